What follows belongs to an exercise in optimizing a design on an open flow for small area; a production flow would make more cautious choices. Where RTL was checked, it was by simulation tests only, not by an equivalence proof against the original. Runs are listed by start time; runs that overlapped did not see each other's results, and the first one shown may already differ from the original design. Some runs may be left out. An edit can pass the tests and still lose a function that they never use. No functional check of the RTL was part of runs 3 to 5.

**design/flow/design.v**
```verilog
`timescale 1ns / 1ps
module baud_rate (
    input  wire clk,
    input  wire reset,
    output wire baud_tick
);
    parameter BAUD = 9600;
    parameter BAUD_COUNT = 5;
    reg [$clog2(BAUD_COUNT)-1 : 0] count_reg, count_next; 
    reg [16:0] baud_count;
    reg baud_tick_reg, baud_tick_next;
    assign baud_tick = baud_tick_reg;
    always @(posedge clk, posedge reset) begin
        if (reset) begin 
            count_reg <= 0;
            baud_tick_reg <= 0;
        end
        else begin
            count_reg <= count_next;
            baud_tick_reg <= baud_tick_next;
        end
    end
    always @(*) begin
        count_next = count_reg;
        baud_tick_next = 0;
        if(count_reg == BAUD_COUNT - 1)begin
            count_next = 0;
            baud_tick_next = 1'b1;
        end else begin
            count_next = count_reg + 1;
            baud_tick_next = 1'b0;
        end
    end
endmodule
`timescale 1ns / 1ps
module btn_debounce (
    input  wire clk,
    input  wire reset,
    input  wire i_btn,
    output wire o_btn
);
    parameter F_COUNT = 10;
    reg [$clog2(F_COUNT)-1 : 0] r_counter;
    reg r_clk;
    reg [15:0] q_reg, q_next;
    reg  r_edge_q;
    wire w_debounce;
    always @(posedge clk, posedge reset) begin
        if (reset) begin
            r_counter <= 1'b0;
            r_clk <= 1'b0;
        end else begin
            if (r_counter == F_COUNT - 1) begin
                r_counter <= 1'b0;
                r_clk <= 1'b1;
            end 
            else begin
                r_counter <= r_counter + 1;
                r_clk <= 1'b0;
            end
        end
    end
    always @(posedge clk, posedge reset) begin
        if (reset) begin
            q_reg <= 0;
        end else if (r_clk) begin
            q_reg <= q_next;
        end
    end
    always @(i_btn, q_reg, r_clk) begin
        q_next = {i_btn, q_reg[15:1]};
    end
    assign w_debounce = &q_reg;
    always @(posedge clk, posedge reset) begin
        if (reset) begin
            r_edge_q <= 0;
        end else begin
            r_edge_q <= w_debounce;
        end
    end
    assign o_btn = (~r_edge_q) & w_debounce;
endmodule
`timescale 1ns / 1ps
module dht11_controller (
    input  wire       clk,
    input  wire       reset,
    input  wire       start,
    output wire [7:0] rh_data,
    output wire [7:0] temp_data,
    output wire       dht11_done,
    output wire       dht11_valid,   
    input  wire       dht11_in,
    output wire       dht11_out,
    output wire       dht11_oe
);
    wire w_tick, w_sec_tick;
    tick_gen_10us U_TICK (
        .clk(clk),
        .reset(reset),
        .o_tick(w_tick)
    );
    parameter IDLE = 0, START = 1, WAIT = 2, SYNCL = 3, 
            SYNCH = 4, DATA_SYNC = 5, DATA_DETECT = 6, STOP = 7;
    reg [2:0] c_state, n_state;
    reg [$clog2(1900) - 1:0] tick_cnt_reg, tick_cnt_next;
    reg dht11_reg, dht11_next;
    reg io_en_reg, io_en_next;
    reg valid_reg, valid_next;
    reg dht11_done_reg, dht11_done_next;
    reg [39:0] data_reg, data_next;
    reg [5:0] dcnt_reg, dcnt_next;
    assign dht11_out = dht11_reg;
    assign dht11_oe  = io_en_reg;
    wire   dht11_io  = dht11_in;
    assign dht11_valid = valid_reg;
    assign rh_data = data_reg[39:32];
    assign temp_data = data_reg[23:16];
    always @(posedge clk, posedge reset) begin
        if (reset) begin
            c_state        <= 0;
            tick_cnt_reg   <= 0;
            dht11_reg      <= 1;
            io_en_reg      <= 1;
            data_reg       <= 0;
            valid_reg      <= 0;
            dcnt_reg       <= 0;
            dht11_done_reg <= 0;
        end else begin
            c_state        <= n_state;
            tick_cnt_reg   <= tick_cnt_next;
            dht11_reg      <= dht11_next;
            io_en_reg      <= io_en_next;
            data_reg       <= data_next;
            valid_reg      <= valid_next;
            dcnt_reg       <= dcnt_next;
            dht11_done_reg <= dht11_done_next;
        end
    end
    always @(*) begin
        n_state         = c_state;
        tick_cnt_next   = tick_cnt_reg;
        dht11_next      = dht11_reg;
        io_en_next      = io_en_reg;
        valid_next      = valid_reg;
        data_next       = data_reg;
        dcnt_next       = dcnt_reg;
        dht11_done_next = dht11_done_reg;
        case (c_state)
            IDLE: begin
                dht11_next      = 1'b1;
                io_en_next      = 1'b1;
                dcnt_next       = 0;
                dht11_done_next = 1'b0;
                if (start) begin
                    n_state = START;
                end
            end
            START: begin
                if (w_tick) begin
                    dht11_next = 1'b0;
                    if (tick_cnt_reg == 1900) begin
                        n_state = WAIT;
                        tick_cnt_next = 0;
                    end else begin
                        tick_cnt_next = tick_cnt_reg + 1;
                    end
                end
            end
            WAIT: begin
                dht11_next = 1'b1;
                if (w_tick) begin
                    if (tick_cnt_reg == 2) begin
                        n_state = SYNCL;
                        tick_cnt_next = 0;
                        io_en_next = 0;
                    end else begin
                        tick_cnt_next = tick_cnt_reg + 1;
                    end
                end
            end
            SYNCL: begin
                if (w_tick) begin
                    if (dht11_io) begin
                        n_state = SYNCH;
                    end
                end
            end
            SYNCH: begin
                if (w_tick) begin
                    tick_cnt_next = tick_cnt_reg + 1;
                    if (!dht11_io) begin
                        n_state = DATA_SYNC;
                        tick_cnt_next = 0;
                        valid_next = 0;
                    end 
                    else if (tick_cnt_reg > 1000) begin   
                        n_state = IDLE;   
                        tick_cnt_next = 0;
                    end
                end
            end
            DATA_SYNC: begin
                if (w_tick) begin
                    if (dht11_io) begin
                        tick_cnt_next = 0;
                        n_state = DATA_DETECT;
                    end
                end
                if (dcnt_reg > 39) begin
                    n_state = STOP;
                end
            end
            DATA_DETECT: begin 
                if (w_tick && dcnt_reg < 40) begin
                    if (dht11_io) begin
                        tick_cnt_next = tick_cnt_reg + 1;
                    end else begin
                        if (tick_cnt_reg >= 5) begin
                            data_next[39-dcnt_reg] = 1'b1;
                        end else begin
                            data_next[39-dcnt_reg] = 1'b0;
                        end
                        n_state = DATA_SYNC;
                        dcnt_next = dcnt_reg + 1;
                        tick_cnt_next = 0;
                    end
                end
            end
            STOP: begin
                valid_next = ((data_reg[39:32] + data_reg[31:24] + data_reg[23:16] + data_reg[15:8]) == data_reg[7:0])? 1 : 0;
                if (w_tick) begin
                    if (!dht11_io) begin
                        tick_cnt_next = tick_cnt_reg + 1;
                    end
                    if (tick_cnt_reg > 3) begin
                        n_state = IDLE;
                        tick_cnt_next = 0;
                        dht11_done_next = 1'b1;
                    end
                end
            end
        endcase
    end
endmodule
module tick_gen_10us (
    input  wire clk,
    input  wire reset,
    output wire o_tick
);
    parameter F_COUNT = 4;
    reg [$clog2(F_COUNT)-1 : 0] cnt_reg;
    reg tick_reg;
    assign o_tick = tick_reg;
    always @(posedge clk, posedge reset) begin
        if (reset) begin
            cnt_reg  <= 0;
            tick_reg <= 0;
        end else begin
            if (cnt_reg == F_COUNT - 1) begin
                cnt_reg  <= 0;
                tick_reg <= 1'b1;
            end else begin
                cnt_reg  <= cnt_reg + 1;
                tick_reg <= 1'b0;
            end
        end
    end
endmodule
`timescale 1ns / 1ps
module fifo (
    input wire clk,
    input wire reset,
    input wire push,
    input wire pop,
    input wire [7:0] push_data,
    output wire full,
    output wire empty,
    output wire [7:0] pop_data
);
    wire [3:0] w_w_ptr, w_r_ptr;
    register_file #(
        .DEPTH(16),
        .WIDTH(4)
    ) U_REG_FILE (
        .clk(clk),
        .wr_en(push & (~full)),
        .wdata(push_data),
        .w_ptr(w_w_ptr),   
        .r_ptr(w_r_ptr),   
        .rdata(pop_data)
    );
    fifo_cu U_FIFOCU (
        .clk  (clk),
        .reset(reset),
        .push (push),
        .pop  (pop),
        .w_ptr(w_w_ptr),
        .r_ptr(w_r_ptr),
        .full (full),
        .empty(empty)
    );
endmodule
module register_file #(
    parameter DEPTH = 16,
    WIDTH = 4
) (
    input  wire             clk,
    input  wire             wr_en,
    input  wire [      7:0] wdata,
    input  wire [WIDTH-1:0] w_ptr,   
    input  wire [WIDTH-1:0] r_ptr,   
    output wire [      7:0] rdata
);
    reg [7:0] mem[0:DEPTH-1];   
    assign rdata = mem[r_ptr]; 
    always @(posedge clk) begin
        if (wr_en) begin
            mem[w_ptr] <= wdata;
        end
    end
endmodule
module fifo_cu (
    input  wire       clk,
    input  wire       reset,
    input  wire       push,
    input  wire       pop,
    output wire [3:0] w_ptr,
    output wire [3:0] r_ptr,
    output wire       full,
    output wire       empty
);
    reg [3:0] w_ptr_reg, w_ptr_next, r_ptr_reg, r_ptr_next;
    reg full_reg, full_next, empty_reg, empty_next;
    assign w_ptr = w_ptr_reg;
    assign r_ptr = r_ptr_reg;
    assign full = full_reg;
    assign empty = empty_reg;
    always @(posedge clk, posedge reset) begin
        if (reset) begin
            w_ptr_reg <= 0;
            r_ptr_reg <= 0;
            full_reg  <= 0;
            empty_reg <= 1;
        end else begin
            w_ptr_reg <= w_ptr_next;
            r_ptr_reg <= r_ptr_next;
            full_reg  <= full_next;
            empty_reg <= empty_next;
        end
    end
    always @(*) begin
        w_ptr_next = w_ptr_reg;
        r_ptr_next = r_ptr_reg;
        full_next  = full_reg;
        empty_next = empty_reg;
        case ({
            pop, push
        })
            2'b01: begin
                if (full_reg == 1'b0) begin
                    w_ptr_next = w_ptr_reg + 1;
                    empty_next = 1'b0;
                    if (w_ptr_next == r_ptr_reg) begin
                        full_next = 1'b1;
                    end
                end
            end
            2'b10: begin
                if (empty_reg == 1'b0) begin
                    r_ptr_next = r_ptr_reg + 1;
                    full_next  = 1'b0;
                    if (r_ptr_next == w_ptr_reg) begin
                        empty_next = 1'b1;
                    end
                end
            end
            2'b11: begin
                if (empty_reg == 1'b1) begin
                    w_ptr_next = w_ptr_reg + 1;
                    empty_next = 1'b0;
                end else if (full_reg == 1'b1) begin
                    r_ptr_next = r_ptr_reg + 1;
                    full_next  = 1'b0;
                end else begin
                    w_ptr_next = w_ptr_reg + 1;
                    r_ptr_next = r_ptr_reg + 1;
                end
            end
        endcase
    end
endmodule
`timescale 1ns / 1ps
module sender_uart (
    input  wire       clk,
    input  wire       reset,
    input  wire       rx,
    input  wire       temp_start,
    input  wire       humi_start,
    input  wire [7:0] i_max_temp,
    input  wire [7:0] i_min_temp,
    input  wire [7:0] i_max_humi,
    input  wire [7:0] i_min_humi,
    output wire       tx,
    output wire       rx_done,
    output wire [7:0] rx_data
);
    reg [1:0] c_state, n_state;
    reg [7:0] send_data_reg, send_data_next;
    reg send_reg, send_next;
    reg mode_reg, mode_next;
    reg [4:0] send_cnt_reg, send_cnt_next;
    wire [23:0] w_max_temp, w_min_temp;
    wire [23:0] w_max_humi, w_min_humi;
    wire tx_done, w_tx_full;
    data_to_ascii U_MAX_TEMP (
        .i_data(i_max_temp),
        .o_data(w_max_temp)
    );
    data_to_ascii U_MIN_TEMP (
        .i_data(i_min_temp),
        .o_data(w_min_temp)
    );
    data_to_ascii U_MAX_HUMI (
        .i_data(i_max_humi),
        .o_data(w_max_humi)
    );
    data_to_ascii U_MIN_HUMI (
        .i_data(i_min_humi),
        .o_data(w_min_humi)
    );
    uart_controller U_UART_CTRL (
        .clk(clk),
        .reset(reset),
        .tx_push_data(send_data_reg),
        .rx(rx),
        .tx_push(send_reg),
        .rx_done(rx_done),
        .tx_done(tx_done),
        .tx_full(w_tx_full),
        .rx_data(rx_data),
        .tx(tx),
        .tx_busy()
    );
    always @(posedge clk, posedge reset) begin
        if (reset) begin
            c_state       <= 0;
            send_data_reg <= 0;
            send_reg      <= 0;
            send_cnt_reg  <= 0;
            mode_reg      <= 0;
        end else begin
            c_state       <= n_state;
            send_data_reg <= send_data_next;
            send_reg      <= send_next;
            send_cnt_reg  <= send_cnt_next;
            mode_reg      <= mode_next;
        end
    end
    always @(*) begin
        n_state        = c_state;
        send_data_next = send_data_reg;
        send_next      = send_reg;
        send_cnt_next  = send_cnt_reg;
        mode_next      = mode_reg;
        case (c_state)
            0: begin
                mode_next = 0;
                if (temp_start) begin
                    n_state = 1;
                    send_cnt_next = 0;
                    mode_next = 1;
                end else if (humi_start) begin
                    n_state = 1;
                    send_cnt_next = 0;
                end
            end
            1: begin
                if (~w_tx_full) begin
                    send_next = 1'b1;
                    if (send_cnt_reg < 26) begin
                        case (send_cnt_reg)
                            1: send_data_next = "m";
                            2: send_data_next = "a";
                            3: send_data_next = "x";
                            4: send_data_next = " ";
                            5: send_data_next = (mode_reg) ? "t" : "h";
                            6: send_data_next = (mode_reg) ? "e" : "u";
                            7: send_data_next = (mode_reg) ? "m" : "m";
                            8: send_data_next = (mode_reg) ? "p" : "i";
                            9: send_data_next = " ";   
                            10: send_data_next = (mode_reg) ? w_max_temp[15 :8] : w_max_humi[15 :8];   
                            11:send_data_next = (mode_reg) ? w_max_temp[7: 0] : w_max_humi[7: 0];   
                            12: send_data_next = ",";
                            13: send_data_next = " ";
                            14: send_data_next = "m";
                            15: send_data_next = "i";
                            16: send_data_next = "n";
                            17: send_data_next = " ";
                            18: send_data_next = (mode_reg) ? "t" : "h";
                            19: send_data_next = (mode_reg) ? "e" : "u";
                            20: send_data_next = (mode_reg) ? "m" : "m";
                            21: send_data_next = (mode_reg) ? "p" : "i";
                            22: send_data_next = " ";
                            23: send_data_next = (mode_reg) ? w_min_temp[15 :8] : w_min_humi[15 :8];
                            24: send_data_next = (mode_reg) ? w_min_temp[7: 0] : w_min_humi[7: 0];  
                            25: send_data_next = "\n";
                        endcase
                        send_cnt_next = send_cnt_reg + 1;
                    end else begin
                        n_state   = 0;
                        send_next = 0;
                    end
                end else n_state = c_state;
            end
        endcase
    end
endmodule
module data_to_ascii (
    input  wire [ 7:0] i_data,
    output wire [15:0] o_data
);
    assign o_data[7:0]   = (i_data % 10) + 8'h30;
    assign o_data[15:8]  = ((i_data / 10) % 10) + 8'h30;
endmodule
`timescale 1ns / 1ps
module sender_uart_for_watch (
    input  wire       clk,
    input  wire       reset,
    input  wire       rx,
    input  wire       start,
    input  wire [7:0] i_temp,
    input  wire [7:0] i_humi,
    input  wire [5:0] i_sec,
    input  wire [5:0] i_min,
    input  wire [5:0] i_hour,
    output wire       tx,
    output wire       rx_done,
    output wire [7:0] rx_data
);
    reg [1:0] c_state, n_state;
    reg [7:0] send_data_reg, send_data_next;
    reg send_reg, send_next;
    reg mode_reg, mode_next;
    reg [5:0] send_cnt_reg, send_cnt_next;
    wire [15:0] w_temp;
    wire [15:0] w_humi;
    wire tx_done, w_tx_full;
    data_to_ascii U_TEMP (
        .i_data(i_temp),
        .o_data(w_temp)
    );
    data_to_ascii U_HUMI (
        .i_data(i_humi),
        .o_data(w_humi)
    );
    wire [7:0] ascii_hour_hi = (i_hour / 10) + 8'd48;
    wire [7:0] ascii_hour_lo = (i_hour % 10) + 8'd48;
    wire [7:0] ascii_min_hi  = (i_min / 10)  + 8'd48;
    wire [7:0] ascii_min_lo  = (i_min % 10)  + 8'd48;
    wire [7:0] ascii_sec_hi  = (i_sec / 10)  + 8'd48;
    wire [7:0] ascii_sec_lo  = (i_sec % 10)  + 8'd48;
    uart_controller U_UART_CTRL (
        .clk(clk),
        .reset(reset),
        .tx_push_data(send_data_reg),
        .rx(rx),
        .tx_push(send_reg),
        .rx_done(rx_done),
        .tx_done(tx_done),
        .tx_full(w_tx_full),
        .rx_data(rx_data),
        .tx(tx),
        .tx_busy()
    );
    always @(posedge clk, posedge reset) begin
        if (reset) begin
            c_state       <= 0;
            send_data_reg <= 0;
            send_reg      <= 0;
            send_cnt_reg  <= 0;
        end else begin
            c_state       <= n_state;
            send_data_reg <= send_data_next;
            send_reg      <= send_next;
            send_cnt_reg  <= send_cnt_next;
        end
    end
    always @(*) begin
        n_state        = c_state;
        send_data_next = send_data_reg;
        send_next      = send_reg;
        send_cnt_next  = send_cnt_reg;
        case (c_state)
            0: begin
                if (start) begin
                    n_state = 1;
                end 
            end
            1: begin
                    n_state = 2;
            end
            2: begin
                if (~w_tx_full) begin
                    send_next = 1'b1;
                    if (send_cnt_reg < 34) begin
                        case (send_cnt_reg)
                        0:  send_data_next = "t";
                        1:  send_data_next = "i";
                        2:  send_data_next = "m";
                        3:  send_data_next = "e";
                        4:  send_data_next = " ";
                        5:  send_data_next = ascii_hour_hi;
                        6:  send_data_next = ascii_hour_lo;
                        7:  send_data_next = ":";
                        8:  send_data_next = ascii_min_hi;
                        9:  send_data_next = ascii_min_lo;
                        10: send_data_next = ":";
                        11: send_data_next = ascii_sec_hi;
                        12: send_data_next = ascii_sec_lo;
                        13: send_data_next = ",";
                        14: send_data_next = " ";
                        15: send_data_next = "t";
                        16: send_data_next = "e";
                        17: send_data_next = "m";
                        18: send_data_next = "p";
                        19: send_data_next = " ";
                        20: send_data_next = ":";
                        21: send_data_next = " ";
                        22: send_data_next = w_temp[15:8];
                        23: send_data_next = w_temp[7:0];
                        24: send_data_next = ",";
                        25: send_data_next = " ";
                        26: send_data_next = "h";
                        27: send_data_next = "u";
                        28: send_data_next = "m";
                        29: send_data_next = "i";
                        30: send_data_next = " ";
                        31: send_data_next = w_humi[15:8];
                        32: send_data_next = w_humi[7:0];
                        33: send_data_next = "\n";
                        endcase
                        send_cnt_next = send_cnt_reg + 1;
                    end else begin
                        n_state   = 0;
                        send_next = 0;
                        send_cnt_next = 0;
                    end
                end else n_state = c_state;
            end
        endcase
    end
endmodule
`timescale 1ns / 1ps
module sr04_controller (
    input        clk,
    input        rst,
    input        start,
    input        echo,
    output       trigger,
    output [9:0] dist_data,
    output       dist_done
);
    wire w_tick;
    distance U_distance (
        .clk(clk),
        .rst(rst),
        .echo(echo),
        .i_tick(w_tick),
        .distance(dist_data),
        .dist_done(dist_done)
    );
    start_trigger U_start_trigger (
        .clk(clk),
        .rst(rst),
        .i_tick(w_tick),
        .start(start),
        .o_sr04_trigger(trigger)
    );
    tick_gen U_tick_gen (
        .clk(clk),
        .rst(rst),
        .o_tick_1mhz(w_tick)
    );
endmodule
module distance (
    input        clk,
    input        rst,
    input        echo,
    input        i_tick,                 
    output [9:0] distance,
    output       dist_done
);
    parameter IDLE = 0;
    parameter ECHO = 1;
    reg c_state, n_state;
    reg [5:0] count_reg, count_next;     
    reg [9:0] dist_reg, dist_next;
    reg dist_done_reg, dist_done_next;
    assign distance = dist_reg;
    assign dist_done = dist_done_reg;
    always @(posedge clk, posedge rst) begin
        if (rst) begin
            c_state       <= 0;
            count_reg     <= 0;
            dist_reg      <= 0;
            dist_done_reg <= 0;
        end
        else begin
            c_state       <= n_state;
            count_reg     <= count_next;
            dist_reg      <= dist_next;
            dist_done_reg <= dist_done_next;
        end
    end
    always @(*) begin
        n_state        = c_state;
        count_next     = count_reg;
        dist_next      = dist_reg;
        dist_done_next = dist_done_reg;
        case (c_state)
            IDLE : begin
                dist_done_next = 0;
                if (i_tick) begin
                    if (echo) begin
                        n_state = ECHO;
                        dist_next = 0;
                    end
                end
            end
            ECHO : begin
                if (i_tick) begin
                    count_next = count_reg + 1;
                    if (count_reg == 58) begin
                        count_next = 0;
                        dist_next = dist_reg + 1;
                    end
                    else if (!echo) begin
                        n_state = IDLE;
                        count_next = 0;
                        dist_done_next = 1;
                    end
                end
            end 
        endcase
    end
endmodule
module start_trigger (
    input  clk,
    input  rst,
    input  i_tick,
    input  start,
    output o_sr04_trigger
);
    reg state_reg, state_next;
    reg [3:0] count_reg, count_next;         
    reg sr04_trigg_reg, sr04_tirgg_next;
    assign o_sr04_trigger = sr04_trigg_reg;
    always @(posedge clk, posedge rst) begin
        if (rst) begin
            state_reg      <= 0;
            sr04_trigg_reg <= 0;
            count_reg      <= 0;
        end else begin
            state_reg      <= state_next;
            sr04_trigg_reg <= sr04_tirgg_next;
            count_reg      <= count_next;
        end
    end
    always @(*) begin
        state_next      = state_reg;
        sr04_tirgg_next = sr04_trigg_reg;
        count_next      = count_reg;
        case (state_reg)
            0: begin
                count_next      = 0;
                sr04_tirgg_next = 1'b0;
                if (start) begin
                    state_next = 1;
                end
            end
            1: begin
                if (i_tick) begin
                    sr04_tirgg_next = 1'b1;
                    count_next = count_reg + 1;
                    if (count_reg == 10) begin
                        state_next = 0;
                    end
                end
            end
        endcase
    end
endmodule
module tick_gen (
    input  clk,
    input  rst,
    output o_tick_1mhz
);
    parameter F_COUNT = 4;
    reg [$clog2(F_COUNT-1):0] count;
    reg tick;
    assign o_tick_1mhz = tick;
    always @(posedge clk, posedge rst) begin
        if (rst) begin
            count <= 0;
            tick  <= 0;
        end else begin
            if (count == (F_COUNT-1)) begin
                count <= 0;
                tick  <= 1'b1;
            end else begin
                count <= count + 1;
                tick  <= 1'b0;
            end
        end
    end
endmodule
`timescale 1ns / 1ps
module stop_watch_dp (
    input wire clk,
    input wire reset,
    input wire run_stop,
    input wire clear,
    output wire [6:0] m_sec,
    output wire [5:0] sec,
    output wire [5:0] min,
    output wire [5:0] hour
);
    wire w_tick_100hz, w_sec_tick, w_min_tick, w_hour_tick;
    time_counter #(
        .BIT_WIDTH (7),
        .TICK_COUNT(100),
        .INIT_VAL  (0)
    ) U_MSEC (
        .clk(clk),
        .reset(reset | clear),
        .i_tick(w_tick_100hz),
        .o_time(m_sec),
        .o_tick(w_sec_tick)
    );
    time_counter #(
        .BIT_WIDTH (6),
        .TICK_COUNT(60),
        .INIT_VAL  (0)
    ) U_SEC (
        .clk(clk),
        .reset(reset | clear),
        .i_tick(w_sec_tick),
        .o_time(sec),
        .o_tick(w_min_tick)
    );
    time_counter #(
        .BIT_WIDTH (6),
        .TICK_COUNT(60),
        .INIT_VAL  (0)
    ) U_MIN (
        .clk(clk),
        .reset(reset | clear),
        .i_tick(w_min_tick),
        .o_time(min),
        .o_tick(w_hour_tick)
    );
    time_counter #(
        .BIT_WIDTH (6),
        .TICK_COUNT(24),
        .INIT_VAL  (0)
    ) U_HOUR (
        .clk(clk),
        .reset(reset | clear),
        .i_tick(w_hour_tick),
        .o_time(hour),
        .o_tick()
    );
    tick_gen_100hz U_TICK_100HZ (
        .clk(clk),
        .en(run_stop),
        .reset(reset | clear),
        .o_tick_100(w_tick_100hz)
    );
endmodule
module tick_gen_100hz (
    input  wire clk,
    input  wire en,
    input  wire reset,
    output reg  o_tick_100
);
    parameter FCOUNT = 5;
    reg [$clog2(FCOUNT)-1:0] r_counter;
    always @(posedge clk, posedge reset) begin
        if (reset) begin
            r_counter  <= 0;
            o_tick_100 <= 1'b0;
        end else if (en) begin
            if (r_counter == FCOUNT - 1) begin
                o_tick_100 <= 1'b1;  
                r_counter <= 0;
            end else begin
                o_tick_100 <= 1'b0;
            end
            r_counter <= r_counter + 1;
        end
    end
endmodule
module time_counter #(
    parameter BIT_WIDTH  = 7,
    parameter TICK_COUNT = 100,
    parameter INIT_VAL   = 0
) (
    input  wire                   clk,
    input  wire                   reset,
    input  wire                   i_tick,
    output wire [BIT_WIDTH-1 : 0] o_time,
    output wire                   o_tick
);
    reg [$clog2(TICK_COUNT)-1 : 0] count_reg, count_next;
    reg o_tick_reg, o_tick_next;
    assign o_time = count_reg;
    assign o_tick = o_tick_reg;
    always @(posedge clk, posedge reset) begin
        if (reset) begin
            count_reg  <= INIT_VAL;
            o_tick_reg <= 0;
        end else begin
            count_reg  <= count_next;
            o_tick_reg <= o_tick_next;
        end
    end
    always @(*) begin
        count_next  = count_reg;
        o_tick_next = o_tick_reg;
        if (i_tick == 1'b1)begin
            if (count_reg == (TICK_COUNT - 1)) begin
                count_next  = 0;
                o_tick_next = 1'b1;
            end else begin
                count_next = count_reg + 1;
            end
        end 
        else o_tick_next = 1'b0;
    end
endmodule
`timescale 1ns / 1ps
module stopwatch_cu (
    input  wire clk,
    input  wire reset,
    input  wire i_runstop,
    input  wire i_clear,
    input  wire i_uart_start,
    input  wire i_uart_stop,
    input  wire i_uart_clear,
    output wire o_run_stop,
    output wire o_clear
);
    reg [1:0] c_state, n_state;
    parameter stop = 2'd0;
    parameter run = 2'd1;
    parameter clear = 2'd2;
    assign o_run_stop = (c_state == run) ? 1 : 0;
    assign o_clear = (c_state == clear) ? 1 : 0;
    always @(posedge clk, posedge reset) begin
        if (reset) begin
            c_state <= stop;
        end else begin
            c_state <= n_state;
        end
    end
    always @(*) begin
        n_state = c_state;
        case (c_state)
            stop:
            if (i_clear | i_uart_clear) n_state = clear;
            else if (i_runstop | i_uart_start) n_state = run;
            run: if (i_runstop | i_uart_stop) n_state = stop;
            clear: if (i_clear | i_uart_stop) n_state = stop;
        endcase
    end
endmodule
module time_cu (
    input  wire       clk,
    input  wire       reset,
    input  wire       sw_setting,
    input  wire       left,
    input  wire       right,
    input  wire       up,
    input  wire       down,
    input  wire       i_uart_right,
    input  wire       i_uart_left,
    input  wire       i_uart_up,
    input  wire       i_uart_down,
    output wire       o_sec_up,
    output wire       o_sec_down,
    output wire       o_min_up,
    output wire       o_min_down,
    output wire       o_hour_up,
    output wire       o_hour_down,
    output reg  [1:0] status
);
    reg [1:0] c_state, n_state;
    parameter sec = 2'd0;
    parameter min = 2'd1;
    parameter hour = 2'd2;
    assign o_sec_up    = (sw_setting && (c_state == sec && (up | i_uart_up))) ? 1 : 0;
    assign o_min_up    = (sw_setting && (c_state == min && (up | i_uart_up))) ? 1 : 0;
    assign o_hour_up   = (sw_setting && (c_state == hour && (up | i_uart_up))) ? 1 : 0;
    assign o_sec_down  = (sw_setting && (c_state == sec && (down | i_uart_down))) ? 1 : 0;
    assign o_min_down  = (sw_setting && (c_state == min && (down | i_uart_down))) ? 1 : 0;
    assign o_hour_down = (sw_setting && (c_state == hour && (down | i_uart_down))) ? 1 : 0;
    always @(posedge clk, posedge reset) begin
        if (reset) begin
            c_state <= sec;
        end else begin
            c_state <= n_state;
        end
    end
    always @(*) begin
        n_state = c_state;
        status = 2'd0;
        if (sw_setting) begin
            case (c_state)
                sec: begin
                    if (left | i_uart_left) n_state = min;
                    else if (right | i_uart_right) n_state = hour;
                    status = 2'd0;
                end
                min: begin
                    if (left | i_uart_left) n_state = hour;
                    else if (right | i_uart_right) n_state = sec;
                    status = 2'd1;
                end
                hour: begin
                    if (left | i_uart_left) n_state = sec;
                    else if (right | i_uart_right) n_state = min;
                    status = 2'd2;
                end
            endcase
        end
    end
endmodule
`timescale 1ns / 1ps
module stop_watch_normal_watch (
    input wire       clk,
    input wire       reset,
    input wire       btnL_clear,
    input wire       btnR_runstop,
    input wire       btnU_up,
    input wire       btnD_down,
    input wire       rx_done,
    input wire [7:0] rx_data,
    input wire [1:0] sw,
    input wire       sw_setting,
    output wire [3:0] led_for_mode,
    output wire [1:0] status_time,
    output wire [6:0] msec_watch,
    output wire [5:0] sec_watch,
    output wire [5:0] min_watch,
    output wire [5:0] hour_watch,
    output wire [1:0] final_switch,
    output wire  final_switch15
);
    wire [ 6:0] w_msec_sw;
    wire [ 5:0] w_sec_sw;
    wire [ 5:0] w_min_sw;
    wire [ 5:0] w_hour_sw;
    wire [ 6:0] w_msec_w;
    wire [ 5:0] w_sec_w;
    wire [ 5:0] w_min_w;
    wire [ 5:0] w_hour_w;
    wire [24:0] w_dp_out;
    wire [3:0] w_out_ctrl, w_btn_ti;
    wire w_runstop, w_clear;
    wire w_sec_up, w_min_up, w_hour_up, w_sec_down, w_min_down, w_hour_down;
    wire [1:0] w_btn_sw;
    wire w_uart_start, w_uart_stop, w_uart_clear, w_uart_right, w_uart_reset,
        w_uart_left, w_uart_up, w_uart_down, w_uart_sw0, w_uart_sw1, w_final_sw0, w_final_sw1, w_uart_sw15, w_final_sw15;
    assign msec_watch = w_dp_out[6:0];
    assign sec_watch  = w_dp_out[12:7];
    assign min_watch  = w_dp_out[18:13];
    assign hour_watch = w_dp_out[24:19];
    assign final_switch = {w_final_sw1, w_final_sw0};
    assign final_switch15 = w_final_sw15;
    led_controller U_LED_CTRL (
        .switch(sw),
        .led_for_mode(led_for_mode)
    );
    demux U_DEMUX (
        .sel(w_final_sw1),
        .btnL(btnL_clear),
        .btnR(btnR_runstop),
        .btnU(btnU_up),
        .btnD(btnD_down),
        .btn_sw(w_btn_sw),
        .btn_ti(w_btn_ti)
    );
    stopwatch_cu U_WATCH_CU (
        .clk(clk),
        .reset(reset | w_uart_reset),
        .i_runstop(w_btn_sw[0]),
        .i_clear(w_btn_sw[1]),
        .i_uart_start(w_uart_start),
        .i_uart_stop(w_uart_stop),
        .i_uart_clear(w_uart_clear),
        .o_run_stop(w_runstop),
        .o_clear(w_clear)
    );
    time_cu U_TIME_CU (
        .clk(clk),
        .reset(reset | w_uart_reset),
        .sw_setting(sw_setting),
        .left(w_btn_ti[3]),
        .right(w_btn_ti[2]),
        .up(w_btn_ti[1]),
        .down(w_btn_ti[0]),
        .i_uart_right(w_uart_right),
        .i_uart_left(w_uart_left),
        .i_uart_up(w_uart_up),
        .i_uart_down(w_uart_down),
        .o_sec_up(w_sec_up),
        .o_sec_down(w_sec_down),
        .o_min_up(w_min_up),
        .o_min_down(w_min_down),
        .o_hour_up(w_hour_up),
        .o_hour_down(w_hour_down),
        .status(status_time)
    );
    uart_convert U_CONVERT(   
        .clk(clk),
        .reset(reset),
        .rx_done(rx_done),
        .rx_data(rx_data),
        .uart_start(w_uart_start),
        .uart_stop(w_uart_stop),
        .uart_clear(w_uart_clear),
        .uart_right(w_uart_right),
        .uart_left(w_uart_left),
        .uart_up(w_uart_up),
        .uart_down(w_uart_down),
        .uart_reset(w_uart_reset),
        .uart_sw0(w_uart_sw0),
        .uart_sw1(w_uart_sw1),
        .uart_sw15(w_uart_sw15)
    );
    switch_state_machine U_SWITCH_PRIORITY (
        .clk(clk),
        .reset(reset),
        .i_sw0(sw[0]),
        .i_sw1(sw[1]),
        .i_uart_sw0(w_uart_sw0),
        .i_uart_sw1(w_uart_sw1),
        .final_sw0(w_final_sw0),
        .final_sw1(w_final_sw1)
    );
switch15_state_machine U_SWITCH15_STATE (
    .clk(clk),
    .reset(reset),
    .i_sw15(sw_setting),
    .i_uart_sw15(w_uart_sw15),
    .final_sw15(w_final_sw15)
);
    stop_watch_dp U_Stopwatch_DP (
        .clk(clk),
        .reset(reset | w_uart_reset),
        .run_stop(w_runstop),
        .clear(w_clear),
        .m_sec(w_msec_sw),
        .sec(w_sec_sw),
        .min(w_min_sw),
        .hour(w_hour_sw)
    );
    time_watch_dp U_TIME_DP (
        .clk(clk),
        .reset(reset | w_uart_reset),
        .sw_setting(sw_setting),
        .sec_up(w_sec_up),
        .min_up(w_min_up),
        .hour_up(w_hour_up),
        .sec_down(w_sec_down),
        .min_down(w_min_down),
        .hour_down(w_hour_down),
        .m_sec(w_msec_w),
        .sec  (w_sec_w),
        .min  (w_min_w),
        .hour (w_hour_w)
    );
    mux2x1 U_MUX2X1 (
        .watch_dp({w_hour_w, w_min_w, w_sec_w, w_msec_w}),
        .stop_watch_dp({w_hour_sw, w_min_sw, w_sec_sw, w_msec_sw}),
        .switch1(w_final_sw1),
        .out_data_path(w_dp_out)
    );
endmodule
module mux2x1 (
    input  wire [24:0] watch_dp,
    input  wire [24:0] stop_watch_dp,
    input  wire        switch1,
    output wire [24:0] out_data_path
);
    assign out_data_path = (~switch1) ? watch_dp : stop_watch_dp;
endmodule
module demux (
    input  wire       sel,
    input  wire       btnL,
    input  wire       btnR,
    input  wire       btnU,
    input  wire       btnD,
    output reg  [1:0] btn_sw,
    output reg  [3:0] btn_ti
);
    always @(*) begin
        btn_sw = 0;
        btn_ti = 0;
        if (sel == 1) btn_sw = {btnL, btnR};
        else btn_ti = {btnL, btnR, btnU, btnD};
    end
endmodule
module led_controller (
    input  wire [1:0] switch,
    output reg  [3:0] led_for_mode
);
    always @(*) begin
        case (switch)
            0: led_for_mode = 4'b0001;
            1: led_for_mode = 4'b0010;
            2: led_for_mode = 4'b1001;
            3: led_for_mode = 4'b1111;
        endcase
    end
endmodule
module switch_state_machine (
    input  wire clk,
    input  wire reset,
    input  wire i_sw0,
    input  wire i_sw1,
    input  wire i_sw15,
    input  wire i_uart_sw0,
    input  wire i_uart_sw1,
    input  wire i_uart_sw15,
    output reg  final_sw0,
    output reg  final_sw1,
    output reg  final_sw15
);
    localparam SW_SEC = 0, SW_MIN = 1, TI_SEC = 2, TI_MIN = 3;
    reg sw0_pre, sw1_pre, uart_sw0_pre, uart_sw1_pre;
    reg edge_sw0, edge_sw1, u_edge_sw0, u_edge_sw1;
    reg [1:0] c_state, n_state;
    always @(posedge clk or posedge reset) begin
        if (reset) begin
            sw0_pre      <= 1'b0;
            sw1_pre      <= 1'b0;
            uart_sw0_pre <= 1'b0;
            uart_sw1_pre <= 1'b0;
            edge_sw0     <= 1'b0;
            edge_sw1     <= 1'b0;
            u_edge_sw0   <= 1'b0;
            u_edge_sw1   <= 1'b0;
            c_state      <= 0;
        end else begin
            edge_sw0     <= i_sw0 ^ sw0_pre;
            edge_sw1     <= i_sw1 ^ sw1_pre;
            u_edge_sw0   <= i_uart_sw0 ^ uart_sw0_pre;
            u_edge_sw1   <= i_uart_sw1 ^ uart_sw1_pre;
            sw0_pre      <= i_sw0;
            sw1_pre      <= i_sw1;
            uart_sw0_pre <= i_uart_sw0;
            uart_sw1_pre <= i_uart_sw1;
            c_state      <= n_state;
        end
    end
    always @(*) begin
        n_state = c_state;
        case (c_state)
            SW_SEC: begin
                if (edge_sw0 && i_sw0 == 1) begin
                    n_state = SW_MIN;
                end else if (edge_sw1 && i_sw1 == 1) begin
                    n_state = TI_SEC;
                end else if (u_edge_sw0 && i_uart_sw0 == 1) begin
                    n_state = SW_MIN;
                end else if (u_edge_sw1 && i_uart_sw1 == 1) begin
                    n_state = TI_SEC;
                end
                final_sw0 = 0;
                final_sw1 = 0;
            end
            SW_MIN: begin
                if (edge_sw0 && i_sw0 == 0) begin
                    n_state = SW_SEC;
                end else if (edge_sw1 && i_sw1 == 1) begin
                    n_state = TI_MIN;
                end else if (u_edge_sw0 && i_uart_sw0 == 0) begin
                    n_state = SW_SEC;
                end else if (u_edge_sw1 && i_uart_sw1 == 1) begin
                    n_state = TI_MIN;
                end
                final_sw0 = 1;
                final_sw1 = 0;
            end
            TI_SEC: begin
                if (edge_sw0 && i_sw0 == 1) begin
                    n_state = TI_MIN;
                end else if (edge_sw1 && i_sw1 == 0) begin
                    n_state = SW_SEC;
                end else if (u_edge_sw0 && i_uart_sw0 == 1) begin
                    n_state = TI_MIN;
                end else if (u_edge_sw1 && i_uart_sw1 == 0) begin
                    n_state = SW_SEC;
                end
                final_sw0 = 0;
                final_sw1 = 1;
            end
            TI_MIN: begin
                if (edge_sw0 && i_sw0 == 0) begin
                    n_state = TI_SEC;
                end else if (edge_sw1 && i_sw1 == 0) begin
                    n_state = SW_MIN;
                end else if (u_edge_sw0 && i_uart_sw0 == 0) begin
                    n_state = TI_SEC;
                end else if (u_edge_sw1 && i_uart_sw1 == 0) begin
                    n_state = SW_MIN;
                end
                final_sw0 = 1;
                final_sw1 = 1;
            end
        endcase
    end
endmodule
module switch15_state_machine (
    input  wire clk,
    input  wire reset,
    input  wire i_sw15,
    input  wire i_uart_sw15,
    output reg  final_sw15
);
    reg sw15_pre;
    reg edge_sw15;
    reg [1:0] c_state, n_state;
    always @(posedge clk or posedge reset) begin
        if (reset) begin
            sw15_pre      <= 1'b0;
            edge_sw15     <= 1'b0;
            c_state      <= 0;
        end else begin
            edge_sw15     <= i_sw15 ^ sw15_pre;
            sw15_pre      <= i_sw15;
            c_state      <= n_state;
        end
    end
    always @(*) begin
        n_state = c_state;
        final_sw15 = 0;
        case (c_state)
            0: begin
                if (edge_sw15 && i_sw15 == 1) begin
                    n_state = 1;
                end else if (edge_sw15 && i_uart_sw15 == 1) begin
                    n_state = 1;
                end
                final_sw15 = 0;
            end
            1: begin
                if (edge_sw15 && i_sw15 == 0) begin
                    n_state = 0;
                end else if (edge_sw15 && i_uart_sw15 == 0) begin
                    n_state = 0;
                end 
                final_sw15 = 1;
            end
        endcase
    end
endmodule
module uart_convert (   
    input  wire       clk,
    input  wire       reset,
    input  wire       rx_done,
    input  wire [7:0] rx_data,
    output reg        uart_start,
    output reg        uart_stop,
    output reg        uart_clear,
    output reg        uart_right,
    output reg        uart_left,
    output reg        uart_up,
    output reg        uart_down,
    output reg        uart_reset,
    output wire       uart_sw0,
    output wire       uart_sw1,
    output wire       uart_sw15
);
    reg sw0_reg, sw0_next, sw1_reg, sw1_next, sw15_reg, sw15_next;
    assign uart_sw0 = sw0_reg;
    assign uart_sw1 = sw1_reg;
   assign uart_sw15 = sw15_reg;
    always @(posedge clk, posedge reset) begin
        if (reset) begin
            sw0_reg <= 1'b0;
            sw1_reg <= 1'b0;
            sw15_reg <= 1'b0;
        end else begin
            sw0_reg <= sw0_next;
            sw1_reg <= sw1_next;
            sw15_reg <= sw15_next;
        end
    end
    always @(*) begin
        uart_start = 1'b0;
        uart_stop  = 1'b0;
        uart_clear = 1'b0;
        uart_right = 1'b0;
        uart_left  = 1'b0;
        uart_up    = 1'b0;
        uart_down  = 1'b0;
        uart_reset = 1'b0;
        sw0_next   = sw0_reg;
        sw1_next   = sw1_reg;
        sw15_next   = sw15_reg;
        if (rx_done)
            case (rx_data)
                8'h47: uart_start = 1'b1;
                8'h53: uart_stop = 1'b1;
                8'h43: uart_clear = 1'b1;
                8'h55: uart_up = 1'b1;
                8'h44: uart_down = 1'b1;
                8'h52: uart_right = 1'b1;
                8'h4c: uart_left = 1'b1;
                8'h1b: uart_reset = 1'b1;
                8'h4e: sw1_next = ~sw1_reg;
                8'h4d: sw0_next = ~sw0_reg;
                8'h4F: sw15_next = ~sw15_reg;
            endcase
    end
endmodule
`timescale 1ns / 1ps
module time_watch_dp (
    input wire clk,
    input wire reset,
    input wire sw_setting,
    input wire sec_up,
    input wire min_up,
    input wire hour_up,
    input wire sec_down,
    input wire min_down,
    input wire hour_down,
    output wire [6:0] m_sec,
    output wire [5:0] sec,
    output wire [5:0] min,
    output wire [5:0] hour
);
    wire w_tick_100hz, w_sec_tick, w_min_tick, w_hour_tick;
    wire [1:0] w_ctrl_sec, w_ctrl_min, w_ctrl_hour;
    time_counter_ti #(
        .BIT_WIDTH (7),
        .TICK_COUNT(100),
        .INIT_VAL  (0)
    ) U_MSEC (
        .clk(clk),
        .reset(reset),
        .sw_setting(sw_setting),
        .i_tick(w_tick_100hz),
        .i_up(1'b0),
        .i_down(1'b0),
        .o_time(m_sec),
        .o_tick(w_sec_tick)
    );
    time_counter_ti #(
        .BIT_WIDTH (6),
        .TICK_COUNT(60),
        .INIT_VAL  (0)
    ) U_SEC (
        .clk(clk),
        .reset(reset),
        .sw_setting(sw_setting),
        .i_tick(w_sec_tick),
        .i_up(sec_up),
        .i_down(sec_down),
        .o_time(sec),
        .o_tick(w_min_tick)
    );
    time_counter_ti #(
        .BIT_WIDTH (6),
        .TICK_COUNT(60),
        .INIT_VAL  (0)
    ) U_MIN (
        .clk(clk),
        .reset(reset),
        .sw_setting(sw_setting),
        .i_tick(w_min_tick),
        .i_up(min_up),
        .i_down(min_down),
        .o_time(min),
        .o_tick(w_hour_tick)
    );
    time_counter_ti #(
        .BIT_WIDTH (6),
        .TICK_COUNT(24),
        .INIT_VAL  (12)
    ) U_HOUR (
        .clk(clk),
        .reset(reset),
        .sw_setting(sw_setting),
        .i_tick(w_hour_tick),
        .i_up(hour_up),
        .i_down(hour_down),
        .o_time(hour),
        .o_tick()
    );
    tick_gen_100hz U_TICK_100HZ (
        .clk(clk),
        .en(1'b1),
        .reset(reset),
        .o_tick_100(w_tick_100hz)
    );
endmodule
module time_counter_ti #(
    parameter BIT_WIDTH  = 7,
    parameter TICK_COUNT = 100,
    parameter INIT_VAL   = 0
) (
    input  wire                   clk,
    input  wire                   reset,
    input  wire                   sw_setting,
    input  wire                   i_tick,
    input  wire                   i_up,
    input  wire                   i_down,
    output wire [BIT_WIDTH-1 : 0] o_time,
    output wire                   o_tick
);
    reg [$clog2(TICK_COUNT)-1 : 0] count_reg, count_next;
    reg o_tick_reg, o_tick_next;
    assign o_time = count_reg;
    assign o_tick = o_tick_reg;
    always @(posedge clk, posedge reset) begin
        if (reset) begin
            count_reg  <= INIT_VAL;
            o_tick_reg <= 0;
        end else begin
            count_reg  <= count_next;
            o_tick_reg <= o_tick_next;
        end
    end
    always @(*) begin
        count_next  = count_reg;
        o_tick_next = o_tick_reg;
        if ((i_tick == 1'b1) && (!sw_setting)) begin
            if (count_reg == (TICK_COUNT - 1)) begin
                count_next  = 0;
                o_tick_next = 1'b1;
            end else begin
                count_next = count_reg + 1;
            end
        end 
        else if ((i_up == 1'b1) && sw_setting) begin
        if (count_reg == (TICK_COUNT - 1)) begin
            count_next  = 0;
            o_tick_next = 1'b1;
        end else begin
            count_next = count_reg + 1;
        end
        end
        else if (i_down == 1'b1) begin
            if (count_reg == 0) begin
                count_next  = TICK_COUNT - 1;
                o_tick_next = 1'b0;
            end else begin
                count_next = count_reg - 1;
            end
        end else o_tick_next = 1'b0;
    end
endmodule
`timescale 1ns / 1ps
module top_dht11 (
    input wire clk,
    input wire reset,
    input wire btn_start,
    input wire btnL_temp,
    input wire btnR_humi,
    input wire dht11_in,
    output wire dht11_out,
    output wire dht11_oe,
    input wire rx,
    output wire       dht11_valid,
    output wire       tx,
    output wire       rx_done,
    output wire [7:0] rh_data,
    output wire [7:0] temp_data,
    output wire [7:0] rx_data
);
    wire [7:0] w_rh_data, w_temp_data, w_rx_data;
    wire [7:0] w_max_temp, w_max_humi, w_min_temp, w_min_humi;
    wire w_update, w_dht11_valid, w_sec_tick;
    assign dht11_valid = w_dht11_valid;
    assign rh_data = w_rh_data;
    assign temp_data = w_temp_data;
    tick_gen_1hz U_1HZ (
        .clk(clk),
        .reset(reset),
        .o_tick(w_sec_tick)
    );
    auto_update U_AUTO_UD (
        .clk(clk),
        .reset(reset),
        .sec_tick(w_sec_tick),
        .update_tick(w_update)
    );
    dht11_controller U_DHT_CTRL (
        .clk(clk),
        .reset(reset),
        .start(btn_start | w_update),
        .rh_data(w_rh_data),
        .temp_data(w_temp_data),
        .dht11_done(),
        .dht11_valid(w_dht11_valid),   
        .dht11_in(dht11_in),
        .dht11_out(dht11_out),
        .dht11_oe(dht11_oe)
    );
    max_min_decision U_MAX_MIN (
        .clk(clk),
        .reset(reset),
        .dht11_valid(w_dht11_valid),
        .rh_data(w_rh_data),
        .temp_data(w_temp_data),
        .max_humi(w_max_humi),
        .max_temp(w_max_temp),
        .min_humi(w_min_humi),
        .min_temp(w_min_temp)
    );
    sender_uart U_ART_SEND (
        .clk(clk),
        .reset(reset),
        .rx(rx),
        .temp_start(btnL_temp),
        .humi_start(btnR_humi),
        .i_max_temp(w_max_temp),
        .i_min_temp(w_min_temp),
        .i_max_humi(w_max_humi),
        .i_min_humi(w_min_humi),
        .tx(tx),
        .rx_done(rx_done),
        .rx_data(rx_data)
    );
endmodule
module max_min_decision (
    input  wire       clk,
    input  wire       reset,
    input  wire       dht11_valid,
    input  wire [7:0] rh_data,
    input  wire [7:0] temp_data,
    output wire [7:0] max_humi,
    output wire [7:0] max_temp,
    output wire [7:0] min_humi,
    output wire [7:0] min_temp
);
    reg [7:0]
        temp_max_reg,
        temp_min_reg,
        humi_max_reg,
        humi_min_reg,
        temp_max_next,
        temp_min_next,
        humi_max_next,
        humi_min_next;
    assign max_humi = humi_max_reg;
    assign max_temp = temp_max_reg;
    assign min_humi = humi_min_reg;
    assign min_temp = temp_min_reg;
    always @(posedge clk, posedge reset) begin
        if (reset) begin
            temp_max_reg <= 0;
            temp_min_reg <= 8'hff;
            humi_max_reg <= 0;
            humi_min_reg <= 8'hff;
        end else begin
            temp_max_reg <= temp_max_next;
            temp_min_reg <= temp_min_next;
            humi_max_reg <= humi_max_next;
            humi_min_reg <= humi_min_next;
        end
    end
    always @(*) begin
        temp_max_next = temp_max_reg;
        temp_min_next = temp_min_reg;
        humi_max_next = humi_max_reg;
        humi_min_next = humi_min_reg;
        if (dht11_valid) begin
            if (temp_data > temp_max_reg) temp_max_next = temp_data;
            if (temp_data < temp_min_reg) temp_min_next = temp_data;
            if (rh_data > humi_max_reg && rh_data < 100)
                humi_max_next = rh_data;
            if (rh_data < humi_min_reg) humi_min_next = rh_data;
        end
    end
endmodule
module auto_update (
    input  wire clk,
    input  wire reset,
    input  wire sec_tick,
    output wire update_tick
);
    reg u_tick_reg, u_tick_next;
    reg [4:0] sec_cnt_reg, sec_cnt_next;
    assign update_tick = u_tick_reg;
    always @(posedge clk, posedge reset) begin
        if (reset) begin
            sec_cnt_reg <= 0;
            u_tick_reg  <= 0;
        end else begin
            sec_cnt_reg <= sec_cnt_next;
            u_tick_reg  <= u_tick_next;
        end
    end
    always @(*) begin
        sec_cnt_next = sec_cnt_reg;
        u_tick_next  = u_tick_reg;
        if (sec_tick) begin
            if (sec_cnt_reg == 4) begin
                u_tick_next  = 1;
                sec_cnt_next = 0;
            end else begin
                sec_cnt_next = sec_cnt_reg + 1;
            end
        end else u_tick_next = 0;
    end
endmodule
module tick_gen_1hz (
    input  wire clk,
    input  wire reset,
    output wire o_tick
);
    parameter F_COUNT = 4096;
    reg [$clog2(F_COUNT)-1 : 0] cnt_reg;
    reg tick_reg;
    assign o_tick = tick_reg;
    always @(posedge clk, posedge reset) begin
        if (reset) begin
            cnt_reg  <= 0;
            tick_reg <= 0;
        end else begin
            if (cnt_reg == F_COUNT - 1) begin
                cnt_reg  <= 0;
                tick_reg <= 1'b1;
            end else begin
                cnt_reg  <= cnt_reg + 1;
                tick_reg <= 1'b0;
            end
        end
    end
endmodule
`timescale 1ns / 1ps
module uart_controller (
    input  wire       clk,
    input  wire       reset,
    input  wire [7:0] tx_push_data,
    input  wire       rx,
    input  wire       tx_push,
    output wire       rx_done,
    output wire       tx_done,
    output wire       tx_full,
    output wire [7:0] rx_data,
    output wire       tx,
    output wire       tx_busy
);
    wire w_bd_tick, w_tx_busy, w_tx_start;
    wire [7:0] w_rx_pop_data, w_tx_pop_data;
    assign tx_busy = w_tx_busy;
    baud_rate U_BR (
        .clk(clk),
        .reset(reset),
        .baud_tick(w_bd_tick)
    );
    uart_tx U_TX (
        .clk(clk),
        .reset(reset),
        .baud_tick(w_bd_tick),
        .start(~w_tx_start),
        .din(w_tx_pop_data),
        .o_tx_done(tx_done),
        .o_tx_busy(w_tx_busy),
        .o_tx(tx)
    );
    uart_rx U_RX (
        .clk(clk),
        .reset(reset),
        .rx(rx),
        .b_tick(w_bd_tick),
        .o_rx_done(rx_done),
        .o_dout(rx_data)
    );
    fifo U_TX_FIFO (
        .clk(clk),
        .reset(reset),
        .push(tx_push),
        .pop(~w_tx_busy),
        .push_data(tx_push_data),
        .full(tx_full),
        .empty(w_tx_start),   
        .pop_data(w_tx_pop_data)
    );
endmodule
`timescale 1ns / 1ps
module uart_rx (
    input  wire       clk,
    input  wire       reset,
    input  wire       rx,
    input  wire       b_tick,
    output wire       o_rx_done,
    output wire [7:0] o_dout
);
    localparam IDLE = 0, START = 1, DATA = 2, DATA_READ = 3, STOP = 4;
    reg [2:0] c_state, n_state;
    reg [3:0] b_cnt_reg, b_cnt_next;
    reg [3:0] data_cnt_reg, data_cnt_next;
    reg [7:0] dout_reg, dout_next;
    reg rx_done_reg, rx_done_next;
    assign o_dout = dout_reg;
    assign o_rx_done = rx_done_reg;
    always @(posedge clk, posedge reset) begin
        if (reset) begin
            c_state      <= IDLE;
            b_cnt_reg    <= 0;
            data_cnt_reg <= 0;
            dout_reg     <= 0;
            rx_done_reg <= 0;
        end else begin
            c_state      <= n_state;
            b_cnt_reg    <= b_cnt_next;
            data_cnt_reg <= data_cnt_next;
            dout_reg    <= dout_next;
            rx_done_reg <= rx_done_next;
        end
    end
    always @(*) begin
        n_state       = c_state;
        b_cnt_next    = b_cnt_reg;
        data_cnt_next = data_cnt_reg;
        dout_next     = dout_reg;
        rx_done_next = rx_done_reg;
        case (c_state)
            IDLE: begin
                b_cnt_next = 0;
                data_cnt_next = 0;
                rx_done_next = 0;
                if (b_tick) begin
                    if (rx == 0) begin
                        n_state = START;
                    end
                end
            end
            START: begin
                if (b_tick) begin
                    if (b_cnt_reg == 11) begin
                        n_state = DATA_READ;
                        b_cnt_next = 0;
                    end else b_cnt_next = b_cnt_reg + 1;
                end
            end
            DATA_READ: begin
                dout_next = {rx, dout_reg[7:1]};
                n_state   = DATA;
            end
            DATA: begin
                if (b_tick) begin
                    if (b_cnt_reg == 7) begin
                        if (data_cnt_reg == 7) begin
                            n_state = STOP;
                        end else begin
                            data_cnt_next = data_cnt_reg + 1;
                            b_cnt_next = 0;
                            n_state = DATA_READ;
                        end
                    end
                    else b_cnt_next = b_cnt_reg + 1;
                end 
            end
            STOP: begin
                if (b_tick) begin
                    n_state = IDLE;
                    rx_done_next = 1;
                end
            end
        endcase
    end
endmodule
`timescale 1ns / 1ps
module uart_tx (
    input  wire       clk,
    input  wire       reset,
    input  wire       baud_tick,
    input  wire       start,
    input  wire [7:0] din,
    output wire       o_tx_done,
    output wire       o_tx_busy,
    output wire       o_tx
);
    localparam IDLE = 0, START = 1, DATA = 2, STOP = 3;
    reg [1:0] c_state, n_state;
    reg tx_out_reg, tx_out_next;
    reg [2:0] data_count_reg, data_count_next;
    reg [3:0] b_cnt_reg, b_cnt_next;
    reg tx_done_reg, tx_busy_reg, tx_busy_next, tx_done_next;
    reg [7:0] data_reg, data_next;
    assign o_tx = tx_out_reg;
    assign o_tx_done = tx_done_reg;
    assign o_tx_busy = tx_busy_reg;
    always @(posedge clk, posedge reset) begin
        if (reset) begin
            c_state        <= 0;
            tx_out_reg     <= 1'b1;   
            data_count_reg <= 0;
            data_reg       <= 0;
            b_cnt_reg      <= 0;   
            tx_done_reg = 1'b0;
            tx_busy_reg = 1'b0;
        end else begin
            c_state        <= n_state;
            tx_out_reg     <= tx_out_next;
            data_count_reg <= data_count_next;
            b_cnt_reg      <= b_cnt_next;
            data_reg       <= data_next;
            tx_done_reg    <= tx_done_next;
            tx_busy_reg    <= tx_busy_next;
        end
    end
    always @(*) begin
        n_state         = c_state;
        tx_out_next     = tx_out_reg;
        data_count_next = data_count_reg;
        b_cnt_next      = b_cnt_reg;
        data_next       = data_reg;
        tx_done_next    = tx_done_reg;
        tx_busy_next    = tx_busy_reg;
        case (c_state)
            IDLE: begin
                b_cnt_next = 0;
                data_count_next = 0;
                tx_out_next = 1'b1;
                tx_done_next = 1'b0;
                tx_busy_next = 1'b0;
                if (start == 1'b1)begin
                    n_state = START; 
                    tx_busy_next = 1'b1;
                    data_next = din;
                end
            end
            START: begin
                if (baud_tick == 1'b1) begin
                    tx_out_next = 0;
                    if (b_cnt_reg == 8) begin
                        n_state = DATA;
                        data_count_next = 0;
                        b_cnt_next = 0;
                    end else begin
                        b_cnt_next = b_cnt_reg + 1;
                    end
                end
            end
            DATA: begin
                tx_out_next = data_reg[data_count_reg];   
                if (baud_tick == 1'b1) begin
                    if (b_cnt_reg == 7) begin
                        if (data_count_reg == 3'd7) begin
                            n_state = STOP;
                        end
                        b_cnt_next = 0;
                        data_count_next = data_count_reg + 1;
                    end else begin
                        b_cnt_next = b_cnt_reg + 1;
                    end
                end
            end
            STOP:
            if (baud_tick == 1'b1) begin
                tx_out_next = 1'b1;
                if (b_cnt_reg == 7) begin
                    n_state = IDLE;
                    tx_done_next = 1'b1;
                    tx_busy_next = 1'b0;
                end else begin
                    b_cnt_next = b_cnt_reg + 1;
                end
            end
        endcase
    end
endmodule
`timescale 1ns / 1ps
module project_top (
    input wire       clk,
    input wire       reset,
    input wire       btnU,
    input wire       btnD,
    input wire       btnR,
    input wire       btnL,
    input wire [3:0] sw,
    input wire       sw15,
    input wire       dht11_in,
    input wire       rx,
    input wire       echo,
    output wire       dht11_out,
    output wire       dht11_oe,
    output wire       trig,
    output reg        tx,
    output wire       disp_setting,
    output wire       disp_uart_sw0,
    output wire [1:0] disp_status,
    output wire [6:0] disp_msec,
    output wire [5:0] disp_sec,
    output wire [5:0] disp_min,
    output wire [5:0] disp_hour,
    output wire [7:0] disp_rh,
    output wire [7:0] disp_temp,
    output wire [9:0] disp_dist
);
    wire w_btnu_db, w_btnr_db, w_btnd_db, w_btnl_db;
    wire w_dht11_tx, w_watch_tx;
    wire w_dht11_rx, w_watch_rx, w_rx_done_watch, w_rx_done_dht, w_final_switch15;
    wire uart_sw2, uart_sw3;
    wire [9:0] w_dist_data;
    wire [7:0] w_rh_data, w_temp_data, w_rx_data_watch, w_rx_data_dht;
    wire [2:0] w_dht_btn;
    wire [3:0] w_stopwatch_btn;
    wire [1:0] w_status_time, w_final_switch;
    wire [6:0] w_msec;
    wire [5:0] w_sec, w_min, w_hour;
    assign w_dht11_rx = (sw[2]) ? rx : 1;
    assign w_watch_rx = (~sw[2]) ? rx : 1;
    demux_top U_DEMUX (
        .sw2(sw[2]),
        .btnL(w_btnl_db),
        .btnR(w_btnr_db),
        .btnU(w_btnu_db),
        .btnD(w_btnd_db),
        .btn_dht(w_dht_btn),
        .btn_sw(w_stopwatch_btn)
    );
    btn_debounce U_BTNR (
        .clk  (clk),
        .reset(reset),
        .i_btn(btnR),
        .o_btn(w_btnr_db)
    );
    btn_debounce U_BTNL (
        .clk  (clk),
        .reset(reset),
        .i_btn(btnL),
        .o_btn(w_btnl_db)
    );
    btn_debounce U_BTNU (
        .clk  (clk),
        .reset(reset),
        .i_btn(btnU),
        .o_btn(w_btnu_db)
    );
    btn_debounce U_BTND (
        .clk  (clk),
        .reset(reset),
        .i_btn(btnD),
        .o_btn(w_btnd_db)
    );
    sr04_controller U_sr04_controller (
        .clk(clk),
        .rst(reset),
        .start(w_btnu_db & sw[3]),
        .echo(echo),
        .trigger(trig),
        .dist_data(w_dist_data),
        .dist_done()
    );
    stop_watch_normal_watch U_WATCH (
        .clk(clk),
        .reset(reset),
        .btnL_clear(w_btnl_db),
        .btnR_runstop(w_btnr_db),
        .btnU_up(w_btnu_db),
        .btnD_down(w_btnd_db),
        .rx_done(w_rx_done_watch),
        .rx_data(w_rx_data_watch),
        .sw(sw[1:0]),
        .sw_setting(sw15),
        .led_for_mode(),
        .status_time(w_status_time),
        .msec_watch(w_msec),
        .sec_watch(w_sec),
        .min_watch(w_min),
        .hour_watch(w_hour),
        .final_switch(w_final_switch),
        .final_switch15(w_final_switch15)
    );
    sender_uart_for_watch U_SEND_WATCH (
        .clk(clk),
        .reset(reset),
        .rx(w_watch_rx),
        .start((~sw[2]) & w_btnu_db & (~sw[1])),
        .i_temp(w_temp_data),
        .i_humi(w_rh_data),
        .i_sec(w_sec),
        .i_min(w_min),
        .i_hour(w_hour),
        .tx(w_watch_tx),
        .rx_done(w_rx_done_watch),
        .rx_data(w_rx_data_watch)
    );
    top_dht11 U_DHT11 (
        .clk(clk),
        .reset(reset),
        .btn_start(w_dht_btn[0]),
        .btnL_temp(w_dht_btn[2]),
        .btnR_humi(w_dht_btn[1]),
        .dht11_in(dht11_in),
        .dht11_out(dht11_out),
        .dht11_oe(dht11_oe),
        .rx(w_dht11_rx),
        .dht11_valid(),
        .rx_done(w_rx_done_dht),
        .rx_data(w_rx_data_dht),
        .tx(w_dht11_tx),
        .rh_data(w_rh_data),
        .temp_data(w_temp_data)
    );
    assign disp_setting  = w_final_switch15 && (~w_final_switch[1]);
    assign disp_uart_sw0 = w_final_switch[0];
    assign disp_status   = w_status_time;
    assign disp_msec     = w_msec;
    assign disp_sec      = w_sec;
    assign disp_min      = w_min;
    assign disp_hour     = w_hour;
    assign disp_rh       = w_rh_data;
    assign disp_temp     = w_temp_data;
    assign disp_dist     = w_dist_data;
    always @(*) begin
        tx = 1;
        if (sw[2] == 0) tx = w_watch_tx;
        else tx = w_dht11_tx;
    end
endmodule
module demux_top (
    input  wire       sw2,
    input  wire       btnL,
    input  wire       btnR,
    input  wire       btnU,
    input  wire       btnD,
    output reg  [2:0] btn_dht,
    output reg  [3:0] btn_sw
);
    always @(*) begin
        btn_dht = 0;
        btn_sw  = 0;
        if (sw2 == 0) btn_sw = {btnL, btnR, btnU, btnD};
        else btn_dht = {btnL, btnR, btnU};
    end
endmodule
```
**design/flow/run.sh**
```bash
#!/bin/bash
# synth_recipe.tcl (not shown) runs the flow's synth.tcl, then flattens the netlist and writes it again
# the make line also repeats each setting of config.mk as NAME=value (left out here)
make -C /OpenROAD-flow-scripts/flow DESIGN_CONFIG=/design/flow/config.mk WORK_HOME=/design/flow/orfs CLKGATE_MAP_FILE= SYNTH_SCRIPT=/design/flow/synth_recipe.tcl finish
```
**design/flow/config.mk**
```make
export PLATFORM = sky130hd
export DESIGN_NAME = project_top
export DESIGN_NICKNAME = project_top
export VERILOG_FILES = /design/flow/design.v
export SDC_FILE = /design/flow/constraint.sdc
export NUM_CORES = 4
export LEC_CHECK = 0
export CAP_MARGIN = 20
export CORE_MARGIN = 2
export CORE_UTILIZATION = 40
export SLEW_MARGIN = 20
```
**design/flow/constraint.sdc**
```tcl
create_clock -name core_clock -period 10.0 [get_ports {clk}]
set_input_delay 2.0000 -clock core_clock [delete_from_list [all_inputs] [get_ports {clk}]]
set_output_delay 2.0000 -clock core_clock [all_outputs]
set_load 0.01 [all_outputs]
```
==> impl_metrics.py, run 1 <==
metrics = {
    "sta": {
        "finalClockSkew_ns": 0.0318,
        "tightest_slew_ns": 1.06,
        "hold_viol": 0,
        "max_slew_margin_pct": 28.2,
        "min_period_ns": 6.61,
        "setup_tns_ns": 0,
        "whs_ns": 0.426,
        "max_freq_mhz": 151,
        "min_period_over_period_pct": 66.1,
        "setup_viol": 0,
        "drv_slew": 0,
        "rsz0062_at_grt": "no",
    },
    "floorplan": {
        "die_h_um": 334,
        "fp-row-count": 120,
        "die-area_um2": 111000,
        "io_pins": 73,
        "die_w_um": 334,
        "initial_utilization_pct": 40.5,
        "core_um2": 108000,
    },
    "global_route": {
        "grt_first_pass_wirelength_mm": 174,
        "grt_pass1_vias": 31806,
        "grt-ovfl-total": 0,
        "grt.total_usage_pct": 19.2,
        "antenna_found_initial": 4,
        "grt_max_degree": 114,
    },
    "cts": {
        "cts_sinks": 689,
        "root_buffer": "clkbuf_16",
        "cts_tree": "yes",
        "ctsResizeCount": 0,
        "cts_hold_buffers": 0,
        "htree_levels": 3,
        "cts_setup_buffers": 0,
        "numCtsBuffers": 80,
        "clk_latency_ns": 0.67,
        "clk_path_buf_depth": 3,
        "cts.clk_slew.worst_paths_ns": 0.06,
    },
    "setup_path": {
        "end_kind": "register",
        "cp.required_ns": 10.53,
        "critPathKind": "register to register",
        "r2r_setup_slack_ns": 3.39,
        "worstPathArrival_ns": 7.14,
        "crit_fanout": 23,
        "startpoint_type": "register",
    },
    "cells_and_area": {
        "syn_to_final_growth_pct": 10.3,
        "regArea_um2": 18600,
        "fin_nets": 4571,
        "multi_input_area_um2": 23200,
        "fillers": 10194,
        "fin_cells": 5816,
        "drive_above_1_share_pct": 11.1,
        "final_util_pct": 44.6,
    },
    "placed_design": {
        "io_buffers": 71,
        "dpl.cell_count": 5667,
        "hpwl_mm": 75.8,
        "place_congestion": 0.899,
    },
    "synthesis": {
        "synth.largest_area_cell": "dfrtp_1",
        "synth_area_um2": 43500,
        "ys_top_cells_by_area": "dfrtp_1, edfxtp_1, ha_1",
        "synth-edff-count": 256,
        "yosysUniqueCellTypes": 120,
        "ys.flop_type": "dfrtp_1",
        "syn-instance-count": 4390,
        "ys_seq_area_share_pct": 42.7,
        "async_flop_share_pct": 62.8,
        "synth.most_common_cell": "nand2_1",
        "synth_commonest_cells": "nand2_1, dfrtp_1, nor2_1, o21ai_0, edfxtp_1",
        "mappedNetlistNets": 4615,
        "yosys_warnings": 36,
        "ys_ff_latch": 689,
        "synth_area_per_cell_um2": 9.91,
        "synth_top_area_share_pct": 23.5,
    },
    "min_path": {
        "hold_path.class": "register to register",
    },
    "route": {
        "viasPerCell": 5.79,
        "vias": 33675,
        "avgRoutedWirePerCell_um": 18.7,
        "routed_wl_mm": 109,
        "drtIter0Drc": 2708,
        "remaining_drc_errors": 0,
        "drtAntennaViolNets": 0,
        "firstDrtPassIters": 6,
    },
    "status": {
        "outcome": "complete, no violations",
    },
    "job": {
        "cap_violations": 0,
    },
}
critical path, stage by stage, from the launching register on:
cell and delay [ns]:
dfstp_2 0.76, nor2_1 0.20, inv_2 0.12, ha_1 0.27, and2b_1 0.53, a21oi_2 0.19
a2111oi_4 0.43, nor2_2 0.14, nand2_4 0.13, inv_2 0.13, a311o_1 0.37, a32o_1 0.41
nand2_4 0.21, inv_2 0.10, xnor2_1 0.17, ha_1 0.24, nor2b_1 0.13, mux2i_1 0.08
nor3_1 0.17, a211oi_1 0.10, or4_1 0.54, a32oi_1 0.26, o31ai_2 0.14, ha_1 0.31
a21oi_1 0.04, o32a_1 0.31
path summary, 6_finish.rpt:
| path | from | endpoint | depth (start not counted) |
|---|---|---|---|
| min | U_DHT11.U_DHT_CTRL.U_TICK.cnt_reg[0] | U_DHT11.U_DHT_CTRL.U_TICK.cnt_reg[0] | 1 |
| max reg2reg | U_DHT11.U_MAX_MIN.temp_min_reg[5] | U_DHT11.U_ART_SEND.send_data_reg[5] | 25 |
| max in group asynchronous | reset | U_DHT11.U_DHT_CTRL.tick_cnt_reg[6] | 4 |
| min in group asynchronous | U_SEND_WATCH.U_UART_CTRL.U_RX.dout_reg[6] | U_WATCH.U_TIME_CU.c_state[0] | 3 |
| max | U_DHT11.U_MAX_MIN.temp_min_reg[5] | U_DHT11.U_ART_SEND.send_data_reg[5] | 25 |
| min reg2reg | U_DHT11.U_DHT_CTRL.U_TICK.cnt_reg[0] | U_DHT11.U_DHT_CTRL.U_TICK.cnt_reg[0] | 1 |
through the flow:
step                      cell area, um^2  setup slack (ns)
after global placement              45300              3.58
after CTS                           48000              3.49
after detailed placement            45300              3.55
after floorplan                     43500              3.09
after global routing                48000              3.04
final                               48000              3.39
per-layer routing:
layer	vias up	global-route usage [%]	routed length, um
met1	16491	27.1	50600
met2	896	30.3	49000
li1	16115	-	-
met5	-	0	13
met3	171	2.99	5880
met4	2	5.88	3050
cell families after synthesis:
| kind of cell | share of synthesized area (%) |
|---|---|
| AND/OR/NAND/NOR | 16.6 |
| AO/OA/AOI/OAI | 16.9 |
| flip-flops | 42.7 |
| buffers and inverters | 4.02 |
| multiplexers | 9.49 |
| adder cells (fa/ha/maj) | 6.61 |
| XOR/XNOR | 3.72 |
| other | 0.00862 |
cells in the final DEF (no fill, tap or decap), drive strengths merged, types with 17 or more instances in the layout:
master         netlist  final
mux2i               48     48
or3                 28     28
nand3              123    123
nand2b              81     81
nor4                32     32
a221oi              22     22
a21o                41     41
and2                53     53
dfrtp              409    409
o31ai               45     45
xnor2              112    112
inv                200    202
a31oi               58     58
mux4                84     84
o21ai              337    337
ha                 197    197
nand3b              22     22
a211oi              56     56
edfxtp             256    256
a21oi              212    212
buf                 68     27
o21a                25     25
xor2                72     72
mux2               156    156
nor2b               68     68
o221ai              17     17
clkbuf             156    118
clkdlybuf4s50        0     71
o22ai               28     28
dfstp               24     24
nor2               341    341
clkinv              12     31
nand2              418    418
o211ai              30     30
nor3               108    108
and3                51     51
nand4               63     63
cell type report:
cell class	count	share of cell area, %
multi-input combinational	3265	48.4
tap	1403	3.66
timing repair buffer	98	1.96
inverter	212	1.67
clock buffer	118	4.91
antenna	2	0.0104
sequential	689	38.7
clock inverter	29	0.704
Power of run 1 is not shown: the default activity estimate is doubtful for this run.
==> run 2: changes to the inputs <==
==> design/flow/design.v (replaced) <==
`timescale 1ns / 1ps
module project_top (
    input wire       clk,
    input wire       reset,
    input wire       btnU,
    input wire       btnD,
    input wire       btnR,
    input wire       btnL,
    input wire [3:0] sw,
    input wire       sw15,
    input wire       dht11_in,
    input wire       rx,
    input wire       echo,
    output wire       dht11_out,
    output wire       dht11_oe,
    output wire       trig,
    output wire       tx,
    output wire       disp_setting,
    output wire       disp_uart_sw0,
    output wire [1:0] disp_status,
    output wire [6:0] disp_msec,
    output wire [5:0] disp_sec,
    output wire [5:0] disp_min,
    output wire [5:0] disp_hour,
    output wire [7:0] disp_rh,
    output wire [7:0] disp_temp,
    output wire [9:0] disp_dist
);
    reg [11:0] t12;
    reg [2:0]  t5;
    always @(posedge clk, posedge reset) begin
        if (reset) begin
            t12 <= 12'd0;
            t5  <= 3'd5;
        end else begin
            t12 <= t12 + 12'd1;
            case (t5)
                3'd4:    t5 <= 3'd0;
                3'd5:    t5 <= 3'd1;
                default: t5 <= t5 + 3'd1;
            endcase
        end
    end
    wire started   = (t5 != 3'd5);
    wire baud_tick = (t5 == 3'd0);                        
    wire tick4     = (t12[1:0] == 2'd0) & started;        
    wire sec_tick  = (t12 == 12'd0) & started;            
    wire db_clk    = (t5 == 3'd0) & ~t12[0];              
    wire db_phase  = (t5 == 3'd1) & t12[0];               
    reg [2:0] auto_cnt;
    always @(posedge clk, posedge reset) begin
        if (reset) auto_cnt <= 3'd0;
        else if (sec_tick) auto_cnt <= (auto_cnt == 3'd5) ? 3'd1 : auto_cnt + 3'd1;
    end
    wire auto_update = (auto_cnt == 3'd5) & (t12 == 12'd1);
    reg [4:0] cnt_u, cnt_d, cnt_r, cnt_l;
    always @(posedge clk, posedge reset) begin
        if (reset) begin
            cnt_u <= 5'd0;
            cnt_d <= 5'd0;
            cnt_r <= 5'd0;
            cnt_l <= 5'd0;
        end else if (db_clk) begin
            cnt_u <= ~btnU ? 5'd0 : (cnt_u[4] ? 5'd17 : cnt_u + 5'd1);
            cnt_d <= ~btnD ? 5'd0 : (cnt_d[4] ? 5'd17 : cnt_d + 5'd1);
            cnt_r <= ~btnR ? 5'd0 : (cnt_r[4] ? 5'd17 : cnt_r + 5'd1);
            cnt_l <= ~btnL ? 5'd0 : (cnt_l[4] ? 5'd17 : cnt_l + 5'd1);
        end
    end
    wire b_u = db_phase & (cnt_u == 5'd16);
    wire b_d = db_phase & (cnt_d == 5'd16);
    wire b_r = db_phase & (cnt_r == 5'd16);
    wire b_l = db_phase & (cnt_l == 5'd16);
    sr04_unit U_SR04 (
        .clk(clk), .reset(reset), .tick(tick4),
        .start(b_u & sw[3]), .echo(echo),
        .trig(trig), .dist_data(disp_dist)
    );
    wire       dht_valid;
    wire [7:0] rh_data, temp_data;
    dht11_unit U_DHT (
        .clk(clk), .reset(reset), .tick(tick4),
        .start((b_u & sw[2]) | auto_update),
        .dht11_in(dht11_in), .dht11_out(dht11_out), .dht11_oe(dht11_oe),
        .valid(dht_valid), .rh(rh_data), .temp(temp_data)
    );
    assign disp_rh   = rh_data;
    assign disp_temp = temp_data;
    wire [7:0] max_humi, max_temp, min_humi, min_temp;
    max_min_decision U_MAX_MIN (
        .clk(clk), .reset(reset), .dht11_valid(dht_valid),
        .rh_data(rh_data), .temp_data(temp_data),
        .max_humi(max_humi), .max_temp(max_temp),
        .min_humi(min_humi), .min_temp(min_temp)
    );
    wire dht_tx;
    sensor_sender U_SSEND (
        .clk(clk), .reset(reset), .baud_tick(baud_tick),
        .temp_start(b_l & sw[2]), .humi_start(b_r & sw[2]),
        .max_temp(max_temp), .min_temp(min_temp),
        .max_humi(max_humi), .min_humi(min_humi),
        .tx(dht_tx)
    );
    wire       rx_done;
    wire [7:0] rx_data;
    wire       watch_tx;
    uart_rx_unit U_RX (
        .clk(clk), .reset(reset), .rx(sw[2] | rx), .b_tick(baud_tick),
        .rx_done(rx_done), .dout(rx_data)
    );
    watch_unit U_WATCH (
        .clk(clk), .reset(reset),
        .btnL(b_l), .btnR(b_r), .btnU(b_u), .btnD(b_d),
        .rx_done(rx_done), .rx_data(rx_data),
        .sw(sw[1:0]), .sw15(sw15),
        .disp_setting(disp_setting), .disp_uart_sw0(disp_uart_sw0),
        .status(disp_status),
        .msec(disp_msec), .sec(disp_sec), .min(disp_min), .hour(disp_hour)
    );
    watch_sender U_WSEND (
        .clk(clk), .reset(reset), .baud_tick(baud_tick),
        .start(~sw[2] & b_u & ~sw[1]),
        .i_temp(temp_data), .i_humi(rh_data),
        .i_sec(disp_sec), .i_min(disp_min), .i_hour(disp_hour[4:0]),
        .tx(watch_tx)
    );
    assign tx = sw[2] ? dht_tx : watch_tx;
endmodule
module uart_tx_unit (
    input  wire       clk,
    input  wire       reset,
    input  wire       baud_tick,
    input  wire       start,
    input  wire [7:0] din,
    output wire       busy,
    output wire       tx
);
    localparam IDLE = 2'd0, START = 2'd1, DATA = 2'd2, STOP = 2'd3;
    reg [1:0] state;
    reg       tx_reg;
    reg [2:0] dcnt;
    reg [3:0] bcnt;
    assign busy = (state != IDLE);
    assign tx   = tx_reg;
    always @(posedge clk, posedge reset) begin
        if (reset) begin
            state  <= IDLE;
            tx_reg <= 1'b1;
        end else begin
            case (state)
                IDLE: begin
                    tx_reg <= 1'b1;
                    if (start) state <= START;
                end
                START: if (baud_tick) begin
                    tx_reg <= 1'b0;
                    if (bcnt == 4'd8) state <= DATA;
                end
                DATA: begin
                    tx_reg <= din[dcnt];
                    if (baud_tick && bcnt == 4'd7 && dcnt == 3'd7) state <= STOP;
                end
                STOP: if (baud_tick) begin
                    tx_reg <= 1'b1;
                    if (bcnt == 4'd7) state <= IDLE;
                end
            endcase
        end
    end
    always @(posedge clk) begin
        case (state)
            IDLE: begin
                bcnt <= 4'd0;
                dcnt <= 3'd0;
            end
            START: if (baud_tick) begin
                if (bcnt == 4'd8) begin
                    bcnt <= 4'd0;
                    dcnt <= 3'd0;
                end else bcnt <= bcnt + 4'd1;
            end
            DATA: if (baud_tick) begin
                if (bcnt == 4'd7) begin
                    bcnt <= 4'd0;
                    dcnt <= dcnt + 3'd1;
                end else bcnt <= bcnt + 4'd1;
            end
            STOP: if (baud_tick && bcnt != 4'd7) bcnt <= bcnt + 4'd1;
        endcase
    end
endmodule
module fifo_count (
    input  wire clk,
    input  wire reset,
    input  wire push,
    input  wire pop,
    output wire full,
    output wire empty
);
    reg [4:0] cnt;
    assign full  = (cnt == 5'd16);
    assign empty = (cnt == 5'd0);
    always @(posedge clk, posedge reset) begin
        if (reset) cnt <= 5'd0;
        else if (push & ~full & ~(pop & ~empty)) cnt <= cnt + 5'd1;
        else if (pop & ~empty & ~(push & ~full & ~empty) & ~(push & empty)) cnt <= cnt - 5'd1;
    end
endmodule
module watch_sender (
    input  wire       clk,
    input  wire       reset,
    input  wire       baud_tick,
    input  wire       start,
    input  wire [7:0] i_temp,
    input  wire [7:0] i_humi,
    input  wire [5:0] i_sec,
    input  wire [5:0] i_min,
    input  wire [4:0] i_hour,
    output wire       tx
);
    reg [1:0] state;
    reg       send;
    reg [5:0] cnt;
    wire      full, empty, busy;
    wire load = (state == 2'd2) & ~full & (cnt < 6'd34);
    always @(posedge clk, posedge reset) begin
        if (reset) begin
            state <= 2'd0;
            send  <= 1'b0;
            cnt   <= 6'd0;
        end else begin
            case (state)
                2'd0: if (start) state <= 2'd1;
                2'd1: state <= 2'd2;
                2'd2: if (~full) begin
                    if (cnt < 6'd34) begin
                        send <= 1'b1;
                        cnt  <= cnt + 6'd1;
                    end else begin
                        state <= 2'd0;
                        send  <= 1'b0;
                        cnt   <= 6'd0;
                    end
                end
                default: ;
            endcase
        end
    end
    reg [7:0] val;
    always @(*) begin
        case (cnt)
            6'd5, 6'd6:   val = {3'd0, i_hour};
            6'd8, 6'd9:   val = {2'd0, i_min};
            6'd11, 6'd12: val = {2'd0, i_sec};
            6'd22, 6'd23: val = i_temp;
            default:      val = i_humi;
        endcase
    end
    wire [3:0] d_hi = (val / 8'd10) % 8'd10;
    wire [3:0] d_lo = val % 8'd10;
    reg [1:0] h1;
    reg [3:0] h0, m0, s0, t1, t0, u1, u0;
    reg [2:0] m1, s1;
    always @(posedge clk) begin
        if (load) begin
            case (cnt)
                6'd5:  h1 <= d_hi[1:0];
                6'd6:  h0 <= d_lo;
                6'd8:  m1 <= d_hi[2:0];
                6'd9:  m0 <= d_lo;
                6'd11: s1 <= d_hi[2:0];
                6'd12: s0 <= d_lo;
                6'd22: t1 <= d_hi;
                6'd23: t0 <= d_lo;
                6'd31: u1 <= d_hi;
                6'd32: u0 <= d_lo;
                default: ;
            endcase
        end
    end
    fifo_count U_CNT (
        .clk(clk), .reset(reset), .push(send), .pop(~busy),
        .full(full), .empty(empty)
    );
    reg [5:0] tp;
    always @(posedge clk, posedge reset) begin
        if (reset) tp <= 6'd33;
        else if (~busy & ~empty) tp <= (tp == 6'd33) ? 6'd0 : tp + 6'd1;
    end
    reg [7:0] byte_out;
    always @(*) begin
        case (tp)
            6'd0:  byte_out = "t";
            6'd1:  byte_out = "i";
            6'd2:  byte_out = "m";
            6'd3:  byte_out = "e";
            6'd4:  byte_out = " ";
            6'd5:  byte_out = {6'b001100, h1};
            6'd6:  byte_out = {4'b0011, h0};
            6'd7:  byte_out = ":";
            6'd8:  byte_out = {5'b00110, m1};
            6'd9:  byte_out = {4'b0011, m0};
            6'd10: byte_out = ":";
            6'd11: byte_out = {5'b00110, s1};
            6'd12: byte_out = {4'b0011, s0};
            6'd13: byte_out = ",";
            6'd14: byte_out = " ";
            6'd15: byte_out = "t";
            6'd16: byte_out = "e";
            6'd17: byte_out = "m";
            6'd18: byte_out = "p";
            6'd19: byte_out = " ";
            6'd20: byte_out = ":";
            6'd21: byte_out = " ";
            6'd22: byte_out = {4'b0011, t1};
            6'd23: byte_out = {4'b0011, t0};
            6'd24: byte_out = ",";
            6'd25: byte_out = " ";
            6'd26: byte_out = "h";
            6'd27: byte_out = "u";
            6'd28: byte_out = "m";
            6'd29: byte_out = "i";
            6'd30: byte_out = " ";
            6'd31: byte_out = {4'b0011, u1};
            6'd32: byte_out = {4'b0011, u0};
            default: byte_out = "\n";
        endcase
    end
    uart_tx_unit U_TX (
        .clk(clk), .reset(reset), .baud_tick(baud_tick),
        .start(~empty), .din(byte_out), .busy(busy), .tx(tx)
    );
endmodule
module sensor_sender (
    input  wire       clk,
    input  wire       reset,
    input  wire       baud_tick,
    input  wire       temp_start,
    input  wire       humi_start,
    input  wire [7:0] max_temp,
    input  wire [7:0] min_temp,
    input  wire [7:0] max_humi,
    input  wire [7:0] min_humi,
    output wire       tx
);
    reg       state;
    reg       send;
    reg       mode;
    reg [4:0] cnt;
    wire      full, empty, busy;
    wire load = state & ~full & (cnt < 5'd26);
    always @(posedge clk, posedge reset) begin
        if (reset) begin
            state <= 1'b0;
            send  <= 1'b0;
            cnt   <= 5'd0;
            mode  <= 1'b0;
        end else begin
            if (~state) begin
                if (temp_start | humi_start) begin
                    state <= 1'b1;
                    cnt   <= 5'd0;
                    mode  <= temp_start;
                end
            end else if (~full) begin
                if (cnt < 5'd26) begin
                    send <= 1'b1;
                    cnt  <= cnt + 5'd1;
                end else begin
                    state <= 1'b0;
                    send  <= 1'b0;
                end
            end
        end
    end
    wire [7:0] val = cnt[4] ? (mode ? min_temp : min_humi) : (mode ? max_temp : max_humi);
    wire [3:0] d_hi = (val / 8'd10) % 8'd10;
    wire [3:0] d_lo = val % 8'd10;
    reg       mode_a, mode_b;
    reg [3:0] x1, x0, n1, n0;
    always @(posedge clk) begin
        if (load) begin
            case (cnt)
                5'd5:  mode_a <= mode;
                5'd10: x1 <= d_hi;
                5'd11: x0 <= d_lo;
                5'd18: mode_b <= mode;
                5'd23: n1 <= d_hi;
                5'd24: n0 <= d_lo;
                default: ;
            endcase
        end
    end
    fifo_count U_CNT (
        .clk(clk), .reset(reset), .push(send), .pop(~busy),
        .full(full), .empty(empty)
    );
    reg [4:0] tp;
    reg       not_first;
    always @(posedge clk, posedge reset) begin
        if (reset) begin
            tp        <= 5'd25;
            not_first <= 1'b0;
        end else if (~busy & ~empty) begin
            tp <= (tp == 5'd25) ? 5'd0 : tp + 5'd1;
            if (tp == 5'd0) not_first <= 1'b1;
        end
    end
    reg [7:0] byte_out;
    always @(*) begin
        case (tp)
            5'd0:  byte_out = not_first ? "\n" : 8'h00;
            5'd1:  byte_out = "m";
            5'd2:  byte_out = "a";
            5'd3:  byte_out = "x";
            5'd4:  byte_out = " ";
            5'd5:  byte_out = mode_a ? "t" : "h";
            5'd6:  byte_out = mode_a ? "e" : "u";
            5'd7:  byte_out = "m";
            5'd8:  byte_out = mode_a ? "p" : "i";
            5'd9:  byte_out = " ";
            5'd10: byte_out = {4'b0011, x1};
            5'd11: byte_out = {4'b0011, x0};
            5'd12: byte_out = ",";
            5'd13: byte_out = " ";
            5'd14: byte_out = "m";
            5'd15: byte_out = "i";
            5'd16: byte_out = "n";
            5'd17: byte_out = " ";
            5'd18: byte_out = mode_b ? "t" : "h";
            5'd19: byte_out = mode_b ? "e" : "u";
            5'd20: byte_out = "m";
            5'd21: byte_out = mode_b ? "p" : "i";
            5'd22: byte_out = " ";
            5'd23: byte_out = {4'b0011, n1};
            5'd24: byte_out = {4'b0011, n0};
            default: byte_out = "\n";
        endcase
    end
    uart_tx_unit U_TX (
        .clk(clk), .reset(reset), .baud_tick(baud_tick),
        .start(~empty), .din(byte_out), .busy(busy), .tx(tx)
    );
endmodule
module uart_rx_unit (
    input  wire       clk,
    input  wire       reset,
    input  wire       rx,
    input  wire       b_tick,
    output wire       rx_done,
    output wire [7:0] dout
);
    localparam IDLE = 3'd0, START = 3'd1, DATA = 3'd2, DATA_READ = 3'd3, STOP = 3'd4;
    reg [2:0] state;
    reg       done_reg;
    reg [3:0] bcnt;
    reg [2:0] dcnt;
    reg [7:0] data;
    assign rx_done = done_reg;
    assign dout    = data;
    always @(posedge clk, posedge reset) begin
        if (reset) begin
            state    <= IDLE;
            done_reg <= 1'b0;
        end else begin
            case (state)
                IDLE: begin
                    done_reg <= 1'b0;
                    if (b_tick & ~rx) state <= START;
                end
                START: if (b_tick && bcnt == 4'd11) state <= DATA_READ;
                DATA_READ: state <= DATA;
                DATA: if (b_tick && bcnt == 4'd7) state <= (dcnt == 3'd7) ? STOP : DATA_READ;
                STOP: if (b_tick) begin
                    state    <= IDLE;
                    done_reg <= 1'b1;
                end
                default: ;
            endcase
        end
    end
    always @(posedge clk) begin
        case (state)
            IDLE: begin
                bcnt <= 4'd0;
                dcnt <= 3'd0;
            end
            START: if (b_tick) bcnt <= (bcnt == 4'd11) ? 4'd0 : bcnt + 4'd1;
            DATA_READ: data <= {rx, data[7:1]};
            DATA: if (b_tick) begin
                if (bcnt == 4'd7) begin
                    if (dcnt != 3'd7) begin
                        dcnt <= dcnt + 3'd1;
                        bcnt <= 4'd0;
                    end
                end else bcnt <= bcnt + 4'd1;
            end
            default: ;
        endcase
    end
endmodule
module watch_unit (
    input  wire       clk,
    input  wire       reset,
    input  wire       btnL,
    input  wire       btnR,
    input  wire       btnU,
    input  wire       btnD,
    input  wire       rx_done,
    input  wire [7:0] rx_data,
    input  wire [1:0] sw,
    input  wire       sw15,
    output wire       disp_setting,
    output wire       disp_uart_sw0,
    output wire [1:0] status,
    output wire [6:0] msec,
    output wire [5:0] sec,
    output wire [5:0] min,
    output wire [5:0] hour
);
    wire u_start = rx_done & (rx_data == 8'h47);
    wire u_stop  = rx_done & (rx_data == 8'h53);
    wire u_clear = rx_done & (rx_data == 8'h43);
    wire u_up    = rx_done & (rx_data == 8'h55);
    wire u_down  = rx_done & (rx_data == 8'h44);
    wire u_right = rx_done & (rx_data == 8'h52);
    wire u_left  = rx_done & (rx_data == 8'h4c);
    wire w_uart_reset = rx_done & (rx_data == 8'h1b);
    reg usw0, usw1, usw15;
    always @(posedge clk, posedge reset) begin
        if (reset) begin
            usw0  <= 1'b0;
            usw1  <= 1'b0;
            usw15 <= 1'b0;
        end else begin
            if (rx_done & (rx_data == 8'h4d)) usw0 <= ~usw0;
            if (rx_done & (rx_data == 8'h4e)) usw1 <= ~usw1;
            if (rx_done & (rx_data == 8'h4f)) usw15 <= ~usw15;
        end
    end
    reg sw0_pre, sw1_pre, usw0_pre, usw1_pre;
    reg e_sw0, e_sw1, e_usw0, e_usw1;
    reg [1:0] mstate;    
    always @(posedge clk, posedge reset) begin
        if (reset) begin
            sw0_pre  <= 1'b0;
            sw1_pre  <= 1'b0;
            usw0_pre <= 1'b0;
            usw1_pre <= 1'b0;
            e_sw0    <= 1'b0;
            e_sw1    <= 1'b0;
            e_usw0   <= 1'b0;
            e_usw1   <= 1'b0;
            mstate   <= 2'd0;
        end else begin
            e_sw0    <= sw[0] ^ sw0_pre;
            e_sw1    <= sw[1] ^ sw1_pre;
            e_usw0   <= usw0 ^ usw0_pre;
            e_usw1   <= usw1 ^ usw1_pre;
            sw0_pre  <= sw[0];
            sw1_pre  <= sw[1];
            usw0_pre <= usw0;
            usw1_pre <= usw1;
            if (e_sw0 && sw[0] != mstate[0])
                mstate[0] <= sw[0];
            else if (e_sw1 && sw[1] != mstate[1])
                mstate[1] <= sw[1];
            else if (e_usw0 && usw0 != mstate[0])
                mstate[0] <= usw0;
            else if (e_usw1 && usw1 != mstate[1])
                mstate[1] <= usw1;
        end
    end
    wire final_sw0 = mstate[0];
    wire final_sw1 = mstate[1];
    reg sw15_pre, e_sw15, fsw15;
    always @(posedge clk, posedge reset) begin
        if (reset) begin
            sw15_pre <= 1'b0;
            e_sw15   <= 1'b0;
            fsw15    <= 1'b0;
        end else begin
            e_sw15   <= sw15 ^ sw15_pre;
            sw15_pre <= sw15;
            if (e_sw15) begin
                if (~fsw15) begin
                    if (sw15 | usw15) fsw15 <= 1'b1;
                end else begin
                    if (~sw15 | ~usw15) fsw15 <= 1'b0;
                end
            end
        end
    end
    assign disp_setting  = fsw15 & ~final_sw1;
    assign disp_uart_sw0 = final_sw0;
    wire sw_runstop = final_sw1 & btnR;
    wire sw_clear   = final_sw1 & btnL;
    wire ti_left    = ~final_sw1 & btnL;
    wire ti_right   = ~final_sw1 & btnR;
    wire ti_up      = ~final_sw1 & btnU;
    wire ti_down    = ~final_sw1 & btnD;
    wire wreset = reset | w_uart_reset;
    reg [1:0] sc;
    always @(posedge clk, posedge wreset) begin
        if (wreset) sc <= 2'd0;
        else case (sc)
            2'd0: if (sw_clear | u_clear) sc <= 2'd2;
                  else if (sw_runstop | u_start) sc <= 2'd1;
            2'd1: if (sw_runstop | u_stop) sc <= 2'd0;
            2'd2: if (sw_clear | u_stop) sc <= 2'd0;
            default: ;
        endcase
    end
    wire sw_run   = (sc == 2'd1);
    wire sw_clr   = (sc == 2'd2);
    reg [1:0] tc;
    wire t_left  = ti_left | u_left;
    wire t_right = ti_right | u_right;
    always @(posedge clk, posedge wreset) begin
        if (wreset) tc <= 2'd0;
        else if (sw15) case (tc)
            2'd0: if (t_left) tc <= 2'd1; else if (t_right) tc <= 2'd2;
            2'd1: if (t_left) tc <= 2'd2; else if (t_right) tc <= 2'd0;
            2'd2: if (t_left) tc <= 2'd0; else if (t_right) tc <= 2'd1;
            default: ;
        endcase
    end
    assign status = (sw15 && tc != 2'd3) ? tc : 2'd0;
    wire t_up   = sw15 & (ti_up | u_up);
    wire t_down = sw15 & (ti_down | u_down);
    wire sec_up    = t_up & (tc == 2'd0);
    wire min_up    = t_up & (tc == 2'd1);
    wire hour_up   = t_up & (tc == 2'd2);
    wire sec_down  = t_down & (tc == 2'd0);
    wire min_down  = t_down & (tc == 2'd1);
    wire hour_down = t_down & (tc == 2'd2);
    wire sreset = wreset | sw_clr;
    reg [2:0] sp;                
    reg [6:0] s_ms;
    reg [5:0] s_s, s_m;
    reg [4:0] s_h;
    reg       s_ms_t, s_s_t, s_m_t;
    wire      s_tick = (sp == 3'd5);
    always @(posedge clk, posedge sreset) begin
        if (sreset) begin
            sp     <= 3'd0;
            s_ms   <= 7'd0;
            s_s    <= 6'd0;
            s_m    <= 6'd0;
            s_h    <= 5'd0;
            s_ms_t <= 1'b0;
            s_s_t  <= 1'b0;
            s_m_t  <= 1'b0;
        end else begin
            if (sw_run) sp <= sp + 3'd1;
            if (s_tick) begin
                if (s_ms == 7'd99) begin s_ms <= 7'd0; s_ms_t <= 1'b1; end
                else s_ms <= s_ms + 7'd1;
            end else s_ms_t <= 1'b0;
            if (s_ms_t) begin
                if (s_s == 6'd59) begin s_s <= 6'd0; s_s_t <= 1'b1; end
                else s_s <= s_s + 6'd1;
            end else s_s_t <= 1'b0;
            if (s_s_t) begin
                if (s_m == 6'd59) begin s_m <= 6'd0; s_m_t <= 1'b1; end
                else s_m <= s_m + 6'd1;
            end else s_m_t <= 1'b0;
            if (s_m_t) begin
                if (s_h == 5'd23) s_h <= 5'd0;
                else s_h <= s_h + 5'd1;
            end
        end
    end
    reg [2:0] wp;
    reg [6:0] w_ms;
    reg [5:0] w_s, w_m;
    reg [4:0] w_h;
    reg       w_ms_t, w_s_t, w_m_t;
    wire      w_tick = (wp == 3'd5);
    always @(posedge clk, posedge wreset) begin
        if (wreset) begin
            wp     <= 3'd0;
            w_ms   <= 7'd0;
            w_s    <= 6'd0;
            w_m    <= 6'd0;
            w_h    <= 5'd12;
            w_ms_t <= 1'b0;
            w_s_t  <= 1'b0;
            w_m_t  <= 1'b0;
        end else begin
            wp <= wp + 3'd1;
            if (w_tick & ~sw15) begin
                if (w_ms == 7'd99) begin w_ms <= 7'd0; w_ms_t <= 1'b1; end
                else w_ms <= w_ms + 7'd1;
            end else w_ms_t <= 1'b0;
            if ((w_ms_t & ~sw15) | (sec_up & sw15)) begin
                if (w_s == 6'd59) begin w_s <= 6'd0; w_s_t <= 1'b1; end
                else w_s <= w_s + 6'd1;
            end else if (sec_down) begin
                if (w_s == 6'd0) begin w_s <= 6'd59; w_s_t <= 1'b0; end
                else w_s <= w_s - 6'd1;
            end else w_s_t <= 1'b0;
            if ((w_s_t & ~sw15) | (min_up & sw15)) begin
                if (w_m == 6'd59) begin w_m <= 6'd0; w_m_t <= 1'b1; end
                else w_m <= w_m + 6'd1;
            end else if (min_down) begin
                if (w_m == 6'd0) begin w_m <= 6'd59; w_m_t <= 1'b0; end
                else w_m <= w_m - 6'd1;
            end else w_m_t <= 1'b0;
            if ((w_m_t & ~sw15) | (hour_up & sw15)) begin
                if (w_h == 5'd23) w_h <= 5'd0;
                else w_h <= w_h + 5'd1;
            end else if (hour_down) begin
                if (w_h == 5'd0) w_h <= 5'd23;
                else w_h <= w_h - 5'd1;
            end
        end
    end
    assign msec = final_sw1 ? s_ms : w_ms;
    assign sec  = final_sw1 ? s_s : w_s;
    assign min  = final_sw1 ? s_m : w_m;
    assign hour = {1'b0, final_sw1 ? s_h : w_h};
endmodule
module dht11_unit (
    input  wire       clk,
    input  wire       reset,
    input  wire       tick,
    input  wire       start,
    input  wire       dht11_in,
    output wire       dht11_out,
    output wire       dht11_oe,
    output wire       valid,
    output wire [7:0] rh,
    output wire [7:0] temp
);
    localparam IDLE = 3'd0, START = 3'd1, WAIT = 3'd2, SYNCL = 3'd3,
               SYNCH = 3'd4, DATA_SYNC = 3'd5, DATA_DETECT = 3'd6, STOP = 3'd7;
    reg [2:0]  state;
    reg [10:0] tcnt;
    reg        out_reg, oe_reg, valid_reg;
    reg [7:0]  rh_reg, t_reg;
    reg [5:0]  dcnt;
    reg [7:0]  acc;
    assign dht11_out = out_reg;
    assign dht11_oe  = oe_reg;
    assign valid     = valid_reg;
    assign rh        = rh_reg;
    assign temp      = t_reg;
    wire       bit_end = (state == DATA_DETECT) & tick & (dcnt < 6'd40) & ~dht11_in;
    wire       bit_val = (tcnt >= 11'd5);
    wire [2:0] bpos    = ~dcnt[2:0];            
    wire [7:0] onehot  = 8'd1 << bpos;
    wire [7:0] addend  = (dcnt[5:3] == 3'd4) ? (~onehot + 8'd1) : onehot;
    always @(posedge clk) begin
        if (state == IDLE) acc <= 8'd0;
        else if (bit_end & bit_val) acc <= acc + addend;
    end
    always @(posedge clk, posedge reset) begin
        if (reset) begin
            state     <= IDLE;
            tcnt      <= 11'd0;
            out_reg   <= 1'b1;
            oe_reg    <= 1'b1;
            valid_reg <= 1'b0;
            rh_reg    <= 8'd0;
            t_reg     <= 8'd0;
            dcnt      <= 6'd0;
        end else begin
            if (bit_end) begin
                if (dcnt[5:3] == 3'd0) rh_reg[bpos] <= bit_val;
                if (dcnt[5:3] == 3'd2) t_reg[bpos] <= bit_val;
            end
            case (state)
                IDLE: begin
                    out_reg <= 1'b1;
                    oe_reg  <= 1'b1;
                    dcnt    <= 6'd0;
                    if (start) state <= START;
                end
                START: if (tick) begin
                    out_reg <= 1'b0;
                    if (tcnt == 11'd1900) begin
                        state <= WAIT;
                        tcnt  <= 11'd0;
                    end else tcnt <= tcnt + 11'd1;
                end
                WAIT: begin
                    out_reg <= 1'b1;
                    if (tick) begin
                        if (tcnt == 11'd2) begin
                            state  <= SYNCL;
                            tcnt   <= 11'd0;
                            oe_reg <= 1'b0;
                        end else tcnt <= tcnt + 11'd1;
                    end
                end
                SYNCL: if (tick & dht11_in) state <= SYNCH;
                SYNCH: if (tick) begin
                    if (~dht11_in) begin
                        state     <= DATA_SYNC;
                        tcnt      <= 11'd0;
                        valid_reg <= 1'b0;
                    end else if (tcnt > 11'd1000) begin
                        state <= IDLE;
                        tcnt  <= 11'd0;
                    end else tcnt <= tcnt + 11'd1;
                end
                DATA_SYNC: begin
                    if (dcnt > 6'd39) state <= STOP;
                    else if (tick & dht11_in) begin
                        tcnt  <= 11'd0;
                        state <= DATA_DETECT;
                    end
                    if ((dcnt > 6'd39) & tick & dht11_in) tcnt <= 11'd0;
                end
                DATA_DETECT: if (tick && dcnt < 6'd40) begin
                    if (dht11_in) tcnt <= tcnt + 11'd1;
                    else begin
                        state <= DATA_SYNC;
                        dcnt  <= dcnt + 6'd1;
                        tcnt  <= 11'd0;
                    end
                end
                STOP: begin
                    valid_reg <= (acc == 8'd0);
                    if (tick) begin
                        if (tcnt > 11'd3) begin
                            state <= IDLE;
                            tcnt  <= 11'd0;
                        end else if (~dht11_in) tcnt <= tcnt + 11'd1;
                    end
                end
            endcase
        end
    end
endmodule
module max_min_decision (
    input  wire       clk,
    input  wire       reset,
    input  wire       dht11_valid,
    input  wire [7:0] rh_data,
    input  wire [7:0] temp_data,
    output reg  [7:0] max_humi,
    output reg  [7:0] max_temp,
    output reg  [7:0] min_humi,
    output reg  [7:0] min_temp
);
    always @(posedge clk, posedge reset) begin
        if (reset) begin
            max_temp <= 8'd0;
            min_temp <= 8'hff;
            max_humi <= 8'd0;
            min_humi <= 8'hff;
        end else if (dht11_valid) begin
            if (temp_data > max_temp) max_temp <= temp_data;
            if (temp_data < min_temp) min_temp <= temp_data;
            if (rh_data > max_humi && rh_data < 8'd100) max_humi <= rh_data;
            if (rh_data < min_humi) min_humi <= rh_data;
        end
    end
endmodule
module sr04_unit (
    input  wire       clk,
    input  wire       reset,
    input  wire       tick,
    input  wire       start,
    input  wire       echo,
    output wire       trig,
    output wire [9:0] dist_data
);
    reg       d_state;
    reg [5:0] d_cnt;
    reg [9:0] d_reg;
    assign dist_data = d_reg;
    always @(posedge clk, posedge reset) begin
        if (reset) begin
            d_state <= 1'b0;
            d_cnt   <= 6'd0;
            d_reg   <= 10'd0;
        end else if (tick) begin
            if (~d_state) begin
                if (echo) begin
                    d_state <= 1'b1;
                    d_reg   <= 10'd0;
                end
            end else begin
                if (d_cnt == 6'd58) begin
                    d_cnt <= 6'd0;
                    d_reg <= d_reg + 10'd1;
                end else if (~echo) begin
                    d_state <= 1'b0;
                    d_cnt   <= 6'd0;
                end else d_cnt <= d_cnt + 6'd1;
            end
        end
    end
    reg       t_state;
    reg       t_reg;
    reg [3:0] t_cnt;
    assign trig = t_reg;
    always @(posedge clk, posedge reset) begin
        if (reset) begin
            t_state <= 1'b0;
            t_reg   <= 1'b0;
            t_cnt   <= 4'd0;
        end else if (~t_state) begin
            t_cnt <= 4'd0;
            t_reg <= 1'b0;
            if (start) t_state <= 1'b1;
        end else if (tick) begin
            t_reg <= 1'b1;
            t_cnt <= t_cnt + 4'd1;
            if (t_cnt == 4'd10) t_state <= 1'b0;
        end
    end
endmodule
==> impl_metrics.py, run 2 <==
metrics = {
    "status": {
        "outcome": "complete, no violations",
    },
    "min_path": {
        "hold_path.class": "register to register",
        "hold_start": "U_WATCH.sw0_pre",
    },
    "cells_and_area": {
        "fin_nets": 2615,
        "final_common_cell": "nand2_1",
        "final_cell_mix": "nand2_1, o21ai_0, dfrtp_1, nor2_1, ha_1",
        "postLayoutCellArea_um2": 24800,
        "largest_register_ffs": 12,
        "syn_to_final_growth_pct": 12.6,
        "drive_above_1_share_pct": 7.58,
        "antennaDiodeCount": 0,
    },
    "floorplan": {
        "fp-row-count": 86,
        "die-area_um2": 57000,
        "die_w_um": 239,
        "io_pins": 73,
        "die_h_um": 239,
        "core_um2": 54800,
        "initial_utilization_pct": 40.2,
    },
    "placed_design": {
        "io_buffers": 71,
        "hpwl_mm": 39.4,
        "placed_area_um2": 23400,
        "pre_cts_slack_ns": 4.30,
        "place_congestion": 0.877,
    },
    "route": {
        "drtIter0Drc": 1421,
        "drtAntennaViolNets": 0,
        "vias": 18052,
        "viasPerCell": 5.67,
        "remaining_drc_errors": 0,
        "avgRoutedWirePerCell_um": 17.0,
        "firstDrtPassIters": 5,
        "routed_wl_mm": 54.3,
    },
    "setup_path": {
        "startpoint_type": "primary input",
        "cp_slowest_stage_delay_ns": 0.83,
        "cp.required_ns": 8.00,
        "end_kind": "output pin",
        "critical-path-top-delay-family": "buffers and inverters",
        "cp_common_cell": "clkdlybuf4s50_1",
        "critPathLaunch": "sw[2]",
        "cp_num_buf_inv": 2,
        "cp_slowest_cell": "clkdlybuf4s50_1",
        "reg2reg_from": "U_WSEND.cnt[0]",
        "crit_fanout": 5,
        "worstPathArrival_ns": 3.70,
        "critPathKind": "primary input to output pin",
        "worstPathCellList": "clkdlybuf4s50_1 > mux2_2 > clkdlybuf4s50_1",
    },
    "synthesis": {
        "ys_ff_latch": 352,
        "mappedNetlistNets": 2578,
        "async_flop_share_pct": 74.1,
        "synth.most_common_cell": "nand2_1",
        "synth_top_area_share_pct": 26.3,
        "yosys_warnings": 10,
        "ys_seq_area_share_pct": 41.8,
        "synth-edff-count": 83,
        "yosysUniqueCellTypes": 101,
        "syn-instance-count": 2409,
        "synth_commonest_cells": "nand2_1, o21ai_0, dfrtp_1, nor2_1, ha_1",
        "synth_area_um2": 22000,
        "ys.flop_type": "dfrtp_1",
        "ys_top_cells_by_area": "dfrtp_1, edfxtp_1, ha_1",
        "synth.largest_area_cell": "dfrtp_1",
        "synth_area_per_cell_um2": 9.15,
    },
    "sta": {
        "max_slew_margin_pct": 36.2,
        "whs_ns": 0.434,
        "finalClockSkew_ns": 0.0251,
        "setup_viol": 0,
        "min_period_over_period_pct": 57.0,
        "tightest_slew_ns": 0.956,
        "setup_ws_ns": 4.30,
        "max_freq_mhz": 175,
        "drv_slew": 0,
        "setup_tns_ns": 0,
        "rsz0062_at_grt": "no",
        "hold_viol": 0,
        "min_period_ns": 5.70,
    },
    "cts": {
        "cts_hold_buffers": 0,
        "cts_sinks": 352,
        "ctsResizeCount": 0,
        "cts.clk_slew.worst_paths_ns": 0.05,
        "root_buffer": "clkbuf_16",
        "numCtsBuffers": 43,
        "htree_levels": 2,
        "clk_latency_ns": 0.57,
        "cts_tree": "yes",
        "cts_setup_buffers": 0,
        "clk_path_buf_depth": 3,
    },
    "global_route": {
        "grt.total_usage_pct": 19.1,
        "antenna_found_initial": 0,
        "grt-ovfl-total": 0,
        "grt_pass1_vias": 17216,
        "grt_first_pass_wirelength_mm": 89.5,
        "grt_max_degree": 120,
    },
    "job": {
        "cap_violations": 0,
    },
}
run 2: changes by cell type after synthesis, moves of 48 or more:
cell      change
dfrtp_1     -177
edfxtp_1    -173
nand2_1     -169
nor2_1      -117
mux2_2      -116
clkbuf_1     -93
a21oi_1      -87
o21ai_0      -83
mux4_2       -76
xnor2_1      -69
inv_1        -55
nand2b_1     -48
run 2: metrics by stage:
stage / util, % / instances
after CTS: 45.3 / 3185
after floorplan: - / 2409
final: 45.3 / 3185
after detailed placement: 42.6 / 3105
after global placement: 42.6 / 3105
after global routing: 45.3 / 3185
run 2: layer usage:
metal  vias up  track usage (%)  wire [um]
met5         -                0          0
met4         0             6.52       1450
met1      8738             25.7      24800
met3        87             2.94       2780
met2       443             31.3      25200
li1       8784                -          -
run 2: cells by family after synthesis:
family | share of synthesized area, %
other | 0.0170
xor gates and xnor gates | 3.30
buffers and inverters | 4.14
muxes | 4.11
adders and majority gates | 8.99
AOI/OAI and AO/OA | 17.8
DFF | 41.8
and+or+nand+nor | 19.8
run 2: path summary, 6_finish.rpt:
path	end	slack, ns	cells after the start
setup reg to reg	U_WSEND.t1[2]	4.32	21
hold / removal	U_WATCH.e_sw0	0.43	1
setup / recovery	tx	4.30	3
hold reg to reg	U_WATCH.e_sw0	0.43	1
min in group asynchronous	U_WATCH.w_ms[3]	0.52	2
max in group asynchronous	U_WATCH.s_h[3]	6.55	5
run 2: layout make-up:
type,count,area (um^2)
sequential,352,9220
clock buffer,59,1200
timing repair buffer,79,774
inverter,142,542
multi-input combinational,1828,12000
tap,704,881
clock inverter,21,243
fill,5138,30000
run 2: worst register-to-register path: cells and delay by family, from the launching register on:
kind,cells,cell delay (ns)
buffers and inverters,2,0.30
AND/OR/NAND/NOR,3,0.48
flip-flops,1,0.44
AO/OA/AOI/OAI,10,2.32
multiplexers,2,0.80
adder cells (fa/ha/maj),4,1.14
Power of run 2 is not shown: the default activity estimate is doubtful for this run.
==> run 3: changes to the inputs <==
--- a/design/flow/design.v
+++ b/design/flow/design.v
@@ -189,23 +189,6 @@
         endcase
     end
 endmodule
-module fifo_count (
-    input  wire clk,
-    input  wire reset,
-    input  wire push,
-    input  wire pop,
-    output wire full,
-    output wire empty
-);
-    reg [4:0] cnt;
-    assign full  = (cnt == 5'd16);
-    assign empty = (cnt == 5'd0);
-    always @(posedge clk, posedge reset) begin
-        if (reset) cnt <= 5'd0;
-        else if (push & ~full & ~(pop & ~empty)) cnt <= cnt + 5'd1;
-        else if (pop & ~empty & ~(push & ~full & ~empty) & ~(push & empty)) cnt <= cnt - 5'd1;
-    end
-endmodule
 module watch_sender (
     input  wire       clk,
     input  wire       reset,
@@ -227,25 +210,25 @@
         if (reset) begin
             state <= 2'd0;
             send  <= 1'b0;
-            cnt   <= 6'd0;
         end else begin
             case (state)
                 2'd0: if (start) state <= 2'd1;
                 2'd1: state <= 2'd2;
                 2'd2: if (~full) begin
-                    if (cnt < 6'd34) begin
-                        send <= 1'b1;
-                        cnt  <= cnt + 6'd1;
-                    end else begin
+                    if (cnt < 6'd34) send <= 1'b1;
+                    else begin
                         state <= 2'd0;
                         send  <= 1'b0;
-                        cnt   <= 6'd0;
                     end
                 end
                 default: ;
             endcase
         end
     end
+    always @(posedge clk) begin
+        if (state == 2'd1) cnt <= 6'd0;
+        else if (state == 2'd2 && ~full && cnt < 6'd34) cnt <= cnt + 6'd1;
+    end
     reg [7:0] val;
     always @(*) begin
         case (cnt)
@@ -278,11 +261,10 @@
             endcase
         end
     end
-    fifo_count U_CNT (
-        .clk(clk), .reset(reset), .push(send), .pop(~busy),
-        .full(full), .empty(empty)
-    );
     reg [5:0] tp;
+    wire [6:0] x = {1'b0, cnt} - {1'b0, tp};
+    assign empty = send ? (x == 7'd2  || x == 7'h60) : (tp == 6'd33);
+    assign full  = send ? (x == 7'd18 || x == 7'h70) : (tp == 6'd17);
     always @(posedge clk, posedge reset) begin
         if (reset) tp <= 6'd33;
         else if (~busy & ~empty) tp <= (tp == 6'd33) ? 6'd0 : tp + 6'd1;
@@ -353,26 +335,26 @@
         if (reset) begin
             state <= 1'b0;
             send  <= 1'b0;
-            cnt   <= 5'd0;
-            mode  <= 1'b0;
         end else begin
             if (~state) begin
-                if (temp_start | humi_start) begin
-                    state <= 1'b1;
-                    cnt   <= 5'd0;
-                    mode  <= temp_start;
-                end
+                if (temp_start | humi_start) state <= 1'b1;
             end else if (~full) begin
-                if (cnt < 5'd26) begin
-                    send <= 1'b1;
-                    cnt  <= cnt + 5'd1;
-                end else begin
+                if (cnt < 5'd26) send <= 1'b1;
+                else begin
                     state <= 1'b0;
                     send  <= 1'b0;
                 end
             end
         end
     end
+    always @(posedge clk) begin
+        if (~state) begin
+            if (temp_start | humi_start) begin
+                cnt  <= 5'd0;
+                mode <= temp_start;
+            end
+        end else if (~full && cnt < 5'd26) cnt <= cnt + 5'd1;
+    end
     wire [7:0] val = cnt[4] ? (mode ? min_temp : min_humi) : (mode ? max_temp : max_humi);
     wire [3:0] d_hi = (val / 8'd10) % 8'd10;
     wire [3:0] d_lo = val % 8'd10;
@@ -391,12 +373,11 @@
             endcase
         end
     end
-    fifo_count U_CNT (
-        .clk(clk), .reset(reset), .push(send), .pop(~busy),
-        .full(full), .empty(empty)
-    );
     reg [4:0] tp;
     reg       not_first;
+    wire [5:0] x = {1'b0, cnt} - {1'b0, tp};
+    assign empty = send ? (x == 6'd2  || x == 6'h28) : (tp == 5'd25);
+    assign full  = send ? (x == 6'd18 || x == 6'h38) : (tp == 5'd9);
     always @(posedge clk, posedge reset) begin
         if (reset) begin
             tp        <= 5'd25;
@@ -538,29 +519,27 @@
             if (rx_done & (rx_data == 8'h4f)) usw15 <= ~usw15;
         end
     end
-    reg sw0_pre, sw1_pre, usw0_pre, usw1_pre;
-    reg e_sw0, e_sw1, e_usw0, e_usw1;
+    reg sw0_pre, sw1_pre, rxd1, rxd2;
+    reg e_sw0, e_sw1;
+    wire e_usw0 = rxd2 & (rx_data == 8'h4d);
+    wire e_usw1 = rxd2 & (rx_data == 8'h4e);
     reg [1:0] mstate;    
     always @(posedge clk, posedge reset) begin
         if (reset) begin
             sw0_pre  <= 1'b0;
             sw1_pre  <= 1'b0;
-            usw0_pre <= 1'b0;
-            usw1_pre <= 1'b0;
+            rxd1     <= 1'b0;
+            rxd2     <= 1'b0;
             e_sw0    <= 1'b0;
             e_sw1    <= 1'b0;
-            e_usw0   <= 1'b0;
-            e_usw1   <= 1'b0;
             mstate   <= 2'd0;
         end else begin
             e_sw0    <= sw[0] ^ sw0_pre;
             e_sw1    <= sw[1] ^ sw1_pre;
-            e_usw0   <= usw0 ^ usw0_pre;
-            e_usw1   <= usw1 ^ usw1_pre;
             sw0_pre  <= sw[0];
             sw1_pre  <= sw[1];
-            usw0_pre <= usw0;
-            usw1_pre <= usw1;
+            rxd1     <= rx_done;
+            rxd2     <= rxd1;
             if (e_sw0 && sw[0] != mstate[0])
                 mstate[0] <= sw[0];
             else if (e_sw1 && sw[1] != mstate[1])
@@ -754,17 +733,32 @@
     always @(posedge clk) begin
         if (state == IDLE) acc <= 8'd0;
         else if (bit_end & bit_val) acc <= acc + addend;
+        if (state == IDLE) dcnt <= 6'd0;
+        else if (bit_end) dcnt <= dcnt + 6'd1;
+    end
+    always @(posedge clk) begin
+        case (state)
+            IDLE:        tcnt <= 11'd0;
+            START:       if (tick) tcnt <= (tcnt == 11'd1900) ? 11'd0 : tcnt + 11'd1;
+            WAIT:        if (tick) tcnt <= (tcnt == 11'd2) ? 11'd0 : tcnt + 11'd1;
+            SYNCH:       if (tick) tcnt <= (~dht11_in | (tcnt == 11'd1001)) ? 11'd0 : tcnt + 11'd1;
+            DATA_SYNC:   if (tick & dht11_in) tcnt <= 11'd0;
+            DATA_DETECT: if (tick && dcnt < 6'd40) tcnt <= dht11_in ? tcnt + 11'd1 : 11'd0;
+            STOP:        if (tick) begin
+                             if (tcnt[2]) tcnt <= 11'd0;
+                             else if (~dht11_in) tcnt <= tcnt + 11'd1;
+                         end
+            default: ;
+        endcase
     end
     always @(posedge clk, posedge reset) begin
         if (reset) begin
             state     <= IDLE;
-            tcnt      <= 11'd0;
             out_reg   <= 1'b1;
             oe_reg    <= 1'b1;
             valid_reg <= 1'b0;
             rh_reg    <= 8'd0;
             t_reg     <= 8'd0;
-            dcnt      <= 6'd0;
         end else begin
             if (bit_end) begin
                 if (dcnt[5:3] == 3'd0) rh_reg[bpos] <= bit_val;
@@ -774,61 +768,34 @@
                 IDLE: begin
                     out_reg <= 1'b1;
                     oe_reg  <= 1'b1;
-                    dcnt    <= 6'd0;
                     if (start) state <= START;
                 end
                 START: if (tick) begin
                     out_reg <= 1'b0;
-                    if (tcnt == 11'd1900) begin
-                        state <= WAIT;
-                        tcnt  <= 11'd0;
-                    end else tcnt <= tcnt + 11'd1;
+                    if (tcnt == 11'd1900) state <= WAIT;
                 end
                 WAIT: begin
                     out_reg <= 1'b1;
-                    if (tick) begin
-                        if (tcnt == 11'd2) begin
-                            state  <= SYNCL;
-                            tcnt   <= 11'd0;
-                            oe_reg <= 1'b0;
-                        end else tcnt <= tcnt + 11'd1;
+                    if (tick && tcnt == 11'd2) begin
+                        state  <= SYNCL;
+                        oe_reg <= 1'b0;
                     end
                 end
                 SYNCL: if (tick & dht11_in) state <= SYNCH;
                 SYNCH: if (tick) begin
                     if (~dht11_in) begin
                         state     <= DATA_SYNC;
-                        tcnt      <= 11'd0;
                         valid_reg <= 1'b0;
-                    end else if (tcnt > 11'd1000) begin
-                        state <= IDLE;
-                        tcnt  <= 11'd0;
-                    end else tcnt <= tcnt + 11'd1;
+                    end else if (tcnt == 11'd1001) state <= IDLE;
                 end
                 DATA_SYNC: begin
                     if (dcnt > 6'd39) state <= STOP;
-                    else if (tick & dht11_in) begin
-                        tcnt  <= 11'd0;
-                        state <= DATA_DETECT;
-                    end
-                    if ((dcnt > 6'd39) & tick & dht11_in) tcnt <= 11'd0;
-                end
-                DATA_DETECT: if (tick && dcnt < 6'd40) begin
-                    if (dht11_in) tcnt <= tcnt + 11'd1;
-                    else begin
-                        state <= DATA_SYNC;
-                        dcnt  <= dcnt + 6'd1;
-                        tcnt  <= 11'd0;
-                    end
+                    else if (tick & dht11_in) state <= DATA_DETECT;
                 end
+                DATA_DETECT: if (tick && dcnt < 6'd40 && ~dht11_in) state <= DATA_SYNC;
                 STOP: begin
                     valid_reg <= (acc == 8'd0);
-                    if (tick) begin
-                        if (tcnt > 11'd3) begin
-                            state <= IDLE;
-                            tcnt  <= 11'd0;
-                        end else if (~dht11_in) tcnt <= tcnt + 11'd1;
-                    end
+                    if (tick & tcnt[2]) state <= IDLE;
                 end
             endcase
         end
@@ -840,21 +807,23 @@
     input  wire       dht11_valid,
     input  wire [7:0] rh_data,
     input  wire [7:0] temp_data,
-    output reg  [7:0] max_humi,
+    output wire [7:0] max_humi,
     output reg  [7:0] max_temp,
     output reg  [7:0] min_humi,
     output reg  [7:0] min_temp
 );
+    reg [6:0] max_h;
+    assign max_humi = {1'b0, max_h};
     always @(posedge clk, posedge reset) begin
         if (reset) begin
             max_temp <= 8'd0;
             min_temp <= 8'hff;
-            max_humi <= 8'd0;
+            max_h <= 7'd0;
             min_humi <= 8'hff;
         end else if (dht11_valid) begin
             if (temp_data > max_temp) max_temp <= temp_data;
             if (temp_data < min_temp) min_temp <= temp_data;
-            if (rh_data > max_humi && rh_data < 8'd100) max_humi <= rh_data;
+            if (rh_data > max_humi && rh_data < 8'd100) max_h <= rh_data[6:0];
             if (rh_data < min_humi) min_humi <= rh_data;
         end
     end
@@ -902,15 +871,16 @@
         if (reset) begin
             t_state <= 1'b0;
             t_reg   <= 1'b0;
-            t_cnt   <= 4'd0;
         end else if (~t_state) begin
-            t_cnt <= 4'd0;
             t_reg <= 1'b0;
             if (start) t_state <= 1'b1;
         end else if (tick) begin
             t_reg <= 1'b1;
-            t_cnt <= t_cnt + 4'd1;
             if (t_cnt == 4'd10) t_state <= 1'b0;
         end
     end
+    always @(posedge clk) begin
+        if (~t_state) t_cnt <= 4'd0;
+        else if (tick) t_cnt <= t_cnt + 4'd1;
+    end
 endmodule
--- a/design/flow/config.mk
+++ b/design/flow/config.mk
@@ -5,7 +5,13 @@
 export SDC_FILE = /design/flow/constraint.sdc
 export NUM_CORES = 4
 export LEC_CHECK = 0
+export ABC_AREA = 1
+export ABC_CLOCK_PERIOD_IN_PS = 10000
 export CAP_MARGIN = 20
 export CORE_MARGIN = 2
-export CORE_UTILIZATION = 40
+export CORE_UTILIZATION = 65
+export CTS_BUF_LIST = sky130_fd_sc_hd__clkbuf_4
+export CTS_CLUSTER_DIAMETER = 40
+export CTS_CLUSTER_SIZE = 8
+export PLACE_DENSITY = 0.75
 export SLEW_MARGIN = 20
==> impl_metrics.py, run 3 <==
metrics = {
    "synthesis": {
        "synth_top_family_by_area": "simple AND/OR/NAND/NOR gates",
        "synth_mux_area_share_pct": 0.146,
        "ys_seq_area_share_pct": 41.5,
        "synth_commonest_cells": "nand2_1, inv_1, nor2_1, o21ai_0, dfrtp_1",
        "synth_top_area_share_pct": 21.7,
        "synth_area_um2": 21500,
        "synth.largest_area_cell": "dfrtp_1",
        "ys_top_cells_by_area": "dfrtp_1, edfxtp_1, ha_1",
        "synth_area_per_cell_um2": 8.05,
        "synth_fa_ha_area_share_pct": 9.42,
        "yosys_warnings": 9,
        "synth_compound_area_share_pct": 14.7,
        "synth_xor_area_share_pct": 3.34,
        "yosysUniqueCellTypes": 73,
        "ys_ff_latch": 339,
        "synth.most_common_cell": "nand2_1",
        "async_flop_share_pct": 63.4,
        "synth-edff-count": 100,
        "mappedNetlistNets": 2843,
        "syn-instance-count": 2668,
        "ys.flop_type": "dfrtp_1",
        "yosys.area_share.simple_pct": 22.7,
    },
    "min_path": {
        "hold_path.class": "register to register",
        "hold_start": "U_WATCH.rxd1",
    },
    "setup_path": {
        "worstPathCellList": "clkdlybuf4s50_1 > inv_1 > nand2_1 > nand2_1 > clkdlybuf4s50_1",
        "critPathLaunch": "sw[2]",
        "critPathKind": "primary input to output pin",
        "cp_slowest_stage_delay_ns": 0.60,
        "cp_num_buf_inv": 3,
        "worstPathArrival_ns": 3.55,
        "crit_fanout": 6,
        "end_kind": "output pin",
        "reg2reg_from": "U_SSEND.mode",
        "cp.required_ns": 8.00,
        "startpoint_type": "primary input",
        "cp_slowest_cell": "clkdlybuf4s50_1",
        "critical-path-top-delay-family": "buffers and inverters",
    },
    "route": {
        "avgRoutedWirePerCell_um": 15.4,
        "drtIter0Drc": 1313,
        "vias": 18525,
        "remaining_drc_errors": 0,
        "routed_wl_mm": 50.1,
        "viasPerCell": 5.69,
        "drtAntennaViolNets": 0,
        "firstDrtPassIters": 8,
    },
    "cts": {
        "clk_path_buf_depth": 3,
        "clk_latency_ns": 0.78,
        "cts_tree": "yes",
        "cts_hold_buffers": 0,
        "htree_levels": 2,
        "cts_setup_buffers": 0,
        "numCtsBuffers": 54,
        "ctsResizeCount": 0,
        "cts_sinks": 339,
        "cts.clk_slew.worst_paths_ns": 0.09,
        "root_buffer": "clkbuf_4",
    },
    "sta": {
        "drv_slew": 0,
        "min_period_ns": 5.55,
        "tightest_slew_ns": 1.03,
        "max_slew_margin_pct": 31.0,
        "hold_viol": 0,
        "min_period_over_period_pct": 55.5,
        "setup_tns_ns": 0,
        "max_freq_mhz": 180,
        "rsz0062_at_grt": "no",
        "finalClockSkew_ns": 0.0341,
        "setup_viol": 0,
    },
    "status": {
        "outcome": "complete, no violations",
    },
    "cells_and_area": {
        "final_common_cell": "nand2_1",
        "syn_to_final_growth_pct": 9.38,
        "drive_above_1_share_pct": 8.07,
        "final_cell_mix": "nand2_1, inv_1, nor2_1, o21ai_0, dfrtp_1",
        "fin_nets": 2943,
        "largest_register_ffs": 12,
    },
    "placed_design": {
        "io_buffers": 71,
        "hpwl_mm": 37.7,
        "place_congestion": 0.929,
    },
    "global_route": {
        "grt_first_pass_wirelength_mm": 83.6,
        "grt_max_degree": 89,
        "grt.total_usage_pct": 29.7,
        "antenna_found_initial": 1,
        "grt_pass1_vias": 17821,
        "grt-ovfl-total": 0,
    },
    "job": {
        "cap_violations": 0,
    },
    "floorplan": {
        "io_pins": 73,
        "initial_utilization_pct": 66.0,
        "die_w_um": 186,
        "fp-row-count": 66,
        "die_h_um": 186,
        "die-area_um2": 34500,
        "core_um2": 32500,
    },
}
-- run 3: cell type report --
class	count	area [um^2]
Sequential cell	339	8900
Antenna cell	2	5.00
Fill cell	2605	9050
Clock inverter	13	126
Multi-Input combinational cell	1859	10800
Clock buffer	88	661
Inverter	436	1640
Tap cell	442	553
Timing Repair Buffer	78	763
-- run 3: final timing paths --
check	slack (ns)	to	cells after the start
hold reg to reg	0.36	U_WATCH.rxd2	0
setup reg to reg	4.93	U_SSEND.x1[3]	32
max in group asynchronous	6.84	t12[6]	3
min in group asynchronous	0.59	U_WATCH.w_m[0]	3
setup / recovery	4.45	tx	5
hold / removal	0.36	U_WATCH.rxd2	0
-- run 3: logic make-up after synthesis --
| family | Yosys count |
|---|---|
| muxes | 3 |
| buffers and inverters | 470 |
| AOI/OAI and AO/OA | 526 |
| other | 1 |
| xor gates and xnor gates | 82 |
| DFF | 339 |
| adders and majority gates | 161 |
| and+or+nand+nor | 1086 |
-- run 3: per-stage QoR --
stage / setup slack (ns) / hold slack [ns] / instances / cell area [um^2] / utilization, %
6_report: 4.45 / 0.360 / 3257 / 23500 / 72.2
5_1_grt: 4.31 / 0.372 / 3256 / 23500 / 72.2
4_1_cts: 4.44 / 0.364 / 3255 / 23500 / 72.1
3_5_place_dp: 4.44 / 0.344 / 3154 / 22700 / 69.7
3_3_place_gp: 4.48 / 0.334 / 3154 / 22700 / 69.7
2_1_floorplan: 3.98 / 0.331 / 2668 / 21500 / -
-- run 3: worst register-to-register path: cells and delay by family (launching register included) --
kind / cells / cell delay, ns
buf+inv: 4 / 0.48
compound gates: 5 / 0.79
simple gates: 22 / 2.46
fa+ha+maj: 1 / 0.19
flops: 1 / 0.90
-- run 3: layer usage --
metal	part of all wire, %	vias to the layer above	global-route usage (%)
met3	5.6	132	5.17
met4	3.6	0	12.6
met5	0	-	0
met1	44	8665	38.7
li1	-	9191	-
met2	47	537	49.1
Power of run 3 is not shown: the default activity estimate is doubtful for this run.
==> run 4: changes to the inputs <==
--- a/design/flow/config.mk
+++ b/design/flow/config.mk
@@ -10,8 +10,6 @@
 export CAP_MARGIN = 20
 export CORE_MARGIN = 2
 export CORE_UTILIZATION = 65
-export CTS_BUF_LIST = sky130_fd_sc_hd__clkbuf_4
-export CTS_CLUSTER_DIAMETER = 40
-export CTS_CLUSTER_SIZE = 8
+export CTS_BUF_LIST = sky130_fd_sc_hd__clkbuf_8
 export PLACE_DENSITY = 0.75
 export SLEW_MARGIN = 20
==> impl_metrics.py, run 4 <==
metrics = {
    "route": {
        "vias": 18553,
        "drtIter0Drc": 1317,
        "remaining_drc_errors": 0,
        "drtAntennaViolNets": 0,
        "viasPerCell": 5.69,
        "routed_wl_mm": 50.3,
        "avgRoutedWirePerCell_um": 15.4,
        "firstDrtPassIters": 6,
    },
    "cts": {
        "cts_sinks": 339,
        "clk_latency_ns": 0.63,
        "root_buffer": "clkbuf_8",
        "clk_path_buf_depth": 3,
        "htree_levels": 2,
        "cts_tree": "yes",
        "ctsResizeCount": 0,
        "cts_hold_buffers": 0,
        "cts_setup_buffers": 0,
        "numCtsBuffers": 56,
        "cts.clk_slew.worst_paths_ns": 0.06,
    },
    "sta": {
        "hold_viol": 0,
        "min_period_ns": 5.55,
        "tightest_slew_ns": 1.04,
        "max_freq_mhz": 180,
        "max_slew_margin_pct": 30.0,
        "setup_tns_ns": 0,
        "drv_slew": 0,
        "setup_viol": 0,
        "min_period_over_period_pct": 55.5,
        "rsz0062_at_grt": "no",
        "finalClockSkew_ns": 0.0360,
    },
    "setup_path": {
        "r2r_setup_slack_ns": 4.98,
        "critPathKind": "primary input to output pin",
        "cp_num_cells": 5,
        "critical-path-top-delay-family": "buffers and inverters",
        "reg2reg_from": "U_WSEND.cnt[0]",
        "startpoint_type": "primary input",
        "end_kind": "output pin",
        "critPathLaunch": "sw[2]",
        "worstPathArrival_ns": 3.55,
        "cp_num_buf_inv": 3,
        "cp.required_ns": 8.00,
        "crit_path_end": "tx",
        "worstPathCellList": "clkdlybuf4s50_1 > inv_1 > nand2_1 > nand2_1 > clkdlybuf4s50_1",
        "cp_slowest_cell": "clkdlybuf4s50_1",
        "r2r-end": "U_WSEND.m1[2]",
        "crit_fanout": 6,
        "worstRegToRegCells": 35,
        "cp_slowest_stage_delay_ns": 0.59,
    },
    "synthesis": {
        "ys_ff_latch": 339,
        "mappedNetlistNets": 2843,
        "synth.most_common_cell": "nand2_1",
        "yosys_warnings": 9,
        "async_flop_share_pct": 63.4,
        "syn-instance-count": 2668,
        "synth_top_area_share_pct": 21.7,
        "synth_area_per_cell_um2": 8.05,
        "synth_commonest_cells": "nand2_1, inv_1, nor2_1, o21ai_0, dfrtp_1",
        "ys.flop_type": "dfrtp_1",
        "synth.largest_area_cell": "dfrtp_1",
        "ys_seq_area_share_pct": 41.5,
        "yosysUniqueCellTypes": 73,
        "ys_top_cells_by_area": "dfrtp_1, edfxtp_1, ha_1",
        "synth-edff-count": 100,
        "synth_area_um2": 21500,
    },
    "min_path": {
        "holdPathStages": 0,
        "hold_path.class": "register to register",
    },
    "global_route": {
        "grt.total_usage_pct": 29.8,
        "grt-ovfl-total": 0,
        "grt_max_degree": 89,
        "grt_pass1_vias": 17901,
        "antenna_found_initial": 0,
        "grt_first_pass_wirelength_mm": 84.1,
    },
    "cells_and_area": {
        "syn_to_final_growth_pct": 10.7,
        "fin_nets": 2946,
        "largest_register_ffs": 12,
        "fillers": 2535,
        "final_cell_mix": "inv_1, nand2_1, nor2_1, o21ai_0, dfrtp_1",
        "drive_above_1_share_pct": 7.42,
        "antennaDiodeCount": 0,
    },
    "floorplan": {
        "die_w_um": 186,
        "io_pins": 73,
        "die_h_um": 186,
        "core_um2": 32500,
        "die-area_um2": 34500,
        "initial_utilization_pct": 66.0,
        "fp-row-count": 66,
    },
    "placed_design": {
        "place_congestion": 0.929,
        "hpwl_mm": 37.7,
        "io_buffers": 71,
    },
    "job": {
        "cap_violations": 0,
    },
    "status": {
        "outcome": "complete, no violations",
    },
}
==> run 4: cell counts after synthesis <==
Identical to the previous run, type by type.
==> run 4: worst min path at each step <==
stage                             from  slack [ns]           end
after detailed placement  U_WATCH.rxd1        0.34  U_WATCH.rxd2
after global placement    U_WATCH.rxd1        0.33  U_WATCH.rxd2
final                     U_WATCH.rxd1        0.35  U_WATCH.rxd2
after floorplan           U_WATCH.rxd1        0.33  U_WATCH.rxd2
after CTS                 U_WATCH.rxd1        0.35  U_WATCH.rxd2
after global routing      U_WATCH.rxd1        0.36  U_WATCH.rxd2
==> run 4: area by class of cell <==
| class | instances | area, um^2 | share of cell area, % |
|---|---|---|---|
| Multi-Input combinational cell | 1859 | 10800 | 45.6 |
| Clock inverter | 43 | 223 | 0.937 |
| Timing Repair Buffer | 79 | 771 | 3.24 |
| Sequential cell | 339 | 8900 | 37.4 |
| Tap cell | 442 | 553 | 2.33 |
| Clock buffer | 62 | 853 | 3.59 |
| Inverter | 436 | 1640 | 6.90 |
==> run 4: cells by family after synthesis <==
group	count (synthesis)	share of synthesized area (%)
buf+inv	470	8.25
simple gates	1086	22.7
fa+ha+maj	161	9.42
mux	3	0.146
flops	339	41.5
xor+xnor	82	3.34
compound gates	526	14.7
other cells	1	0.0175
==> run 4: layer usage <==
| layer | vias to the layer above | track usage, % | wire length, um |
|---|---|---|---|
| li1 | 9177 | - | - |
| met5 | - | 0 | 0 |
| met2 | 500 | 49.5 | 23700 |
| met4 | 0 | 13.0 | 1970 |
| met3 | 147 | 5.20 | 2810 |
| met1 | 8729 | 38.5 | 21800 |
==> run 4: through the flow <==
stage | hold slack, ns | area, um^2 | std cells | util (%) | setup slack [ns]
after floorplan | 0.331 | 21500 | 2668 | - | 3.98
after detailed placement | 0.344 | 22700 | 3154 | 69.7 | 4.44
final | 0.355 | 23800 | 3260 | 73.1 | 4.45
after CTS | 0.355 | 23800 | 3259 | 73.0 | 4.44
after global routing | 0.363 | 23800 | 3260 | 73.1 | 4.33
after global placement | 0.334 | 22700 | 3154 | 69.7 | 4.48
==> run 4: worst reg2reg max path, delay by kind of cell, from the launching register on <==
kind | cells | cell delay [ns]
simple gates | 24 | 2.47
fa+ha+maj | 4 | 1.04
compound gates | 2 | 0.53
flops | 1 | 0.38
buf+inv | 5 | 0.34
Power of run 4 is not shown: the default activity estimate is doubtful for this run.
==> run 5: changes to the inputs <==
--- a/design/flow/design.v
+++ b/design/flow/design.v
@@ -26,14 +26,17 @@
     output wire [7:0] disp_temp,
     output wire [9:0] disp_dist
 );
-    reg [11:0] t12;
-    reg [2:0]  t5;
+    reg [1:0] t2;
+    reg [9:0] tu;
+    reg [2:0] t5;
     always @(posedge clk, posedge reset) begin
         if (reset) begin
-            t12 <= 12'd0;
-            t5  <= 3'd5;
+            t2 <= 2'd0;
+            tu <= 10'd0;
+            t5 <= 3'd5;
         end else begin
-            t12 <= t12 + 12'd1;
+            t2 <= t2 + 2'd1;
+            if (t2 == 2'd3) tu <= {tu[8:0], tu[9] ^ tu[2] ^ (tu[8:0] == 9'd0)};
             case (t5)
                 3'd4:    t5 <= 3'd0;
                 3'd5:    t5 <= 3'd1;
@@ -43,16 +46,17 @@
     end
     wire started   = (t5 != 3'd5);
     wire baud_tick = (t5 == 3'd0);                        
-    wire tick4     = (t12[1:0] == 2'd0) & started;        
-    wire sec_tick  = (t12 == 12'd0) & started;            
-    wire db_clk    = (t5 == 3'd0) & ~t12[0];              
-    wire db_phase  = (t5 == 3'd1) & t12[0];               
+    wire tu_zero   = (tu == 10'd0);
+    wire tick4     = (t2 == 2'd0) & started;              
+    wire sec_tick  = tick4 & tu_zero;                     
+    wire db_clk    = (t5 == 3'd0) & ~t2[0];               
+    wire db_phase  = (t5 == 3'd1) & t2[0];                
     reg [2:0] auto_cnt;
     always @(posedge clk, posedge reset) begin
         if (reset) auto_cnt <= 3'd0;
         else if (sec_tick) auto_cnt <= (auto_cnt == 3'd5) ? 3'd1 : auto_cnt + 3'd1;
     end
-    wire auto_update = (auto_cnt == 3'd5) & (t12 == 12'd1);
+    wire auto_update = (auto_cnt == 3'd5) & (t2 == 2'd1) & tu_zero;    
     reg [4:0] cnt_u, cnt_d, cnt_r, cnt_l;
     always @(posedge clk, posedge reset) begin
         if (reset) begin
@@ -139,7 +143,8 @@
     reg [1:0] state;
     reg       tx_reg;
     reg [2:0] dcnt;
-    reg [3:0] bcnt;
+    reg [3:0] bcnt;      
+    wire [3:0] bnext = {bcnt[2:0], ~(bcnt[3] ^ bcnt[0])};
     assign busy = (state != IDLE);
     assign tx   = tx_reg;
     always @(posedge clk, posedge reset) begin
@@ -154,15 +159,15 @@
                 end
                 START: if (baud_tick) begin
                     tx_reg <= 1'b0;
-                    if (bcnt == 4'd8) state <= DATA;
+                    if (bcnt == 4'd6) state <= DATA;
                 end
                 DATA: begin
                     tx_reg <= din[dcnt];
-                    if (baud_tick && bcnt == 4'd7 && dcnt == 3'd7) state <= STOP;
+                    if (baud_tick && bcnt == 4'd3 && dcnt == 3'd7) state <= STOP;
                 end
                 STOP: if (baud_tick) begin
                     tx_reg <= 1'b1;
-                    if (bcnt == 4'd7) state <= IDLE;
+                    if (bcnt == 4'd3) state <= IDLE;
                 end
             endcase
         end
@@ -174,18 +179,18 @@
                 dcnt <= 3'd0;
             end
             START: if (baud_tick) begin
-                if (bcnt == 4'd8) begin
+                if (bcnt == 4'd6) begin
                     bcnt <= 4'd0;
                     dcnt <= 3'd0;
-                end else bcnt <= bcnt + 4'd1;
+                end else bcnt <= bnext;
             end
             DATA: if (baud_tick) begin
-                if (bcnt == 4'd7) begin
+                if (bcnt == 4'd3) begin
                     bcnt <= 4'd0;
                     dcnt <= dcnt + 3'd1;
-                end else bcnt <= bcnt + 4'd1;
+                end else bcnt <= bnext;
             end
-            STOP: if (baud_tick && bcnt != 4'd7) bcnt <= bcnt + 4'd1;
+            STOP: if (baud_tick && bcnt != 4'd3) bcnt <= bnext;
         endcase
     end
 endmodule
@@ -358,12 +363,11 @@
     wire [7:0] val = cnt[4] ? (mode ? min_temp : min_humi) : (mode ? max_temp : max_humi);
     wire [3:0] d_hi = (val / 8'd10) % 8'd10;
     wire [3:0] d_lo = val % 8'd10;
-    reg       mode_a, mode_b;
+    reg       mode_b;
     reg [3:0] x1, x0, n1, n0;
     always @(posedge clk) begin
         if (load) begin
             case (cnt)
-                5'd5:  mode_a <= mode;
                 5'd10: x1 <= d_hi;
                 5'd11: x0 <= d_lo;
                 5'd18: mode_b <= mode;
@@ -395,10 +399,10 @@
             5'd2:  byte_out = "a";
             5'd3:  byte_out = "x";
             5'd4:  byte_out = " ";
-            5'd5:  byte_out = mode_a ? "t" : "h";
-            5'd6:  byte_out = mode_a ? "e" : "u";
+            5'd5:  byte_out = mode ? "t" : "h";
+            5'd6:  byte_out = mode ? "e" : "u";
             5'd7:  byte_out = "m";
-            5'd8:  byte_out = mode_a ? "p" : "i";
+            5'd8:  byte_out = mode ? "p" : "i";
             5'd9:  byte_out = " ";
             5'd10: byte_out = {4'b0011, x1};
             5'd11: byte_out = {4'b0011, x0};
@@ -434,7 +438,8 @@
     localparam IDLE = 3'd0, START = 3'd1, DATA = 3'd2, DATA_READ = 3'd3, STOP = 3'd4;
     reg [2:0] state;
     reg       done_reg;
-    reg [3:0] bcnt;
+    reg [3:0] bcnt;      
+    wire [3:0] bnext = {bcnt[2:0], ~(bcnt[3] ^ bcnt[0])};
     reg [2:0] dcnt;
     reg [7:0] data;
     assign rx_done = done_reg;
@@ -449,9 +454,9 @@
                     done_reg <= 1'b0;
                     if (b_tick & ~rx) state <= START;
                 end
-                START: if (b_tick && bcnt == 4'd11) state <= DATA_READ;
+                START: if (b_tick && bcnt == 4'd7) state <= DATA_READ;
                 DATA_READ: state <= DATA;
-                DATA: if (b_tick && bcnt == 4'd7) state <= (dcnt == 3'd7) ? STOP : DATA_READ;
+                DATA: if (b_tick && bcnt == 4'd3) state <= (dcnt == 3'd7) ? STOP : DATA_READ;
                 STOP: if (b_tick) begin
                     state    <= IDLE;
                     done_reg <= 1'b1;
@@ -466,15 +471,15 @@
                 bcnt <= 4'd0;
                 dcnt <= 3'd0;
             end
-            START: if (b_tick) bcnt <= (bcnt == 4'd11) ? 4'd0 : bcnt + 4'd1;
+            START: if (b_tick) bcnt <= (bcnt == 4'd7) ? 4'd0 : bnext;
             DATA_READ: data <= {rx, data[7:1]};
             DATA: if (b_tick) begin
-                if (bcnt == 4'd7) begin
+                if (bcnt == 4'd3) begin
                     if (dcnt != 3'd7) begin
                         dcnt <= dcnt + 3'd1;
                         bcnt <= 4'd0;
                     end
-                end else bcnt <= bcnt + 4'd1;
+                end else bcnt <= bnext;
             end
             default: ;
         endcase
@@ -715,7 +720,12 @@
     localparam IDLE = 3'd0, START = 3'd1, WAIT = 3'd2, SYNCL = 3'd3,
                SYNCH = 3'd4, DATA_SYNC = 3'd5, DATA_DETECT = 3'd6, STOP = 3'd7;
     reg [2:0]  state;
-    reg [10:0] tcnt;
+    reg [7:0]  tcu;
+    reg [2:0]  tcl;
+    wire [7:0] tcu_next = (tcl == 3'd7) ? {tcu[6:0], tcu[7] ^ tcu[6] ^ tcu[1] ^ tcu[0] ^ (tcu[6:0] == 7'd0)} : tcu;
+    wire       tc_1900  = (tcu == 8'd180) & (tcl == 3'd4);
+    wire       tc_1001  = (tcu == 8'd185) & (tcl == 3'd1);
+    wire       tc_2     = (tcu == 8'd0) & (tcl == 3'd2);
     reg        out_reg, oe_reg, valid_reg;
     reg [7:0]  rh_reg, t_reg;
     reg [5:0]  dcnt;
@@ -726,7 +736,7 @@
     assign rh        = rh_reg;
     assign temp      = t_reg;
     wire       bit_end = (state == DATA_DETECT) & tick & (dcnt < 6'd40) & ~dht11_in;
-    wire       bit_val = (tcnt >= 11'd5);
+    wire       bit_val = (tcu != 8'd0) | (tcl >= 3'd5);
     wire [2:0] bpos    = ~dcnt[2:0];            
     wire [7:0] onehot  = 8'd1 << bpos;
     wire [7:0] addend  = (dcnt[5:3] == 3'd4) ? (~onehot + 8'd1) : onehot;
@@ -736,21 +746,30 @@
         if (state == IDLE) dcnt <= 6'd0;
         else if (bit_end) dcnt <= dcnt + 6'd1;
     end
-    always @(posedge clk) begin
+    reg tc_clr, tc_inc;
+    always @(*) begin
+        tc_clr = 1'b0;
+        tc_inc = 1'b0;
         case (state)
-            IDLE:        tcnt <= 11'd0;
-            START:       if (tick) tcnt <= (tcnt == 11'd1900) ? 11'd0 : tcnt + 11'd1;
-            WAIT:        if (tick) tcnt <= (tcnt == 11'd2) ? 11'd0 : tcnt + 11'd1;
-            SYNCH:       if (tick) tcnt <= (~dht11_in | (tcnt == 11'd1001)) ? 11'd0 : tcnt + 11'd1;
-            DATA_SYNC:   if (tick & dht11_in) tcnt <= 11'd0;
-            DATA_DETECT: if (tick && dcnt < 6'd40) tcnt <= dht11_in ? tcnt + 11'd1 : 11'd0;
-            STOP:        if (tick) begin
-                             if (tcnt[2]) tcnt <= 11'd0;
-                             else if (~dht11_in) tcnt <= tcnt + 11'd1;
-                         end
+            IDLE:        tc_clr = 1'b1;
+            START:       if (tick) begin tc_clr = tc_1900; tc_inc = ~tc_1900; end
+            WAIT:        if (tick) begin tc_clr = tc_2; tc_inc = ~tc_2; end
+            SYNCH:       if (tick) begin tc_clr = ~dht11_in | tc_1001; tc_inc = ~tc_clr; end
+            DATA_SYNC:   tc_clr = tick & dht11_in;
+            DATA_DETECT: if (tick && dcnt < 6'd40) begin tc_clr = ~dht11_in; tc_inc = dht11_in; end
+            STOP:        if (tick) begin tc_clr = tcl[2]; tc_inc = ~tcl[2] & ~dht11_in; end
             default: ;
         endcase
     end
+    always @(posedge clk) begin
+        if (tc_clr) begin
+            tcu <= 8'd0;
+            tcl <= 3'd0;
+        end else if (tc_inc) begin
+            tcu <= tcu_next;
+            tcl <= tcl + 3'd1;
+        end
+    end
     always @(posedge clk, posedge reset) begin
         if (reset) begin
             state     <= IDLE;
@@ -772,11 +791,11 @@
                 end
                 START: if (tick) begin
                     out_reg <= 1'b0;
-                    if (tcnt == 11'd1900) state <= WAIT;
+                    if (tc_1900) state <= WAIT;
                 end
                 WAIT: begin
                     out_reg <= 1'b1;
-                    if (tick && tcnt == 11'd2) begin
+                    if (tick && tc_2) begin
                         state  <= SYNCL;
                         oe_reg <= 1'b0;
                     end
@@ -786,7 +805,7 @@
                     if (~dht11_in) begin
                         state     <= DATA_SYNC;
                         valid_reg <= 1'b0;
-                    end else if (tcnt == 11'd1001) state <= IDLE;
+                    end else if (tc_1001) state <= IDLE;
                 end
                 DATA_SYNC: begin
                     if (dcnt > 6'd39) state <= STOP;
@@ -795,7 +814,7 @@
                 DATA_DETECT: if (tick && dcnt < 6'd40 && ~dht11_in) state <= DATA_SYNC;
                 STOP: begin
                     valid_reg <= (acc == 8'd0);
-                    if (tick & tcnt[2]) state <= IDLE;
+                    if (tick & tcl[2]) state <= IDLE;
                 end
             endcase
         end
@@ -838,7 +857,7 @@
     output wire [9:0] dist_data
 );
     reg       d_state;
-    reg [5:0] d_cnt;
+    reg [5:0] d_cnt;     
     reg [9:0] d_reg;
     assign dist_data = d_reg;
     always @(posedge clk, posedge reset) begin
@@ -853,19 +872,19 @@
                     d_reg   <= 10'd0;
                 end
             end else begin
-                if (d_cnt == 6'd58) begin
+                if (d_cnt == 6'd62) begin
                     d_cnt <= 6'd0;
                     d_reg <= d_reg + 10'd1;
                 end else if (~echo) begin
                     d_state <= 1'b0;
                     d_cnt   <= 6'd0;
-                end else d_cnt <= d_cnt + 6'd1;
+                end else d_cnt <= {d_cnt[4:0], ~(d_cnt[5] ^ d_cnt[0])};
             end
         end
     end
     reg       t_state;
     reg       t_reg;
-    reg [3:0] t_cnt;
+    reg [3:0] t_cnt;     
     assign trig = t_reg;
     always @(posedge clk, posedge reset) begin
         if (reset) begin
@@ -876,11 +895,11 @@
             if (start) t_state <= 1'b1;
         end else if (tick) begin
             t_reg <= 1'b1;
-            if (t_cnt == 4'd10) t_state <= 1'b0;
+            if (t_cnt == 4'd11) t_state <= 1'b0;
         end
     end
     always @(posedge clk) begin
         if (~t_state) t_cnt <= 4'd0;
-        else if (tick) t_cnt <= t_cnt + 4'd1;
+        else if (tick) t_cnt <= {t_cnt[2:0], ~(t_cnt[3] ^ t_cnt[0])};
     end
 endmodule
==> design/flow/flow/run.sh (new file) <==
#!/bin/bash
set -e
cp standard.sh standard_sh.txt
cp synth_recipe.tcl synth_recipe_tcl.txt
export BUFFER_PORTS_ARGS="-buffer_cell sky130_fd_sc_hd__buf_1"
export CTS_ARGS="-sink_clustering_enable -repair_clock_nets -buf_list sky130_fd_sc_hd__clkbuf_4 -sink_clustering_size 10 -sink_clustering_max_diameter 50 -dont_use_dummy_load"
bash standard.sh > standard.log 2>&1
==> design/flow/standard.sh (new file) <==
#!/bin/bash
# synth_recipe.tcl (not shown) runs the flow's synth.tcl, then flattens the netlist and writes it again
# the make line also repeats each setting of config.mk as NAME=value (left out here)
make -C /OpenROAD-flow-scripts/flow DESIGN_CONFIG=/design/flow/config.mk WORK_HOME=/design/flow/orfs CLKGATE_MAP_FILE= SYNTH_SCRIPT=/design/flow/synth_recipe.tcl "${@:-finish}"
--- a/design/flow/config.mk
+++ b/design/flow/config.mk
@@ -10,6 +10,5 @@
 export CAP_MARGIN = 20
 export CORE_MARGIN = 2
 export CORE_UTILIZATION = 65
-export CTS_BUF_LIST = sky130_fd_sc_hd__clkbuf_8
 export PLACE_DENSITY = 0.75
 export SLEW_MARGIN = 20
removed: design/flow/run.sh
==> impl_metrics.py, run 5 <==
metrics = {
    "route": {
        "viasPerCell": 5.82,
        "drtIter0Drc": 1080,
        "routed-wl-met2_mm": 22.5,
        "drtAntennaViolNets": 0,
        "vias": 17996,
        "firstDrtPassIters": 10,
        "wl_met3_mm": 2.48,
        "avgRoutedWirePerCell_um": 15.5,
        "highest_layer": "met4",
        "remaining_drc_errors": 0,
        "routed_wl_mm": 48.0,
        "routedLengthMet1_mm": 21.3,
    },
    "synthesis": {
        "synth_area_per_cell_um2": 7.99,
        "ys_top_cells_by_area": "dfrtp_1, edfxtp_1, ha_1",
        "synth.largest_area_cell": "dfrtp_1",
        "yosysUniqueCellTypes": 71,
        "syn-instance-count": 2607,
        "ys_seq_area_share_pct": 42.0,
        "async_flop_share_pct": 63.6,
        "yosys_warnings": 9,
        "synth.most_common_cell": "inv_1",
        "synth_top_area_share_pct": 22.3,
        "synth_area_um2": 20800,
        "synth_commonest_cells": "inv_1, nand2_1, nor2_1, o21ai_0, dfrtp_1",
        "synth-edff-count": 88,
        "ys.flop_type": "dfrtp_1",
        "ys_ff_latch": 338,
        "mappedNetlistNets": 2770,
    },
    "min_path": {
        "hold_path.class": "register to register",
    },
    "setup_path": {
        "crit_fanout": 10,
        "cp.required_ns": 10.40,
        "critPathKind": "register to register",
        "cp_num_buf_inv": 6,
        "worstPathArrival_ns": 5.30,
        "cp_slowest_stage_delay_ns": 0.41,
        "cp_common_cell": "nand2_1",
        "critical-path-top-delay-family": "simple AND/OR/NAND/NOR gates",
        "end_kind": "register",
        "startpoint_type": "register",
        "r2r_setup_slack_ns": 5.10,
        "cp_slowest_cell": "dfxtp_1",
    },
    "sta": {
        "tightest_slew_ns": 1.07,
        "drv_slew": 0,
        "min_period_ns": 4.90,
        "hold_viol": 0,
        "min_period_over_period_pct": 49.0,
        "max_freq_mhz": 204,
        "setup_tns_ns": 0,
        "finalClockSkew_ns": 0.0829,
        "setup_viol": 0,
        "max_slew_margin_pct": 28.0,
        "rsz0062_at_grt": "no",
    },
    "global_route": {
        "grt.total_usage_pct": 29.1,
        "grt_pass1_vias": 17198,
        "antenna_found_initial": 2,
        "grt_max_degree": 80,
        "grt_first_pass_wirelength_mm": 80.5,
        "grt-ovfl-total": 0,
    },
    "cells_and_area": {
        "syn_to_final_growth_pct": 4.83,
        "multi_input_area_um2": 10300,
        "fin_cells": 3092,
        "fillers": 2689,
        "final_cell_mix": "inv_1, nand2_1, nor2_1, o21ai_0, dfrtp_1",
        "final_common_cell": "inv_1",
        "regArea_um2": 8760,
        "fin_nets": 2853,
        "drive_above_1_share_pct": 5.58,
    },
    "cts": {
        "cts.clk_slew.worst_paths_ns": 0.11,
        "ctsResizeCount": 0,
        "cts_hold_buffers": 0,
        "clk_latency_ns": 0.71,
        "cts_setup_buffers": 0,
        "clk_path_buf_depth": 3,
        "htree_levels": 2,
        "numCtsBuffers": 41,
        "cts_sinks": 338,
        "cts_tree": "yes",
        "root_buffer": "clkbuf_4",
    },
    "status": {
        "outcome": "complete, no violations",
    },
    "job": {
        "cap_violations": 0,
    },
    "floorplan": {
        "initial_utilization_pct": 66.0,
        "die-area_um2": 33500,
        "io_pins": 73,
        "core_um2": 31600,
        "die_w_um": 183,
        "die_h_um": 183,
        "fp-row-count": 65,
    },
    "placed_design": {
        "hpwl_mm": 36.9,
        "io_buffers": 71,
        "dpl.cell_count": 3049,
        "place_congestion": 0.923,
    },
}
## run 5: changes by cell type in the layout (fill, tap and decap cells not counted), sizes merged, moves of 21 or more
| cell | delta |
|---|---|
| nand3 | -23 |
| buf | +71 |
| nand2 | -34 |
| inv | -26 |
| o21ai | +38 |
| clkdlybuf4s50 | -71 |
| clkbuf | -21 |
| xor2 | -24 |
## run 5: final cells by class
cell class | instances | share of cell area (%)
Tap cell | 402 | 2.30
Antenna cell | 2 | 0.0229
Inverter | 430 | 7.44
Multi-Input combinational cell | 1800 | 47.2
Clock buffer | 41 | 1.41
Timing Repair Buffer | 79 | 1.50
Sequential cell | 338 | 40.1
## run 5: worst reg2reg max path: cells and delay by family (launching register included)
family,cells,cell delay [ns]
compound gates,2,0.25
buf+inv,6,0.48
fa+ha+maj,4,0.87
flops,1,0.41
simple gates,27,2.64
## run 5: logic make-up after synthesis
kind of cell	share of synthesized area, %
flip-flops	42.0
XOR/XNOR	2.35
AND/OR/NAND/NOR	22.0
multiplexers	0.144
adder cells (fa/ha/maj)	8.98
other	0.0180
buffers and inverters	8.53
AO/OA/AOI/OAI	16.0
## run 5: worst paths after layout
path | startpoint | cells after the start | to
min in group asynchronous | U_RX.data[6] | 3 | U_WATCH.w_h[4]
max | U_WSEND.cnt[1] | 39 | U_WSEND.t1[3]
max in group asynchronous | reset | 3 | tu[5]
min reg2reg | U_WATCH.rxd1 | 0 | U_WATCH.rxd2
min | U_WATCH.rxd1 | 0 | U_WATCH.rxd2
max reg2reg | U_WSEND.cnt[1] | 39 | U_WSEND.t1[3]
## run 5: routing by layer
metal	global-route usage (%)	up-vias
li1	-	8899
met1	38.6	8499
met3	3.79	117
met5	0	-
met4	11.7	0
met2	48.6	481
## run 5: metrics by stage
step	utilization, %	setup slack (ns)	cell area, um^2	hold slack (ns)
2_1_floorplan	-	3.98	20800	0.331
3_3_place_gp	68.2	5.17	21500	0.337
3_5_place_dp	68.2	5.12	21500	0.354
4_1_cts	69.2	5.12	21800	0.386
5_1_grt	69.2	4.59	21800	0.381
6_report	69.2	5.10	21800	0.386
Power of run 5 is not shown: the default activity estimate is doubtful for this run.
==> run 6: changes to the inputs <==
--- a/design/flow/design.v
+++ b/design/flow/design.v
@@ -207,25 +207,17 @@
     output wire       tx
 );
     reg [1:0] state;
-    reg       send;
     reg [5:0] cnt;
     wire      full, empty, busy;
     wire load = (state == 2'd2) & ~full & (cnt < 6'd34);
+    wire send = (state == 2'd2) & (cnt != 6'd0);
     always @(posedge clk, posedge reset) begin
-        if (reset) begin
-            state <= 2'd0;
-            send  <= 1'b0;
-        end else begin
+        if (reset) state <= 2'd0;
+        else begin
             case (state)
                 2'd0: if (start) state <= 2'd1;
                 2'd1: state <= 2'd2;
-                2'd2: if (~full) begin
-                    if (cnt < 6'd34) send <= 1'b1;
-                    else begin
-                        state <= 2'd0;
-                        send  <= 1'b0;
-                    end
-                end
+                2'd2: if (~full && cnt >= 6'd34) state <= 2'd0;
                 default: ;
             endcase
         end
@@ -331,26 +323,16 @@
     output wire       tx
 );
     reg       state;
-    reg       send;
     reg       mode;
     reg [4:0] cnt;
     wire      full, empty, busy;
     wire load = state & ~full & (cnt < 5'd26);
+    wire send = state & (cnt != 5'd0);
     always @(posedge clk, posedge reset) begin
-        if (reset) begin
-            state <= 1'b0;
-            send  <= 1'b0;
-        end else begin
-            if (~state) begin
-                if (temp_start | humi_start) state <= 1'b1;
-            end else if (~full) begin
-                if (cnt < 5'd26) send <= 1'b1;
-                else begin
-                    state <= 1'b0;
-                    send  <= 1'b0;
-                end
-            end
-        end
+        if (reset) state <= 1'b0;
+        else if (~state) begin
+            if (temp_start | humi_start) state <= 1'b1;
+        end else if (~full && cnt >= 5'd26) state <= 1'b0;
     end
     always @(posedge clk) begin
         if (~state) begin
@@ -863,7 +845,6 @@
     always @(posedge clk, posedge reset) begin
         if (reset) begin
             d_state <= 1'b0;
-            d_cnt   <= 6'd0;
             d_reg   <= 10'd0;
         end else if (tick) begin
             if (~d_state) begin
@@ -872,16 +853,18 @@
                     d_reg   <= 10'd0;
                 end
             end else begin
-                if (d_cnt == 6'd62) begin
-                    d_cnt <= 6'd0;
-                    d_reg <= d_reg + 10'd1;
-                end else if (~echo) begin
-                    d_state <= 1'b0;
-                    d_cnt   <= 6'd0;
-                end else d_cnt <= {d_cnt[4:0], ~(d_cnt[5] ^ d_cnt[0])};
+                if (d_cnt == 6'd62) d_reg <= d_reg + 10'd1;
+                else if (~echo) d_state <= 1'b0;
             end
         end
     end
+    always @(posedge clk) begin
+        if (~d_state) d_cnt <= 6'd0;
+        else if (tick) begin
+            if (d_cnt == 6'd62 || ~echo) d_cnt <= 6'd0;
+            else d_cnt <= {d_cnt[4:0], ~(d_cnt[5] ^ d_cnt[0])};
+        end
+    end
     reg       t_state;
     reg       t_reg;
     reg [3:0] t_cnt;     
==> design/flow/flow/run.sh (replaced) <==
#!/bin/bash
set -e
export BUFFER_PORTS_ARGS="-buffer_cell sky130_fd_sc_hd__buf_1"
export CTS_ARGS="-sink_clustering_enable -repair_clock_nets -buf_list sky130_fd_sc_hd__clkbuf_4 -sink_clustering_size 8 -sink_clustering_max_diameter 40 -dont_use_dummy_load"
bash standard.sh > standard.log 2>&1
==> impl_metrics.py, run 6 <==
metrics = {
    "synthesis": {
        "ys_seq_area_share_pct": 41.5,
        "synth_area_per_cell_um2": 7.93,
        "synth_area_um2": 20900,
        "yosys.area_share.simple_pct": 21.8,
        "yosys_warnings": 9,
        "synth.most_common_cell": "inv_1",
        "syn-instance-count": 2636,
        "synth_xor_area_share_pct": 2.93,
        "yosysUniqueCellTypes": 69,
        "synth_commonest_cells": "inv_1, nand2_1, nor2_1, o21ai_0, dfrtp_1",
        "synth_compound_area_share_pct": 15.9,
        "async_flop_share_pct": 61.6,
        "synth_top_family_by_area": "simple AND/OR/NAND/NOR gates",
        "ys.flop_type": "dfrtp_1",
        "synth_top_area_share_pct": 21.3,
        "mappedNetlistNets": 2800,
        "ys_top_cells_by_area": "dfrtp_1, edfxtp_1, ha_1",
        "synth_fa_ha_area_share_pct": 9.01,
        "synth_mux_area_share_pct": 0.144,
        "ys_ff_latch": 336,
        "synth-edff-count": 88,
        "synth.largest_area_cell": "dfrtp_1",
    },
    "global_route": {
        "grt-ovfl-total": 0,
        "antenna_found_initial": 1,
        "grt_pass1_vias": 17418,
        "grt_first_pass_wirelength_mm": 82.8,
        "grt.total_usage_pct": 30.1,
        "grt_max_degree": 88,
    },
    "min_path": {
        "hold_path.class": "register to register",
        "holdPathStages": 0,
        "hold_start": "U_WATCH.rxd1",
        "whs_endpoint": "U_WATCH.rxd2",
    },
    "setup_path": {
        "cp_slowest_cell": "dfrtp_1",
        "cp.required_ns": 10.47,
        "r2r-end": "U_WSEND.t1[3]",
        "critical-path-top-delay-family": "simple AND/OR/NAND/NOR gates",
        "critPathKind": "register to register",
        "startpoint_type": "register",
        "cp_slowest_stage_delay_ns": 0.79,
        "cp_num_buf_inv": 5,
        "cp_common_cell": "nand2_2",
        "reg2reg_from": "U_WATCH.mstate[1]",
        "end_kind": "register",
        "cp_num_cells": 35,
        "worstRegToRegCells": 35,
        "worstPathArrival_ns": 5.66,
        "r2r_setup_slack_ns": 4.81,
        "crit_fanout": 29,
    },
    "sta": {
        "max_freq_mhz": 193,
        "max_slew_margin_pct": 28.7,
        "finalClockSkew_ns": 0.0635,
        "drv_slew": 0,
        "setup_viol": 0,
        "min_period_over_period_pct": 51.9,
        "setup_tns_ns": 0,
        "tightest_slew_ns": 1.06,
        "whs_ns": 0.358,
        "rsz0062_at_grt": "no",
        "hold_viol": 0,
        "min_period_ns": 5.19,
    },
    "floorplan": {
        "core_um2": 31600,
        "fp-row-count": 65,
        "io_pins": 73,
        "initial_utilization_pct": 66.1,
        "die_w_um": 183,
        "die-area_um2": 33600,
        "die_h_um": 183,
    },
    "cells_and_area": {
        "final_cell_mix": "inv_1, nand2_1, nor2_1, o21ai_0, dfrtp_1",
        "final_common_cell": "inv_1",
        "multi_input_area_um2": 10400,
        "drive_above_1_share_pct": 6.44,
        "fillers": 2591,
        "fin_cells": 3138,
        "regArea_um2": 8680,
        "syn_to_final_growth_pct": 5.38,
        "fin_nets": 2900,
    },
    "placed_design": {
        "io_buffers": 71,
        "hpwl_mm": 38.1,
        "dpl.cell_count": 3082,
        "place_congestion": 0.961,
    },
    "cts": {
        "cts_hold_buffers": 0,
        "ctsResizeCount": 0,
        "clk_latency_ns": 0.76,
        "root_buffer": "clkbuf_4",
        "clk_path_buf_depth": 3,
        "cts_setup_buffers": 0,
        "cts_sinks": 336,
        "cts_tree": "yes",
        "numCtsBuffers": 54,
        "htree_levels": 2,
        "cts.clk_slew.worst_paths_ns": 0.09,
    },
    "route": {
        "drtAntennaViolNets": 0,
        "vias": 18187,
        "drtIter0Drc": 1350,
        "firstDrtPassIters": 9,
        "routed_wl_mm": 49.9,
        "avgRoutedWirePerCell_um": 15.9,
        "remaining_drc_errors": 0,
        "viasPerCell": 5.80,
    },
    "status": {
        "outcome": "complete, no violations",
    },
    "job": {
        "cap_violations": 0,
    },
}
==> run 6: final cells by class <==
type / count / area share [%]
well taps: 402 / 2.28
multi-input cells: 1816 / 47.3
flip-flops and latches: 336 / 39.4
clock buffers: 54 / 1.84
diodes: 2 / 0.0227
repair buffers: 81 / 1.55
inverters: 447 / 7.64
==> run 6: per-stage QoR <==
step	instance area [um^2]	utilization (%)	setup slack, ns
after floorplan	20900	-	4.20
after global placement	21600	68.4	5.13
after detailed placement	21600	68.4	4.91
after CTS	22000	69.6	4.87
after global routing	22000	69.7	4.36
final	22000	69.7	4.81
==> run 6: cells by family (layout without fill, tap and decap cells) <==
| family | count (synthesis) | count (layout) |
|---|---|---|
| AND/OR/NAND/NOR | 1023 | 1023 |
| AO/OA/AOI/OAI | 569 | 569 |
| buffers and inverters | 484 | 582 |
| flip-flops | 336 | 336 |
| adder cells (fa/ha/maj) | 150 | 150 |
| XOR/XNOR | 70 | 70 |
| multiplexers | 3 | 3 |
| other | 1 | 3 |
==> run 6: per-layer routing <==
layer	up-vias	GRT usage, %	wire length, um
li1	9051	-	-
met1	8434	39.3	21500
met2	579	50.5	23300
met3	123	5.20	3390
met4	0	11.3	1740
met5	-	0	0
==> run 6: worst max path at each step <==
stage,start,end,slack [ns]
5_1_grt,U_WATCH.mstate[1],U_WSEND.u1[3],4.36
4_1_cts,U_WATCH.mstate[1],U_WSEND.s1[2],4.87
3_3_place_gp,sw[2],tx,5.13
2_1_floorplan,reset,U_WATCH.s_h[0],4.20
6_report,U_WATCH.mstate[1],U_WSEND.t1[3],4.81
3_5_place_dp,U_WATCH.mstate[1],U_WSEND.t1[3],4.91
==> run 6: worst register-to-register path: cells and delay by family (launching register included) <==
| kind | cells | cell delay [ns] |
|---|---|---|
| and+or+nand+nor | 23 | 1.99 |
| DFF | 1 | 0.79 |
| buffers and inverters | 5 | 0.76 |
| AOI/OAI and AO/OA | 4 | 0.73 |
| adders and majority gates | 3 | 0.64 |
Power of run 6 is not shown: the default activity estimate is doubtful for this run.
==> run 7: changes to the inputs <==
==> design/flow/flow/run.sh (replaced) <==
#!/bin/bash
# The standard layout with three changes to how it is built:
#  1. after the standard synthesis, the combinational logic is re-mapped with an
#     area-oriented ABC script (flow/resynth.sh, flow/map.abc); every register of the
#     standard synthesis is kept as is (name, cell type, connections)
#  2. ports are buffered with the smallest buffer (buf_1)
#  3. clock tree: clkbuf_4 leaf buffers in small clusters, no dummy loads
# Logs: synth.log, resynth.log, standard.log here; ORFS's own logs under orfs/logs.
set -euo pipefail
export BUFFER_PORTS_ARGS="-buffer_cell sky130_fd_sc_hd__buf_1"
export CTS_ARGS="-sink_clustering_enable -repair_clock_nets -buf_list sky130_fd_sc_hd__clkbuf_4 -sink_clustering_size 8 -sink_clustering_max_diameter 40 -dont_use_dummy_load"
bash standard.sh synth > synth.log 2>&1
R=orfs/results/$FLOW_PLATFORM/project_top/base
cp $R/1_2_yosys.v $R/1_2_yosys_standard.v
bash flow/resynth.sh $R/1_2_yosys_standard.v $R/1_2_yosys.v $PWD/flow/map.abc resynth.log
rm -f $R/1_synth.odb $R/1_synth.sdc
bash standard.sh > standard.log 2>&1
==> design/flow/flow/map.abc (new file) <==
strash
dc2
dch -f
amap
strash
dc2
dch -f
amap
topo
==> design/flow/flow/resynth.sh (new file) <==
#!/bin/bash
# Re-map the combinational logic of the standard synthesis netlist with ABC (area
# mapping), keeping every flip-flop instance (name, cell type, connections) unchanged.
# usage: resynth.sh IN.v OUT.v ABC_SCRIPT LOG
set -euo pipefail
IN=$1; OUT=$2; SCR=$3; LOG=$4
YOSYS=${YOSYS_EXE:-$FLOW_HOME/../tools/install/yosys/bin/yosys}
LIB=$FLOW_HOME/platforms/sky130hd/lib/sky130_fd_sc_hd__tt_025C_1v80.lib
DU=""
for c in probe_p_8 probec_p_8 lpflow_bleeder_1 lpflow_clkbufkapwr_1 lpflow_clkbufkapwr_16 \
    lpflow_clkbufkapwr_2 lpflow_clkbufkapwr_4 lpflow_clkbufkapwr_8 lpflow_clkinvkapwr_1 \
    lpflow_clkinvkapwr_16 lpflow_clkinvkapwr_2 lpflow_clkinvkapwr_4 lpflow_clkinvkapwr_8 \
    lpflow_decapkapwr_12 lpflow_decapkapwr_3 lpflow_decapkapwr_4 lpflow_decapkapwr_6 \
    lpflow_decapkapwr_8 lpflow_inputiso0n_1 lpflow_inputiso0p_1 lpflow_inputiso1n_1 \
    lpflow_inputiso1p_1 lpflow_inputisolatch_1 lpflow_isobufsrc_1 lpflow_isobufsrc_16 \
    lpflow_isobufsrc_2 lpflow_isobufsrc_4 lpflow_isobufsrc_8 lpflow_isobufsrckapwr_16 \
    lpflow_lsbuf_lh_hl_isowell_tap_1 lpflow_lsbuf_lh_hl_isowell_tap_2 \
    lpflow_lsbuf_lh_hl_isowell_tap_4 lpflow_lsbuf_lh_isowell_4 lpflow_lsbuf_lh_isowell_tap_1 \
    lpflow_lsbuf_lh_isowell_tap_2 lpflow_lsbuf_lh_isowell_tap_4; do
  DU="$DU -dont_use sky130_fd_sc_hd__$c"
done
# the sequential cells of the netlist are kept as black boxes
SEQ=$(grep -o "sky130_fd_sc_hd__[a-z0-9_]*" "$IN" | sort -u | grep -E "__(df|edf|sdf|dl|sedf)" | tr '\n' ' ')
"$YOSYS" -l "$LOG" -p "
read_liberty -ignore_miss_func $LIB
blackbox $SEQ
read_verilog $IN
hierarchy -top $FLOW_TOP
flatten
opt_clean -purge
abc -script $SCR -liberty $LIB $DU
opt_clean -purge
hilomap -singleton -hicell sky130_fd_sc_hd__conb_1 HI -locell sky130_fd_sc_hd__conb_1 LO
splitnets
opt_clean -purge
insbuf -buf sky130_fd_sc_hd__buf_1 A X
rename -hide w:_*.*
stat -liberty $LIB
write_verilog -noattr -noexpr -nohex -nodec $OUT
" > /dev/null
==> impl_metrics.py, run 7 <==
metrics = {
    "setup_path": {
        "cp.required_ns": 10.48,
        "startpoint_type": "register",
        "cp_slowest_stage_delay_ns": 0.82,
        "critical-path-top-delay-family": "compound AO/OA/AOI/OAI gates",
        "critPathKind": "register to register",
        "end_kind": "register",
        "r2r_setup_slack_ns": 3.86,
        "cp_slowest_cell": "o32ai_1",
        "cp_common_cell": "nor2_1",
        "crit_fanout": 9,
        "worstPathCellList": "clkinv_1 > o32ai_1 > or4_1 > o221ai_1 > a221oi_1 > nand2_1 > a21oi_1 > nor2_1 > a21oi_1 > a21oi_1 > nor2_1 > nor2_1 > nor2_1 > a31oi_1 > nor2b_1 > o21ai_0 > clkinv_1 > a21oi_1 > nand2_1 > clkinv_1 > nor2_1 > nor2_1 > clkinv_1 > o21bai_1",
        "cp_num_buf_inv": 4,
        "worstPathArrival_ns": 6.63,
    },
    "sta": {
        "min_period_ns": 6.14,
        "tightest_slew_ns": 1.14,
        "hold_viol": 0,
        "min_period_over_period_pct": 61.4,
        "rsz0062_at_grt": "no",
        "setup_viol": 0,
        "max_freq_mhz": 163,
        "finalClockSkew_ns": 0.0875,
        "setup_tns_ns": 0,
        "max_slew_margin_pct": 23.5,
        "setup_ws_ns": 3.86,
        "drv_slew": 0,
    },
    "floorplan": {
        "core_um2": 26200,
        "initial_utilization_pct": 66.4,
        "fp-row-count": 59,
        "io_pins": 73,
        "die_w_um": 168,
        "die-area_um2": 28100,
        "die_h_um": 168,
    },
    "cts": {
        "numCtsBuffers": 52,
        "clk_latency_ns": 0.72,
        "clk_path_buf_depth": 3,
        "ctsResizeCount": 0,
        "cts_setup_buffers": 0,
        "cts.clk_slew.worst_paths_ns": 0.09,
        "cts_sinks": 336,
        "root_buffer": "clkbuf_4",
        "cts_hold_buffers": 0,
        "htree_levels": 2,
        "cts_tree": "yes",
    },
    "global_route": {
        "grt_first_pass_wirelength_mm": 70.7,
        "antenna_found_initial": 1,
        "grt.total_usage_pct": 30.6,
        "grt_max_degree": 77,
        "grt-ovfl-total": 0,
        "grt_pass1_vias": 14800,
    },
    "cells_and_area": {
        "fin_nets": 2202,
        "final_cell_mix": "nor2_1, clkinv_1, dfrtp_1, nand2_1, a21oi_1",
        "fillers": 2107,
        "syn_to_final_growth_pct": 6.09,
        "drive_above_1_share_pct": 4.16,
        "final_common_cell": "nor2_1",
    },
    "synthesis": {
        "mappedNetlistNets": 2096,
        "synth_area_um2": 17400,
        "synth_area_per_cell_um2": 8.36,
        "yosys_warnings": 9,
        "syn-instance-count": 2082,
    },
    "route": {
        "drtIter0Drc": 1465,
        "routed_wl_mm": 42.6,
        "firstDrtPassIters": 6,
        "vias": 15679,
        "avgRoutedWirePerCell_um": 16.9,
        "remaining_drc_errors": 0,
        "viasPerCell": 6.22,
        "drtAntennaViolNets": 0,
    },
    "min_path": {
        "hold_path.class": "register to register",
    },
    "placed_design": {
        "io_buffers": 71,
        "place_congestion": 0.968,
        "pre_cts_slack_ns": 4.02,
        "hpwl_mm": 32.0,
    },
    "job": {
        "cap_violations": 0,
    },
    "status": {
        "outcome": "complete, no violations",
    },
}
-- run 7: per-layer routing --
metal,track usage [%],vias up,share of wire (%)
met4,14.9,0,4.9
met2,51.7,549,48
met5,0,-,0
li1,-,7685,-
met1,38.9,7296,42
met3,4.68,149,5.9
-- run 7: path summary, 6_finish.rpt --
path,from,to,cells past startpoint
worst max-delay path,U_WSEND.cnt[3],U_WSEND.s0[1],24
worst min-delay path,U_WATCH.rxd1,U_WATCH.rxd2,0
worst max register to register,U_WSEND.cnt[3],U_WSEND.s0[1],24
worst min register to register,U_WATCH.rxd1,U_WATCH.rxd2,0
max in group asynchronous,reset,U_MAX_MIN.max_h[0],3
min in group asynchronous,U_WATCH.sc[0],U_WATCH.sp[1],2
-- run 7: metrics by stage --
step | util [%] | hold slack [ns] | std cells | cell area, um^2
6_report | 70.4 | 0.354 | 2522 | 18500
3_5_place_dp | 68.9 | 0.336 | 2469 | 18100
3_3_place_gp | 68.9 | 0.333 | 2469 | 18100
5_1_grt | 70.4 | 0.362 | 2522 | 18500
4_1_cts | 70.4 | 0.356 | 2521 | 18500
2_1_floorplan | - | 0.331 | 2082 | 17400
-- run 7: final cells by class --
class,count,area (um^2),area share (%)
Multi-Input combinational cell,1387,7390,40.0
Clock buffer,52,390,2.11
Inverter,333,1250,6.80
Sequential cell,336,8680,47.0
Timing Repair Buffer,78,319,1.73
Antenna cell,1,2.50,0.0136
Tap cell,335,419,2.27
-- run 7: worst register-to-register path, cell delays in order, from the launching register on --
cell      delay, ns
dfxtp_1        0.42
clkinv_1       0.25
o32ai_1        0.82
or4_1          0.36
o221ai_1       0.16
a221oi_1       0.48
nand2_1        0.15
a21oi_1        0.43
nor2_1         0.12
a21oi_1        0.17
a21oi_1        0.11
nor2_1         0.21
nor2_1         0.07
nor2_1         0.15
a31oi_1        0.08
nor2b_1        0.18
o21ai_0        0.45
clkinv_1       0.23
a21oi_1        0.23
nand2_1        0.10
clkinv_1       0.07
nor2_1         0.05
nor2_1         0.16
clkinv_1       0.18
o21bai_1       0.31
Power of run 7 is not shown: the default activity estimate is doubtful for this run.
==> run 8: changes to the inputs <==
==> design/flow/flow/run.sh (replaced) <==
#!/bin/bash
# The standard layout with three changes to how it is built:
#  1. after the standard synthesis, the combinational logic is re-mapped with an
#     area-oriented ABC script (flow/resynth.sh, flow/map.abc); every register of the
#     standard synthesis is kept as is (name, cell type, connections)
#  2. ports are buffered with the smallest buffer (buf_1)
#  3. clock tree: clkbuf_8 leaf buffers in clusters of up to 16, no dummy loads
# Logs: synth.log, resynth.log, standard.log here; ORFS's own logs under orfs/logs.
set -euo pipefail
export BUFFER_PORTS_ARGS="-buffer_cell sky130_fd_sc_hd__buf_1"
export CTS_ARGS="-sink_clustering_enable -repair_clock_nets -buf_list sky130_fd_sc_hd__clkbuf_8 -sink_clustering_size 16 -sink_clustering_max_diameter 60 -dont_use_dummy_load"
bash standard.sh synth > synth.log 2>&1
R=orfs/results/$FLOW_PLATFORM/project_top/base
cp $R/1_2_yosys.v $R/1_2_yosys_standard.v
bash flow/resynth.sh $R/1_2_yosys_standard.v $R/1_2_yosys.v $PWD/flow/map.abc resynth.log
rm -f $R/1_synth.odb $R/1_synth.sdc
bash standard.sh > standard.log 2>&1
==> impl_metrics.py, run 8 <==
metrics = {
    "status": {
        "outcome": "complete, no violations",
    },
    "route": {
        "drtIter0Drc": 1390,
        "remaining_drc_errors": 0,
        "viasPerCell": 6.24,
        "firstDrtPassIters": 7,
        "routed_wl_mm": 42.2,
        "vias": 15609,
        "avgRoutedWirePerCell_um": 16.9,
        "drtAntennaViolNets": 0,
    },
    "setup_path": {
        "r2r-end": "U_WSEND.u0[1]",
        "worstPathCellList": "clkinv_1 > o32ai_1 > or4_1 > o221ai_1 > a221oi_1 > nand2_1 > a21oi_1 > nor2_1 > a31oi_1 > nor2b_1 > nor2_1 > nor2_1 > nor2_1 > nor2_1 > a21oi_1 > o21ai_0 > clkinv_1 > a21oi_1 > nand2_1 > clkinv_1 > nor2_1 > nor2_1 > clkinv_1 > o21bai_1",
        "critPathKind": "register to register",
        "cp.required_ns": 10.38,
        "end_kind": "register",
        "worstRegToRegCells": 24,
        "cp_slowest_cell": "o32ai_1",
        "crit_fanout": 9,
        "cp_slowest_stage_delay_ns": 0.76,
        "startpoint_type": "register",
        "reg2reg_from": "U_WSEND.cnt[2]",
        "worstPathArrival_ns": 6.47,
        "r2r_setup_slack_ns": 3.91,
        "cp_common_cell": "nor2_1",
    },
    "floorplan": {
        "io_pins": 73,
        "die_h_um": 168,
        "die-area_um2": 28100,
        "fp-row-count": 59,
        "core_um2": 26200,
        "die_w_um": 168,
        "initial_utilization_pct": 66.4,
    },
    "cts": {
        "clk_latency_ns": 0.61,
        "root_buffer": "clkbuf_8",
        "cts_setup_buffers": 0,
        "cts_hold_buffers": 0,
        "numCtsBuffers": 31,
        "cts_tree": "yes",
        "ctsResizeCount": 0,
        "cts_sinks": 336,
        "cts.clk_slew.worst_paths_ns": 0.09,
        "clk_path_buf_depth": 3,
        "htree_levels": 1,
    },
    "sta": {
        "tightest_slew_ns": 1.09,
        "min_period_over_period_pct": 60.9,
        "setup_viol": 0,
        "finalClockSkew_ns": 0.0795,
        "min_period_ns": 6.09,
        "hold_viol": 0,
        "rsz0062_at_grt": "no",
        "drv_slew": 0,
        "setup_tns_ns": 0,
        "max_freq_mhz": 164,
        "max_slew_margin_pct": 27.0,
    },
    "global_route": {
        "grt_pass1_vias": 14567,
        "grt.total_usage_pct": 30.2,
        "grt_max_degree": 77,
        "antenna_found_initial": 0,
        "grt-ovfl-total": 0,
        "grt_first_pass_wirelength_mm": 70.0,
    },
    "cells_and_area": {
        "fin_nets": 2181,
        "fin_cells": 2500,
        "antennaDiodeCount": 0,
        "multi_input_area_um2": 7390,
        "fillers": 2086,
        "drive_above_1_share_pct": 3.23,
        "regArea_um2": 8680,
        "syn_to_final_growth_pct": 6.29,
        "postLayoutCellArea_um2": 18500,
        "final_cell_mix": "nor2_1, clkinv_1, dfrtp_1, nand2_1, a21oi_1",
        "final_common_cell": "nor2_1",
    },
    "placed_design": {
        "hpwl_mm": 32.0,
        "placed_area_um2": 18100,
        "dpl.cell_count": 2469,
        "io_buffers": 71,
        "place_congestion": 0.968,
    },
    "synthesis": {
        "mappedNetlistNets": 2096,
        "synth_area_per_cell_um2": 8.36,
        "syn-instance-count": 2082,
        "yosys_warnings": 9,
        "synth_area_um2": 17400,
    },
    "min_path": {
        "holdPathStages": 0,
        "hold_path.class": "register to register",
        "hold_start": "U_WATCH.rxd1",
        "whs_endpoint": "U_WATCH.rxd2",
    },
    "job": {
        "cap_violations": 0,
    },
}
-- run 8: metrics by stage --
step / setup WS [ns] / hold WS [ns] / util (%)
2_1_floorplan: 4.82 / 0.331 / -
3_3_place_gp: 4.40 / 0.333 / 68.9
3_5_place_dp: 4.02 / 0.336 / 68.9
4_1_cts: 4.00 / 0.359 / 70.6
5_1_grt: 2.97 / 0.363 / 70.6
6_report: 3.91 / 0.356 / 70.6
-- run 8: layer usage --
metal | GRT usage (%) | up-vias | wire [um]
met1 | 39.1 | 7296 | 17700
met4 | 12.6 | 0 | 1830
met3 | 3.88 | 127 | 2490
li1 | - | 7616 | -
met5 | 0 | - | 0
met2 | 51.6 | 570 | 20200
-- run 8: critical path, delay by kind of cell (launching register included) --
family	cells	cell delay (ns)
simple gates	11	1.62
compound gates	9	3.10
buf+inv	4	0.68
flops	1	0.49
-- run 8: worst max path at each step --
stage	from	slack (ns)	end	cells after the start
after floorplan	U_WATCH.mstate[1]	4.82	U_WSEND.h0[2]	26
after global placement	U_WSEND.cnt[3]	4.40	U_WSEND.t0[1]	24
after detailed placement	U_WSEND.cnt[3]	4.02	U_WSEND.h0[1]	24
after CTS	U_WSEND.cnt[2]	4.00	U_WSEND.u0[1]	24
after global routing	U_WSEND.cnt[3]	2.97	U_WSEND.u0[1]	24
final	U_WSEND.cnt[2]	3.91	U_WSEND.u0[1]	24
-- run 8: layout make-up --
| type | count | share of cell area [%] |
|---|---|---|
| Clock buffer | 31 | 2.31 |
| Inverter | 333 | 6.79 |
| Multi-Input combinational cell | 1387 | 40.0 |
| Sequential cell | 336 | 46.9 |
| Tap cell | 335 | 2.27 |
| Timing Repair Buffer | 78 | 1.73 |
Power of run 8 is not shown: the default activity estimate is doubtful for this run.
==> run 9: changes to the inputs <==
==> design/flow/flow/run.sh (replaced) <==
#!/bin/bash
# The standard layout with three changes to how it is built:
#  1. after the standard synthesis, the combinational logic is re-mapped with an
#     area-oriented ABC script (flow/resynth.sh, flow/map.abc); every register of the
#     standard synthesis is kept as is (name, cell type, connections)
#  2. ports are buffered with the smallest buffer (buf_1)
#  3. clock tree: clkbuf_4 leaf buffers in small clusters, no dummy loads
# Logs: synth.log, resynth.log, standard.log here; ORFS's own logs under orfs/logs.
set -euo pipefail
export BUFFER_PORTS_ARGS="-buffer_cell sky130_fd_sc_hd__buf_1"
export CTS_ARGS="-sink_clustering_enable -repair_clock_nets -buf_list sky130_fd_sc_hd__clkbuf_4 -sink_clustering_size 8 -sink_clustering_max_diameter 40 -dont_use_dummy_load"
bash standard.sh synth > synth.log 2>&1
R=orfs/results/$FLOW_PLATFORM/project_top/base
cp $R/1_2_yosys.v $R/1_2_yosys_standard.v
bash flow/resynth.sh $R/1_2_yosys_standard.v $R/1_2_yosys.v $PWD/flow/map.abc resynth.log
rm -f $R/1_synth.odb $R/1_synth.sdc
bash standard.sh > standard.log 2>&1
--- a/design/flow/config.mk
+++ b/design/flow/config.mk
@@ -9,6 +9,6 @@
 export ABC_CLOCK_PERIOD_IN_PS = 10000
 export CAP_MARGIN = 20
 export CORE_MARGIN = 2
-export CORE_UTILIZATION = 65
-export PLACE_DENSITY = 0.75
+export CORE_UTILIZATION = 80
+export PLACE_DENSITY = 0.88
 export SLEW_MARGIN = 20
==> impl_metrics.py, run 9 <==
metrics = {
    "cells_and_area": {
        "syn_to_final_growth_pct": 5.61,
        "final_common_cell": "nor2_1",
        "drive_above_1_share_pct": 4.08,
        "final_cell_mix": "nor2_1, clkinv_1, dfrtp_1, nand2_1, a21oi_1",
        "fillers": 1138,
        "fin_nets": 2200,
    },
    "floorplan": {
        "die_w_um": 151,
        "initial_utilization_pct": 82.2,
        "die_h_um": 151,
        "core_um2": 21200,
        "io_pins": 73,
        "die-area_um2": 22900,
        "fp-row-count": 53,
    },
    "cts": {
        "clk_path_buf_depth": 3,
        "cts_hold_buffers": 0,
        "clk_latency_ns": 0.71,
        "ctsResizeCount": 0,
        "root_buffer": "clkbuf_4",
        "cts_setup_buffers": 0,
        "cts_tree": "yes",
        "numCtsBuffers": 50,
        "cts_sinks": 336,
        "cts.clk_slew.worst_paths_ns": 0.10,
        "htree_levels": 2,
    },
    "global_route": {
        "grt_max_degree": 80,
        "antenna_found_initial": 1,
        "grt_pass1_vias": 15983,
        "grt.total_usage_pct": 41.2,
        "grt_first_pass_wirelength_mm": 75.0,
        "grt-ovfl-total": 0,
    },
    "min_path": {
        "hold_start": "U_WATCH.rxd1",
        "holdPathStages": 0,
        "whs_endpoint": "U_WATCH.rxd2",
        "hold_path.class": "register to register",
    },
    "route": {
        "avgRoutedWirePerCell_um": 19.0,
        "viasPerCell": 6.84,
        "remaining_drc_errors": 0,
        "routed_wl_mm": 46.8,
        "drtAntennaViolNets": 0,
        "firstDrtPassIters": 6,
        "vias": 16830,
        "drtIter0Drc": 1840,
    },
    "synthesis": {
        "syn-instance-count": 2082,
        "synth_area_um2": 17400,
        "synth_area_per_cell_um2": 8.36,
        "mappedNetlistNets": 2096,
        "yosys_warnings": 9,
    },
    "setup_path": {
        "r2r-end": "U_WSEND.u0[1]",
        "startpoint_type": "register",
        "end_kind": "register",
        "reg2reg_from": "U_WSEND.cnt[3]",
        "worstRegToRegCells": 24,
        "worstPathArrival_ns": 6.84,
        "r2r_setup_slack_ns": 3.63,
        "critPathKind": "register to register",
        "cp.required_ns": 10.46,
        "crit_fanout": 9,
    },
    "sta": {
        "setup_tns_ns": 0,
        "finalClockSkew_ns": 0.0542,
        "drv_slew": 0,
        "max_slew_margin_pct": 27.2,
        "setup_viol": 0,
        "hold_viol": 0,
        "rsz0062_at_grt": "no",
        "max_freq_mhz": 157,
        "min_period_ns": 6.37,
        "tightest_slew_ns": 1.08,
        "min_period_over_period_pct": 63.7,
    },
    "job": {
        "cap_violations": 0,
    },
    "placed_design": {
        "hpwl_mm": 33.5,
        "place_congestion": 0.977,
        "io_buffers": 71,
    },
    "status": {
        "outcome": "complete, no violations",
    },
}
run 9: worst max-delay path by stage:
| stage | startpoint | to | slack [ns] | cells after the start |
|---|---|---|---|---|
| 6_report | U_WSEND.cnt[3] | U_WSEND.u0[1] | 3.63 | 24 |
| 5_1_grt | U_WSEND.cnt[2] | U_WSEND.t0[1] | 2.91 | 25 |
| 4_1_cts | U_WSEND.cnt[3] | U_WSEND.t0[1] | 3.83 | 24 |
| 3_5_place_dp | U_WSEND.cnt[2] | U_WSEND.m0[1] | 3.91 | 24 |
| 3_3_place_gp | U_WSEND.cnt[3] | U_WSEND.t0[1] | 4.55 | 24 |
| 2_1_floorplan | U_WATCH.mstate[1] | U_WSEND.h0[2] | 4.82 | 26 |
run 9: routing by layer:
metal,part of all wire (%),global-route usage (%),vias up,wire [um]
met2,48,69.0,1121,22600
met4,6.2,24.8,0,2890
met3,9.7,8.59,282,4530
li1,-,-,7662,-
met5,0,0,-,0
met1,36,49.2,7765,16800
run 9: per-stage QoR:
stage / utilization, % / cell area [um^2] / hold slack [ns] / std cells / setup slack (ns)
final: 86.9 / 18400 / 0.353 / 2461 / 3.63
after global placement: 85.0 / 18000 / 0.336 / 2409 / 4.55
after global routing: 86.9 / 18400 / 0.370 / 2461 / 2.91
after detailed placement: 85.0 / 18000 / 0.351 / 2409 / 3.91
after floorplan: - / 17400 / 0.331 / 2082 / 4.82
after CTS: 86.8 / 18400 / 0.360 / 2459 / 3.83
run 9: critical path, cell delays in order (launching register included):
cell and delay (ns):
dfxtp_1 0.41, clkinv_1 0.23, o32ai_1 0.79, or4_1 0.35, o221ai_1 0.16, a221oi_1 0.44
nand2_1 0.14, a21oi_1 0.46, nor2_1 0.11, a31oi_1 0.22, nor2b_1 0.31, nor2_1 0.13
nor2_1 0.17, nor2_1 0.09, nor2_1 0.11, a21oi_1 0.06, o21ai_0 0.50, clkinv_1 0.26
a21oi_1 0.26, nand2_1 0.10, clkinv_1 0.07, nor2_1 0.05, nor2_1 0.16, clkinv_1 0.18
o21bai_1 0.36
run 9: final cells by class:
cell class              instances  area, um^2  share of cell area [%]
flip-flops and latches        336        8680                    47.2
multi-input cells            1387        7390                    40.2
inverters                     333        1250                    6.83
clock buffers                  50         375                    2.04
well taps                     275         344                    1.87
repair buffers                 78         323                    1.76
diodes                          2        5.00                  0.0272
Power of run 9 is not shown: the default activity estimate is doubtful for this run.
==> run 10: changes to the inputs <==
--- a/design/flow/flow/run.sh
+++ b/design/flow/flow/run.sh
@@ -8,7 +8,7 @@
 # Logs: synth.log, resynth.log, standard.log here; ORFS's own logs under orfs/logs.
 set -euo pipefail
 export BUFFER_PORTS_ARGS="-buffer_cell sky130_fd_sc_hd__buf_1"
-export CTS_ARGS="-sink_clustering_enable -repair_clock_nets -buf_list sky130_fd_sc_hd__clkbuf_4 -sink_clustering_size 8 -sink_clustering_max_diameter 40 -dont_use_dummy_load"
+export CTS_ARGS="-sink_clustering_enable -repair_clock_nets -buf_list {sky130_fd_sc_hd__clkbuf_2 sky130_fd_sc_hd__clkbuf_4} -sink_clustering_size 8 -sink_clustering_max_diameter 40 -dont_use_dummy_load"
 bash standard.sh synth > synth.log 2>&1
 R=orfs/results/$FLOW_PLATFORM/project_top/base
 cp $R/1_2_yosys.v $R/1_2_yosys_standard.v
--- a/design/flow/config.mk
+++ b/design/flow/config.mk
@@ -9,6 +9,6 @@
 export ABC_CLOCK_PERIOD_IN_PS = 10000
 export CAP_MARGIN = 20
 export CORE_MARGIN = 2
-export CORE_UTILIZATION = 80
-export PLACE_DENSITY = 0.88
+export CORE_UTILIZATION = 65
+export PLACE_DENSITY = 0.75
 export SLEW_MARGIN = 20
==> impl_metrics.py, run 10 <==
metrics = {
    "cts": {
        "cts_tree": "yes",
        "clk_path_buf_depth": 3,
        "numCtsBuffers": 52,
        "root_buffer": "clkbuf_4",
        "cts_sinks": 336,
        "cts_hold_buffers": 0,
        "cts_setup_buffers": 0,
        "ctsResizeCount": 0,
        "htree_levels": 2,
        "clk_latency_ns": 0.72,
        "cts.clk_slew.worst_paths_ns": 0.09,
    },
    "cells_and_area": {
        "syn_to_final_growth_pct": 6.09,
        "final_common_cell": "nor2_1",
        "final_cell_mix": "nor2_1, clkinv_1, dfrtp_1, nand2_1, a21oi_1",
        "fin_nets": 2202,
        "drive_above_1_share_pct": 4.16,
    },
    "synthesis": {
        "syn-instance-count": 2082,
        "yosys_warnings": 9,
        "synth_area_um2": 17400,
        "synth_area_per_cell_um2": 8.36,
        "mappedNetlistNets": 2096,
    },
    "global_route": {
        "grt_max_degree": 77,
        "grt_pass1_vias": 14800,
        "grt_first_pass_wirelength_mm": 70.7,
        "antenna_found_initial": 1,
        "grt-ovfl-total": 0,
        "grt.total_usage_pct": 30.6,
    },
    "setup_path": {
        "cp.required_ns": 10.48,
        "r2r_setup_slack_ns": 3.86,
        "end_kind": "register",
        "startpoint_type": "register",
        "critPathKind": "register to register",
        "crit_fanout": 9,
        "worstPathArrival_ns": 6.63,
    },
    "route": {
        "routed_wl_mm": 42.6,
        "viasPerCell": 6.22,
        "firstDrtPassIters": 6,
        "remaining_drc_errors": 0,
        "drtAntennaViolNets": 0,
        "drtIter0Drc": 1465,
        "vias": 15679,
        "avgRoutedWirePerCell_um": 16.9,
    },
    "floorplan": {
        "die_h_um": 168,
        "die_w_um": 168,
        "initial_utilization_pct": 66.4,
        "core_um2": 26200,
        "io_pins": 73,
        "fp-row-count": 59,
        "die-area_um2": 28100,
    },
    "sta": {
        "finalClockSkew_ns": 0.0875,
        "hold_viol": 0,
        "rsz0062_at_grt": "no",
        "max_freq_mhz": 163,
        "min_period_ns": 6.14,
        "drv_slew": 0,
        "setup_tns_ns": 0,
        "setup_viol": 0,
        "min_period_over_period_pct": 61.4,
        "max_slew_margin_pct": 23.5,
        "tightest_slew_ns": 1.14,
    },
    "placed_design": {
        "io_buffers": 71,
        "hpwl_mm": 32.0,
        "place_congestion": 0.968,
    },
    "status": {
        "outcome": "complete, no violations",
    },
    "min_path": {
        "hold_path.class": "register to register",
    },
    "job": {
        "cap_violations": 0,
    },
}
run 10: metrics by stage:
| step | hold slack, ns | worst slack, ns | area [um^2] | cells | util [%] |
|---|---|---|---|---|---|
| finish | 0.354 | 3.86 | 18500 | 2522 | 70.4 |
| global placement | 0.333 | 4.40 | 18100 | 2469 | 68.9 |
| detailed placement | 0.336 | 4.02 | 18100 | 2469 | 68.9 |
| floorplan | 0.331 | 4.82 | 17400 | 2082 | - |
| CTS | 0.356 | 3.98 | 18500 | 2521 | 70.4 |
| global route | 0.362 | 2.95 | 18500 | 2522 | 70.4 |
run 10: worst paths after layout:
path | startpoint | to | depth (start not counted)
worst min-delay path | U_WATCH.rxd1 | U_WATCH.rxd2 | 0
worst min register to register | U_WATCH.rxd1 | U_WATCH.rxd2 | 0
max in group asynchronous | reset | U_MAX_MIN.max_h[0] | 3
min in group asynchronous | U_WATCH.sc[0] | U_WATCH.sp[1] | 2
worst max-delay path | U_WSEND.cnt[3] | U_WSEND.s0[1] | 24
worst max register to register | U_WSEND.cnt[3] | U_WSEND.s0[1] | 24
run 10: area by class of cell:
cell class,instances,area (um^2)
flip-flops and latches,336,8680
well taps,335,419
inverters,333,1250
diodes,1,2.50
multi-input cells,1387,7390
repair buffers,78,319
clock buffers,52,390
fillers,2107,7750
run 10: critical path, stage by stage (launching register included):
cell      delay [ns]
dfxtp_1         0.42
clkinv_1        0.25
o32ai_1         0.82
or4_1           0.35
o221ai_1        0.16
a221oi_1        0.48
nand2_1         0.15
a21oi_1         0.43
nor2_1          0.12
a21oi_1         0.17
a21oi_1         0.11
nor2_1          0.21
nor2_1          0.07
nor2_1          0.15
a31oi_1         0.08
nor2b_1         0.18
o21ai_0         0.45
clkinv_1        0.23
a21oi_1         0.23
nand2_1         0.10
clkinv_1        0.07
nor2_1          0.05
nor2_1          0.16
clkinv_1        0.18
o21bai_1        0.31
run 10: per-layer routing:
metal	vias up	GRT usage, %	routed length [um]
met2	549	51.7	20200
met1	7296	38.9	17700
met4	0	14.9	2080
li1	7685	-	-
met3	149	4.68	2530
met5	-	0	0
Power of run 10 is not shown: the default activity estimate is doubtful for this run.
==> run 11: changes to the inputs <==
--- a/design/flow/flow/run.sh
+++ b/design/flow/flow/run.sh
@@ -8,7 +8,7 @@
 # Logs: synth.log, resynth.log, standard.log here; ORFS's own logs under orfs/logs.
 set -euo pipefail
 export BUFFER_PORTS_ARGS="-buffer_cell sky130_fd_sc_hd__buf_1"
-export CTS_ARGS="-sink_clustering_enable -repair_clock_nets -buf_list {sky130_fd_sc_hd__clkbuf_2 sky130_fd_sc_hd__clkbuf_4} -sink_clustering_size 8 -sink_clustering_max_diameter 40 -dont_use_dummy_load"
+export CTS_ARGS="-sink_clustering_enable -repair_clock_nets -buf_list sky130_fd_sc_hd__clkbuf_4 -sink_clustering_size 9 -sink_clustering_max_diameter 45 -dont_use_dummy_load"
 bash standard.sh synth > synth.log 2>&1
 R=orfs/results/$FLOW_PLATFORM/project_top/base
 cp $R/1_2_yosys.v $R/1_2_yosys_standard.v
==> impl_metrics.py, run 11 <==
metrics = {
    "min_path": {
        "hold_path.class": "register to register",
    },
    "global_route": {
        "grt.total_usage_pct": 30.5,
        "grt_max_degree": 77,
        "grt_pass1_vias": 14680,
        "grt_first_pass_wirelength_mm": 70.5,
        "antenna_found_initial": 2,
        "grt-ovfl-total": 0,
    },
    "floorplan": {
        "initial_utilization_pct": 66.4,
        "core_um2": 26200,
        "io_pins": 73,
        "die_h_um": 168,
        "die-area_um2": 28100,
        "die_w_um": 168,
        "fp-row-count": 59,
    },
    "route": {
        "routed_wl_mm": 42.5,
        "routed-wl-met2_mm": 20.6,
        "drtIter0Drc": 1454,
        "firstDrtPassIters": 8,
        "viasPerCell": 6.20,
        "highest_layer": "met4",
        "drtAntennaViolNets": 0,
        "vias": 15611,
        "routedLengthMet1_mm": 17.5,
        "avgRoutedWirePerCell_um": 16.9,
        "wl_met3_mm": 2.59,
        "remaining_drc_errors": 0,
    },
    "sta": {
        "setup_tns_ns": 0,
        "tightest_slew_ns": 1.10,
        "setup_viol": 0,
        "drv_slew": 0,
        "max_slew_margin_pct": 26.1,
        "min_period_over_period_pct": 61.5,
        "hold_viol": 0,
        "finalClockSkew_ns": 0.0673,
        "min_period_ns": 6.15,
        "rsz0062_at_grt": "no",
        "max_freq_mhz": 163,
        "setup_ws_ns": 3.85,
        "whs_ns": 0.356,
    },
    "setup_path": {
        "critPathLaunch": "U_WSEND.cnt[3]",
        "startpoint_type": "register",
        "cp.required_ns": 10.47,
        "worstPathArrival_ns": 6.61,
        "crit_path_end": "U_WSEND.m0[1]",
        "end_kind": "register",
        "critPathKind": "register to register",
        "r2r_setup_slack_ns": 3.85,
        "worstRegToRegCells": 24,
        "reg2reg_from": "U_WSEND.cnt[3]",
        "r2r-end": "U_WSEND.m0[1]",
        "crit_fanout": 9,
    },
    "synthesis": {
        "syn-instance-count": 2082,
        "synth_area_um2": 17400,
        "mappedNetlistNets": 2096,
        "yosys_warnings": 9,
        "synth_area_per_cell_um2": 8.36,
    },
    "placed_design": {
        "pre_cts_slack_ns": 4.02,
        "hpwl_mm": 32.0,
        "io_buffers": 71,
        "placed_area_um2": 18100,
        "place_congestion": 0.968,
    },
    "cells_and_area": {
        "drive_above_1_share_pct": 3.90,
        "final_common_cell": "nor2_1",
        "fin_nets": 2196,
        "fillers": 2113,
        "final_cell_mix": "nor2_1, clkinv_1, dfrtp_1, nand2_1, a21oi_1",
        "postLayoutCellArea_um2": 18400,
        "syn_to_final_growth_pct": 5.85,
    },
    "status": {
        "outcome": "complete, no violations",
    },
    "cts": {
        "numCtsBuffers": 46,
        "root_buffer": "clkbuf_4",
        "clk_latency_ns": 0.70,
        "clk_path_buf_depth": 3,
        "htree_levels": 2,
        "cts_tree": "yes",
        "cts_hold_buffers": 0,
        "cts_setup_buffers": 0,
        "cts.clk_slew.worst_paths_ns": 0.09,
        "ctsResizeCount": 0,
        "cts_sinks": 336,
    },
    "job": {
        "cap_violations": 0,
    },
}
## run 11: critical path, stage by stage, from the launching register on
cell and delay (ns):
dfxtp_1 0.42, clkinv_1 0.25, o32ai_1 0.81, or4_1 0.35, o221ai_1 0.16, a221oi_1 0.50, nand2_1 0.15, a21oi_1 0.43
nor2_1 0.13, a21oi_1 0.17, a21oi_1 0.12, nor2_1 0.21, nor2_1 0.07, nor2_1 0.15, a31oi_1 0.08, nor2b_1 0.18
o21ai_0 0.45, clkinv_1 0.23, a21oi_1 0.23, nand2_1 0.10, clkinv_1 0.07, nor2_1 0.05, nor2_1 0.16, clkinv_1 0.17
o21bai_1 0.31
## run 11: area by class of cell
cell class              count  area, um^2  share of cell area, %
diodes                      2        5.00                 0.0272
clock buffers              46         345                   1.88
flip-flops and latches    336        8680                   47.1
inverters                 333        1250                   6.81
repair buffers             78         319                   1.73
multi-input cells        1387        7390                   40.1
well taps                 335         419                   2.28
## run 11: how the worst min path moves through the flow
stage | from | end | slack, ns | depth (start not counted)
2_1_floorplan | U_WATCH.rxd1 | U_WATCH.rxd2 | 0.33 | 0
3_3_place_gp | U_WATCH.rxd1 | U_WATCH.rxd2 | 0.33 | 0
3_5_place_dp | U_WATCH.rxd1 | U_WATCH.rxd2 | 0.34 | 0
4_1_cts | U_WATCH.rxd1 | U_WATCH.rxd2 | 0.36 | 0
5_1_grt | U_WATCH.rxd1 | U_WATCH.rxd2 | 0.36 | 0
6_report | U_WATCH.rxd1 | U_WATCH.rxd2 | 0.36 | 0
## run 11: stage by stage
step	instances	util [%]
finish	2517	70.3
global route	2516	70.3
CTS	2515	70.3
detailed placement	2469	68.9
global placement	2469	68.9
floorplan	2082	-
## run 11: routing by layer
layer | track usage (%) | vias to the layer above
li1 | - | 7667
met1 | 38.7 | 7282
met2 | 52.1 | 531
met3 | 4.77 | 131
met4 | 13.7 | 0
met5 | 0 | -
Power of run 11 is not shown: the default activity estimate is doubtful for this run.

static timing again, ports no longer ideal:
In the flow no input, the clock included, has a driving cell. The finished layouts below were timed again as built, in two steps.
Step 1: set_driving_cell puts a clkbuf_16 on clk and a buf_2 on each other input, an assumption about the parent block.
Step 2 moves the port delays by t, midway between the first and last clock arrival at a register: inputs arrive t later, outputs are due t later. That takes back most of the time a late clock gives input paths.
Slacks: no drivers / after step 1 / after step 2; pairs: no drivers / after step 1.
| run | shift t [ns] | setup slack, ns | worst setup path at the end | cell pins on the clock port's net |
|---|---|---|---|---|
| run 1 | 0.728 | 3.395 / 3.395 / 3.395 | register to register | 1 |
| run 2 | 0.613 | 4.301 / 4.272 / 4.272 | input to output | 1 |
| run 3 | 0.809 | 4.448 / 4.427 / 4.427 | input to output | 1 |
| run 4 | 0.666 | 4.453 / 4.429 / 4.429 | input to output | 1 |
| run 5 | 0.709 | 5.099 / 5.099 / 5.099 | register to register | 1 |
| run 6 | 0.776 | 4.810 / 4.810 / 4.810 | register to register | 1 |
| run 7 | 0.716 | 3.855 / 3.855 / 3.855 | register to register | 1 |
| run 8 | 0.621 | 3.910 / 3.910 / 3.910 | register to register | 1 |
| run 9 | 0.726 | 3.626 / 3.626 / 3.626 | register to register | 1 |
| run 10 | 0.716 | 3.855 / 3.855 / 3.855 | register to register | 1 |
| run 11 | 0.719 | 3.852 / 3.852 / 3.852 | register to register | 1 |
After both steps every run listed still meets setup and hold. The setup slack of run 2, which loses most, moves by -0.029 ns with the drivers and by -0.029 ns with both steps.
